Background: an optimization exercise with open tools, aiming at small area. Do not read the settings as production practice.
Where RTL was checked, it was by simulation tests only, not by an equivalence proof against the original.
The runs stand in the order in which they began. Some may have run side by side, so a run need not build on the results above it, and the first need not be the original design.
Some runs may be left out. An edit can pass the tests and still lose a function that they never use.
Function not checked in runs 3 and 11: the RTL went through the layout flow alone.
The flow treats the clock pin as an ideal source, which a real chip does not have.
Power and IR drop assume default switching activity.

==> flow/design.v <==
module counter16 #(
	parameter min = 8'h00, 
	parameter max = 8'hFF, 
	parameter init = min 
) (
	input clk,
	input rst,
	input e, 
	output reg [7:0] q
);
	wire sw_add = q == min;
	wire sw_sub = q == max;
	reg op;
	wire op_add = (~op & ~sw_add & ~sw_sub) | (op & sw_add);
	always @(posedge clk) begin
		if (rst) begin
			op <= 1'b0;
			q <= init;
		end else if (e) begin
			op <= sw_add ? 1'b0 : (sw_sub ? 1'b1 : op);
			q <= op_add ? (q + 8'h1) : (q - 8'h1);
		end
	end
endmodule
module psc4 #(
	parameter div = 4'b1
) (
	input clk, 
	input rst,
	input ce,
	output q
);
	reg [3:0] cnt;
	assign q = cnt == 4'b0;
	always @(posedge clk) begin
		if (rst)
			cnt <= div;
		else if (ce)
			cnt <= cnt == 4'b0 ? div : (cnt - 4'b1);
	end
endmodule
module tim16 #(
	parameter psc = 16'h0
) (
	input clk, 
	input rst,
	input en, 
	input [15:0] arr, 
	input [15:0] cmp0, 
	input [15:0] cmp1,
	input [15:0] cmp2, 
	input [15:0] cmp3,
	output out, 
	output upd,
	output cmp0_out,
	output cmp1_out,
	output cmp2_out,
	output cmp3_out
);
	reg [15:0] psc_cnt;
	wire inc_cnt = psc_cnt == 16'h0;
	reg prl_empty;
	reg [15:0] prl_arr;	
	reg [15:0] cnt;
	wire rst_cnt = cnt == (prl_empty ? arr : prl_arr);
	assign out = rst_cnt;
	assign upd = en & inc_cnt & rst_cnt;
	reg [15:0] prl_cmp0;
	reg [15:0] prl_cmp1;
	reg [15:0] prl_cmp2;
	reg [15:0] prl_cmp3;
	assign cmp0_out = en & (cnt <= (prl_empty ? cmp0 : prl_cmp0));
	assign cmp1_out = en & (cnt <= (prl_empty ? cmp1 : prl_cmp1));
	assign cmp2_out = en & (cnt <= (prl_empty ? cmp2 : prl_cmp2));
	assign cmp3_out = en & (cnt <= (prl_empty ? cmp3 : prl_cmp3));
	always @(posedge clk) begin
		if (rst) begin
			psc_cnt <= psc;
			prl_empty <= 1'b1;
			prl_arr <= 16'h0;
			cnt <= 16'h0;
			prl_cmp0 <= 16'b0;
			prl_cmp1 <= 16'b0;
			prl_cmp2 <= 16'b0;
			prl_cmp3 <= 16'b0;
		end else begin
			if (en & prl_empty) begin
				prl_arr <= arr;
				prl_cmp0 <= cmp0;
				prl_cmp1 <= cmp1;
				prl_cmp2 <= cmp2;
				prl_cmp3 <= cmp3;
				prl_empty <= 1'b0;
			end
			if (en & inc_cnt & rst_cnt) begin
				prl_cmp0 <= cmp0;
				prl_cmp1 <= cmp1;
				prl_cmp2 <= cmp2;
				prl_cmp3 <= cmp3;
				prl_arr <= arr;
			end
			if (en & inc_cnt) begin
				cnt <= rst_cnt ? 16'h0 : cnt + 16'h1;
			end
			if (en) begin
				psc_cnt <= inc_cnt ? psc : psc_cnt - 16'h1;
			end
		end
	end
endmodule
module led_driver(
	input CLK, 
	input RST,
	output LED_R, 
	output LED_G, 
	output LED_B, 
	output VAL_CLK, 
	output PWM_CLK
);
	wire val_clk, pwm_clk;
	wire pwm_fall, val_fall;
	assign VAL_CLK = val_clk;
	assign PWM_CLK = pwm_clk;
	assign val_fall = pwm_fall & val_clk;
	wire [7:0] led_pwm_val_r, led_pwm_val_g, led_pwm_val_b;
	counter16 #(
		.min(8'd0),
		.max(8'd124),
		.init(8'd31)
	) led_cnt_r (
		.clk(CLK),
		.rst(RST),
		.e(val_fall), 
		.q(led_pwm_val_r)
	);
	counter16 #(
		.min(8'd0),
		.max(8'd124),
		.init(8'd62)
	) led_cnt_g (
		.clk(CLK),
		.rst(RST),
		.e(val_fall), 
		.q(led_pwm_val_g)
	);
	counter16 #(
		.min(8'd0),
		.max(8'd124),
		.init(8'd93)
	) led_cnt_b (
		.clk(CLK),
		.rst(RST),
		.e(val_fall), 
		.q(led_pwm_val_b)
	);
	psc4 #(
		.div(4'd9)
	) pwm_scl (
		.clk(CLK),
		.rst(RST),
		.ce(pwm_fall),
		.q(val_clk)
	);
	tim16 #(
		.psc(16'd24)
	) led_pwm_tim (
		.clk(CLK),
		.rst(RST),
		.en(1'b1),
		.arr(16'd999), 
		.out(pwm_clk),
		.upd(pwm_fall),
		.cmp0({ 5'b0, led_pwm_val_r, 3'b0 }), 
		.cmp1({ 5'b0, led_pwm_val_g, 3'b0 }),
		.cmp2({ 5'b0, led_pwm_val_b, 3'b0 }),
		.cmp3(16'd0),
		.cmp0_out(LED_R),
		.cmp1_out(LED_G),
		.cmp2_out(LED_B),
		.cmp3_out()
	);
endmodule
==> flow/run.sh <==
#!/bin/bash
# synth_recipe.tcl (not shown) runs the flow's synth.tcl, then flattens the netlist and writes it again
# the make line also repeats each setting of config.mk as NAME=value (left out here)
make -C /OpenROAD-flow-scripts/flow DESIGN_CONFIG=/design/flow/config.mk WORK_HOME=/design/flow/orfs CLKGATE_MAP_FILE= SYNTH_SCRIPT=/design/flow/synth_recipe.tcl finish
==> flow/config.mk <==
export PLATFORM = sky130hd
export DESIGN_NAME = led_driver
export DESIGN_NICKNAME = led_driver
export VERILOG_FILES = /design/flow/design.v
export SDC_FILE = /design/flow/constraint.sdc
export NUM_CORES = 4
export LEC_CHECK = 0
export CAP_MARGIN = 20
export CORE_MARGIN = 2
export CORE_UTILIZATION = 40
export SLEW_MARGIN = 20
==> flow/constraint.sdc <==
create_clock -name core_clock -period 10.0 [get_ports {CLK}]
set_input_delay 2.0000 -clock core_clock [delete_from_list [all_inputs] [get_ports {CLK}]]
set_output_delay 2.0000 -clock core_clock [all_outputs]
set_load 0.01 [all_outputs]
==> results.rst, run 1 <==
.. list-table::
   :header-rows: 1

   * - Metric
     - Value
   * - Run status
     - no timing/DRC/antenna violations
   * - Die area
     - 19,000 um^2
   * - Arrival time at the worst endpoint
     - 4.46 ns
   * - Critical path data required time
     - 8.00 ns
   * - X dimension of the die
     - 138 um
   * - Highest clock frequency the design can meet
     - 155 MHz
   * - Kind of end point of the critical path
     - output port
   * - Number of DRC violations after detailed routing
     - 0
   * - Share of post-route cells with drive strength above 1
     - 5.94%
   * - Total standard cell area after synthesis
     - 7170 um^2
   * - Syn-to-layout area delta
     - 10.9%
   * - CP Launch Type
     - flop
   * - Hold-fix buffers, CTS
     - 0
   * - Congestion Overflow GR
     - 0
   * - Buffers on Ports
     - 6
   * - Routability cong.
     - 0.772
   * - Largest net degree at the start of global routing
     - 58
   * - Power density normalized to cell area
     - 150 nW/um^2
   * - Total of endpoints with negative setup slack in the final report
     - 0
   * - Worst Clk Skew
     - 0.0110 ns
   * - Synth Flop Type
     - sky130_fd_sc_hd__dfxtp_1
   * - I/O pin total
     - 7
   * - Number of instances in the synthesized netlist
     - 815
   * - Initial antenna violation count
     - 0
   * - Die outline height
     - 138 um
   * - Post-synth ARST share
     - 0%
   * - Leak
     - 3.18 nW
   * - Starting utilization of the core area
     - 41.1%
   * - Register bit total from synthesis
     - 128
   * - Distinct cell type count of the synthesized netlist
     - 58
   * - Cell Count Post-Placement
     - 1,018
   * - Worst setup path class
     - flop to output port
   * - Clock root cell
     - sky130_fd_sc_hd__clkbuf_16
   * - Detailed-route vias per instance
     - 5.29
   * - Post-detailed-route count of antenna-violating nets
     - 0
   * - Number of cells in the finished layout apart from fillers
     - 1,050
   * - Critical Path Fanout Max
     - 50
   * - Post-synthesis average cell area
     - 8.79 um^2
   * - Post-CTS clock slew at the launch and capture registers of the worst setup and hold paths
     - 0.05 ns
   * - Clock latency of the later-clocked register in the worst-skew pair
     - 0.42 ns
   * - Number of rows created at floorplan
     - 48
   * - Actual slew at the worst max-slew pin
     - 0.845 ns
   * - Estimated wirelength of the detail-placed design
     - 10,400 um
   * - Cells along the critical path
     - buf_4 -> clkinv_1 -> nand2_1 -> ha_1 -> nand4_1 -> or3_1 -> nor4_1 -> nor2_1 -> a21oi_1 -> clkdlybuf4s50_1
   * - Unrepaired setup endpoints after global routing
     - false
   * - WL final
     - 15,700 um
   * - Synthesized Nets
     - 888
   * - Final max-slew violation count
     - 0
   * - Vias in the first global route
     - 5,262
   * - Relative slew slack
     - 43.7%
   * - Delay of the slowest cell on the worst path
     - 0.86 ns
   * - Max rail drop VDD
     - 0.000112 V
   * - WP buf/inv
     - 3
   * - Final-layout setup total negative slack
     - 0 ns
   * - Worst hold-check path type
     - flop to flop
   * - Area of the core region
     - 17,400 um^2
   * - Hold Vio Cnt, Final
     - 0
   * - Clock tree buffer depth
     - 2
   * - Category of cells accounting for the largest share of critical-path delay
     - buffers and inverters
   * - Detailed-route via count
     - 5,555
   * - Sequential fraction of the synthesis area
     - 35.8%
   * - Number of enable flip-flop cells after synthesis
     - 0
   * - PostCTS Resize Cnt
     - 0
   * - Clock tree from TritonCTS
     - done
   * - Critical path's slowest cell
     - sky130_fd_sc_hd__clkinv_1
   * - Drt wl/cell
     - 14.9 um
   * - Total number of nets in the final design
     - 886
   * - Util after Layout
     - 45.6%
   * - Number of buffers created by CTS
     - 17
   * - Detailed-router iteration count before antenna repair
     - 6
   * - Final critical-path required period
     - 6.46 ns
   * - Count of warnings emitted by yosys
     - 5
   * - Count of maximum capacitance violations
     - 0
   * - First-pass GRT wire length
     - 26,600 um
   * - Clock H-tree levels
     - 4
   * - Violation count after the first detailed-route iteration
     - 300
   * - # Post-CTS Setup Buffers
     - 0
   * - All-Layer GR Usage
     - 18.0%
   * - Number of sinks handled by clock tree synthesis
     - 128
   * - Fin crit share
     - 64.6%
   * - Diodes inserted
     - 0
==> worst paths after layout <==
check / from / end / slack [ns] / depth (start not counted)
worst max-delay path: led_pwm_tim.prl_empty / LED_G / 3.54 / 10
worst min-delay path: led_pwm_tim.prl_cmp2[14] / led_pwm_tim.prl_cmp2[14] / 0.45 / 2
worst max register to register: led_pwm_tim.prl_empty / led_cnt_b.op / 6.35 / 9
worst min register to register: led_pwm_tim.prl_cmp2[14] / led_pwm_tim.prl_cmp2[14] / 0.45 / 2
==> routing by layer <==
metal / share of wire (%) / GRT usage [%] / up-vias
li1: - / - / 2906
met1: 51 / 24.4 / 2576
met2: 45 / 28.7 / 62
met3: 3.2 / 4.79 / 11
met4: 0.81 / 4.14 / 0
met5: 0 / 0 / -
==> placed cells by master, fill, tap and decap left out, types with 11 or more instances in the layout <==
master and count:
sky130_fd_sc_hd__nand3_1 12, sky130_fd_sc_hd__nor2b_1 23, sky130_fd_sc_hd__nand2_1 59, sky130_fd_sc_hd__o21ai_0 34, sky130_fd_sc_hd__clkbuf_16 17, sky130_fd_sc_hd__a21oi_1 50
sky130_fd_sc_hd__xnor2_1 29, sky130_fd_sc_hd__a21o_1 12, sky130_fd_sc_hd__nand4_1 15, sky130_fd_sc_hd__a211oi_1 29, sky130_fd_sc_hd__dfxtp_1 127, sky130_fd_sc_hd__and2_1 11
sky130_fd_sc_hd__nor3_1 22, sky130_fd_sc_hd__inv_1 26, sky130_fd_sc_hd__ha_1 68, sky130_fd_sc_hd__mux2i_1 32, sky130_fd_sc_hd__nor2_1 109, sky130_fd_sc_hd__xor2_1 16
sky130_fd_sc_hd__or3_1 13
==> power breakdown <==
group | total (mW) | internal [mW] | switching (mW)
Clock | 0.604 | 0.390 | 0.214
Sequential | 0.530 | 0.522 | 0.00795
Combinational | 0.0593 | 0.0237 | 0.0356
==> cell usage after synthesis, types with 2 or more instances <==
library cell | n | area share [%]
sky130_fd_sc_hd__or4_4 | 2 | 0.31
sky130_fd_sc_hd__inv_1 | 26 | 1.4
sky130_fd_sc_hd__nor4bb_1 | 4 | 0.56
sky130_fd_sc_hd__nand2_1 | 59 | 3.1
sky130_fd_sc_hd__nand3_1 | 12 | 0.84
sky130_fd_sc_hd__xor2_1 | 16 | 2.0
sky130_fd_sc_hd__clkinv_1 | 2 | 0.10
sky130_fd_sc_hd__o41ai_1 | 4 | 0.49
sky130_fd_sc_hd__a21o_1 | 12 | 1.3
sky130_fd_sc_hd__nor4_1 | 6 | 0.52
sky130_fd_sc_hd__a21oi_1 | 50 | 3.5
sky130_fd_sc_hd__buf_6 | 5 | 0.79
sky130_fd_sc_hd__a31oi_1 | 4 | 0.35
sky130_fd_sc_hd__o21a_1 | 7 | 0.73
sky130_fd_sc_hd__a211o_1 | 7 | 0.86
sky130_fd_sc_hd__buf_2 | 9 | 0.63
sky130_fd_sc_hd__nand2b_1 | 8 | 0.70
sky130_fd_sc_hd__or4_1 | 3 | 0.31
sky130_fd_sc_hd__nor3_4 | 2 | 0.45
sky130_fd_sc_hd__mux2i_1 | 32 | 4.5
sky130_fd_sc_hd__fa_1 | 3 | 0.84
sky130_fd_sc_hd__o21ai_0 | 34 | 2.4
sky130_fd_sc_hd__ha_1 | 68 | 12
sky130_fd_sc_hd__buf_4 | 2 | 0.21
sky130_fd_sc_hd__and4b_1 | 3 | 0.42
sky130_fd_sc_hd__o31ai_1 | 2 | 0.21
sky130_fd_sc_hd__and3_1 | 5 | 0.44
sky130_fd_sc_hd__nand4_1 | 15 | 1.3
sky130_fd_sc_hd__nor2_1 | 109 | 5.7
sky130_fd_sc_hd__a32oi_1 | 4 | 0.49
sky130_fd_sc_hd__a211oi_1 | 29 | 3.0
sky130_fd_sc_hd__dfxtp_1 | 128 | 36
sky130_fd_sc_hd__and2_1 | 11 | 0.96
sky130_fd_sc_hd__xnor2_1 | 29 | 3.5
sky130_fd_sc_hd__o211ai_1 | 7 | 0.73
sky130_fd_sc_hd__clkbuf_1 | 15 | 0.79
sky130_fd_sc_hd__or3_1 | 13 | 1.1
sky130_fd_sc_hd__nor3_1 | 22 | 1.5
sky130_fd_sc_hd__nor2b_1 | 23 | 2.0
sky130_fd_sc_hd__a22oi_1 | 5 | 0.52
==> kinds of logic (layout without fill, tap and decap cells) <==
kind of cell / after synthesis / after routing / share of synthesized area [%]
adder cells (fa/ha/maj): 71 / 71 / 12.7
XOR/XNOR: 45 / 45 / 5.50
AND/OR/NAND/NOR: 308 / 308 / 22.1
flip-flops: 128 / 128 / 35.8
AO/OA/AOI/OAI: 170 / 170 / 15.3
multiplexers: 32 / 32 / 4.47
buffers and inverters: 61 / 71 / 4.22
==> metrics by stage <==
step / instance area, um^2 / hold slack, ns / setup WS (ns) / total power [mW]
floorplan: 7170 / 0.430 / 5.34 / 0.587
global placement: 7340 / 0.443 / 4.01 / 0.598
detailed placement: 7340 / 0.447 / 3.90 / 0.599
CTS: 7920 / 0.454 / 3.44 / 1.21
global route: 7950 / 0.476 / 3.18 / 1.24
finish: 7950 / 0.448 / 3.54 / 1.19
==> state kept, by name, summed over array words and instances, names as in the netlist <==
register / flops
led_cnt_g.q: 8
led_pwm_tim.prl_cmp1: 16
led_pwm_tim.cnt: 16
led_pwm_tim.prl_empty: 1
led_pwm_tim.prl_cmp2: 16
led_cnt_g.op: 1
led_pwm_tim.prl_cmp0: 16
led_cnt_b.q: 8
led_pwm_tim.psc_cnt: 16
led_cnt_b.op: 1
led_cnt_r.q: 8
pwm_scl.cnt: 4
led_cnt_r.op: 1
led_pwm_tim.prl_arr: 16
==> tightest hold or removal path, stage by stage, from the launching register on <==
cell                      delay (ns)
sky130_fd_sc_hd__dfxtp_1        0.29
sky130_fd_sc_hd__nand2_1        0.07
sky130_fd_sc_hd__nor2_1         0.04
==> final cells by class <==
| type | instances | area, um^2 |
|---|---|---|
| multi-input combinational | 626 | 4300 |
| inverter | 29 | 110 |
| fill | 1732 | 9470 |
| clock inverter | 6 | 80.1 |
| timing repair buffer | 11 | 113 |
| clock buffer | 25 | 495 |
| tap | 225 | 282 |
| sequential | 128 | 2560 |
==> inputs of run 2 (changes only) <==
==> flow/design.v (replaced) <==
module led_driver(
	input CLK,
	input RST,
	output LED_R,
	output LED_G,
	output LED_B,
	output VAL_CLK,
	output PWM_CLK
);
	reg [4:0] ps;
	reg [2:0] lo;
	reg [2:0] hq;
	reg [4:0] hy;
	reg [3:0] g;
	reg [2:0] k;
	reg [4:0] x;
	wire tick = ~|ps;
	wire last = hq[2] & hq[0] & lo[2] & lo[1];
	wire fend = tick & last;
	wire hinc = tick & (&lo);
	wire step = fend & g[3] & ~g[2] & g[0];    
	assign PWM_CLK = last;
	assign VAL_CLK = g[3] & ~g[0];               
	always @(posedge CLK) begin
		if (RST) begin
			ps <= 5'd24;
			lo <= 3'd7;
			hq <= 3'd0;
			hy <= 5'd31;
			g <= 4'd15;
			k <= 3'd0;
			x <= 5'd0;
		end else begin
			ps <= tick ? 5'd24 : ps - 5'd1;
			if (tick)
				lo <= lo + 3'd1;
			if (fend) begin
				hq <= 3'd0;
				hy <= 5'd31;
			end else if (hinc) begin
				if (&hy) begin
					hy <= 5'd1;
					hq <= hq + 3'd1;
				end else
					hy <= hy + 5'd1;
			end
			if (fend)
				g <= (g[3] & g[0] & ~g[2]) ? 4'd0 : g + 4'd1;
			if (step) begin
				if (x[4] & x[3] & x[2] & x[1]) begin
					x <= 5'd0;
					k <= k + 3'd1;
				end else
					x <= x + 5'd1;
			end
		end
	end
	wire ya = hy <= x;         
	wire yb = hy <= ~x;        
	function led;
		input [2:0] m;
		input [2:0] hq;
		input ya, yb;
		reg [2:0] qs;
		begin
			qs = {1'b0, m[1:0] ^ {2{m[2]}}};
			led = (hq <= qs) | ((hq == qs + 3'd1) & (m[2] ? yb : ya));
		end
	endfunction
	assign LED_R = led(k + 3'd1, hq, ya, yb);
	assign LED_G = led(k + 3'd2, hq, ya, yb);
	assign LED_B = led(k + 3'd3, hq, ya, yb);
endmodule
==> flow/flow/run.sh (new file) <==
#!/bin/bash
# Layout flow: the standard flow (standard.sh) with
#  - ports buffered with the smallest buffer
#  - clock tree with small clock buffers and no dummy loads
# Each tool's output goes to the logs under orfs/logs; make's output to standard.log.
set -euo pipefail
W=$(pwd)
cat > "$W/area.abc" <<EOA
strash
&get -n
&deepsyn -T 60
&put
amap
topo
EOA
cat > "$W/area_synth.tcl" <<EOT
# synth_recipe.tcl with ABC given the area script above
proc abc {args} {
  set i [lsearch -exact \$args -script]
  if { \$i >= 0 } { set args [lreplace \$args \$i [expr {\$i + 1}] -script $W/area.abc] }
  yosys abc {*}\$args
}
source $W/synth_recipe.tcl
EOT
bash standard.sh SYNTH_SCRIPT="$W/area_synth.tcl" ADDER_MAP_FILE= \
  "BUFFER_PORTS_ARGS=-buffer_cell sky130_fd_sc_hd__buf_1" \
  "CTS_ARGS=-sink_clustering_enable -repair_clock_nets -buf_list sky130_fd_sc_hd__clkbuf_8 -dont_use_dummy_load" \
  finish > "$W/standard.log" 2>&1
==> flow/standard.sh (new file) <==
#!/bin/bash
# synth_recipe.tcl (not shown) runs the flow's synth.tcl, then flattens the netlist and writes it again
# the make line also repeats each setting of config.mk as NAME=value (left out here)
make -C /OpenROAD-flow-scripts/flow DESIGN_CONFIG=/design/flow/config.mk WORK_HOME=/design/flow/orfs CLKGATE_MAP_FILE= SYNTH_SCRIPT=/design/flow/synth_recipe.tcl "${@:-finish}"
removed: flow/run.sh
==> run 2 against run 1 <==
Register-to-register slack improved by 0.53 ns; largest cell class unchanged; still clean; critical path depth did not move; global-route usage fell by 3.3 points.
==> results.rst, run 2 <==
.. list-table::
   :header-rows: 1

   * - Metric
     - Value
   * - Buffers on Ports
     - 6 (unchanged)
   * - Number of DRC violations after detailed routing
     - 0 (unchanged)
   * - Largest registers ranked by flip-flop count
     - hy x5, ps x5, x x5
   * - Post-synth ARST share
     - 0% (unchanged)
   * - Leak
     - 0.468 nW (-85%)
   * - Ranking of synthesized cells by instance count
     - 29 x sky130_fd_sc_hd__nor2_1, 28 x sky130_fd_sc_hd__dfxtp_1, 27 x sky130_fd_sc_hd__clkinv_1, 23 x sky130_fd_sc_hd__o21ai_0, 15 x sky130_fd_sc_hd__nand2_1
   * - P_sw
     - 0.0383 mW (-85%)
   * - Critical path data required time
     - 8.00 ns (about the same)
   * - Number of sinks handled by clock tree synthesis
     - 28 (-78%)
   * - Part of the power in the clock network
     - 32.1% (-19 points)
   * - Number of buffers created by CTS
     - 3 (-14)
   * - # Post-CTS Setup Buffers
     - 0 (unchanged)
   * - Combinational power share
     - 4.3% (-0.7 points)
   * - Hold-fix buffers, CTS
     - 0 (unchanged)
   * - Register bit total from synthesis
     - 28 (-78%)
   * - CP Launch Type
     - flop
   * - Total standard cell area after synthesis
     - 1280 um^2 (-82%)
   * - Hold Vio Cnt, Final
     - 0 (unchanged)
   * - Final critical-path required period
     - 3.87 ns (-2.59 ns)
   * - Share of post-route cells with drive strength above 1
     - 1.67% (-4.3 points)
   * - Most common cell after layout, fill and taps aside
     - sky130_fd_sc_hd__nor2_1
   * - Distinct cell type count of the synthesized netlist
     - 26 (-55%)
   * - Clock H-tree levels
     - 1 (-3)
   * - Die outline height
     - 60.5 um (-56%)
   * - Starting utilization of the core area
     - 41.8% (+0.65 points)
   * - I/O pin total
     - 7 (unchanged)
   * - Final max-slew violation count
     - 0 (unchanged)
   * - Switch share
     - 21.0% (-0.60 points)
   * - Routability cong.
     - 0.835 (+8.1%)
   * - Total number of nets in the final design
     - 184 (-79%)
   * - Post-detailed-route count of antenna-violating nets
     - 0 (unchanged)
   * - Number of enable flip-flop cells after synthesis
     - 0 (unchanged)
   * - Relative slew slack
     - 71.8% (+28 points)
   * - Most repeated cell in the gate-level netlist after synthesis
     - sky130_fd_sc_hd__nor2_1
   * - Post-synthesis average cell area
     - 7.46 um^2 (-15%)
   * - PostCTS Resize Cnt
     - 0 (unchanged)
   * - Syn-to-layout area delta
     - 9.31%
   * - WL final
     - 2360 um (-85%)
   * - Detailed-route vias per instance
     - 5.08 (-4.0%)
   * - Largest net degree at the start of global routing
     - 17 (-71%)
   * - Area of the core region
     - 3050 um^2 (-82%)
   * - Relative contribution of sequential cells to total power
     - 63.6% (+19 points)
   * - Die area
     - 3660 um^2 (-81%)
   * - Initial antenna violation count
     - 0 (unchanged)
   * - Sequential fraction of the synthesis area
     - 43.9% (+8.2 points)
   * - Top library cells by usage in the layout, fill and taps aside
     - 29 x sky130_fd_sc_hd__nor2_1, 28 x sky130_fd_sc_hd__dfxtp_1, 27 x sky130_fd_sc_hd__clkinv_1, 23 x sky130_fd_sc_hd__o21ai_0, 15 x sky130_fd_sc_hd__nand2_1
   * - Fin crit share
     - 38.7% (-26 points)
   * - Actual slew at the worst max-slew pin
     - 0.419 ns (-0.426 ns)
   * - Cells taking the most area after synthesis
     - sky130_fd_sc_hd__dfxtp_1 44%, sky130_fd_sc_hd__o21ai_0 9.0%, sky130_fd_sc_hd__nor2_1 8.5%
   * - Power density normalized to cell area
     - 131 nW/um^2 (-13%)
   * - First-pass GRT wire length
     - 4180 um (-84%)
   * - Estimated wirelength of the detail-placed design
     - 1920 um (-82%)
   * - Total of endpoints with negative setup slack in the final report
     - 0 (unchanged)
   * - Critical Path Fanout Max
     - 6 (-88%)
   * - Worst Clk Skew
     - 0.0133 ns (+0.00231 ns)
   * - All-Layer GR Usage
     - 14.7% (-3.3 points)
   * - Clock tree buffer depth
     - 2 (unchanged)
   * - Synth area leader
     - sky130_fd_sc_hd__dfxtp_1
   * - Worst hold-check path type
     - flop to flop
   * - Drt wl/cell
     - 10.6 um (-29%)
   * - Number of instances in the synthesized netlist
     - 171 (-79%)
   * - Detailed-route via count
     - 1,138 (-80%)
   * - Vias in the first global route
     - 1,003 (-81%)
   * - Worst setup path class
     - flop to output port
   * - Detailed-router iteration count before antenna repair
     - 4 (-2)
   * - Count of maximum capacitance violations
     - 0 (unchanged)
   * - X dimension of the die
     - 60.5 um (-56%)
   * - Congestion Overflow GR
     - 0 (unchanged)
   * - Kind of end point of the critical path
     - output port
   * - Run status
     - no timing/DRC/antenna violations
   * - Clock latency of the later-clocked register in the worst-skew pair
     - 0.27 ns (-0.15 ns)
   * - Count of warnings emitted by yosys
     - 1 (-4)
   * - Internal power component
     - 0.144 mW (-85%)
   * - Number of rows created at floorplan
     - 20 (-58%)
   * - Diodes inserted
     - 0 (unchanged)
   * - Synth Flop Type
     - sky130_fd_sc_hd__dfxtp_1
   * - Top cell type's share of synthesized area
     - 43.9% (+8.2 points)
   * - Unrepaired setup endpoints after global routing
     - false
   * - Clock root cell
     - sky130_fd_sc_hd__clkbuf_8
   * - Post-CTS clock slew at the launch and capture registers of the worst setup and hold paths
     - 0.09 ns (+0.04 ns)
   * - Post-route worst hold slack
     - 0.440 ns (-0.00828 ns)
   * - Violation count after the first detailed-route iteration
     - 78 (-74%)
   * - Fill cell instance count of the final layout
     - 305 (-82%)
   * - Arrival time at the worst endpoint
     - 1.87 ns (-2.59 ns)
   * - Highest clock frequency the design can meet
     - 258 MHz (+67%)
   * - Final-layout setup total negative slack
     - 0 ns (unchanged)
   * - Clock tree from TritonCTS
     - done
   * - Synthesized Nets
     - 173 (-81%)
   * - Max rail drop VDD
     - 0.0000554 V (-51%)
-- run 2: power groups by stage --
stage	clock network [mW]	registers [mW]	logic, mW
2_1_floorplan	0	0.118	0.00602
3_5_place_dp	0	0.119	0.00791
6_report	0.0586	0.116	0.00787
3_3_place_gp	0	0.118	0.00753
4_1_cts	0.0623	0.116	0.00799
5_1_grt	0.0664	0.116	0.00916
-- run 2: per-layer routing --
metal  routed length (um)  vias to the layer above  GRT usage, %
met2                 1080                       11          23.1
met4                   38                        0          4.66
li1                     -                      615             -
met5                    0                        -             0
met1                 1190                      506          20.7
met3                   54                        6          2.56
-- run 2: final cells by class --
class	count	area, um^2	area share, %
Tap cell	44	55.1	3.95
Clock buffer	3	41.3	2.96
Multi-Input combinational cell	116	614	44.0
Timing Repair Buffer	6	22.5	1.61
Inverter	27	101	7.26
Sequential cell	28	561	40.2
-- run 2: cells by family after synthesis --
kind of cell	Yosys count	share of synthesized area, %
compound gates	59	29.0
buf+inv	27	7.94
flops	28	43.9
simple gates	57	19.1
-- run 2: final timing paths --
check | start | end | slack, ns | cells after the start
max reg2reg | ps[1] | hq[2] | 6.88 | 16
max | x[1] | LED_R | 6.13 | 10
min | ps[0] | ps[0] | 0.44 | 1
min reg2reg | ps[0] | ps[0] | 0.44 | 1
-- run 2: per-stage QoR --
step	setup WS, ns	area [um^2]	utilization (%)	instances	total power [mW]
2_1_floorplan	6.57	1280	-	171	0.124
3_3_place_gp	6.45	1350	44.3	221	0.126
3_5_place_dp	6.40	1350	44.3	221	0.126
4_1_cts	6.10	1400	45.7	224	0.186
5_1_grt	5.88	1400	45.7	224	0.192
6_report	6.13	1400	45.7	224	0.182
-- run 2: critical path, cell delays in order (launching register included) --
cell,delay [ns]
sky130_fd_sc_hd__dfxtp_1,0.42
sky130_fd_sc_hd__clkinv_1,0.11
sky130_fd_sc_hd__o211ai_1,0.16
sky130_fd_sc_hd__o21ai_0,0.10
sky130_fd_sc_hd__o21ai_0,0.08
sky130_fd_sc_hd__nand2_1,0.07
sky130_fd_sc_hd__o221ai_1,0.07
sky130_fd_sc_hd__o21a_1,0.16
sky130_fd_sc_hd__o21ai_0,0.10
sky130_fd_sc_hd__o21ai_0,0.18
sky130_fd_sc_hd__buf_1,0.17
==> inputs of run 3 (changes only) <==
--- a/flow/design.v
+++ b/flow/design.v
@@ -14,5 +14,5 @@
 	reg [3:0] g;
-	reg [2:0] k;
+	reg [3:0] k;
 	reg [4:0] x;
-	wire tick = ~|ps;
+	wire tick = ~ps[3] & ~ps[1] & ~ps[0];
 	wire last = hq[2] & hq[0] & lo[2] & lo[1];
@@ -25,3 +25,3 @@
 		if (RST) begin
-			ps <= 5'd24;
+			ps <= 5'd2;
 			lo <= 3'd7;
@@ -30,6 +30,6 @@
 			g <= 4'd15;
-			k <= 3'd0;
+			k <= 4'd0;
 			x <= 5'd0;
 		end else begin
-			ps <= tick ? 5'd24 : ps - 5'd1;
+			ps <= tick ? 5'd2 : {ps[3:0], ps[4] ^ ps[1]};
 			if (tick)
@@ -51,3 +51,3 @@
 					x <= 5'd0;
-					k <= k + 3'd1;
+					k <= {k[2:0], ~k[3]};
 				end else
@@ -60,3 +60,3 @@
 	function led;
-		input [2:0] m;
+		input [3:0] b;
 		input [2:0] hq;
@@ -65,9 +65,12 @@
 		begin
-			qs = {1'b0, m[1:0] ^ {2{m[2]}}};
-			led = (hq <= qs) | ((hq == qs + 3'd1) & (m[2] ? yb : ya));
+			qs = b[0] + b[1] + b[2];
+			led = (hq <= qs) | ((hq == qs + 3'd1) & (b[3] ? yb : ya));
 		end
 	endfunction
-	assign LED_R = led(k + 3'd1, hq, ya, yb);
-	assign LED_G = led(k + 3'd2, hq, ya, yb);
-	assign LED_B = led(k + 3'd3, hq, ya, yb);
+	wire [3:0] m1 = {k[2:0], ~k[3]};
+	wire [3:0] m2 = {m1[2:0], ~m1[3]};
+	wire [3:0] m3 = {m2[2:0], ~m2[3]};
+	assign LED_R = led(m1, hq, ya, yb);
+	assign LED_G = led(m2, hq, ya, yb);
+	assign LED_B = led(m3, hq, ya, yb);
 endmodule
==> flow/flow/run.sh (replaced) <==
#!/bin/bash
# Layout flow: the standard flow (standard.sh) with
#  - ports buffered with the smallest buffer
#  - clock tree of clkbuf_8 buffers, no dummy loads
# make's output goes to standard.log, each tool's to its log under orfs/logs.
set -euo pipefail
W=$(pwd)
for s in 1 2 3 4 5 6; do
  printf 'strash\n&get -n\n&deepsyn -T 30 -S %s\n&put\n%s\ntopo\n' $s \
    "$([ $((s % 2)) = 0 ] && echo 'dch -f
amap' || echo amap)" > "$W/area$s.abc"
done
cat > "$W/area_synth.tcl" <<EOT
# synth_recipe.tcl, with each ABC run replaced by the best of several area-only runs
proc abc {args} {
  set lib {}
  set i [lsearch -exact \$args -liberty]
  if { \$i >= 0 } { set lib [lindex \$args [expr {\$i + 1}]] }
  set i [lsearch -exact \$args -script]
  yosys design -save my_pre_abc
  set best {}
  foreach s {1 2 3 4 5 6} {
    yosys design -load my_pre_abc
    yosys abc {*}[lreplace \$args \$i [expr {\$i + 1}] -script $W/area\$s.abc]
    yosys tee -q -o $W/abc_area\$s.txt stat -liberty \$lib
    set f [open $W/abc_area\$s.txt]; set t [read \$f]; close \$f
    regexp {Chip area for module[^:]*: *([0-9.]+)} \$t -> a
    puts "ABC run \$s: area \$a"
    if { \$best eq {} || \$a < \$best } { set best \$a; yosys design -save my_best_abc }
  }
  yosys design -load my_best_abc
  puts "ABC best area \$best"
}
source $W/synth_recipe.tcl
EOT
bash standard.sh SYNTH_SCRIPT="$W/area_synth.tcl" ADDER_MAP_FILE= \
  "BUFFER_PORTS_ARGS=-buffer_cell sky130_fd_sc_hd__buf_1" \
  "CTS_ARGS=-sink_clustering_enable -repair_clock_nets -buf_list sky130_fd_sc_hd__clkbuf_8 -dont_use_dummy_load" \
  finish > "$W/standard.log" 2>&1
==> run 3 against run 2 <==
Worst setup slack got worse by 0.044 ns; die area decreased by 1.5%; worst hold slack improved by 0.011 ns; core utilization increased by 0.63 points; critical path type unchanged; largest power group unchanged; highest routed layer unchanged.
==> results.rst, run 3 <==
.. list-table::
   :header-rows: 1

   * - Metric
     - Value
   * - Area of the core region
     - 3030 um^2 (-0.82%)
   * - Die outline height
     - 60.0 um (-0.74%)
   * - Worst flop-to-flop path startpoint
     - ps[1]
   * - Critical path data required time
     - 8.00 ns (about the same)
   * - Arrival time at the worst endpoint
     - 1.92 ns (+0.05 ns)
   * - Final-layout setup total negative slack
     - 0 ns (unchanged)
   * - Power density normalized to cell area
     - 166 nW/um^2 (+27%)
   * - Total of endpoints with negative setup slack in the final report
     - 0 (unchanged)
   * - Actual slew at the worst max-slew pin
     - 0.611 ns (+0.192 ns)
   * - Critical Path Source
     - x[1]
   * - Fin crit share
     - 39.2% (+0.44 points)
   * - Run status
     - no timing/DRC/antenna violations
   * - Largest registers ranked by flip-flop count
     - hy x5, ps x5, x x5
   * - Post-CTS clock slew at the launch and capture registers of the worst setup and hold paths
     - 0.05 ns (-0.04 ns)
   * - WL final
     - 2490 um (+5.3%)
   * - Clock H-tree levels
     - 2 (+1)
   * - Diodes inserted
     - 0 (unchanged)
   * - Count of maximum capacitance violations
     - 0 (unchanged)
   * - Total standard cell area after synthesis
     - 1260 um^2 (-1.6%)
   * - Clock latency of the later-clocked register in the worst-skew pair
     - 0.28 ns (about the same)
   * - Post-synthesis average cell area
     - 7.61 um^2 (+2.0%)
   * - Distinct cell type count of the synthesized netlist
     - 27 (+3.8%)
   * - End of the critical path
     - LED_B
   * - Number of buffers created by CTS
     - 5 (+2)
   * - First-pass GRT wire length
     - 4420 um (+5.8%)
   * - Relative slew slack
     - 58.9% (-13 points)
   * - Number of instances in the synthesized netlist
     - 165 (-3.5%)
   * - Estimated wirelength of the detail-placed design
     - 1910 um (-0.35%)
   * - Largest net degree at the start of global routing
     - 10 (-7)
   * - Synth Flop Type
     - sky130_fd_sc_hd__dfxtp_1
   * - Top cell type's share of synthesized area
     - 46.2% (+2.3 points)
   * - Syn-to-layout area delta
     - 11.7%
   * - Synth area leader
     - sky130_fd_sc_hd__dfxtp_1
   * - PostCTS Resize Cnt
     - 0 (unchanged)
   * - # Post-CTS Setup Buffers
     - 0 (unchanged)
   * - Number of enable flip-flop cells after synthesis
     - 0 (unchanged)
   * - I/O pin total
     - 7 (unchanged)
   * - Final critical-path required period
     - 3.92 ns (+0.0439 ns)
   * - Final max-slew violation count
     - 0 (unchanged)
   * - Clock tree from TritonCTS
     - done
   * - Post-synth ARST share
     - 0% (unchanged)
   * - X dimension of the die
     - 60.0 um (-0.74%)
   * - Most repeated cell in the gate-level netlist after synthesis
     - sky130_fd_sc_hd__nor2_1
   * - Count of warnings emitted by yosys
     - 1 (unchanged)
   * - Drt wl/cell
     - 11.3 um (+7.2%)
   * - Worst Clk Skew
     - 0.0144 ns (+0.00108 ns)
   * - Detailed-router iteration count before antenna repair
     - 5 (+1)
   * - CP Launch Type
     - flop
   * - Hold Vio Cnt, Final
     - 0 (unchanged)
   * - Cells taking the most area after synthesis
     - sky130_fd_sc_hd__dfxtp_1 46%, sky130_fd_sc_hd__nor2_1 9.0%, sky130_fd_sc_hd__clkinv_1 7.5%
   * - Sequential fraction of the synthesis area
     - 46.2% (+2.3 points)
   * - Vias in the first global route
     - 1,064 (+6.1%)
   * - Violation count after the first detailed-route iteration
     - 69 (-12%)
   * - FF-to-FF End
     - k[2]
   * - Die area
     - 3600 um^2 (-1.5%)
   * - Detailed-route via count
     - 1,148 (+0.88%)
   * - Register-to-Register Setup Slack
     - 7.28 ns (+0.40 ns)
   * - Initial antenna violation count
     - 0 (unchanged)
   * - Clock root cell
     - sky130_fd_sc_hd__clkbuf_8
   * - Critical Path Fanout Max
     - 6 (unchanged)
   * - Unrepaired setup endpoints after global routing
     - false
   * - Buffers on Ports
     - 6 (unchanged)
   * - Routability cong.
     - 0.811 (-2.9%)
   * - Most common cell after layout, fill and taps aside
     - sky130_fd_sc_hd__nor2_1
   * - Post-route worst hold slack
     - 0.450 ns (+0.0105 ns)
   * - Top library cells by usage in the layout, fill and taps aside
     - 30 x sky130_fd_sc_hd__nor2_1, 29 x sky130_fd_sc_hd__dfxtp_1, 25 x sky130_fd_sc_hd__clkinv_1, 18 x sky130_fd_sc_hd__o21ai_0, 13 x sky130_fd_sc_hd__nand2_1
   * - Ranking of synthesized cells by instance count
     - 30 x sky130_fd_sc_hd__nor2_1, 29 x sky130_fd_sc_hd__dfxtp_1, 25 x sky130_fd_sc_hd__clkinv_1, 18 x sky130_fd_sc_hd__o21ai_0, 13 x sky130_fd_sc_hd__nand2_1
   * - Max rail drop VDD
     - 0.0000963 V (+74%)
   * - All-Layer GR Usage
     - 17.1% (+2.4 points)
   * - Worst hold-check path type
     - flop to flop
   * - Number of DRC violations after detailed routing
     - 0 (unchanged)
   * - Clock tree buffer depth
     - 2 (unchanged)
   * - Leak
     - 0.481 nW (+2.6%)
   * - Kind of end point of the critical path
     - output port
   * - Synthesized Nets
     - 167 (-3.5%)
   * - Fill cell instance count of the final layout
     - 322 (+5.6%)
   * - Total number of nets in the final design
     - 180 (-2.2%)
   * - Starting utilization of the core area
     - 41.5% (-0.32 points)
   * - Hold-fix buffers, CTS
     - 0 (unchanged)
   * - Congestion Overflow GR
     - 0 (unchanged)
   * - Number of rows created at floorplan
     - 20 (unchanged)
   * - Detailed-route vias per instance
     - 5.22 (+2.7%)
   * - Number of sinks handled by clock tree synthesis
     - 29 (+3.6%)
   * - Share of post-route cells with drive strength above 1
     - 2.84% (+1.2 points)
   * - Worst setup path class
     - flop to output port
   * - Register bit total from synthesis
     - 29 (+3.6%)
   * - Highest clock frequency the design can meet
     - 255 MHz (-1.1%)
   * - Post-detailed-route count of antenna-violating nets
     - 0 (unchanged)
   * - R2R cell count
     - 10 (-6)
## run 3: changes by cell type in the layout (fill, tap and decap cells not counted), sizes merged, moves of 2 or more
cell    change
o21ai       -5
o22ai       +2
clkbuf      +2
and2        -2
a31oi       +3
a22oi       -2
and3        +2
nand2       -2
clkinv      -2
nor3        +6
o21a        -5
a21oi       -3
## run 3: cell type report
| cell class | instances | area, um^2 | share of cell area [%] |
|---|---|---|---|
| inverter | 25 | 93.8 | 6.69 |
| clock buffer | 5 | 68.8 | 4.91 |
| tap | 44 | 55.1 | 3.93 |
| multi-input combinational | 111 | 582 | 41.5 |
| sequential | 29 | 581 | 41.4 |
| timing repair buffer | 6 | 22.5 | 1.61 |
## run 3: through the flow
step	utilization, %	cells	total power, mW	setup WS (ns)	instance area [um^2]
2_1_floorplan	-	165	0.147	6.55	1260
3_3_place_gp	44.0	215	0.152	6.42	1330
3_5_place_dp	44.0	215	0.153	6.36	1330
4_1_cts	46.3	220	0.237	6.05	1400
5_1_grt	46.3	220	0.247	5.87	1400
6_report	46.3	220	0.233	6.08	1400
## run 3: worst max-delay path, stage by stage (launching register included)
cell                       delay [ns]
sky130_fd_sc_hd__dfxtp_1         0.41
sky130_fd_sc_hd__clkinv_1        0.11
sky130_fd_sc_hd__o211ai_1        0.16
sky130_fd_sc_hd__o221ai_1        0.13
sky130_fd_sc_hd__o221ai_1        0.08
sky130_fd_sc_hd__o221ai_1        0.13
sky130_fd_sc_hd__o21ai_0         0.14
sky130_fd_sc_hd__or2_0           0.15
sky130_fd_sc_hd__a21oi_1         0.07
sky130_fd_sc_hd__a21oi_1         0.11
sky130_fd_sc_hd__buf_1           0.16
## run 3: worst min path at each step
stage          startpoint  endpoint  slack [ns]  cells after the start
6_report            ps[0]     ps[1]        0.45                      1
5_1_grt             ps[0]     ps[1]        0.47                      1
4_1_cts             ps[0]     ps[1]        0.46                      1
3_5_place_dp        ps[0]     ps[1]        0.44                      1
3_3_place_gp        ps[0]     ps[1]        0.42                      1
2_1_floorplan       ps[0]     ps[1]        0.41                      1
## run 3: report_power, final
part           internal (mW)  leakage [nW]  switching (mW)
Combinational        0.00738         0.208          0.0140
Sequential             0.124         0.236         0.00616
Clock                 0.0444        0.0359          0.0380
Total                  0.175         0.481          0.0582
## run 3: cells by family (layout without fill, tap and decap cells)
family,after synthesis,in the layout,share of synthesized area [%]
flops,29,29,46.2
compound gates,50,50,25.2
buf+inv,25,36,7.47
simple gates,61,61,21.1
## run 3: routing by layer
layer,wire (um),up-vias,GRT usage (%)
met3,101,6,7.14
li1,-,606,-
met5,0,-,0
met4,52,0,7.62
met1,1120,521,18.8
met2,1220,15,28.6
==> inputs of run 4 (changes only) <==
--- a/flow/design.v
+++ b/flow/design.v
@@ -14,3 +14,3 @@
 	reg [3:0] g;
-	reg [3:0] k;
+	reg [2:0] k;
 	reg [4:0] x;
@@ -30,3 +30,3 @@
 			g <= 4'd15;
-			k <= 4'd0;
+			k <= 3'd0;
 			x <= 5'd0;
@@ -51,3 +51,3 @@
 					x <= 5'd0;
-					k <= {k[2:0], ~k[3]};
+					k <= k + 3'd1;
 				end else
@@ -60,3 +60,3 @@
 	function led;
-		input [3:0] b;
+		input [2:0] m;
 		input [2:0] hq;
@@ -65,12 +65,9 @@
 		begin
-			qs = b[0] + b[1] + b[2];
-			led = (hq <= qs) | ((hq == qs + 3'd1) & (b[3] ? yb : ya));
+			qs = {1'b0, m[1:0] ^ {2{m[2]}}};
+			led = (hq <= qs) | ((hq == qs + 3'd1) & (m[2] ? yb : ya));
 		end
 	endfunction
-	wire [3:0] m1 = {k[2:0], ~k[3]};
-	wire [3:0] m2 = {m1[2:0], ~m1[3]};
-	wire [3:0] m3 = {m2[2:0], ~m2[3]};
-	assign LED_R = led(m1, hq, ya, yb);
-	assign LED_G = led(m2, hq, ya, yb);
-	assign LED_B = led(m3, hq, ya, yb);
+	assign LED_R = led(k + 3'd1, hq, ya, yb);
+	assign LED_G = led(k + 3'd2, hq, ya, yb);
+	assign LED_B = led(k + 3'd3, hq, ya, yb);
 endmodule
==> run 4 against run 3 <==
Register-to-register slack better by 0.08 ns; total power down 13%; worst hold slack better by 0.016 ns; global-route usage down 2.0 points; sequential power down 5%; first-iteration DRC count down 5.8%; cell count down 4.5%; critical path depth up 6; non-clock buffer count unchanged.
==> results.rst, run 4 <==
.. list-table::
   :header-rows: 1

   * - Metric
     - Value
   * - Run status
     - no timing/DRC/antenna violations
   * - Routability cong.
     - 0.791 (-2.4%)
   * - Detailed-router iteration count before antenna repair
     - 4 (-1)
   * - Total of endpoints with negative setup slack in the final report
     - 0 (unchanged)
   * - Syn-to-layout area delta
     - 8.47%
   * - Number of rows created at floorplan
     - 20 (unchanged)
   * - Number of sinks handled by clock tree synthesis
     - 28 (-3.4%)
   * - Hold Vio Cnt, Final
     - 0 (unchanged)
   * - Die area
     - 3560 um^2 (-1.1%)
   * - Top cell type's share of synthesized area
     - 45.2% (-1.1 points)
   * - Clock latency of the later-clocked register in the worst-skew pair
     - 0.27 ns (about the same)
   * - Fill cell instance count of the final layout
     - 327 (+1.6%)
   * - Unrepaired setup endpoints after global routing
     - false
   * - Final-layout setup total negative slack
     - 0 ns (unchanged)
   * - Largest registers ranked by flip-flop count
     - hy x5, ps x5, x x5
   * - I/O pin total
     - 7 (unchanged)
   * - Detailed-route vias per instance
     - 5.40 (+3.6%)
   * - Congestion Overflow GR
     - 0 (unchanged)
   * - Post-synth ARST share
     - 0% (unchanged)
   * - Initial antenna violation count
     - 0 (unchanged)
   * - Sequential cell area
     - 561 um^2 (-3.4%)
   * - Starting utilization of the core area
     - 41.3% (-0.15 points)
   * - Total standard cell area after synthesis
     - 1240 um^2 (-1.2%)
   * - Synthesized Nets
     - 170 (+1.8%)
   * - Diodes inserted
     - 0 (unchanged)
   * - Actual slew at the worst max-slew pin
     - 0.551 ns (-0.0597 ns)
   * - Estimated wirelength of the detail-placed design
     - 1900 um (-0.34%)
   * - # Post-CTS Setup Buffers
     - 0 (unchanged)
   * - Critical path data required time
     - 8.00 ns (about the same)
   * - Worst hold-check path type
     - flop to flop
   * - Ranking of synthesized cells by instance count
     - 37 x sky130_fd_sc_hd__nor2_1, 28 x sky130_fd_sc_hd__clkinv_1, 28 x sky130_fd_sc_hd__dfxtp_1, 16 x sky130_fd_sc_hd__o21ai_0, 12 x sky130_fd_sc_hd__nand2_1
   * - Clock tree from TritonCTS
     - done
   * - Number of instances in the synthesized netlist
     - 168 (+1.8%)
   * - Die outline height
     - 59.7 um (-0.56%)
   * - Final max-slew violation count
     - 0 (unchanged)
   * - Critical Path Fanout Max
     - 5 (-1)
   * - Count of warnings emitted by yosys
     - 1 (unchanged)
   * - Max rail drop VDD
     - 0.0000967 V (+0.49%)
   * - Clock tree buffer depth
     - 2 (unchanged)
   * - Total number of nets in the final design
     - 181 (+0.56%)
   * - Number of enable flip-flop cells after synthesis
     - 0 (unchanged)
   * - Detailed-route via count
     - 1,135 (-1.1%)
   * - Post-CTS clock slew at the launch and capture registers of the worst setup and hold paths
     - 0.09 ns (+0.04 ns)
   * - Overall Power
     - 0.203 mW (-13%)
   * - Number of DRC violations after detailed routing
     - 0 (unchanged)
   * - Worst Slack Setup Final
     - 5.19 ns (-0.895 ns)
   * - Number of cells in the finished layout apart from fillers
     - 210 (-4.5%)
   * - PostCTS Resize Cnt
     - 0 (unchanged)
   * - Cell Count Post-Placement
     - 207 (-3.7%)
   * - Relative slew slack
     - 63.0% (+4.1 points)
   * - CP Launch Type
     - flop
   * - All-Layer GR Usage
     - 15.1% (-2.0 points)
   * - Area of the core region
     - 3000 um^2 (-0.83%)
   * - Distinct cell type count of the synthesized netlist
     - 24 (-11%)
   * - Register bit total from synthesis
     - 28 (-3.4%)
   * - Most repeated cell in the gate-level netlist after synthesis
     - sky130_fd_sc_hd__nor2_1
   * - Count of maximum capacitance violations
     - 0 (unchanged)
   * - Synth area leader
     - sky130_fd_sc_hd__dfxtp_1
   * - Largest net degree at the start of global routing
     - 17 (+7)
   * - Power density normalized to cell area
     - 150 nW/um^2 (-9.6%)
   * - Worst setup path class
     - flop to output port
   * - Highest clock frequency the design can meet
     - 208 MHz (-19%)
   * - Top library cells by usage in the layout, fill and taps aside
     - 37 x sky130_fd_sc_hd__nor2_1, 28 x sky130_fd_sc_hd__clkinv_1, 28 x sky130_fd_sc_hd__dfxtp_1, 16 x sky130_fd_sc_hd__o21ai_0, 12 x sky130_fd_sc_hd__nand2_1
   * - Clock H-tree levels
     - 1 (-1)
   * - Cells taking the most area after synthesis
     - sky130_fd_sc_hd__dfxtp_1 45%, sky130_fd_sc_hd__nor2_1 11%, sky130_fd_sc_hd__clkinv_1 8.5%
   * - Clock root cell
     - sky130_fd_sc_hd__clkbuf_8
   * - Worst Clk Skew
     - 0.0111 ns (-0.00322 ns)
   * - Minimum setup slack after placement
     - 5.51 ns (-0.850 ns)
   * - WL final
     - 2430 um (-2.2%)
   * - Post-synthesis average cell area
     - 7.39 um^2 (-3.0%)
   * - Buffers on Ports
     - 6 (unchanged)
   * - Kind of end point of the critical path
     - output port
   * - Fin crit share
     - 48.1% (+9.0 points)
   * - Hold-fix buffers, CTS
     - 0 (unchanged)
   * - Leak
     - 0.461 nW (-4.1%)
   * - Vias in the first global route
     - 981 (-7.8%)
   * - Violation count after the first detailed-route iteration
     - 65 (-5.8%)
   * - Synth Flop Type
     - sky130_fd_sc_hd__dfxtp_1
   * - Drt wl/cell
     - 11.6 um (+2.4%)
   * - Area occupied by multi-input gates
     - 576 um^2 (-1.1%)
   * - Arrival time at the worst endpoint
     - 2.81 ns (+0.89 ns)
   * - Number of buffers created by CTS
     - 3 (-2)
   * - Post-detailed-route count of antenna-violating nets
     - 0 (unchanged)
   * - First-pass GRT wire length
     - 4080 um (-7.6%)
   * - Final critical-path required period
     - 4.81 ns (+0.895 ns)
   * - Most common cell after layout, fill and taps aside
     - sky130_fd_sc_hd__nor2_1
   * - X dimension of the die
     - 59.7 um (-0.56%)
   * - Sequential fraction of the synthesis area
     - 45.2% (-1.1 points)
   * - Share of post-route cells with drive strength above 1
     - 1.69% (-1.1 points)
## run 4: final timing paths
path | endpoint | slack (ns) | cells past startpoint | startpoint
setup reg to reg | k[2] | 7.36 | 8 | ps[1]
setup / recovery | LED_B | 5.19 | 16 | x[1]
hold / removal | ps[3] | 0.47 | 1 | ps[2]
hold reg to reg | ps[3] | 0.47 | 1 | ps[2]
## run 4: area by class of cell
class / count / area share [%]
repair buffers: 6 / 1.67
inverters: 28 / 7.81
multi-input cells: 112 / 42.8
well taps: 33 / 3.07
flip-flops and latches: 28 / 41.6
clock buffers: 3 / 3.07
## run 4: critical path: stages (launching register included)
cell	delay (ns)
sky130_fd_sc_hd__dfxtp_1	0.41
sky130_fd_sc_hd__clkinv_1	0.14
sky130_fd_sc_hd__a21oi_1	0.14
sky130_fd_sc_hd__o21ai_0	0.09
sky130_fd_sc_hd__o221ai_1	0.07
sky130_fd_sc_hd__o21ai_0	0.10
sky130_fd_sc_hd__a21oi_1	0.12
sky130_fd_sc_hd__a21oi_1	0.07
sky130_fd_sc_hd__o22ai_1	0.18
sky130_fd_sc_hd__nand2_1	0.09
sky130_fd_sc_hd__o21a_1	0.17
sky130_fd_sc_hd__a21oi_1	0.26
sky130_fd_sc_hd__nor2_1	0.11
sky130_fd_sc_hd__a21oi_1	0.18
sky130_fd_sc_hd__clkinv_1	0.09
sky130_fd_sc_hd__a31oi_1	0.16
sky130_fd_sc_hd__buf_1	0.16
## run 4: logic make-up (layout without fill, tap and decap cells)
group | Yosys count | in the layout | synth area share, %
AO/OA/AOI/OAI | 47 | 47 | 24.1
buffers and inverters | 28 | 37 | 8.47
AND/OR/NAND/NOR | 65 | 65 | 22.3
flip-flops | 28 | 28 | 45.2
## run 4: power breakdown
| group | internal (mW) | switching (mW) | total, mW | leakage, nW |
|---|---|---|---|---|
| logic | 0.00678 | 0.0124 | 0.0192 | 0.211 |
| registers | 0.118 | 0.00575 | 0.124 | 0.228 |
| clock network | 0.0270 | 0.0323 | 0.0593 | 0.0216 |
## run 4: per-layer routing
| metal | share of wire [%] | global-route usage (%) | wire (um) |
|---|---|---|---|
| met5 | 0 | 0 | 0 |
| met4 | 1.3 | 5.71 | 32 |
| met3 | 3.7 | 4.55 | 91 |
| met2 | 45 | 23.4 | 1110 |
| met1 | 49 | 19.7 | 1200 |
## run 4: through the flow
| stage | util (%) | area (um^2) | hold WS, ns |
|---|---|---|---|
| 6_report | 44.8 | 1350 | 0.467 |
| 3_5_place_dp | 43.5 | 1310 | 0.447 |
| 5_1_grt | 44.8 | 1350 | 0.480 |
| 2_1_floorplan | - | 1240 | 0.420 |
| 3_3_place_gp | 43.5 | 1310 | 0.441 |
| 4_1_cts | 44.8 | 1350 | 0.469 |
==> inputs of run 5 (changes only) <==
--- a/flow/flow/run.sh
+++ b/flow/flow/run.sh
@@ -3,3 +3,4 @@
 #  - ports buffered with the smallest buffer
-#  - clock tree of clkbuf_8 buffers, no dummy loads
+#  - clock tree: one buffer (flow/clkbuf.tcl, run before CTS) drives every register's clock
+#    pin; the clock port drives only that buffer, so CTS has nothing left to build
 # make's output goes to standard.log, each tool's to its log under orfs/logs.
@@ -37,3 +38,3 @@
   "BUFFER_PORTS_ARGS=-buffer_cell sky130_fd_sc_hd__buf_1" \
-  "CTS_ARGS=-sink_clustering_enable -repair_clock_nets -buf_list sky130_fd_sc_hd__clkbuf_8 -dont_use_dummy_load" \
+  "PRE_CTS_TCL=$W/flow/clkbuf.tcl" "CTS_ARGS=-clk_nets CLK" \
   finish > "$W/standard.log" 2>&1
==> flow/flow/clkbuf.tcl (new file) <==
# Drive all clock sinks from one buffer placed at their centroid; the clock port drives only it.
set cell sky130_fd_sc_hd__buf_12
set block [ord::get_db_block]
set db [ord::get_db]
set master [$db findMaster $cell]
set clk [$block findNet CLK]
set sinks [$clk getITerms]
set net [odb::dbNet_create $block clknet_0_CLK]
$net setSigType CLOCK
$clk setSigType CLOCK
set inst [odb::dbInst_create $block $master clkbuf_0_CLK]
set sx 0; set sy 0; set n 0
foreach it $sinks {
  set i [$it getInst]
  set bb [$i getBBox]
  set sx [expr {$sx + ([$bb xMin] + [$bb xMax]) / 2}]
  set sy [expr {$sy + ([$bb yMin] + [$bb yMax]) / 2}]
  incr n
  $it disconnect
  $it connect $net
}
[$inst findITerm A] connect $clk
[$inst findITerm X] connect $net
$inst setLocation [expr {$sx / $n}] [expr {$sy / $n}]
$inst setPlacementStatus PLACED
global_connect
puts "clock buffer $cell drives $n sinks"
==> run 5 against run 4 <==
Still clean; worst hold slack better by 0.0024 ns; clock skew down 0.0083 ns; cell count shrank 0.95%; via count shrank 2.2%; combinational power is essentially flat; sequential power barely moved; sequential cell count unchanged; global-route usage is 1.5 points lower; routed wire length down 2.0%; critical path depth stayed put; die area stayed put; highest routed layer unchanged.
==> results.rst, run 5 <==
.. list-table::
   :header-rows: 1

   * - Metric
     - Value
   * - PostCTS Resize Cnt
     - 0 (unchanged)
   * - Worst Clk Skew
     - 0.00283 ns (-0.00832 ns)
   * - Register bit total from synthesis
     - 28 (unchanged)
   * - Critical Path Fanout Max
     - 5 (unchanged)
   * - Synth area leader
     - sky130_fd_sc_hd__dfxtp_1
   * - Final-layout setup total negative slack
     - 0 ns (unchanged)
   * - Number of instances in the synthesized netlist
     - 168 (unchanged)
   * - Congestion Overflow GR
     - 0 (unchanged)
   * - Register-to-Register Setup Slack
     - 7.36 ns (about the same)
   * - Share of post-route cells with drive strength above 1
     - 0.571% (-1.1 points)
   * - Startpoint of the worst hold path
     - ps[2]
   * - Starting utilization of the core area
     - 41.3% (unchanged)
   * - Post-CTS clock slew at the launch and capture registers of the worst setup and hold paths
     - 0.10 ns (about the same)
   * - Post-detailed-route count of antenna-violating nets
     - 0 (unchanged)
   * - I/O pin total
     - 7 (unchanged)
   * - Buffers on Ports
     - 6 (unchanged)
   * - Number of rows created at floorplan
     - 20 (unchanged)
   * - Relative slew slack
     - 62.7% (-0.25 points)
   * - Highest clock frequency the design can meet
     - 212 MHz (+2.2%)
   * - Largest registers ranked by flip-flop count
     - hy x5, ps x5, x x5
   * - Max rail drop VDD
     - 0.0000648 V (-33%)
   * - Worst flop-to-flop path startpoint
     - ps[1]
   * - Synth Flop Type
     - sky130_fd_sc_hd__dfxtp_1
   * - Min-Delay Endpoint
     - ps[3]
   * - Hold-fix buffers, CTS
     - 0 (unchanged)
   * - WL final
     - 2390 um (-2.0%)
   * - Kind of end point of the critical path
     - output port
   * - Top library cells by usage in the layout, fill and taps aside
     - 37 x sky130_fd_sc_hd__nor2_1, 28 x sky130_fd_sc_hd__clkinv_1, 28 x sky130_fd_sc_hd__dfxtp_1, 16 x sky130_fd_sc_hd__o21ai_0, 12 x sky130_fd_sc_hd__nand2_1
   * - Die outline height
     - 59.7 um (unchanged)
   * - Final critical-path required period
     - 4.71 ns (-0.105 ns)
   * - Count of warnings emitted by yosys
     - 1 (unchanged)
   * - Die area
     - 3560 um^2 (unchanged)
   * - # Post-CTS Setup Buffers
     - 0 (unchanged)
   * - Leak
     - 0.449 nW (-2.6%)
   * - Hold Crit Depth
     - 1 (unchanged)
   * - Total number of nets in the final design
     - 179 (-1.1%)
   * - Post-synth ARST share
     - 0% (unchanged)
   * - Vias in the first global route
     - 951 (-3.1%)
   * - Hold Vio Cnt, Final
     - 0 (unchanged)
   * - Area occupied by multi-input gates
     - 576 um^2 (unchanged)
   * - Fin crit share
     - 47.1% (-1.0 points)
   * - Actual slew at the worst max-slew pin
     - 0.555 ns (+0.00374 ns)
   * - Count of maximum capacitance violations
     - 0 (unchanged)
   * - Detailed-route vias per instance
     - 5.34 (-1.3%)
   * - Sequential fraction of the synthesis area
     - 45.2% (unchanged)
   * - Detailed-route via count
     - 1,110 (-2.2%)
   * - CP Launch Type
     - flop
   * - Unrepaired setup endpoints after global routing
     - false
   * - Number of DRC violations after detailed routing
     - 0 (unchanged)
   * - Clock latency of the later-clocked register in the worst-skew pair
     - 0.14 ns (-0.13 ns)
   * - All-Layer GR Usage
     - 13.6% (-1.5 points)
   * - Post-route worst hold slack
     - 0.469 ns (+0.00238 ns)
   * - Run status
     - no timing/DRC/antenna violations
   * - Most common cell after layout, fill and taps aside
     - sky130_fd_sc_hd__nor2_1
   * - Drt wl/cell
     - 11.5 um (-1.1%)
   * - Ranking of synthesized cells by instance count
     - 37 x sky130_fd_sc_hd__nor2_1, 28 x sky130_fd_sc_hd__clkinv_1, 28 x sky130_fd_sc_hd__dfxtp_1, 16 x sky130_fd_sc_hd__o21ai_0, 12 x sky130_fd_sc_hd__nand2_1
   * - Total of endpoints with negative setup slack in the final report
     - 0 (unchanged)
   * - Detailed-router iteration count before antenna repair
     - 4 (unchanged)
   * - Fill cell instance count of the final layout
     - 326 (-0.31%)
   * - Cells taking the most area after synthesis
     - sky130_fd_sc_hd__dfxtp_1 45%, sky130_fd_sc_hd__nor2_1 11%, sky130_fd_sc_hd__clkinv_1 8.5%
   * - Synthesized Nets
     - 170 (unchanged)
   * - Largest net degree at the start of global routing
     - 29 (+12)
   * - Most repeated cell in the gate-level netlist after synthesis
     - sky130_fd_sc_hd__nor2_1
   * - Top cell type's share of synthesized area
     - 45.2% (unchanged)
   * - Final max-slew violation count
     - 0 (unchanged)
   * - Initial antenna violation count
     - 0 (unchanged)
   * - X dimension of the die
     - 59.7 um (unchanged)
   * - Worst setup path class
     - flop to output port
   * - Sequential cell area
     - 561 um^2 (unchanged)
   * - Worst hold-check path type
     - flop to flop
   * - FF-to-FF End
     - k[2]
   * - Arrival time at the worst endpoint
     - 2.71 ns (-0.10 ns)
   * - Syn-to-layout area delta
     - 6.75%
   * - Routability cong.
     - 0.791 (unchanged)
   * - Power density normalized to cell area
     - 141 nW/um^2 (-6.4%)
   * - Distinct cell type count of the synthesized netlist
     - 24 (unchanged)
   * - Post-synthesis average cell area
     - 7.39 um^2 (unchanged)
   * - Violation count after the first detailed-route iteration
     - 63 (-3.1%)
   * - Number of enable flip-flop cells after synthesis
     - 0 (unchanged)
   * - Total standard cell area after synthesis
     - 1240 um^2 (unchanged)
   * - First-pass GRT wire length
     - 3990 um (-2.4%)
   * - R2R cell count
     - 8 (unchanged)
   * - Area of the core region
     - 3000 um^2 (unchanged)
   * - Diodes inserted
     - 0 (unchanged)
   * - Estimated wirelength of the detail-placed design
     - 1900 um (unchanged)
   * - Critical path data required time
     - 8.00 ns (about the same)
==> run 5: per-layer routing <==
layer / GRT usage (%) / part of all wire [%] / vias up
met1: 20.1 / 52 / 502
met2: 22.7 / 45 / 11
met3: 0.866 / 2.6 / 2
li1: - / - / 595
met4: 0.952 / 0.67 / 0
met5: 0 / 0 / -
==> run 5: kinds of logic (layout without fill, tap and decap cells) <==
kind of cell,count (synthesis),after routing,synth area share [%]
buf+inv,28,35,8.47
simple gates,65,65,22.3
compound gates,47,47,24.1
flops,28,28,45.2
==> run 5: power by group <==
part / leakage (nW) / switching, mW / internal, mW / total [mW]
logic: 0.211 / 0.0124 / 0.00679 / 0.0192
registers: 0.228 / 0.00565 / 0.118 / 0.124
clock network: 0.00940 / 0.0271 / 0.0163 / 0.0435
==> run 5: area by class of cell <==
| type | instances | share of cell area (%) |
|---|---|---|
| Multi-Input combinational cell | 112 | 43.4 |
| Sequential cell | 28 | 42.3 |
| Tap cell | 33 | 3.12 |
| Inverter | 28 | 7.93 |
| Timing Repair Buffer | 6 | 1.70 |
| Buffer | 1 | 1.51 |
==> run 5: how the worst max path moves through the flow <==
stage	from	end	slack, ns	cells after the start
3_3_place_gp	x[1]	LED_B	5.62	16
5_1_grt	x[1]	LED_B	5.05	16
2_1_floorplan	x[1]	LED_B	5.85	15
4_1_cts	x[1]	LED_B	5.47	16
6_report	x[1]	LED_B	5.29	16
3_5_place_dp	x[1]	LED_B	5.51	16
==> run 5: through the flow <==
stage          setup WS, ns  std cells  power [mW]  area [um^2]  utilization [%]
2_1_floorplan          5.85        168       0.140         1240                -
3_3_place_gp           5.62        207       0.145         1310             43.5
3_5_place_dp           5.51        207       0.146         1310             43.5
4_1_cts                5.47        208       0.179         1330             44.1
5_1_grt                5.05        208       0.197         1330             44.1
6_report               5.29        208       0.187         1330             44.1
==> run 5: critical path: stages (launching register included) <==
cell and delay (ns):
sky130_fd_sc_hd__dfxtp_1 0.42, sky130_fd_sc_hd__clkinv_1 0.14, sky130_fd_sc_hd__a21oi_1 0.14, sky130_fd_sc_hd__o21ai_0 0.09, sky130_fd_sc_hd__o221ai_1 0.07, sky130_fd_sc_hd__o21ai_0 0.10, sky130_fd_sc_hd__a21oi_1 0.12, sky130_fd_sc_hd__a21oi_1 0.07
sky130_fd_sc_hd__o22ai_1 0.18, sky130_fd_sc_hd__nand2_1 0.09, sky130_fd_sc_hd__o21a_1 0.17, sky130_fd_sc_hd__a21oi_1 0.27, sky130_fd_sc_hd__nor2_1 0.11, sky130_fd_sc_hd__a21oi_1 0.18, sky130_fd_sc_hd__clkinv_1 0.09, sky130_fd_sc_hd__a31oi_1 0.16
sky130_fd_sc_hd__buf_1 0.16
==> inputs of run 6 (changes only) <==
--- a/flow/design.v
+++ b/flow/design.v
@@ -30,3 +30,3 @@
 			g <= 4'd15;
-			k <= 3'd0;
+			k <= 3'd2;
 			x <= 5'd0;
@@ -66,8 +66,8 @@
 			qs = {1'b0, m[1:0] ^ {2{m[2]}}};
-			led = (hq <= qs) | ((hq == qs + 3'd1) & (m[2] ? yb : ya));
+			led = hq <= qs + (m[2] ? yb : ya);
 		end
 	endfunction
-	assign LED_R = led(k + 3'd1, hq, ya, yb);
-	assign LED_G = led(k + 3'd2, hq, ya, yb);
-	assign LED_B = led(k + 3'd3, hq, ya, yb);
+	assign LED_R = led(k - 3'd1, hq, ya, yb);
+	assign LED_G = led(k, hq, ya, yb);
+	assign LED_B = led(k + 3'd1, hq, ya, yb);
 endmodule
--- a/flow/flow/run.sh
+++ b/flow/flow/run.sh
@@ -8,6 +8,11 @@
 W=$(pwd)
-for s in 1 2 3 4 5 6; do
-  printf 'strash\n&get -n\n&deepsyn -T 30 -S %s\n&put\n%s\ntopo\n' $s \
-    "$([ $((s % 2)) = 0 ] && echo 'dch -f
-amap' || echo amap)" > "$W/area$s.abc"
+# ABC scripts: &deepsyn (seeds 1-3) followed by one of three area mappers
+n=0
+for seed in 1 2 3; do
+  for map in 'amap' 'dch
+amap' 'dch -f
+amap'; do
+    n=$((n + 1))
+    printf 'strash\n&get -n\n&deepsyn -T 20 -S %s\n&put\n%s\ntopo\n' $seed "$map" > "$W/area$n.abc"
+  done
 done
@@ -22,3 +27,3 @@
   set best {}
-  foreach s {1 2 3 4 5 6} {
+  foreach s {1 2 3 4 5 6 7 8 9} {
     yosys design -load my_pre_abc
==> run 6 against run 5 <==
Sequential power is essentially flat; design area increased by 0.85%; clock power is 2% higher; first-iteration DRC count grew 46%; die area grew 0.84%; largest power group unchanged; via count grew 3.2%.
==> results.rst, run 6 <==
.. list-table::
   :header-rows: 1

   * - Metric
     - Value
   * - Run status
     - no timing/DRC/antenna violations
   * - All-Layer GR Usage
     - 15.0% (+1.4 points)
   * - Largest registers ranked by flip-flop count
     - hy x5, ps x5, x x5
   * - Diodes inserted
     - 0 (unchanged)
   * - Worst setup path class
     - flop to output port
   * - Final critical-path required period
     - 4.13 ns (-0.578 ns)
   * - Count of maximum capacitance violations
     - 0 (unchanged)
   * - Arrival time at the worst endpoint
     - 2.13 ns (-0.58 ns)
   * - Ranking of synthesized cells by instance count
     - 29 x sky130_fd_sc_hd__nor2_1, 28 x sky130_fd_sc_hd__dfxtp_1, 25 x sky130_fd_sc_hd__clkinv_1, 15 x sky130_fd_sc_hd__o21ai_0, 13 x sky130_fd_sc_hd__nand2_1
   * - Critical path data required time
     - 8.00 ns (about the same)
   * - First-pass GRT wire length
     - 4400 um (+10%)
   * - Die area
     - 3590 um^2 (+0.84%)
   * - Power density normalized to cell area
     - 139 nW/um^2 (-1.0%)
   * - Top library cells by usage in the layout, fill and taps aside
     - 29 x sky130_fd_sc_hd__nor2_1, 28 x sky130_fd_sc_hd__dfxtp_1, 25 x sky130_fd_sc_hd__clkinv_1, 15 x sky130_fd_sc_hd__o21ai_0, 13 x sky130_fd_sc_hd__nand2_1
   * - Final max-slew violation count
     - 0 (unchanged)
   * - Initial antenna violation count
     - 0 (unchanged)
   * - Buffers on Ports
     - 6 (unchanged)
   * - Sequential fraction of the synthesis area
     - 44.8% (-0.41 points)
   * - Synthesized Nets
     - 166 (-2.4%)
   * - Number of DRC violations after detailed routing
     - 0 (unchanged)
   * - Critical Path Fanout Max
     - 5 (unchanged)
   * - PostCTS Resize Cnt
     - 0 (unchanged)
   * - Detailed-route vias per instance
     - 5.61 (+5.2%)
   * - Worst hold-check path type
     - flop to flop
   * - CP Launch Type
     - flop
   * - Drt wl/cell
     - 11.8 um (+3.1%)
   * - Highest clock frequency the design can meet
     - 242 MHz (+14%)
   * - Number of cells in the finished layout apart from fillers
     - 204 (-1.9%)
   * - Worst flop-to-flop path startpoint
     - ps[1]
   * - Count of warnings emitted by yosys
     - 1 (unchanged)
   * - Congestion Overflow GR
     - 0 (unchanged)
   * - Detailed-route via count
     - 1,145 (+3.2%)
   * - Die outline height
     - 60.0 um (+0.42%)
   * - WL final
     - 2410 um (+1.1%)
   * - Final-layout setup total negative slack
     - 0 ns (unchanged)
   * - Vias in the first global route
     - 1,052 (+11%)
   * - Area of the core region
     - 3000 um^2 (unchanged)
   * - Hold-fix buffers, CTS
     - 0 (unchanged)
   * - Synth area leader
     - sky130_fd_sc_hd__dfxtp_1
   * - Minimum setup slack after placement
     - 6.10 ns (+0.596 ns)
   * - # Post-CTS Setup Buffers
     - 0 (unchanged)
   * - Post-detailed-route count of antenna-violating nets
     - 0 (unchanged)
   * - Worst Slack Setup Final
     - 5.87 ns (+0.578 ns)
   * - Util after Layout
     - 44.5% (+0.38 points)
   * - Syn-to-layout area delta
     - 6.69% (about the same)
   * - Post-synth ARST share
     - 0% (unchanged)
   * - Number of rows created at floorplan
     - 20 (unchanged)
   * - Fill cell instance count of the final layout
     - 317 (-2.8%)
   * - Total of endpoints with negative setup slack in the final report
     - 0 (unchanged)
   * - Distinct cell type count of the synthesized netlist
     - 27 (+13%)
   * - Leak
     - 0.479 nW (+6.8%)
   * - Unrepaired setup endpoints after global routing
     - false
   * - Number of enable flip-flop cells after synthesis
     - 0 (unchanged)
   * - Estimated wirelength of the detail-placed design
     - 1890 um (-0.46%)
   * - Total standard cell area after synthesis
     - 1250 um^2 (+0.91%)
   * - Largest net degree at the start of global routing
     - 29 (unchanged)
   * - Cell Count Post-Placement
     - 203 (-1.9%)
   * - Post-synthesis average cell area
     - 7.64 um^2 (+3.4%)
   * - Synth Flop Type
     - sky130_fd_sc_hd__dfxtp_1
   * - Fin crit share
     - 41.3% (-5.8 points)
   * - Relative slew slack
     - 50.3% (-12 points)
   * - Startpoint of the worst hold path
     - ps[4]
   * - Hold Vio Cnt, Final
     - 0 (unchanged)
   * - Max rail drop VDD
     - 0.0000681 V (+5.1%)
   * - Register bit total from synthesis
     - 28 (unchanged)
   * - I/O pin total
     - 7 (unchanged)
   * - Number of instances in the synthesized netlist
     - 164 (-2.4%)
   * - Most repeated cell in the gate-level netlist after synthesis
     - sky130_fd_sc_hd__nor2_1
   * - Top cell type's share of synthesized area
     - 44.8% (-0.41 points)
   * - Worst Clk Skew
     - 0.00173 ns (-0.00110 ns)
   * - Most common cell after layout, fill and taps aside
     - sky130_fd_sc_hd__nor2_1
   * - Routability cong.
     - 0.875 (+11%)
   * - Post-CTS clock slew at the launch and capture registers of the worst setup and hold paths
     - 0.11 ns (about the same)
   * - Share of post-route cells with drive strength above 1
     - 0.585% (+0.013 points)
   * - Starting utilization of the core area
     - 41.7% (+0.38 points)
   * - Clock latency of the later-clocked register in the worst-skew pair
     - 0.14 ns (about the same)
   * - Cells taking the most area after synthesis
     - sky130_fd_sc_hd__dfxtp_1 45%, sky130_fd_sc_hd__nor2_1 8.7%, sky130_fd_sc_hd__clkinv_1 7.5%
   * - Actual slew at the worst max-slew pin
     - 0.740 ns (+0.185 ns)
   * - Kind of end point of the critical path
     - output port
   * - Violation count after the first detailed-route iteration
     - 92 (+46%)
   * - Detailed-router iteration count before antenna repair
     - 6 (+2)
   * - Total number of nets in the final design
     - 175 (-2.2%)
   * - X dimension of the die
     - 60.0 um (+0.42%)
   * - Critical Path Source
     - x[2]
-- run 6: changes by cell type after synthesis, sizes merged, moves of 3 or more --
| cell | before | now |
|---|---|---|
| nor2 | 37 | 29 |
| o221ai | 3 | 0 |
| a221oi | 3 | 0 |
| o22ai | 4 | 9 |
| a21oi | 9 | 6 |
| clkinv | 28 | 25 |
-- run 6: worst paths after layout --
check | cells after the start | end | slack (ns)
hold / removal | 1 | ps[0] | 0.46
hold reg to reg | 1 | ps[0] | 0.46
setup / recovery | 9 | LED_R | 5.87
setup reg to reg | 11 | k[1] | 7.20
-- run 6: stage by stage --
step | hold slack [ns] | area [um^2] | power [mW]
final | 0.463 | 1340 | 0.186
after detailed placement | 0.451 | 1320 | 0.145
after global placement | 0.440 | 1320 | 0.144
after global routing | 0.500 | 1340 | 0.197
after CTS | 0.450 | 1340 | 0.178
after floorplan | 0.420 | 1250 | 0.139
-- run 6: layer usage --
| layer | track usage, % | part of all wire, % | vias to the layer above |
|---|---|---|---|
| met5 | 0 | 0 | - |
| met4 | 0.952 | 0.66 | 0 |
| met3 | 0.866 | 3.4 | 2 |
| met2 | 27.3 | 47 | 28 |
| met1 | 20.3 | 49 | 514 |
| li1 | - | - | 601 |
-- run 6: area by class of cell --
cell class | count | area [um^2] | area share (%)
Timing Repair Buffer | 6 | 22.5 | 1.69
Inverter | 25 | 93.8 | 7.02
Buffer | 1 | 20.0 | 1.50
Sequential cell | 28 | 561 | 41.9
Tap cell | 33 | 41.3 | 3.09
Multi-Input combinational cell | 111 | 598 | 44.8
-- run 6: where the power goes --
| part | total, mW | switching (mW) | internal (mW) | leakage (nW) |
|---|---|---|---|---|
| combinational | 0.0178 | 0.0113 | 0.00647 | 0.241 |
| sequential | 0.124 | 0.00604 | 0.118 | 0.228 |
| clock | 0.0442 | 0.0278 | 0.0163 | 0.00940 |
| total | 0.186 | 0.0452 | 0.141 | 0.479 |
-- run 6: critical path: stages, from the launching register on --
cell and delay [ns]:
sky130_fd_sc_hd__dfxtp_1 0.41, sky130_fd_sc_hd__clkinv_1 0.13, sky130_fd_sc_hd__a222oi_1 0.35, sky130_fd_sc_hd__o22ai_1 0.15
sky130_fd_sc_hd__or2_0 0.24, sky130_fd_sc_hd__and3_1 0.20, sky130_fd_sc_hd__nor2_1 0.12, sky130_fd_sc_hd__nor2_1 0.06
sky130_fd_sc_hd__o22ai_1 0.15, sky130_fd_sc_hd__buf_1 0.17
-- run 6: cell families after synthesis --
kind of cell / count (synthesis) / share of synthesized area, %
flip-flops: 28 / 44.8
AND/OR/NAND/NOR: 62 / 22.2
AO/OA/AOI/OAI: 49 / 25.6
buffers and inverters: 25 / 7.49
==> inputs of run 7 (changes only) <==
--- a/flow/flow/run.sh
+++ b/flow/flow/run.sh
@@ -41,5 +41,24 @@
 EOT
-bash standard.sh SYNTH_SCRIPT="$W/area_synth.tcl" ADDER_MAP_FILE= \
-  "BUFFER_PORTS_ARGS=-buffer_cell sky130_fd_sc_hd__buf_1" \
-  "PRE_CTS_TCL=$W/flow/clkbuf.tcl" "CTS_ARGS=-clk_nets CLK" \
-  finish > "$W/standard.log" 2>&1
+cat > "$W/clkslew.tcl" <<EOT
+source \$::env(SCRIPTS_DIR)/load.tcl
+load_design 6_final.odb 6_final.sdc
+read_spef \$::env(RESULTS_DIR)/6_final.spef
+set_propagated_clock [all_clocks]
+set mx 0
+foreach p [get_pins -hier */CLK] { set s [get_property \$p slew_max]; if { \$s > \$mx } { set mx \$s } }
+set f [open $W/clkslew.txt w]; puts \$f \$mx; close \$f
+EOT
+targets=finish
+for cell in buf_6 buf_8 buf_12 clkbuf_16; do
+  export FLOW_CLKBUF=sky130_fd_sc_hd__$cell
+  bash standard.sh SYNTH_SCRIPT="$W/area_synth.tcl" ADDER_MAP_FILE= \
+    "BUFFER_PORTS_ARGS=-buffer_cell sky130_fd_sc_hd__buf_1" \
+    "PRE_CTS_TCL=$W/flow/clkbuf.tcl" "CTS_ARGS=-clk_nets CLK" \
+    $targets >> "$W/standard.log" 2>&1
+  bash standard.sh RUN_SCRIPT="$W/clkslew.tcl" run > "$W/clkslew_$cell.log" 2>&1
+  slew=$(cat "$W/clkslew.txt")
+  echo "clock buffer $cell: largest clock pin slew $slew ns" >> "$W/standard.log"
+  if awk -v s="$slew" 'BEGIN { exit !(s < 0.118) }'; then break; fi
+  cp -r "$W/orfs/logs" "$W/logs_$cell"   # keep this try's logs; the next try cleans them
+  targets="clean_cts clean_route clean_finish finish"
+done
--- a/flow/flow/clkbuf.tcl
+++ b/flow/flow/clkbuf.tcl
@@ -1,3 +1,3 @@
 # Drive all clock sinks from one buffer placed at their centroid; the clock port drives only it.
-set cell sky130_fd_sc_hd__buf_12
+set cell $::env(FLOW_CLKBUF)
 set block [ord::get_db_block]
--- a/flow/config.mk
+++ b/flow/config.mk
@@ -9,3 +9,4 @@
 export CORE_MARGIN = 2
-export CORE_UTILIZATION = 40
+export CORE_UTILIZATION = 65
+export PLACE_DENSITY = 0.85
 export SLEW_MARGIN = 20
==> run 7 against run 6 <==
Global-route usage rose by 7.9 points; area after synthesis did not move; critical path depth did not move; sequential cell count did not move; fmax fell by 0.35%; register-to-register slack got worse by 0.02 ns; worst setup slack got worse by 0.015 ns; sequential power barely moved; combinational power rose by 2%; die area fell by 36%; worst hold slack improved by 0.0093 ns; critical path type unchanged.
==> results.rst, run 7 <==
.. list-table::
   :header-rows: 1

   * - Metric
     - Value
   * - Most common cell after layout, fill and taps aside
     - sky130_fd_sc_hd__nor2_1
   * - Critical path's slowest cell
     - sky130_fd_sc_hd__dfxtp_1
   * - Part of the power in the clock network
     - 23.3% (-0.4 points)
   * - Number of instances in the synthesized netlist
     - 164 (unchanged)
   * - Routability cong.
     - 0.839 (-4.1%)
   * - WP buf/inv
     - 2 (unchanged)
   * - Share of synthesized cell area in and, or, nand and nor gates
     - 22.2% (unchanged)
   * - Post-route cell area
     - 1330 um^2 (-0.75%)
   * - Minimum setup slack after placement
     - 6.08 ns (-0.0213 ns)
   * - Post-route worst hold slack
     - 0.472 ns (+0.00932 ns)
   * - Hold Vio Cnt, Final
     - 0 (unchanged)
   * - Clock latency of the later-clocked register in the worst-skew pair
     - 0.14 ns (about the same)
   * - Die outline height
     - 47.9 um (-20%)
   * - Worst Slack Setup Final
     - 5.85 ns (-0.0147 ns)
   * - Unrepaired setup endpoints after global routing
     - false
   * - Combinational power share
     - 9.8% (+0.3 points)
   * - Synth area leader
     - sky130_fd_sc_hd__dfxtp_1
   * - Switch share
     - 24.1% (-0.16 points)
   * - Diodes inserted
     - 0 (unchanged)
   * - Detailed-route vias per instance
     - 5.89 (+4.9%)
   * - Cell Count Post-Placement
     - 195 (-3.9%)
   * - Ranking of synthesized cells by instance count
     - 29 x sky130_fd_sc_hd__nor2_1, 28 x sky130_fd_sc_hd__dfxtp_1, 25 x sky130_fd_sc_hd__clkinv_1, 15 x sky130_fd_sc_hd__o21ai_0, 13 x sky130_fd_sc_hd__nand2_1
   * - Detailed-route via count
     - 1,154 (+0.79%)
   * - Worst Clk Skew
     - 0.00529 ns (+0.00356 ns)
   * - Total placed instance area
     - 1310 um^2 (-0.76%)
   * - Kind of end point of the critical path
     - output port
   * - Number of cells in the finished layout apart from fillers
     - 196 (-3.9%)
   * - Routed length on met2
     - 1180 um (+4.4%)
   * - Total standard cell area after synthesis
     - 1250 um^2 (unchanged)
   * - Register bit total from synthesis
     - 28 (unchanged)
   * - Delay of the slowest cell on the worst path
     - 0.42 ns (about the same)
   * - Initial antenna violation count
     - 0 (unchanged)
   * - Starting utilization of the core area
     - 71.0% (+29 points)
   * - Metal3 WL
     - 66 um (-20%)
   * - Sequential fraction of the synthesis area
     - 44.8% (unchanged)
   * - Area of the core region
     - 1760 um^2 (-41%)
   * - First-pass GRT wire length
     - 3900 um (-11%)
   * - Worst hold-check path type
     - flop to flop
   * - Cells taking the most area after synthesis
     - sky130_fd_sc_hd__dfxtp_1 45%, sky130_fd_sc_hd__nor2_1 8.7%, sky130_fd_sc_hd__clkinv_1 7.5%
   * - Power density normalized to cell area
     - 140 nW/um^2 (+0.53%)
   * - Drt wl/cell
     - 12.2 um (+3.3%)
   * - Number of enable flip-flop cells after synthesis
     - 0 (unchanged)
   * - Largest net degree at the start of global routing
     - 29 (unchanged)
   * - CP Launch Type
     - flop
   * - # Post-CTS Setup Buffers
     - 0 (unchanged)
   * - Share of post-route cells with drive strength above 1
     - 0.585% (unchanged)
   * - Cells along the critical path
     - clkinv_1 -> a222oi_1 -> o22ai_1 -> or2_0 -> and3_1 -> nor2_1 -> nor2_1 -> o22ai_1 -> buf_1
   * - Hold-fix buffers, CTS
     - 0 (unchanged)
   * - Count of maximum capacitance violations
     - 0 (unchanged)
   * - Critical Path Fanout Max
     - 5 (unchanged)
   * - Run status
     - no timing/DRC/antenna violations
   * - All-Layer GR Usage
     - 22.9% (+7.9 points)
   * - Synthesized Nets
     - 166 (unchanged)
   * - Synth Flop Type
     - sky130_fd_sc_hd__dfxtp_1
   * - Most repeated cell in the gate-level netlist after synthesis
     - sky130_fd_sc_hd__nor2_1
   * - Internal power component
     - 0.141 mW (about the same)
   * - XOR/XNOR share of the synthesized area
     - 0% (unchanged)
   * - WL final
     - 2390 um (-0.75%)
   * - Relative slew slack
     - 51.4% (+1.1 points)
   * - Area occupied by multi-input gates
     - 598 um^2 (unchanged)
   * - Category of cells accounting for the largest share of critical-path delay
     - compound AO/OA/AOI/OAI gates
   * - Post-synth ARST share
     - 0% (unchanged)
   * - P_sw
     - 0.0448 mW (-0.89%)
   * - Largest registers ranked by flip-flop count
     - hy x5, ps x5, x x5
   * - I/O pin total
     - 7 (unchanged)
   * - Sequential cell area
     - 561 um^2 (unchanged)
   * - Top library cells by usage in the layout, fill and taps aside
     - 29 x sky130_fd_sc_hd__nor2_1, 28 x sky130_fd_sc_hd__dfxtp_1, 25 x sky130_fd_sc_hd__clkinv_1, 15 x sky130_fd_sc_hd__o21ai_0, 13 x sky130_fd_sc_hd__nand2_1
   * - X dimension of the die
     - 47.9 um (-20%)
   * - Fill cell instance count of the final layout
     - 153 (-52%)
   * - Syn-to-layout area delta
     - 5.89%
   * - Number of DRC violations after detailed routing
     - 0 (unchanged)
   * - Buffers on Ports
     - 6 (unchanged)
   * - Post-synthesis average cell area
     - 7.64 um^2 (unchanged)
   * - Post-CTS clock slew at the launch and capture registers of the worst setup and hold paths
     - 0.10 ns (about the same)
   * - Adder-cell area share of the yosys netlist
     - 0% (unchanged)
   * - Largest family of logic cells by synthesized area
     - compound AO/OA/AOI/OAI gates
   * - Area fraction in compound gates after synthesis
     - 25.6% (unchanged)
   * - PostCTS Resize Cnt
     - 0 (unchanged)
   * - Relative contribution of sequential cells to total power
     - 66.9% (about the same)
   * - Actual slew at the worst max-slew pin
     - 0.723 ns (-0.0171 ns)
   * - Final max-slew violation count
     - 0 (unchanged)
   * - Count of warnings emitted by yosys
     - 1 (unchanged)
   * - Die area
     - 2290 um^2 (-36%)
   * - Vias in the first global route
     - 948 (-9.9%)
   * - Max rail drop VDD
     - 0.000124 V (+82%)
   * - Violation count after the first detailed-route iteration
     - 46 (-50%)
   * - Estimated wirelength of the detail-placed design
     - 1890 um (-0.34%)
   * - Top layer reached by signal wires
     - met4
   * - Detailed-router iteration count before antenna repair
     - 4 (-2)
   * - Worst setup path class
     - flop to output port
   * - Leak
     - 0.479 nW (unchanged)
   * - Met1 WL
     - 1130 um (-4.6%)
   * - Congestion Overflow GR
     - 0 (unchanged)
   * - Total number of nets in the final design
     - 175 (unchanged)
   * - Distinct cell type count of the synthesized netlist
     - 27 (unchanged)
   * - Post-detailed-route count of antenna-violating nets
     - 0 (unchanged)
   * - Final-layout setup total negative slack
     - 0 ns (unchanged)
   * - Critical path data required time
     - 8.00 ns (about the same)
   * - Total of endpoints with negative setup slack in the final report
     - 0 (unchanged)
   * - Final critical-path required period
     - 4.15 ns (+0.0147 ns)
   * - Mux contribution to synthesized area
     - 0% (unchanged)
   * - Fin crit share
     - 41.5% (+0.15 points)
   * - Number of rows created at floorplan
     - 15 (-25%)
   * - Top cell type's share of synthesized area
     - 44.8% (unchanged)
   * - Highest clock frequency the design can meet
     - 241 MHz (-0.35%)
   * - Arrival time at the worst endpoint
     - 2.15 ns (+0.02 ns)
-- run 7: cell counts after synthesis --
No cell type changed its count.
-- run 7: logic make-up (layout without fill, tap and decap cells) --
logic type      Yosys count  in the layout
simple gates             62             62
flops                    28             28
buf+inv                  25             32
compound gates           49             49
-- run 7: metal layers --
| metal | track usage (%) | vias to the layer above |
|---|---|---|
| li1 | - | 595 |
| met1 | 30.4 | 534 |
| met2 | 42.4 | 23 |
| met3 | 1.13 | 2 |
| met4 | 1.62 | 0 |
| met5 | 0 | - |
-- run 7: worst reg2reg max path, cell delays in order, from the launching register on --
cell,delay [ns]
sky130_fd_sc_hd__dfxtp_1,0.35
sky130_fd_sc_hd__nor3_1,0.43
sky130_fd_sc_hd__clkinv_1,0.20
sky130_fd_sc_hd__nor2_1,0.20
sky130_fd_sc_hd__nand2_1,0.10
sky130_fd_sc_hd__nor2_1,0.12
sky130_fd_sc_hd__nand2_1,0.11
sky130_fd_sc_hd__nor3_1,0.57
sky130_fd_sc_hd__nand2_1,0.19
sky130_fd_sc_hd__nor2_1,0.21
sky130_fd_sc_hd__a21oi_1,0.05
sky130_fd_sc_hd__or2_0,0.19
-- run 7: final cells by class --
type	count	area share, %
Buffer	1	1.51
Inverter	25	7.08
Multi-Input combinational cell	111	45.1
Sequential cell	28	42.3
Tap cell	25	2.36
Timing Repair Buffer	6	1.70
-- run 7: per-stage QoR --
| step | power [mW] | utilization, % |
|---|---|---|
| floorplan | 0.139 | - |
| CTS | 0.178 | 75.2 |
| global route | 0.193 | 75.2 |
| global placement | 0.143 | 74.0 |
| detailed placement | 0.145 | 74.0 |
| finish | 0.186 | 75.2 |
-- run 7: worst paths after layout --
check | from | end | slack [ns] | depth (start not counted)
min | ps[4] | ps[0] | 0.47 | 1
min reg2reg | ps[4] | ps[0] | 0.47 | 1
max | x[2] | LED_R | 5.85 | 9
max reg2reg | ps[1] | k[1] | 7.18 | 11
-- run 7: power groups by stage --
| stage | Sequential, mW | Combinational (mW) | Clock (mW) |
|---|---|---|---|
| after floorplan | 0.125 | 0.0140 | 0 |
| after global placement | 0.126 | 0.0167 | 0 |
| after detailed placement | 0.127 | 0.0180 | 0 |
| after CTS | 0.127 | 0.0182 | 0.0333 |
| after global routing | 0.125 | 0.0216 | 0.0461 |
| final | 0.124 | 0.0182 | 0.0433 |
==> inputs of run 8 (changes only) <==
==> flow/flow/run.sh (replaced) <==
#!/bin/bash
# Layout flow: the standard flow (standard.sh), with these changes:
#  - ports buffered with the smallest buffer (buf_1)
set -euo pipefail
W=$(pwd)
mkdir -p "$W/abc"
n=0
for seed in 1 2 3 4 5 6; do
  for map in 'amap' 'dch
amap'; do
    n=$((n + 1))
    printf 'strash\n&get -n\n&deepsyn -I 1 -J 200 -S %s\n&put\n%s\ntopo\n' $seed "$map" > "$W/abc/area$n.abc"
  done
done
cat > "$W/area_synth.tcl" <<EOT
# synth_recipe.tcl, with the ABC run replaced by the best of the runs in $W/abc
proc abc {args} {
  set dir $W/abc
  set lib {}
  set i [lsearch -exact \$args -liberty]
  if { \$i >= 0 } { set lib [lindex \$args [expr {\$i + 1}]] }
  set i [lsearch -exact \$args -script]
  yosys write_rtlil \$dir/pre_abc.il
  set runs [lsort -dictionary [glob \$dir/area*.abc]]
  set f [open \$dir/jobs.txt w]
  foreach s \$runs {
    set r [file rootname \$s]
    set y [open \$r.ys w]
    puts \$y "read_rtlil \$dir/pre_abc.il"
    puts \$y "abc [join [lreplace \$args \$i [expr {\$i + 1}] -script \$s] { }]"
    puts \$y "tee -q -o \$r.area stat -liberty \$lib"
    close \$y
    puts \$f "\$::env(YOSYS_EXE) -q -l \$r.log -s \$r.ys"
  }
  close \$f
  exec bash -c "xargs -P 4 -I CMD bash -c CMD < \$dir/jobs.txt > \$dir/jobs.log 2>&1 || true"
  set best {}
  foreach s \$runs {
    set r [file rootname \$s]
    if { [catch { set h [open \$r.area]; set t [read \$h]; close \$h }] } { continue }
    if { ![regexp {Chip area for module[^:]*: *([0-9.]+)} \$t -> a] } { continue }
    puts "ABC candidate [file tail \$s]: area \$a"
    if { \$best eq {} || \$a < \$best } { set best \$a; set bests \$s }
  }
  if { \$best eq {} } { set bests [lindex \$runs 0] }
  puts "ABC best candidate [file tail \$bests]: area \$best"
  yosys abc {*}[lreplace \$args \$i [expr {\$i + 1}] -script \$bests]
}
source $W/synth_recipe.tcl
EOT
cat > "$W/clkslew.tcl" <<EOT
source \$::env(SCRIPTS_DIR)/load.tcl
load_design 6_final.odb 6_final.sdc
read_spef \$::env(RESULTS_DIR)/6_final.spef
set_propagated_clock [all_clocks]
set mx 0
foreach p [get_pins -hier */CLK] { set s [get_property \$p slew_max]; if { \$s > \$mx } { set mx \$s } }
set f [open $W/clkslew.txt w]; puts \$f \$mx; close \$f
EOT
targets=finish
for cell in buf_12 clkbuf_16 buf_16; do
  export FLOW_CLKBUF=sky130_fd_sc_hd__$cell
  bash standard.sh SYNTH_SCRIPT="$W/area_synth.tcl" ADDER_MAP_FILE= \
    "BUFFER_PORTS_ARGS=-buffer_cell sky130_fd_sc_hd__buf_1" \
    "PRE_CTS_TCL=$W/flow/clkbuf.tcl" "CTS_ARGS=-clk_nets CLK" \
    $targets >> "$W/standard.log" 2>&1
  bash standard.sh RUN_SCRIPT="$W/clkslew.tcl" run > "$W/clkslew_$cell.log" 2>&1
  slew=$(cat "$W/clkslew.txt")
  echo "clock buffer $cell: largest clock pin slew $slew ns" >> "$W/standard.log"
  if awk -v s="$slew" 'BEGIN { exit !(s < 0.118) }'; then break; fi
  cp -r "$W/orfs/logs" "$W/logs_$cell"   # keep this try's logs; the next try cleans them
  targets="clean_cts clean_route clean_finish finish"
done
--- a/flow/config.mk
+++ b/flow/config.mk
@@ -9,4 +9,3 @@
 export CORE_MARGIN = 2
-export CORE_UTILIZATION = 65
-export PLACE_DENSITY = 0.85
+export CORE_UTILIZATION = 40
 export SLEW_MARGIN = 20
==> run 8 against run 7 <==
Clock power increased by 2%; fmax increased by 0.36%; critical path type unchanged; worst setup slack improved by 0.015 ns; routed wire length increased by 0.75%; still clean on timing, DRC and antenna; die area increased by 57%; area after synthesis unchanged; largest cell class unchanged.
==> results.rst, run 8 <==
.. list-table::
   :header-rows: 1

   * - Metric
     - Value
   * - Run status
     - no timing/DRC/antenna violations
   * - Detailed-route via count
     - 1,145 (-0.78%)
   * - Worst hold-check path type
     - flop to flop
   * - Count of warnings emitted by yosys
     - 1 (unchanged)
   * - Cells taking the most area after synthesis
     - sky130_fd_sc_hd__dfxtp_1 45%, sky130_fd_sc_hd__nor2_1 8.7%, sky130_fd_sc_hd__clkinv_1 7.5%
   * - R2R cell count
     - 11 (unchanged)
   * - Die outline height
     - 60.0 um (+25%)
   * - Most common cell after layout, fill and taps aside
     - sky130_fd_sc_hd__nor2_1
   * - Fin crit share
     - 41.3% (-0.15 points)
   * - Number of rows created at floorplan
     - 20 (+5)
   * - Highest clock frequency the design can meet
     - 242 MHz (+0.36%)
   * - Kind of end point of the critical path
     - output port
   * - Number of DRC violations after detailed routing
     - 0 (unchanged)
   * - Synth area leader
     - sky130_fd_sc_hd__dfxtp_1
   * - Hold Vio Cnt, Final
     - 0 (unchanged)
   * - Drt wl/cell
     - 11.8 um (-3.2%)
   * - Total of endpoints with negative setup slack in the final report
     - 0 (unchanged)
   * - Critical Path Source
     - x[2]
   * - Estimated wirelength of the detail-placed design
     - 1890 um (+0.34%)
   * - Synthesized Nets
     - 166 (unchanged)
   * - Register-to-Register Setup Slack
     - 7.20 ns (+0.02 ns)
   * - Detailed-router iteration count before antenna repair
     - 6 (+2)
   * - Syn-to-layout area delta
     - 6.69%
   * - Number of instances in the synthesized netlist
     - 164 (unchanged)
   * - Total standard cell area after synthesis
     - 1250 um^2 (unchanged)
   * - All-Layer GR Usage
     - 15.0% (-7.9 points)
   * - Worst setup path class
     - flop to output port
   * - Top library cells by usage in the layout, fill and taps aside
     - 29 x sky130_fd_sc_hd__nor2_1, 28 x sky130_fd_sc_hd__dfxtp_1, 25 x sky130_fd_sc_hd__clkinv_1, 15 x sky130_fd_sc_hd__o21ai_0, 13 x sky130_fd_sc_hd__nand2_1
   * - Cells along the critical path
     - clkinv_1 -> a222oi_1 -> o22ai_1 -> or2_0 -> and3_1 -> nor2_1 -> nor2_1 -> o22ai_1 -> buf_1
   * - Distinct cell type count of the synthesized netlist
     - 27 (unchanged)
   * - Largest net degree at the start of global routing
     - 29 (unchanged)
   * - Post-detailed-route count of antenna-violating nets
     - 0 (unchanged)
   * - WL final
     - 2410 um (+0.75%)
   * - I/O pin total
     - 7 (unchanged)
   * - Starting utilization of the core area
     - 41.7% (-29 points)
   * - Largest registers ranked by flip-flop count
     - hy x5, ps x5, x x5
   * - Overall Power
     - 0.186 mW (+0.22%)
   * - Fill cell instance count of the final layout
     - 317 (+110%)
   * - Delay of the slowest cell on the worst path
     - 0.41 ns (about the same)
   * - Final max-slew violation count
     - 0 (unchanged)
   * - Register bit total from synthesis
     - 28 (unchanged)
   * - Synth Flop Type
     - sky130_fd_sc_hd__dfxtp_1
   * - Routability cong.
     - 0.875 (+4.3%)
   * - Worst flop-to-flop path startpoint
     - ps[1]
   * - Power density normalized to cell area
     - 139 nW/um^2 (-0.53%)
   * - Diodes inserted
     - 0 (unchanged)
   * - Clock latency of the later-clocked register in the worst-skew pair
     - 0.14 ns (about the same)
   * - X dimension of the die
     - 60.0 um (+25%)
   * - Post-synth ARST share
     - 0% (unchanged)
   * - Area of the core region
     - 3000 um^2 (+70%)
   * - Final-layout setup total negative slack
     - 0 ns (unchanged)
   * - Arrival time at the worst endpoint
     - 2.13 ns (-0.02 ns)
   * - FF-to-FF End
     - k[1]
   * - Post-synthesis average cell area
     - 7.64 um^2 (unchanged)
   * - First-pass GRT wire length
     - 4400 um (+13%)
   * - Ranking of synthesized cells by instance count
     - 29 x sky130_fd_sc_hd__nor2_1, 28 x sky130_fd_sc_hd__dfxtp_1, 25 x sky130_fd_sc_hd__clkinv_1, 15 x sky130_fd_sc_hd__o21ai_0, 13 x sky130_fd_sc_hd__nand2_1
   * - Die area
     - 3590 um^2 (+57%)
   * - Post-CTS clock slew at the launch and capture registers of the worst setup and hold paths
     - 0.11 ns (about the same)
   * - Critical Path Fanout Max
     - 5 (unchanged)
   * - Number of enable flip-flop cells after synthesis
     - 0 (unchanged)
   * - Relative slew slack
     - 50.3% (-1.1 points)
   * - CP Launch Type
     - flop
   * - Actual slew at the worst max-slew pin
     - 0.740 ns (+0.0171 ns)
   * - Post-route worst hold slack
     - 0.463 ns (-0.00932 ns)
   * - Violation count after the first detailed-route iteration
     - 92 (+100%)
   * - Max rail drop VDD
     - 0.0000681 V (-45%)
   * - Unrepaired setup endpoints after global routing
     - false
   * - # Post-CTS Setup Buffers
     - 0 (unchanged)
   * - Top cell type's share of synthesized area
     - 44.8% (unchanged)
   * - Sequential fraction of the synthesis area
     - 44.8% (unchanged)
   * - PostCTS Resize Cnt
     - 0 (unchanged)
   * - Worst Clk Skew
     - 0.00173 ns (-0.00356 ns)
   * - Count of maximum capacitance violations
     - 0 (unchanged)
   * - End of the critical path
     - LED_R
   * - Detailed-route vias per instance
     - 5.61 (-4.7%)
   * - Total number of nets in the final design
     - 175 (unchanged)
   * - Critical path's slowest cell
     - sky130_fd_sc_hd__dfxtp_1
   * - Most repeated cell in the gate-level netlist after synthesis
     - sky130_fd_sc_hd__nor2_1
   * - Leak
     - 0.479 nW (unchanged)
   * - Vias in the first global route
     - 1,052 (+11%)
   * - Critical path data required time
     - 8.00 ns (about the same)
   * - Final critical-path required period
     - 4.13 ns (-0.0147 ns)
   * - Congestion Overflow GR
     - 0 (unchanged)
   * - Share of post-route cells with drive strength above 1
     - 0.585% (unchanged)
   * - Buffers on Ports
     - 6 (unchanged)
   * - Hold-fix buffers, CTS
     - 0 (unchanged)
   * - Initial antenna violation count
     - 0 (unchanged)
run 8: cell counts after synthesis:
No cell type changed its count.
run 8: logic make-up after synthesis:
kind of cell	Yosys count	synth area share [%]
AO/OA/AOI/OAI	49	25.6
flip-flops	28	44.8
buffers and inverters	25	7.49
AND/OR/NAND/NOR	62	22.2
run 8: how the worst min path moves through the flow:
stage                     start    end  depth (start not counted)
after floorplan           ps[0]  ps[1]                          2
after global placement    ps[4]  ps[0]                          1
after CTS                 ps[3]  ps[1]                          1
final                     ps[4]  ps[0]                          1
after detailed placement  ps[3]  ps[1]                          1
after global routing      ps[3]  ps[1]                          1
run 8: per-stage QoR:
step	worst slack, ns	utilization, %	instances	instance area (um^2)
2_1_floorplan	6.31	-	164	1250
4_1_cts	6.09	44.5	204	1340
6_report	5.87	44.5	204	1340
3_3_place_gp	6.14	43.8	203	1320
3_5_place_dp	6.10	43.8	203	1320
5_1_grt	5.72	44.5	204	1340
run 8: routing by layer:
layer | GRT usage [%] | share of wire [%] | vias up
li1 | - | - | 601
met2 | 27.3 | 47 | 28
met4 | 0.952 | 0.66 | 0
met5 | 0 | 0 | -
met3 | 0.866 | 3.4 | 2
met1 | 20.3 | 49 | 514
run 8: area by class of cell:
type / count / area (um^2) / area share (%)
Buffer: 1 / 20.0 / 1.50
Multi-Input combinational cell: 111 / 598 / 44.8
Inverter: 25 / 93.8 / 7.02
Timing Repair Buffer: 6 / 22.5 / 1.69
Sequential cell: 28 / 561 / 41.9
Tap cell: 33 / 41.3 / 3.09
run 8: worst max-delay path: cells and delay by family (launching register included):
kind	cells	cell delay, ns
buf+inv	2	0.30
flops	1	0.41
simple gates	4	0.62
compound gates	3	0.65
run 8: power breakdown:
| group | total, mW | switching, mW | internal, mW |
|---|---|---|---|
| combinational | 0.0178 | 0.0113 | 0.00647 |
| sequential | 0.124 | 0.00604 | 0.118 |
| clock | 0.0442 | 0.0278 | 0.0163 |
| total | 0.186 | 0.0452 | 0.141 |
==> inputs of run 9 (changes only) <==
--- a/flow/design.v
+++ b/flow/design.v
@@ -30,3 +30,3 @@
 			g <= 4'd15;
-			k <= 3'd2;
+			k <= 3'd0;
 			x <= 5'd0;
@@ -66,8 +66,8 @@
 			qs = {1'b0, m[1:0] ^ {2{m[2]}}};
-			led = hq <= qs + (m[2] ? yb : ya);
+			led = (hq <= qs) | ((hq == qs + 3'd1) & (m[2] ? yb : ya));
 		end
 	endfunction
-	assign LED_R = led(k - 3'd1, hq, ya, yb);
-	assign LED_G = led(k, hq, ya, yb);
-	assign LED_B = led(k + 3'd1, hq, ya, yb);
+	assign LED_R = led(k + 3'd1, hq, ya, yb);
+	assign LED_G = led(k + 3'd2, hq, ya, yb);
+	assign LED_B = led(k + 3'd3, hq, ya, yb);
 endmodule
--- a/flow/flow/run.sh
+++ b/flow/flow/run.sh
@@ -7,8 +7,7 @@
 n=0
-for seed in 1 2 3 4 5 6; do
-  for map in 'amap' 'dch
-amap'; do
-    n=$((n + 1))
-    printf 'strash\n&get -n\n&deepsyn -I 1 -J 200 -S %s\n&put\n%s\ntopo\n' $seed "$map" > "$W/abc/area$n.abc"
-  done
+for seed in $(seq 1 32); do
+  n=$((n + 1))
+  if [ $seed -le 24 ]; then map='dch
+amap'; else map='amap'; fi
+  printf 'strash\n&get -n\n&deepsyn -I 1 -J 200 -S %s\n&put\n%s\ntopo\n' $((seed > 24 ? seed - 24 : seed)) "$map" > "$W/abc/area$n.abc"
 done
==> run 9 against run 8 <==
Clock skew hardly changed; worst setup slack worse by 0.073 ns; sequential cell count stayed put; synthesized cell count stayed put; total power is 3.8% higher; first-iteration DRC count is 33% lower; via count is 1.6% higher; routed wire length is 2.0% higher; sequential power hardly changed; worst hold slack worse by 0.014 ns.
==> results.rst, run 9 <==
.. list-table::
   :header-rows: 1

   * - Metric
     - Value
   * - Leak
     - 0.443 nW (-7.5%)
   * - Final critical-path required period
     - 4.20 ns (+0.0726 ns)
   * - Total number of nets in the final design
     - 175 (unchanged)
   * - Count of maximum capacitance violations
     - 0 (unchanged)
   * - Clock latency of the later-clocked register in the worst-skew pair
     - 0.14 ns (about the same)
   * - Detailed-route vias per instance
     - 5.70 (+1.6%)
   * - Sequential cell area
     - 561 um^2 (unchanged)
   * - Share of post-route cells with drive strength above 1
     - 0.585% (unchanged)
   * - Detailed-route via count
     - 1,163 (+1.6%)
   * - Buffers on Ports
     - 6 (unchanged)
   * - Post-synthesis average cell area
     - 7.57 um^2 (-0.90%)
   * - Worst setup path class
     - flop to output port
   * - Delay of the slowest cell on the worst path
     - 0.40 ns (about the same)
   * - X dimension of the die
     - 59.7 um (-0.42%)
   * - Count of warnings emitted by yosys
     - 1 (unchanged)
   * - CP Launch Type
     - flop
   * - Util after Layout
     - 44.1% (-0.38 points)
   * - Largest family of logic cells by synthesized area
     - compound AO/OA/AOI/OAI gates
   * - Relative slew slack
     - 67.9% (+18 points)
   * - Largest registers ranked by flip-flop count
     - hy x5, ps x5, x x5
   * - Synth area leader
     - sky130_fd_sc_hd__dfxtp_1
   * - Number of DRC violations after detailed routing
     - 0 (unchanged)
   * - Number of instances in the synthesized netlist
     - 164 (unchanged)
   * - Number of cells in the finished layout apart from fillers
     - 204 (unchanged)
   * - Power density normalized to cell area
     - 146 nW/um^2 (+4.6%)
   * - I/O pin total
     - 7 (unchanged)
   * - Cell Count Post-Placement
     - 203 (unchanged)
   * - Actual slew at the worst max-slew pin
     - 0.477 ns (-0.263 ns)
   * - Final max-slew violation count
     - 0 (unchanged)
   * - Total placed instance area
     - 1310 um^2 (-0.86%)
   * - Hold Vio Cnt, Final
     - 0 (unchanged)
   * - Worst Clk Skew
     - 0.00207 ns (+0.000347 ns)
   * - Die outline height
     - 59.7 um (-0.42%)
   * - Total standard cell area after synthesis
     - 1240 um^2 (-0.90%)
   * - Top cell type's share of synthesized area
     - 45.2% (+0.41 points)
   * - Critical Path Fanout Max
     - 4 (-1)
   * - Drt wl/cell
     - 12.1 um (+2.0%)
   * - Mux contribution to synthesized area
     - 0% (unchanged)
   * - Total of endpoints with negative setup slack in the final report
     - 0 (unchanged)
   * - Area occupied by multi-input gates
     - 576 um^2 (-3.8%)
   * - Diodes inserted
     - 0 (unchanged)
   * - Synth Flop Type
     - sky130_fd_sc_hd__dfxtp_1
   * - Arrival time at the worst endpoint
     - 2.20 ns (+0.07 ns)
   * - Register bit total from synthesis
     - 28 (unchanged)
   * - Most common cell after layout, fill and taps aside
     - sky130_fd_sc_hd__nor2_1
   * - Starting utilization of the core area
     - 41.3% (-0.38 points)
   * - Post-CTS clock slew at the launch and capture registers of the worst setup and hold paths
     - 0.11 ns (about the same)
   * - Number of enable flip-flop cells after synthesis
     - 0 (unchanged)
   * - Top library cells by usage in the layout, fill and taps aside
     - 31 x sky130_fd_sc_hd__nor2_1, 28 x sky130_fd_sc_hd__clkinv_1, 28 x sky130_fd_sc_hd__dfxtp_1, 13 x sky130_fd_sc_hd__o21ai_0, 12 x sky130_fd_sc_hd__nand2_1
   * - Highest clock frequency the design can meet
     - 238 MHz (-1.7%)
   * - Most repeated cell in the gate-level netlist after synthesis
     - sky130_fd_sc_hd__nor2_1
   * - Post-detailed-route count of antenna-violating nets
     - 0 (unchanged)
   * - Distinct cell type count of the synthesized netlist
     - 23 (-15%)
   * - Worst hold-check path type
     - flop to flop
   * - Initial antenna violation count
     - 0 (unchanged)
   * - Cells taking the most area after synthesis
     - sky130_fd_sc_hd__dfxtp_1 45%, sky130_fd_sc_hd__nor2_1 9.4%, sky130_fd_sc_hd__clkinv_1 8.5%
   * - Max rail drop VDD
     - 0.000108 V (+58%)
   * - Critical path data required time
     - 8.00 ns (about the same)
   * - WL final
     - 2460 um (+2.0%)
   * - Fill cell instance count of the final layout
     - 321 (+1.3%)
   * - Post-route cell area
     - 1330 um^2 (-0.84%)
   * - Unrepaired setup endpoints after global routing
     - false
   * - First-pass GRT wire length
     - 4310 um (-2.2%)
   * - Detailed-router iteration count before antenna repair
     - 4 (-2)
   * - All-Layer GR Usage
     - 14.8% (-0.21 points)
   * - Run status
     - no timing/DRC/antenna violations
   * - Adder-cell area share of the yosys netlist
     - 0% (unchanged)
   * - Estimated wirelength of the detail-placed design
     - 1950 um (+3.1%)
   * - Largest net degree at the start of global routing
     - 29 (unchanged)
   * - Critical path's slowest cell
     - sky130_fd_sc_hd__dfxtp_1
   * - Share of synthesized cell area in and, or, nand and nor gates
     - 22.2% (about the same)
   * - Violation count after the first detailed-route iteration
     - 62 (-33%)
   * - Area of the core region
     - 3000 um^2 (unchanged)
   * - Area fraction in compound gates after synthesis
     - 24.2% (-1.4 points)
   * - XOR/XNOR share of the synthesized area
     - 0% (unchanged)
   * - PostCTS Resize Cnt
     - 0 (unchanged)
   * - Syn-to-layout area delta
     - 6.75% (about the same)
   * - Fin crit share
     - 42.0% (+0.73 points)
   * - Congestion Overflow GR
     - 0 (unchanged)
   * - Number of rows created at floorplan
     - 20 (unchanged)
   * - Ranking of synthesized cells by instance count
     - 31 x sky130_fd_sc_hd__nor2_1, 28 x sky130_fd_sc_hd__clkinv_1, 28 x sky130_fd_sc_hd__dfxtp_1, 13 x sky130_fd_sc_hd__o21ai_0, 12 x sky130_fd_sc_hd__nand2_1
   * - Post-synth ARST share
     - 0% (unchanged)
   * - Die area
     - 3560 um^2 (-0.83%)
   * - Most common cell on crit path
     - sky130_fd_sc_hd__o22ai_1
   * - Sequential fraction of the synthesis area
     - 45.2% (+0.41 points)
   * - Vias in the first global route
     - 1,052 (unchanged)
   * - Final-layout setup total negative slack
     - 0 ns (unchanged)
   * - Kind of end point of the critical path
     - output port
   * - Cells along the critical path
     - clkinv_1 -> o211ai_1 -> a222oi_1 -> o22ai_1 -> o22ai_1 -> o21ai_0 -> nor2_1 -> o32ai_1 -> buf_1
   * - Synthesized Nets
     - 166 (unchanged)
   * - Hold-fix buffers, CTS
     - 0 (unchanged)
   * - # Post-CTS Setup Buffers
     - 0 (unchanged)
   * - Routability cong.
     - 0.797 (-8.9%)
run 9: metal layers:
layer  track usage [%]  up-vias  share of wire (%)
met3              1.08        4                4.1
met4              2.54        0               0.98
met5                 0        -                  0
li1                  -      591                  -
met2              27.0       23                 49
met1              19.2      545                 46
run 9: critical path: cells and delay by family, from the launching register on:
| kind | cells | cell delay, ns |
|---|---|---|
| flops | 1 | 0.40 |
| buf+inv | 2 | 0.33 |
| compound gates | 6 | 1.24 |
| simple gates | 1 | 0.10 |
run 9: kinds of logic after synthesis:
group,count (synthesis)
AOI/OAI and AO/OA,45
and+or+nand+nor,63
DFF,28
buffers and inverters,28
run 9: cell type report:
| class | instances | area share (%) |
|---|---|---|
| Sequential cell | 28 | 42.3 |
| Timing Repair Buffer | 6 | 1.70 |
| Multi-Input combinational cell | 108 | 43.4 |
| Buffer | 1 | 1.51 |
| Inverter | 28 | 7.93 |
| Tap cell | 33 | 3.12 |
run 9: path summary, 6_finish.rpt:
path | startpoint | depth (start not counted) | slack [ns] | to
min reg2reg | ps[0] | 1 | 0.45 | ps[1]
max reg2reg | hq[0] | 11 | 7.32 | k[2]
min | ps[0] | 1 | 0.45 | ps[1]
max | x[1] | 9 | 5.80 | LED_B
run 9: stage by stage:
stage                     worst slack, ns  hold slack (ns)  total power, mW
after floorplan                      6.24            0.411            0.146
after global placement               6.11            0.417            0.151
after detailed placement             6.01            0.425            0.152
after CTS                            6.01            0.428            0.186
after global routing                 5.57            0.467            0.204
final                                5.80            0.450            0.193
run 9: report_power, final:
| group | leakage, nW | internal [mW] | total (mW) | switching [mW] |
|---|---|---|---|---|
| registers | 0.228 | 0.119 | 0.126 | 0.00683 |
| logic | 0.206 | 0.00892 | 0.0235 | 0.0146 |
| clock network | 0.00940 | 0.0163 | 0.0439 | 0.0275 |
==> inputs of run 10 (changes only) <==
--- a/flow/design.v
+++ b/flow/design.v
@@ -30,3 +30,3 @@
 			g <= 4'd15;
-			k <= 3'd0;
+			k <= 3'd2;
 			x <= 5'd0;
@@ -66,8 +66,8 @@
 			qs = {1'b0, m[1:0] ^ {2{m[2]}}};
-			led = (hq <= qs) | ((hq == qs + 3'd1) & (m[2] ? yb : ya));
+			led = hq <= qs + (m[2] ? yb : ya);
 		end
 	endfunction
-	assign LED_R = led(k + 3'd1, hq, ya, yb);
-	assign LED_G = led(k + 3'd2, hq, ya, yb);
-	assign LED_B = led(k + 3'd3, hq, ya, yb);
+	assign LED_R = led(k - 3'd1, hq, ya, yb);
+	assign LED_G = led(k, hq, ya, yb);
+	assign LED_B = led(k + 3'd1, hq, ya, yb);
 endmodule
==> run 10 against run 9 <==
Routed wire length decreased by 5.7%; critical path depth rose by 2; sequential share of layout area rose by 0.16 points; critical endpoint unchanged; critical path type unchanged.
==> results.rst, run 10 <==
.. list-table::
   :header-rows: 1

   * - Metric
     - Value
   * - Register-to-Register Setup Slack
     - 7.49 ns (+0.17 ns)
   * - Hold-fix buffers, CTS
     - 0 (unchanged)
   * - Ranking of synthesized cells by instance count
     - 34 x sky130_fd_sc_hd__nor2_1, 28 x sky130_fd_sc_hd__dfxtp_1, 26 x sky130_fd_sc_hd__clkinv_1, 17 x sky130_fd_sc_hd__o21ai_0, 10 x sky130_fd_sc_hd__nand2_1
   * - Syn-to-layout area delta
     - 6.78% (about the same)
   * - Vias in the first global route
     - 991 (-5.8%)
   * - Minimum setup slack after placement
     - 6.25 ns (+0.241 ns)
   * - Register bit total from synthesis
     - 28 (unchanged)
   * - Hold Vio Cnt, Final
     - 0 (unchanged)
   * - Final max-slew violation count
     - 0 (unchanged)
   * - Worst hold-check path type
     - flop to flop
   * - Area fraction in compound gates after synthesis
     - 25.4% (+1.2 points)
   * - Largest family of logic cells by synthesized area
     - compound AO/OA/AOI/OAI gates
   * - Distinct cell type count of the synthesized netlist
     - 24 (+4.3%)
   * - Top library cells by usage in the layout, fill and taps aside
     - 34 x sky130_fd_sc_hd__nor2_1, 28 x sky130_fd_sc_hd__dfxtp_1, 26 x sky130_fd_sc_hd__clkinv_1, 17 x sky130_fd_sc_hd__o21ai_0, 10 x sky130_fd_sc_hd__nand2_1
   * - R2R cell count
     - 12 (+1)
   * - I/O pin total
     - 7 (unchanged)
   * - Highest clock frequency the design can meet
     - 254 MHz (+6.9%)
   * - Mux contribution to synthesized area
     - 0% (unchanged)
   * - Post-CTS clock slew at the launch and capture registers of the worst setup and hold paths
     - 0.11 ns (about the same)
   * - X dimension of the die
     - 59.6 um (-0.19%)
   * - Post-synth ARST share
     - 0% (unchanged)
   * - Unrepaired setup endpoints after global routing
     - false
   * - Delay of the slowest cell on the worst path
     - 0.38 ns (-0.02 ns)
   * - Count of warnings emitted by yosys
     - 1 (unchanged)
   * - Final-layout setup total negative slack
     - 0 ns (unchanged)
   * - # Post-CTS Setup Buffers
     - 0 (unchanged)
   * - Detailed-route vias per instance
     - 5.39 (-5.5%)
   * - Worst Slack Setup Final
     - 6.07 ns (+0.272 ns)
   * - Share of synthesized cell area in and, or, nand and nor gates
     - 21.4% (-0.82 points)
   * - Worst setup path class
     - flop to output port
   * - Count of maximum capacitance violations
     - 0 (unchanged)
   * - Final critical-path required period
     - 3.93 ns (-0.272 ns)
   * - Share of post-route cells with drive strength above 1
     - 0.581% (-0.0034 points)
   * - Starting utilization of the core area
     - 41.2% (-0.17 points)
   * - FF-to-FF End
     - hq[2]
   * - Diodes inserted
     - 0 (unchanged)
   * - Critical Path Fanout Max
     - 4 (unchanged)
   * - Cells taking the most area after synthesis
     - sky130_fd_sc_hd__dfxtp_1 45%, sky130_fd_sc_hd__nor2_1 10%, sky130_fd_sc_hd__clkinv_1 7.9%
   * - Total placed instance area
     - 1300 um^2 (-0.38%)
   * - Most common cell after layout, fill and taps aside
     - sky130_fd_sc_hd__nor2_1
   * - Run status
     - no timing/DRC/antenna violations
   * - All-Layer GR Usage
     - 13.7% (-1.1 points)
   * - XOR/XNOR share of the synthesized area
     - 0% (unchanged)
   * - Violation count after the first detailed-route iteration
     - 60 (-3.2%)
   * - Synth Flop Type
     - sky130_fd_sc_hd__dfxtp_1
   * - Actual slew at the worst max-slew pin
     - 0.431 ns (-0.0468 ns)
   * - Die outline height
     - 59.6 um (-0.19%)
   * - Number of enable flip-flop cells after synthesis
     - 0 (unchanged)
   * - Kind of end point of the critical path
     - output port
   * - Max rail drop VDD
     - 0.000107 V (-0.90%)
   * - Die area
     - 3550 um^2 (-0.38%)
   * - Number of instances in the synthesized netlist
     - 165 (+0.61%)
   * - Worst flop-to-flop path startpoint
     - ps[1]
   * - Total number of nets in the final design
     - 176 (+0.57%)
   * - WL final
     - 2320 um (-5.7%)
   * - Estimated wirelength of the detail-placed design
     - 1850 um (-5.1%)
   * - Drt wl/cell
     - 11.3 um (-6.1%)
   * - Critical path data required time
     - 8.00 ns (about the same)
   * - WP buf/inv
     - 3 (+1)
   * - Number of DRC violations after detailed routing
     - 0 (unchanged)
   * - Hold Crit Depth
     - 1 (unchanged)
   * - Initial antenna violation count
     - 0 (unchanged)
   * - Area of the core region
     - 3000 um^2 (unchanged)
   * - Power density normalized to cell area
     - 143 nW/um^2 (-2.2%)
   * - Category of cells accounting for the largest share of critical-path delay
     - compound AO/OA/AOI/OAI gates
   * - Sequential fraction of the synthesis area
     - 45.3% (+0.18 points)
   * - Number of rows created at floorplan
     - 20 (unchanged)
   * - Largest net degree at the start of global routing
     - 29 (unchanged)
   * - Min-Delay Endpoint
     - ps[1]
   * - Relative slew slack
     - 71.1% (+3.1 points)
   * - Detailed-router iteration count before antenna repair
     - 4 (unchanged)
   * - Leak
     - 0.455 nW (+2.6%)
   * - Routability cong.
     - 0.798 (+0.13%)
   * - Arrival time at the worst endpoint
     - 1.93 ns (-0.27 ns)
   * - Worst Clk Skew
     - 0.00865 ns (+0.00657 ns)
   * - CP Launch Type
     - flop
   * - Congestion Overflow GR
     - 0 (unchanged)
   * - Largest registers ranked by flip-flop count
     - hy x5, ps x5, x x5
   * - Synth area leader
     - sky130_fd_sc_hd__dfxtp_1
   * - Detailed-route via count
     - 1,104 (-5.1%)
   * - Post-route cell area
     - 1320 um^2 (-0.38%)
   * - Adder-cell area share of the yosys netlist
     - 0% (unchanged)
   * - Post-detailed-route count of antenna-violating nets
     - 0 (unchanged)
   * - Post-synthesis average cell area
     - 7.49 um^2 (-1.0%)
   * - Top cell type's share of synthesized area
     - 45.3% (+0.18 points)
   * - Clock latency of the later-clocked register in the worst-skew pair
     - 0.14 ns (about the same)
   * - Cells along the critical path
     - clkinv_1 -> o211ai_1 -> a22oi_1 -> a21oi_1 -> a21oi_1 -> a21oi_1 -> o22ai_1 -> o21ai_0 -> clkinv_1 -> a21oi_1 -> buf_1
   * - First-pass GRT wire length
     - 3960 um (-8.0%)
   * - Startpoint of the worst hold path
     - ps[3]
   * - PostCTS Resize Cnt
     - 0 (unchanged)
   * - Synthesized Nets
     - 167 (+0.60%)
   * - Most common cell on crit path
     - sky130_fd_sc_hd__a21oi_1
   * - Fin crit share
     - 39.3% (-2.7 points)
   * - Total of endpoints with negative setup slack in the final report
     - 0 (unchanged)
   * - Buffers on Ports
     - 6 (unchanged)
   * - Critical path's slowest cell
     - sky130_fd_sc_hd__dfxtp_1
   * - Most repeated cell in the gate-level netlist after synthesis
     - sky130_fd_sc_hd__nor2_1
   * - Total standard cell area after synthesis
     - 1240 um^2 (-0.40%)
[run 10: layer usage]
layer  vias to the layer above  GRT usage [%]  routed length [um]
met5                         -              0                   0
met4                         0           1.59                  16
li1                        596              -                   -
met2                        10           23.2                1090
met1                       496           19.8                1160
met3                         2          0.655                  55
[run 10: kinds of logic after synthesis]
| logic type | Yosys count |
|---|---|
| compound gates | 50 |
| flops | 28 |
| buf+inv | 26 |
| simple gates | 61 |
[run 10: power breakdown]
group | switching [mW] | internal (mW)
Clock | 0.0276 | 0.0163
Combinational | 0.0126 | 0.00757
Sequential | 0.00591 | 0.118
[run 10: how the worst max path moves through the flow]
stage | from | end | slack (ns) | depth (start not counted)
floorplan | x[1] | LED_B | 6.45 | 10
global placement | hy[1] | LED_B | 6.30 | 11
detailed placement | x[1] | LED_B | 6.25 | 11
CTS | x[1] | LED_B | 6.25 | 11
global route | x[1] | LED_B | 5.87 | 11
finish | x[1] | LED_B | 6.07 | 11
[run 10: area by class of cell]
type                    count  area [um^2]
well taps                  33         41.3
repair buffers              6         22.5
multi-input cells         111          578
plain buffers               1         20.0
fillers                   318         1680
flip-flops and latches     28          561
inverters                  26         97.6
[run 10: stage by stage]
step	utilization [%]	total power, mW	hold WS [ns]	instances
4_1_cts	44.0	0.180	0.451	205
3_5_place_dp	43.3	0.147	0.449	204
6_report	44.0	0.188	0.464	205
3_3_place_gp	43.3	0.146	0.434	204
2_1_floorplan	-	0.141	0.420	165
5_1_grt	44.0	0.200	0.482	205
==> inputs of run 11 (changes only) <==
--- a/flow/design.v
+++ b/flow/design.v
@@ -42,3 +42,3 @@
 					hy <= 5'd1;
-					hq <= hq + 3'd1;
+					hq <= {hq[2] | (hq[1] & hq[0]), hq[1] ^ hq[0], ~hq[0]};    
 				end else
@@ -47,3 +47,3 @@
 			if (fend)
-				g <= (g[3] & g[0] & ~g[2]) ? 4'd0 : g + 4'd1;
+				g <= {g[3] ? ~g[0] : &g[2:0], ~g[3] & (g[2] ^ (g[1] & g[0])), ~g[3] & (g[1] ^ g[0]), ~g[0]};
 			if (step) begin
@@ -63,6 +63,6 @@
 		input ya, yb;
-		reg [2:0] qs;
+		reg [2:0] t;
 		begin
-			qs = {1'b0, m[1:0] ^ {2{m[2]}}};
-			led = hq <= qs + (m[2] ? yb : ya);
+			t = {1'b0, m[1:0] ^ {2{m[2]}}} + (m[2] ? yb : ya);
+			led = hq[2] ? ~hq[0] & t[2] : ({1'b0, hq[1:0]} <= t);
 		end
==> run 11 against run 10 <==
Largest cell class unchanged; sequential power about the same; critical path depth down 2; still clean; sequential share of layout area about the same; synthesized cell count down 2.4%; fmax up 2.2%; via count up 1.8%; core utilization about the same.
==> results.rst, run 11 <==
.. list-table::
   :header-rows: 1

   * - Metric
     - Value
   * - Run status
     - no timing/DRC/antenna violations
   * - Combinational power share
     - 11.8% (+1.1 points)
   * - Max rail drop VDD
     - 0.0000956 V (-10%)
   * - Die area
     - 3550 um^2 (about the same)
   * - Met2 Usage GRT
     - 28.3% (+5.0 points)
   * - Number of rows created at floorplan
     - 20 (unchanged)
   * - Final-layout setup total negative slack
     - 0 ns (unchanged)
   * - Critical Path Fanout Max
     - 5 (+1)
   * - X dimension of the die
     - 59.6 um (about the same)
   * - Total number of nets in the final design
     - 172 (-2.3%)
   * - CP Launch Type
     - flop
   * - Starting utilization of the core area
     - 41.1% (-0.042 points)
   * - Total standard cell area after synthesis
     - 1230 um^2 (-0.10%)
   * - Worst Slack Setup Final
     - 6.15 ns (+0.0860 ns)
   * - Power density normalized to cell area
     - 145 nW/um^2 (+1.4%)
   * - All-Layer GR Usage
     - 14.7% (+1.1 points)
   * - Number of DRC violations after detailed routing
     - 0 (unchanged)
   * - Violation count after the first detailed-route iteration
     - 81 (+35%)
   * - # Post-CTS Setup Buffers
     - 0 (unchanged)
   * - Post-synthesis average cell area
     - 7.67 um^2 (+2.4%)
   * - Congestion Overflow GR
     - 0 (unchanged)
   * - Synth area leader
     - sky130_fd_sc_hd__dfxtp_1
   * - Worst hold-check path type
     - flop to flop
   * - Startpoint of the worst hold path
     - ps[3]
   * - Top cell type's share of synthesized area
     - 45.4% (+0.046 points)
   * - Post-detailed-route count of antenna-violating nets
     - 0 (unchanged)
   * - Overall Power
     - 0.191 mW (+1.3%)
   * - Top library cells by usage in the layout, fill and taps aside
     - 34 x sky130_fd_sc_hd__nor2_1, 28 x sky130_fd_sc_hd__dfxtp_1, 24 x sky130_fd_sc_hd__clkinv_1, 16 x sky130_fd_sc_hd__o21ai_0, 12 x sky130_fd_sc_hd__nand2_1
   * - Syn-to-layout area delta
     - 6.79% (about the same)
   * - Estimated wirelength of the detail-placed design
     - 1940 um (+4.9%)
   * - Synth Flop Type
     - sky130_fd_sc_hd__dfxtp_1
   * - Worst Clk Skew
     - 0.00146 ns (-0.00719 ns)
   * - Fin crit share
     - 38.5% (-0.86 points)
   * - Min-Delay Endpoint
     - ps[1]
   * - Kind of end point of the critical path
     - output port
   * - Synthesized Nets
     - 163 (-2.4%)
   * - Largest net degree at the start of global routing
     - 29 (unchanged)
   * - Post-synth ARST share
     - 0% (unchanged)
   * - Most Crowded Layer GR
     - met2
   * - Leak
     - 0.435 nW (-4.3%)
   * - Post-route cell area
     - 1320 um^2 (about the same)
   * - Count of warnings emitted by yosys
     - 1 (unchanged)
   * - Relative slew slack
     - 70.8% (-0.28 points)
   * - P_sw
     - 0.0479 mW (+3.8%)
   * - Most common cell after layout, fill and taps aside
     - sky130_fd_sc_hd__nor2_1
   * - Switch share
     - 25.1% (+0.59 points)
   * - Fill cell instance count of the final layout
     - 331 (+4.1%)
   * - Sequential cell area
     - 561 um^2 (unchanged)
   * - Sequential fraction of the synthesis area
     - 45.4% (+0.046 points)
   * - Hold-fix buffers, CTS
     - 0 (unchanged)
   * - Count of maximum capacitance violations
     - 0 (unchanged)
   * - Routing usage on met3
     - 0.655% (unchanged)
   * - Routability cong.
     - 0.820 (+2.7%)
   * - Cells taking the most area after synthesis
     - sky130_fd_sc_hd__dfxtp_1 45%, sky130_fd_sc_hd__nor2_1 10%, sky130_fd_sc_hd__clkinv_1 7.3%
   * - PostCTS Resize Cnt
     - 0 (unchanged)
   * - FF-to-FF End
     - k[2]
   * - Hold Crit Depth
     - 1 (unchanged)
   * - Critical path data required time
     - 8.00 ns (about the same)
   * - Worst setup path class
     - flop to output port
   * - Clock latency of the later-clocked register in the worst-skew pair
     - 0.14 ns (about the same)
   * - Initial antenna violation count
     - 0 (unchanged)
   * - Minimum setup slack after placement
     - 6.34 ns (+0.0889 ns)
   * - Largest registers ranked by flip-flop count
     - hy x5, ps x5, x x5
   * - First-pass GRT wire length
     - 4210 um (+6.3%)
   * - Distinct cell type count of the synthesized netlist
     - 24 (unchanged)
   * - WL final
     - 2460 um (+5.8%)
   * - Share of post-route cells with drive strength above 1
     - 0.595% (+0.014 points)
   * - Total placed instance area
     - 1300 um^2 (about the same)
   * - Actual slew at the worst max-slew pin
     - 0.433 ns (+0.00201 ns)
   * - Area occupied by multi-input gates
     - 584 um^2 (+1.1%)
   * - Vias in the first global route
     - 977 (-1.4%)
   * - Unrepaired setup endpoints after global routing
     - false
   * - Internal power component
     - 0.143 mW (+0.55%)
   * - Relative contribution of sequential cells to total power
     - 65.0% (-0.9 points)
   * - Final max-slew violation count
     - 0 (unchanged)
   * - Highest clock frequency the design can meet
     - 260 MHz (+2.2%)
   * - Critical Path Source
     - k[2]
   * - Total of endpoints with negative setup slack in the final report
     - 0 (unchanged)
   * - I/O pin total
     - 7 (unchanged)
   * - Detailed-route via count
     - 1,124 (+1.8%)
   * - Detailed-route vias per instance
     - 5.59 (+3.8%)
   * - Ranking of synthesized cells by instance count
     - 34 x sky130_fd_sc_hd__nor2_1, 28 x sky130_fd_sc_hd__dfxtp_1, 24 x sky130_fd_sc_hd__clkinv_1, 16 x sky130_fd_sc_hd__o21ai_0, 12 x sky130_fd_sc_hd__nand2_1
   * - Drt wl/cell
     - 12.2 um (+7.9%)
   * - Post-CTS clock slew at the launch and capture registers of the worst setup and hold paths
     - 0.11 ns (about the same)
   * - Buffers on Ports
     - 6 (unchanged)
   * - Arrival time at the worst endpoint
     - 1.85 ns (-0.08 ns)
   * - Detailed-router iteration count before antenna repair
     - 4 (unchanged)
   * - Register-to-Register Setup Slack
     - 7.35 ns (-0.14 ns)
   * - Register bit total from synthesis
     - 28 (unchanged)
   * - Area of the core region
     - 3000 um^2 (unchanged)
   * - Die outline height
     - 59.6 um (about the same)
   * - Most repeated cell in the gate-level netlist after synthesis
     - sky130_fd_sc_hd__nor2_1
   * - Hold Vio Cnt, Final
     - 0 (unchanged)
   * - Number of instances in the synthesized netlist
     - 161 (-2.4%)
   * - Number of enable flip-flop cells after synthesis
     - 0 (unchanged)
   * - Final critical-path required period
     - 3.85 ns (-0.0860 ns)
   * - Met1 Resource Use GR
     - 18.9% (-0.89 points)
   * - Diodes inserted
     - 0 (unchanged)
   * - Worst flop-to-flop path startpoint
     - hq[0]
   * - R2R cell count
     - 10 (-2)
   * - Part of the power in the clock network
     - 23.2% (about the same)
## run 11: cell types whose count changed after synthesis, moves of 2 or more
| cell | before | now |
|---|---|---|
| sky130_fd_sc_hd__a21oi_1 | 9 | 2 |
| sky130_fd_sc_hd__nand3_1 | 0 | 3 |
| sky130_fd_sc_hd__o221ai_1 | 3 | 6 |
| sky130_fd_sc_hd__a31oi_1 | 2 | 0 |
| sky130_fd_sc_hd__clkinv_1 | 26 | 24 |
| sky130_fd_sc_hd__nand2_1 | 10 | 12 |
| sky130_fd_sc_hd__nand4_1 | 2 | 0 |
## run 11: worst max path at each step
stage / end / cells after the start
2_1_floorplan: LED_B / 8
3_3_place_gp: LED_B / 9
3_5_place_dp: LED_G / 9
4_1_cts: LED_G / 9
5_1_grt: LED_G / 9
6_report: LED_G / 9
## run 11: cell type report
cell class,count,share of cell area [%]
Buffer,1,1.52
Inverter,24,6.83
Multi-Input combinational cell,109,44.3
Sequential cell,28,42.5
Tap cell,33,3.13
Timing Repair Buffer,6,1.71
## run 11: metal layers
metal	vias to the layer above	share of wire, %
met5	-	0
met4	0	0.65
met3	2	3.4
met2	23	49
met1	509	46
li1	590	-
## run 11: through the flow
stage	hold WS [ns]	util [%]	instances
2_1_floorplan	0.420	-	161
3_3_place_gp	0.437	43.3	200
3_5_place_dp	0.460	43.3	200
4_1_cts	0.462	43.9	201
5_1_grt	0.502	43.9	201
6_report	0.479	43.9	201
## run 11: power by group through the flow
stage               clock (mW)  sequential [mW]  combinational [mW]
finish                  0.0442            0.124              0.0226
global route            0.0494            0.125              0.0262
global placement             0            0.126              0.0217
floorplan                    0            0.125              0.0177
CTS                     0.0333            0.127              0.0227
detailed placement           0            0.127              0.0225
## run 11: kinds of logic after synthesis
kind of cell | share of synthesized area [%]
compound gates | 25.5
flops | 45.4
buf+inv | 7.30
simple gates | 21.8
## run 11: worst max-delay path, stage by stage, from the launching register on
cell and delay, ns:
sky130_fd_sc_hd__dfxtp_1 0.41, sky130_fd_sc_hd__clkinv_1 0.16, sky130_fd_sc_hd__o221ai_1 0.28, sky130_fd_sc_hd__o21ai_0 0.16, sky130_fd_sc_hd__nor2_1 0.12, sky130_fd_sc_hd__o22ai_1 0.09, sky130_fd_sc_hd__nor2_1 0.14, sky130_fd_sc_hd__a32oi_1 0.06
sky130_fd_sc_hd__o21ai_0 0.10, sky130_fd_sc_hd__buf_1 0.17
==> inputs of run 12 (changes only) <==
--- a/flow/design.v
+++ b/flow/design.v
@@ -17,3 +17,3 @@
 	wire tick = ~ps[3] & ~ps[1] & ~ps[0];
-	wire last = hq[2] & hq[0] & lo[2] & lo[1];
+	wire last = hq[2] & lo[2] & lo[1];
 	wire fend = tick & last;
@@ -28,3 +28,3 @@
 			hq <= 3'd0;
-			hy <= 5'd31;
+			hy <= 5'd0;
 			g <= 4'd15;
@@ -38,3 +38,3 @@
 				hq <= 3'd0;
-				hy <= 5'd31;
+				hy <= 5'd0;
 			end else if (hinc) begin
@@ -42,3 +42,3 @@
 					hy <= 5'd1;
-					hq <= {hq[2] | (hq[1] & hq[0]), hq[1] ^ hq[0], ~hq[0]};    
+					hq <= {hq[1] & hq[0], hq[1] ^ hq[0], ~hq[0]};    
 				end else
@@ -66,3 +66,3 @@
 			t = {1'b0, m[1:0] ^ {2{m[2]}}} + (m[2] ? yb : ya);
-			led = hq[2] ? ~hq[0] & t[2] : ({1'b0, hq[1:0]} <= t);
+			led = ~hq[2] & ({1'b0, hq[1:0]} < t);
 		end
--- a/flow/flow/run.sh
+++ b/flow/flow/run.sh
@@ -5,14 +5,29 @@
 W=$(pwd)
-mkdir -p "$W/abc"
-n=0
-for seed in $(seq 1 32); do
-  n=$((n + 1))
-  if [ $seed -le 24 ]; then map='dch
-amap'; else map='amap'; fi
-  printf 'strash\n&get -n\n&deepsyn -I 1 -J 200 -S %s\n&put\n%s\ntopo\n' $((seed > 24 ? seed - 24 : seed)) "$map" > "$W/abc/area$n.abc"
+NSEED=64
+A="$W/abc"
+mkdir -p "$A"
+MAPS=('strash
+dch
+amap' 'strash
+amap' 'strash
+dch -f
+amap' 'strash
+dch
+amap
+topo
+mfs3 -a' '&get -n
+&dch -f
+&nf -p -R 1000 -F 10 -A 10 -a
+&put')
+for seed in $(seq 1 $NSEED); do
+  printf 'strash\n&get -n\n&deepsyn -I 1 -J 100 -S %s\n&put\nwrite_blif %s\n' $seed "$A/ds$seed.blif" > "$A/s${seed}_m1.abc"
+  printf '%s\ntopo\n' "${MAPS[0]}" >> "$A/s${seed}_m1.abc"
+  for m in 2 3 4 5; do
+    printf 'read_blif %s\n%s\ntopo\n' "$A/ds$seed.blif" "${MAPS[$((m - 1))]}" > "$A/s${seed}_m$m.abc"
+  done
 done
 cat > "$W/area_synth.tcl" <<EOT
-# synth_recipe.tcl, with the ABC run replaced by the best of the runs in $W/abc
+# synth_recipe.tcl, with the ABC run replaced by the best of the candidates in $A
 proc abc {args} {
-  set dir $W/abc
+  set dir $A
   set lib {}
@@ -22,25 +37,31 @@
   yosys write_rtlil \$dir/pre_abc.il
-  set runs [lsort -dictionary [glob \$dir/area*.abc]]
   set f [open \$dir/jobs.txt w]
-  foreach s \$runs {
-    set r [file rootname \$s]
-    set y [open \$r.ys w]
-    puts \$y "read_rtlil \$dir/pre_abc.il"
-    puts \$y "abc [join [lreplace \$args \$i [expr {\$i + 1}] -script \$s] { }]"
-    puts \$y "tee -q -o \$r.area stat -liberty \$lib"
+  for { set s 1 } { \$s <= $NSEED } { incr s } {
+    set y [open \$dir/s\$s.ys w]
+    foreach m {1 2 3 4 5} {
+      if { \$m > 1 } { puts \$y "design -reset" }
+      puts \$y "read_rtlil \$dir/pre_abc.il"
+      puts \$y "abc [join [lreplace \$args \$i [expr {\$i + 1}] -script \$dir/s\${s}_m\$m.abc] { }]"
+      puts \$y "tee -q -o \$dir/s\${s}_m\$m.area stat -liberty \$lib"
+    }
     close \$y
-    puts \$f "\$::env(YOSYS_EXE) -q -l \$r.log -s \$r.ys"
+    puts \$f "\$::env(YOSYS_EXE) -q -l \$dir/s\$s.log -s \$dir/s\$s.ys"
   }
   close \$f
-  exec bash -c "xargs -P 4 -I CMD bash -c CMD < \$dir/jobs.txt > \$dir/jobs.log 2>&1 || true"
+  exec bash -c "xargs -P $NUM_CORES -I CMD bash -c CMD < \$dir/jobs.txt > \$dir/jobs.log 2>&1 || true"
   set best {}
-  foreach s \$runs {
-    set r [file rootname \$s]
-    if { [catch { set h [open \$r.area]; set t [read \$h]; close \$h }] } { continue }
-    if { ![regexp {Chip area for module[^:]*: *([0-9.]+)} \$t -> a] } { continue }
-    puts "ABC candidate [file tail \$s]: area \$a"
-    if { \$best eq {} || \$a < \$best } { set best \$a; set bests \$s }
+  foreach a [lsort -dictionary [glob -nocomplain \$dir/s*_m*.area]] {
+    if { [catch { set h [open \$a]; set t [read \$h]; close \$h }] } { continue }
+    if { ![regexp {Chip area for module[^:]*: *([0-9.]+)} \$t -> v] } { continue }
+    puts "ABC candidate [file tail \$a]: area \$v"
+    if { \$best eq {} || \$v < \$best } { set best \$v; set bests [file rootname \$a].abc }
   }
-  if { \$best eq {} } { set bests [lindex \$runs 0] }
+  if { \$best eq {} } {
+    puts "ABC: no candidate finished, using the first script"
+    set bests \$dir/s1_m1.abc
+  }
   puts "ABC best candidate [file tail \$bests]: area \$best"
+  # a mapper-only script reads its seed's &deepsyn result; make sure it is there
+  regexp {s([0-9]+)_m} [file tail \$bests] -> bs
+  if { ![file exists \$dir/ds\$bs.blif] } { set bests \$dir/s\${bs}_m1.abc }
   yosys abc {*}[lreplace \$args \$i [expr {\$i + 1}] -script \$bests]
==> run 12 against run 11 <==
Still clean on timing, DRC and antenna; cell count shrank 7.0%; design area shrank 3.7%; register-to-register slack gained 0.11 ns.
==> results.rst, run 12 <==
.. list-table::
   :header-rows: 1

   * - Metric
     - Value
   * - Run status
     - no timing/DRC/antenna violations
   * - Most Crowded Layer GR
     - met2
   * - Part of the power in the clock network
     - 25.2% (+2.0 points)
   * - Initial antenna violation count
     - 0 (unchanged)
   * - Hold-fix buffers, CTS
     - 0 (unchanged)
   * - Power density normalized to cell area
     - 137 nW/um^2 (-5.1%)
   * - CP Launch Type
     - flop
   * - PostCTS Resize Cnt
     - 0 (unchanged)
   * - Total standard cell area after synthesis
     - 1190 um^2 (-3.7%)
   * - Number of rows created at floorplan
     - 19 (-5.0%)
   * - Worst Clk Skew
     - 0.00186 ns (+0.000408 ns)
   * - Starting utilization of the core area
     - 42.7% (+1.6 points)
   * - I/O pin total
     - 7 (unchanged)
   * - Die outline height
     - 58.5 um (-1.8%)
   * - Top library cells by usage in the layout, fill and taps aside
     - 28 x sky130_fd_sc_hd__dfxtp_1, 24 x sky130_fd_sc_hd__nor2_1, 21 x sky130_fd_sc_hd__nand2_1, 17 x sky130_fd_sc_hd__clkinv_1, 10 x sky130_fd_sc_hd__o21ai_0
   * - P_sw
     - 0.0376 mW (-21%)
   * - Met2 Usage GRT
     - 24.2% (-4.0 points)
   * - Count of maximum capacitance violations
     - 0 (unchanged)
   * - Top cell type's share of synthesized area
     - 47.2% (+1.8 points)
   * - Number of enable flip-flop cells after synthesis
     - 0 (unchanged)
   * - Met1 Resource Use GR
     - 17.9% (-0.96 points)
   * - Area of the core region
     - 2780 um^2 (-7.4%)
   * - Worst flop-to-flop path startpoint
     - ps[1]
   * - Number of instances in the synthesized netlist
     - 149 (-7.5%)
   * - Critical Path Source
     - x[2]
   * - Register-to-Register Setup Slack
     - 7.46 ns (+0.11 ns)
   * - Vias in the first global route
     - 893 (-8.6%)
   * - First-pass GRT wire length
     - 3780 um (-10%)
   * - Worst hold-check path type
     - flop to flop
   * - Routing usage on met3
     - 0.879% (+0.22 points)
   * - Register bit total from synthesis
     - 28 (unchanged)
   * - Post-synth ARST share
     - 0% (unchanged)
   * - Synth area leader
     - sky130_fd_sc_hd__dfxtp_1
   * - Die area
     - 3420 um^2 (-3.5%)
   * - Ranking of synthesized cells by instance count
     - 28 x sky130_fd_sc_hd__dfxtp_1, 24 x sky130_fd_sc_hd__nor2_1, 21 x sky130_fd_sc_hd__nand2_1, 17 x sky130_fd_sc_hd__clkinv_1, 10 x sky130_fd_sc_hd__o21ai_0
   * - Sequential fraction of the synthesis area
     - 47.2% (+1.8 points)
   * - Kind of end point of the critical path
     - output port
   * - Relative contribution of sequential cells to total power
     - 68.0% (+3.0 points)
   * - R2R cell count
     - 8 (-2)
   * - Final-layout setup total negative slack
     - 0 ns (unchanged)
   * - Syn-to-layout area delta
     - 6.84% (about the same)
   * - X dimension of the die
     - 58.5 um (-1.8%)
   * - End of the critical path
     - LED_R
   * - Critical path data required time
     - 8.00 ns (about the same)
   * - Fin crit share
     - 42.2% (+3.8 points)
   * - Post-synthesis average cell area
     - 7.98 um^2 (+4.0%)
   * - Clock latency of the later-clocked register in the worst-skew pair
     - 0.14 ns (about the same)
   * - Buffers on Ports
     - 6 (unchanged)
   * - Final max-slew violation count
     - 0 (unchanged)
   * - Internal power component
     - 0.137 mW (-4.2%)
   * - Highest clock frequency the design can meet
     - 237 MHz (-8.9%)
   * - Cell Count Post-Placement
     - 186 (-7.0%)
   * - Count of warnings emitted by yosys
     - 1 (unchanged)
   * - All-Layer GR Usage
     - 13.3% (-1.4 points)
   * - Max rail drop VDD
     - 0.0000751 V (-21%)
   * - Congestion Overflow GR
     - 0 (unchanged)
   * - Detailed-router iteration count before antenna repair
     - 4 (unchanged)
   * - Unrepaired setup endpoints after global routing
     - false
   * - Number of cells in the finished layout apart from fillers
     - 187 (-7.0%)
   * - Routability cong.
     - 0.776 (-5.3%)
   * - Largest registers ranked by flip-flop count
     - hy x5, ps x5, x x5
   * - Total of endpoints with negative setup slack in the final report
     - 0 (unchanged)
   * - Arrival time at the worst endpoint
     - 2.22 ns (+0.37 ns)
   * - Estimated wirelength of the detail-placed design
     - 1700 um (-13%)
   * - Most repeated cell in the gate-level netlist after synthesis
     - sky130_fd_sc_hd__dfxtp_1
   * - Cells taking the most area after synthesis
     - sky130_fd_sc_hd__dfxtp_1 47%, sky130_fd_sc_hd__nor2_1 7.6%, sky130_fd_sc_hd__nand2_1 6.6%
   * - Violation count after the first detailed-route iteration
     - 44 (-46%)
   * - Hold Vio Cnt, Final
     - 0 (unchanged)
   * - Distinct cell type count of the synthesized netlist
     - 26 (+8.3%)
   * - Fill cell instance count of the final layout
     - 283 (-15%)
   * - FF-to-FF End
     - k[2]
   * - Drt wl/cell
     - 11.6 um (-5.2%)
   * - Total number of nets in the final design
     - 160 (-7.0%)
   * - Post-CTS clock slew at the launch and capture registers of the worst setup and hold paths
     - 0.11 ns (about the same)
   * - Number of DRC violations after detailed routing
     - 0 (unchanged)
   * - Actual slew at the worst max-slew pin
     - 0.495 ns (+0.0626 ns)
   * - Leak
     - 0.410 nW (-5.8%)
   * - Share of post-route cells with drive strength above 1
     - 0.641% (+0.046 points)
   * - Post-detailed-route count of antenna-violating nets
     - 0 (unchanged)
   * - Largest net degree at the start of global routing
     - 29 (unchanged)
   * - # Post-CTS Setup Buffers
     - 0 (unchanged)
   * - Diodes inserted
     - 0 (unchanged)
   * - Most common cell after layout, fill and taps aside
     - sky130_fd_sc_hd__dfxtp_1
   * - Final critical-path required period
     - 4.22 ns (+0.376 ns)
   * - WL final
     - 2170 um (-12%)
   * - Detailed-route via count
     - 1,022 (-9.1%)
   * - Detailed-route vias per instance
     - 5.47 (-2.3%)
   * - Critical Path Fanout Max
     - 5 (unchanged)
   * - Relative slew slack
     - 66.7% (-4.1 points)
   * - Post-route worst hold slack
     - 0.461 ns (-0.0179 ns)
   * - Switch share
     - 21.6% (-3.5 points)
   * - Synthesized Nets
     - 151 (-7.4%)
   * - Combinational power share
     - 6.9% (-4.9 points)
   * - Synth Flop Type
     - sky130_fd_sc_hd__dfxtp_1
   * - Worst setup path class
     - flop to output port
run 12: cell count changes after synthesis, sizes merged, moves of 2 or more:
cell and change:
nor2 -10, nand2 +9, clkinv -7, o21ai -6, and2 +3, o221ai -3, a211oi +2, nor2b -2
o21a -2, o221a +2, or2 +2, or3 -2
run 12: worst min path at each step:
| stage | startpoint | to | slack (ns) | cells after the start |
|---|---|---|---|---|
| after floorplan | ps[0] | ps[1] | 0.42 | 2 |
| after global placement | ps[3] | ps[1] | 0.44 | 1 |
| after detailed placement | ps[4] | ps[0] | 0.45 | 1 |
| after CTS | ps[2] | ps[3] | 0.45 | 1 |
| after global routing | ps[2] | ps[3] | 0.49 | 1 |
| final | ps[4] | ps[0] | 0.46 | 1 |
run 12: metrics by stage:
step	area, um^2	util, %	setup WS [ns]	power, mW
final	1270	45.7	5.78	0.175
after global routing	1270	45.7	5.48	0.182
after CTS	1270	45.7	5.94	0.167
after detailed placement	1250	44.9	5.95	0.133
after global placement	1250	44.9	6.04	0.133
after floorplan	1190	-	6.21	0.130
run 12: cells by family (layout without fill, tap and decap cells):
group / Yosys count / after routing / synth area share (%)
simple gates: 63 / 63 / 23.1
compound gates: 41 / 41 / 24.4
buf+inv: 17 / 24 / 5.37
flops: 28 / 28 / 47.2
run 12: metal layers:
| metal | vias up | part of all wire [%] |
|---|---|---|
| met5 | - | 0 |
| met4 | 0 | 0.79 |
| met3 | 2 | 3.1 |
| met2 | 14 | 48 |
| met1 | 457 | 48 |
| li1 | 549 | - |
run 12: worst max-delay path: stages, from the launching register on:
cell and delay [ns]:
sky130_fd_sc_hd__dfxtp_1 0.40, sky130_fd_sc_hd__clkinv_1 0.12, sky130_fd_sc_hd__o221ai_1 0.20, sky130_fd_sc_hd__nand3_1 0.09, sky130_fd_sc_hd__o221ai_1 0.08, sky130_fd_sc_hd__o21ai_0 0.14
sky130_fd_sc_hd__a22o_1 0.22, sky130_fd_sc_hd__or2_0 0.22, sky130_fd_sc_hd__a22oi_1 0.24, sky130_fd_sc_hd__o221a_1 0.22, sky130_fd_sc_hd__buf_1 0.15
run 12: area by class of cell:
cell class / instances / area [um^2] / share of cell area [%]
timing repair buffer: 6 / 22.5 / 1.77
inverter: 17 / 63.8 / 5.02
multi-input combinational: 104 / 564 / 44.4
buffer: 1 / 20.0 / 1.58
tap: 31 / 38.8 / 3.05
sequential: 28 / 561 / 44.1
run 12: power groups by stage:
stage | clock network, mW | logic, mW | registers (mW)
floorplan | 0 | 0.00947 | 0.120
global placement | 0 | 0.0117 | 0.121
detailed placement | 0 | 0.0121 | 0.121
CTS | 0.0333 | 0.0122 | 0.121
global route | 0.0487 | 0.0139 | 0.119
finish | 0.0439 | 0.0120 | 0.119
==> inputs of run 13 (changes only) <==
--- a/flow/config.mk
+++ b/flow/config.mk
@@ -8,4 +8,4 @@
 export CAP_MARGIN = 20
-export CORE_MARGIN = 2
-export CORE_UTILIZATION = 40
+export CORE_AREA = 2 2 62 62
+export DIE_AREA = 0 0 64 64
 export SLEW_MARGIN = 20
==> run 13 against run 12 <==
Die area rose by 20%; design area up 1.5%; register-to-register slack got worse by 0.06 ns; critical path type unchanged; largest cell class unchanged; largest power group unchanged.
==> results.rst, run 13 <==
.. list-table::
   :header-rows: 1

   * - Metric
     - Value
   * - Critical Path Fanout Max
     - 5 (unchanged)
   * - Final critical-path required period
     - 4.31 ns (+0.0875 ns)
   * - Run status
     - no timing/DRC/antenna violations
   * - Syn-to-layout area delta
     - 8.42%
   * - Most repeated cell in the gate-level netlist after synthesis
     - sky130_fd_sc_hd__dfxtp_1
   * - Max rail drop VDD
     - 0.0000783 V (+4.3%)
   * - Buffers on Ports
     - 6 (unchanged)
   * - Number of rows created at floorplan
     - 21 (+2)
   * - Hold-fix buffers, CTS
     - 0 (unchanged)
   * - Highest clock frequency the design can meet
     - 232 MHz (-2.0%)
   * - First-pass GRT wire length
     - 3750 um (-0.93%)
   * - WL final
     - 2360 um (+9.2%)
   * - Drt wl/cell
     - 11.7 um (+1.1%)
   * - Share of post-route cells with drive strength above 1
     - 0.641% (unchanged)
   * - Number of enable flip-flop cells after synthesis
     - 0 (unchanged)
   * - All-Layer GR Usage
     - 11.0% (-2.3 points)
   * - Fin crit share
     - 43.1% (+0.87 points)
   * - Count of maximum capacitance violations
     - 0 (unchanged)
   * - # Post-CTS Setup Buffers
     - 0 (unchanged)
   * - Worst setup path class
     - flop to output port
   * - Cells taking the most area after synthesis
     - sky130_fd_sc_hd__dfxtp_1 47%, sky130_fd_sc_hd__nor2_1 7.6%, sky130_fd_sc_hd__nand2_1 6.6%
   * - Util after Layout
     - 38.0% (-7.6 points)
   * - Die area
     - 4100 um^2 (+20%)
   * - Detailed-router iteration count before antenna repair
     - 4 (unchanged)
   * - Actual slew at the worst max-slew pin
     - 0.523 ns (+0.0279 ns)
   * - Die outline height
     - 64 um (+9.4%)
   * - Post-route cell area
     - 1290 um^2 (+1.5%)
   * - Worst Slack Setup Final
     - 5.69 ns (-0.0875 ns)
   * - I/O pin total
     - 7 (unchanged)
   * - Estimated wirelength of the detail-placed design
     - 1840 um (+8.6%)
   * - CP Launch Type
     - flop
   * - Area of the core region
     - 3390 um^2 (+22%)
   * - Arrival time at the worst endpoint
     - 2.31 ns (+0.09 ns)
   * - Final-layout setup total negative slack
     - 0 ns (unchanged)
   * - Kind of end point of the critical path
     - output port
   * - Top cell type's share of synthesized area
     - 47.2% (unchanged)
   * - Number of cells in the finished layout apart from fillers
     - 202 (+8.0%)
   * - Total number of nets in the final design
     - 160 (unchanged)
   * - Relative slew slack
     - 64.9% (-1.9 points)
   * - Final max-slew violation count
     - 0 (unchanged)
   * - Area occupied by multi-input gates
     - 564 um^2 (unchanged)
   * - Distinct cell type count of the synthesized netlist
     - 26 (unchanged)
   * - Total of endpoints with negative setup slack in the final report
     - 0 (unchanged)
   * - Post-CTS clock slew at the launch and capture registers of the worst setup and hold paths
     - 0.10 ns (about the same)
   * - Critical path data required time
     - 8.00 ns (about the same)
   * - Count of warnings emitted by yosys
     - 1 (unchanged)
   * - Sequential fraction of the synthesis area
     - 47.2% (unchanged)
   * - Number of instances in the synthesized netlist
     - 149 (unchanged)
   * - Worst Clk Skew
     - 0.00370 ns (+0.00183 ns)
   * - Sequential cell area
     - 561 um^2 (unchanged)
   * - Clock latency of the later-clocked register in the worst-skew pair
     - 0.14 ns (about the same)
   * - Register-to-Register Setup Slack
     - 7.40 ns (-0.06 ns)
   * - Post-route worst hold slack
     - 0.458 ns (-0.00242 ns)
   * - Power density normalized to cell area
     - 135 nW/um^2 (-1.6%)
   * - Hold Vio Cnt, Final
     - 0 (unchanged)
   * - Synthesized Nets
     - 151 (unchanged)
   * - Register bit total from synthesis
     - 28 (unchanged)
   * - Diodes inserted
     - 0 (unchanged)
   * - Worst hold-check path type
     - flop to flop
   * - Largest net degree at the start of global routing
     - 29 (unchanged)
   * - PostCTS Resize Cnt
     - 0 (unchanged)
   * - Synth area leader
     - sky130_fd_sc_hd__dfxtp_1
   * - X dimension of the die
     - 64 um (+9.4%)
   * - Cell Count Post-Placement
     - 201 (+8.1%)
   * - Leak
     - 0.410 nW (unchanged)
   * - Fill cell instance count of the final layout
     - 346 (+22%)
   * - Top library cells by usage in the layout, fill and taps aside
     - 28 x sky130_fd_sc_hd__dfxtp_1, 24 x sky130_fd_sc_hd__nor2_1, 21 x sky130_fd_sc_hd__nand2_1, 17 x sky130_fd_sc_hd__clkinv_1, 10 x sky130_fd_sc_hd__o21ai_0
   * - Minimum setup slack after placement
     - 5.91 ns (-0.0370 ns)
   * - Hold Crit Depth
     - 1 (unchanged)
   * - Detailed-route via count
     - 1,037 (+1.5%)
   * - Violation count after the first detailed-route iteration
     - 18 (-59%)
   * - Post-synthesis average cell area
     - 7.98 um^2 (unchanged)
   * - Starting utilization of the core area
     - 35.1% (-7.7 points)
   * - Detailed-route vias per instance
     - 5.13 (-6.1%)
   * - Post-synth ARST share
     - 0% (unchanged)
   * - Synth Flop Type
     - sky130_fd_sc_hd__dfxtp_1
   * - Ranking of synthesized cells by instance count
     - 28 x sky130_fd_sc_hd__dfxtp_1, 24 x sky130_fd_sc_hd__nor2_1, 21 x sky130_fd_sc_hd__nand2_1, 17 x sky130_fd_sc_hd__clkinv_1, 10 x sky130_fd_sc_hd__o21ai_0
   * - Total placed instance area
     - 1270 um^2 (+1.5%)
   * - Most common cell after layout, fill and taps aside
     - sky130_fd_sc_hd__dfxtp_1
   * - R2R cell count
     - 8 (unchanged)
   * - Overall Power
     - 0.174 mW (-0.11%)
   * - Unrepaired setup endpoints after global routing
     - false
   * - Vias in the first global route
     - 916 (+2.6%)
   * - Congestion Overflow GR
     - 0 (unchanged)
   * - Total standard cell area after synthesis
     - 1190 um^2 (unchanged)
   * - Number of DRC violations after detailed routing
     - 0 (unchanged)
   * - Routability cong.
     - 0.736 (-5.2%)
   * - Post-detailed-route count of antenna-violating nets
     - 0 (unchanged)
   * - Initial antenna violation count
     - 0 (unchanged)
   * - Largest registers ranked by flip-flop count
     - hy x5, ps x5, x x5
[run 13: final timing paths]
path,startpoint,end
worst min-delay path,ps[3],ps[1]
worst min register to register,ps[3],ps[1]
worst max-delay path,x[2],LED_B
worst max register to register,ps[1],k[2]
[run 13: per-layer routing]
layer / wire, um / share of wire [%] / track usage (%) / vias up
li1: - / - / - / 552
met1: 1110 / 47 / 13.3 / 455
met2: 1100 / 46 / 20.6 / 24
met3: 82 / 3.5 / 0.704 / 6
met4: 72 / 3.0 / 3.26 / 0
met5: 0 / 0 / 0 / -
[run 13: cell families (layout without fill, tap and decap cells)]
logic type | count (synthesis) | in the layout | synth area share (%)
flops | 28 | 28 | 47.2
buf+inv | 17 | 24 | 5.37
compound gates | 41 | 41 | 24.4
simple gates | 63 | 63 | 23.1
[run 13: where the power goes]
group / internal (mW) / switching [mW] / leakage, nW / total [mW]
combinational: 0.00507 / 0.00742 / 0.173 / 0.0125
sequential: 0.116 / 0.00280 / 0.228 / 0.118
clock: 0.0163 / 0.0272 / 0.00940 / 0.0436
[run 13: critical path: stages (launching register included)]
cell and delay (ns):
sky130_fd_sc_hd__dfxtp_1 0.42, sky130_fd_sc_hd__clkinv_1 0.12, sky130_fd_sc_hd__o221ai_1 0.21, sky130_fd_sc_hd__nand3_1 0.10, sky130_fd_sc_hd__o221ai_1 0.08, sky130_fd_sc_hd__o21ai_0 0.15, sky130_fd_sc_hd__a22o_1 0.23, sky130_fd_sc_hd__or2_0 0.23
sky130_fd_sc_hd__a22oi_1 0.26, sky130_fd_sc_hd__o221a_1 0.22, sky130_fd_sc_hd__buf_1 0.15
[run 13: final cells by class]
| class | instances | area share (%) |
|---|---|---|
| Buffer | 1 | 1.55 |
| Inverter | 17 | 4.95 |
| Multi-Input combinational cell | 104 | 43.8 |
| Sequential cell | 28 | 43.5 |
| Tap cell | 46 | 4.47 |
| Timing Repair Buffer | 6 | 1.75 |
==> inputs of run 14 (changes only) <==
--- a/flow/flow/run.sh
+++ b/flow/flow/run.sh
@@ -5,3 +5,3 @@
 W=$(pwd)
-NSEED=64
+SEEDS="$(seq 1 32) 159 280"
 A="$W/abc"
@@ -21,3 +21,3 @@
 &put')
-for seed in $(seq 1 $NSEED); do
+for seed in $SEEDS; do
   printf 'strash\n&get -n\n&deepsyn -I 1 -J 100 -S %s\n&put\nwrite_blif %s\n' $seed "$A/ds$seed.blif" > "$A/s${seed}_m1.abc"
@@ -38,3 +38,3 @@
   set f [open \$dir/jobs.txt w]
-  for { set s 1 } { \$s <= $NSEED } { incr s } {
+  foreach s {$SEEDS} {
     set y [open \$dir/s\$s.ys w]
==> run 14 against run 13 <==
Still clean on timing, DRC and antenna; total power is 0.87% lower; sequential share of layout area is 0.17 points higher; clock skew is 0.0023 ns higher; global-route usage is 0.46 points higher; area after synthesis is 0.42% lower; core utilization is 0.15 points lower; worst setup slack better by 0.24 ns; register-to-register slack better by 0.06 ns; cell count stayed put; fmax is 6.0% higher; combinational power is about 10% lower; critical endpoint unchanged; largest cell class is now sequential cells; highest routed layer unchanged.
==> results.rst, run 14 <==
.. list-table::
   :header-rows: 1

   * - Metric
     - Value
   * - Relative slew slack
     - 63.1% (-1.7 points)
   * - Top library cells by usage in the layout, fill and taps aside
     - 28 x sky130_fd_sc_hd__nor2_1, 28 x sky130_fd_sc_hd__dfxtp_1, 20 x sky130_fd_sc_hd__clkinv_1, 13 x sky130_fd_sc_hd__nand2_1, 11 x sky130_fd_sc_hd__o21ai_0
   * - Power density normalized to cell area
     - 135 nW/um^2 (-0.48%)
   * - Diodes inserted
     - 0 (unchanged)
   * - Syn-to-layout area delta
     - 8.46% (about the same)
   * - Die outline height
     - 64 um (unchanged)
   * - Relative contribution of sequential cells to total power
     - 68.5% (+0.6 points)
   * - Buffers on Ports
     - 6 (unchanged)
   * - Distinct cell type count of the synthesized netlist
     - 25 (-3.8%)
   * - Register bit total from synthesis
     - 28 (unchanged)
   * - Hold-fix buffers, CTS
     - 0 (unchanged)
   * - Detailed-router iteration count before antenna repair
     - 4 (unchanged)
   * - Kind of end point of the critical path
     - output port
   * - Highest clock frequency the design can meet
     - 246 MHz (+6.0%)
   * - Switch share
     - 21.1% (-0.38 points)
   * - X dimension of the die
     - 64 um (unchanged)
   * - Sequential fraction of the synthesis area
     - 47.4% (+0.20 points)
   * - Vias in the first global route
     - 949 (+3.6%)
   * - Number of cells in the finished layout apart from fillers
     - 202 (unchanged)
   * - First-pass GRT wire length
     - 3970 um (+5.9%)
   * - Estimated wirelength of the detail-placed design
     - 1860 um (+0.84%)
   * - Starting utilization of the core area
     - 34.9% (-0.15 points)
   * - Largest net degree at the start of global routing
     - 29 (unchanged)
   * - Total standard cell area after synthesis
     - 1180 um^2 (-0.42%)
   * - Combinational power share
     - 6.5% (-0.7 points)
   * - R2R cell count
     - 13 (+5)
   * - Share of post-route cells with drive strength above 1
     - 0.641% (unchanged)
   * - CP Launch Type
     - flop
   * - Clock latency of the later-clocked register in the worst-skew pair
     - 0.14 ns (about the same)
   * - Post-detailed-route count of antenna-violating nets
     - 0 (unchanged)
   * - Count of warnings emitted by yosys
     - 1 (unchanged)
   * - Area of the core region
     - 3390 um^2 (unchanged)
   * - All-Layer GR Usage
     - 11.5% (+0.46 points)
   * - Number of enable flip-flop cells after synthesis
     - 0 (unchanged)
   * - Routability cong.
     - 0.783 (+6.5%)
   * - Hold Vio Cnt, Final
     - 0 (unchanged)
   * - Total of endpoints with negative setup slack in the final report
     - 0 (unchanged)
   * - Synth Flop Type
     - sky130_fd_sc_hd__dfxtp_1
   * - Hold Crit Depth
     - 1 (unchanged)
   * - Synthesized Nets
     - 151 (unchanged)
   * - Post-CTS clock slew at the launch and capture registers of the worst setup and hold paths
     - 0.10 ns (about the same)
   * - Final-layout setup total negative slack
     - 0 ns (unchanged)
   * - Detailed-route via count
     - 1,044 (+0.68%)
   * - Number of DRC violations after detailed routing
     - 0 (unchanged)
   * - Post-route worst hold slack
     - 0.464 ns (+0.00522 ns)
   * - Leak
     - 0.419 nW (+2.2%)
   * - Delay of the slowest cell on the worst path
     - 0.37 ns (-0.05 ns)
   * - Number of rows created at floorplan
     - 21 (unchanged)
   * - Part of the power in the clock network
     - 25.0% (about the same)
   * - Violation count after the first detailed-route iteration
     - 61 (+43)
   * - Die area
     - 4100 um^2 (unchanged)
   * - Util after Layout
     - 37.9% (-0.15 points)
   * - Final max-slew violation count
     - 0 (unchanged)
   * - Final critical-path required period
     - 4.07 ns (-0.242 ns)
   * - Cells taking the most area after synthesis
     - sky130_fd_sc_hd__dfxtp_1 47%, sky130_fd_sc_hd__nor2_1 8.9%, sky130_fd_sc_hd__clkinv_1 6.3%
   * - Run status
     - no timing/DRC/antenna violations
   * - WL final
     - 2360 um (-0.38%)
   * - Top cell type's share of synthesized area
     - 47.4% (+0.20 points)
   * - Post-synthesis average cell area
     - 7.94 um^2 (-0.42%)
   * - PostCTS Resize Cnt
     - 0 (unchanged)
   * - Cells along the critical path
     - clkinv_1 -> o211ai_1 -> a222oi_1 -> o22ai_1 -> o22ai_1 -> nor2_1 -> a21oi_1 -> a31oi_1 -> nand2_1 -> a31oi_1 -> buf_1
   * - I/O pin total
     - 7 (unchanged)
   * - Count of maximum capacitance violations
     - 0 (unchanged)
   * - Critical Path Fanout Max
     - 5 (unchanged)
   * - Worst Clk Skew
     - 0.00595 ns (+0.00225 ns)
   * - Internal power component
     - 0.136 mW (-0.39%)
   * - P_sw
     - 0.0365 mW (-2.6%)
   * - Post-synth ARST share
     - 0% (unchanged)
   * - Critical path's slowest cell
     - sky130_fd_sc_hd__dfxtp_1
   * - Synth area leader
     - sky130_fd_sc_hd__dfxtp_1
   * - Unrepaired setup endpoints after global routing
     - false
   * - Total number of nets in the final design
     - 160 (unchanged)
   * - Actual slew at the worst max-slew pin
     - 0.549 ns (+0.0258 ns)
   * - Ranking of synthesized cells by instance count
     - 28 x sky130_fd_sc_hd__dfxtp_1, 28 x sky130_fd_sc_hd__nor2_1, 20 x sky130_fd_sc_hd__clkinv_1, 13 x sky130_fd_sc_hd__nand2_1, 11 x sky130_fd_sc_hd__o21ai_0
   * - Largest registers ranked by flip-flop count
     - hy x5, ps x5, x x5
   * - Congestion Overflow GR
     - 0 (unchanged)
   * - Number of instances in the synthesized netlist
     - 149 (unchanged)
   * - Critical path data required time
     - 8.00 ns (about the same)
   * - Max rail drop VDD
     - 0.0000616 V (-21%)
   * - # Post-CTS Setup Buffers
     - 0 (unchanged)
   * - Cell Count Post-Placement
     - 201 (unchanged)
   * - Arrival time at the worst endpoint
     - 2.07 ns (-0.24 ns)
   * - Fin crit share
     - 40.7% (-2.4 points)
   * - Detailed-route vias per instance
     - 5.17 (+0.68%)
   * - Drt wl/cell
     - 11.7 um (-0.38%)
   * - Worst hold-check path type
     - flop to flop
   * - Worst setup path class
     - flop to output port
   * - Initial antenna violation count
     - 0 (unchanged)
## run 14: cell types whose count changed after synthesis, sizes merged, moves of 2 or more
| cell | previous run | this run |
|---|---|---|
| nand2 | 21 | 13 |
| nor2 | 24 | 28 |
| clkinv | 17 | 20 |
| o22ai | 5 | 8 |
| nor3 | 5 | 3 |
| o221a | 2 | 0 |
| or2 | 2 | 0 |
## run 14: path summary, 6_finish.rpt
check                           startpoint     to  slack (ns)
worst max-delay path                  x[1]  LED_B        5.93
worst min-delay path                 ps[2]  ps[3]        0.46
worst max register to register       ps[1]  hq[2]        7.46
worst min register to register       ps[2]  ps[3]        0.46
## run 14: layout make-up
type	instances	area, um^2
Fill cell	356	2110
Multi-Input combinational cell	101	548
Inverter	20	75.1
Buffer	1	20.0
Tap cell	46	57.6
Timing Repair Buffer	6	22.5
Sequential cell	28	561
## run 14: stage by stage
step	worst slack [ns]	instance area [um^2]	power, mW
finish	5.93	1280	0.173
floorplan	6.34	1180	0.129
detailed placement	6.12	1260	0.133
CTS	6.11	1280	0.166
global route	5.72	1280	0.181
global placement	6.18	1260	0.131
## run 14: worst max-delay path, delay by kind of cell, from the launching register on
kind,cells,cell delay (ns)
compound gates,7,1.02
flops,1,0.37
simple gates,2,0.24
buf+inv,2,0.30
## run 14: metal layers
layer / GRT usage, % / share of wire, %
met5: 0 / 0
met3: 0.528 / 2.5
met4: 0.815 / 0.76
met2: 21.6 / 48
met1: 14.9 / 49
## run 14: cells by family after synthesis
kind of cell           count (synthesis)  synth area share [%]
AOI/OAI and AO/OA                     46                  26.3
buffers and inverters                 20                  6.34
and+or+nand+nor                       55                  20.0
DFF                                   28                  47.4
## run 14: power by group through the flow
stage	Sequential [mW]	Combinational, mW	Clock (mW)
after floorplan	0.120	0.00854	0
final	0.119	0.0112	0.0432
after global placement	0.121	0.0104	0
after CTS	0.121	0.0113	0.0333
after detailed placement	0.121	0.0113	0
after global routing	0.119	0.0130	0.0492

static timing again, ports no longer ideal:
Ports are ideal in the flow. The routed layouts listed here were re-timed in OpenROAD.
Step 1, drivers: a clkbuf_16 drives CLK and a buf_2 each remaining input, both assumed.
Step 2 adds t to the input delays and takes it off the output delays; t is the mean of the earliest and latest rising clock arrival at the registers after step 1. Input paths then give back, and output paths get back, about the clock's delay inside the block.
a / b / c = ideal / step 1 / step 2; a / b = the first two.
run	shift t [ns]	setup slack, ns	hold WS [ns]	worst data-port slew with drivers (ns)	pins driven straight from the clock port
run 1	0.452	3.539 / 3.497 / 3.949	0.448 / 0.448 / 0.448	0.02	1
run 2	0.286	6.126 / 6.103 / 6.389	0.440 / 0.440 / 0.440	0.03	1
run 3	0.297	6.082 / 6.059 / 6.356	0.450 / 0.450 / 0.450	0.03	1
run 4	0.293	5.186 / 5.162 / 5.456	0.467 / 0.467 / 0.467	0.03	1
run 5	0.167	5.291 / 5.259 / 5.425	0.469 / 0.469 / 0.469	0.03	1
run 6	0.169	5.868 / 5.836 / 6.005	0.463 / 0.463 / 0.463	0.03	1
run 7	0.162	5.854 / 5.827 / 5.988	0.472 / 0.472 / 0.472	0.03	1
run 8	0.169	5.868 / 5.836 / 6.005	0.463 / 0.463 / 0.463	0.03	1
run 9	0.165	5.796 / 5.766 / 5.931	0.450 / 0.450 / 0.450	0.03	1
run 10	0.167	6.068 / 6.039 / 6.205	0.464 / 0.464 / 0.464	0.03	1
run 11	0.166	6.154 / 6.125 / 6.291	0.479 / 0.479 / 0.479	0.03	1
run 12	0.167	5.778 / 5.748 / 5.915	0.461 / 0.461 / 0.461	0.03	1
run 13	0.171	5.691 / 5.655 / 5.827	0.458 / 0.458 / 0.458	0.03	1
run 14	0.167	5.933 / 5.902 / 6.069	0.464 / 0.464 / 0.464	0.03	1
After both steps every run listed still meets setup and hold.
